Context: an optimization exercise on an open-source flow, tuned for small area and few clock cycles per item. The choices shown serve that exercise and are no tape-out recipe.
The RTL was checked by simulation tests, not by an equivalence proof against the original design.
Runs are listed by start time; runs that overlapped did not see each other's results, and the first one shown may already differ from the original design.
Not every run is shown, and edits may drop behaviour that the tests do not exercise.
Power is estimated from default activity; no workload was simulated.

[design.v]
module add#(
WIDTH=64
) 
(
    input  logic clk,
    input  logic rst_n,
    input  logic add_valid,
	output logic add_ack,
    input  logic [WIDTH-1:0] add_a,
    input  logic [WIDTH-1:0] add_b,
	output logic [WIDTH-1:0] add_result,
	output logic add_res_valid,
	input  logic add_res_ready
);
always_ff @(posedge clk or negedge rst_n)
if (!rst_n) begin
	add_result<=0;
	add_res_valid<=0;
end else begin
	if (add_ack) begin
		add_res_valid<=1'b1;
		add_result<=add_a+add_b;
	end else if (add_res_ready)
		add_res_valid<=1'b0;
end
assign add_ack=add_valid && ((~add_res_valid) || add_res_ready);
endmodule
module sub#(
WIDTH=64
) 
(
    input  logic clk,
    input  logic rst_n,
    input  logic sub_valid,
	output logic sub_ack,
    input  logic [WIDTH-1:0] sub_a,
    input  logic [WIDTH-1:0] sub_b,
	output logic [WIDTH-1:0] sub_result,
	output logic sub_res_valid,
	input  logic sub_res_ready
);
always_ff @(posedge clk or negedge rst_n)
if (!rst_n) begin
	sub_result<=0;
	sub_res_valid<=0;
end else begin
	if (sub_ack) begin
		sub_res_valid<=1'b1;
		sub_result<=sub_a-sub_b;
	end else if (sub_res_ready)
		sub_res_valid<=1'b0;
end
assign sub_ack=sub_valid && ((~sub_res_valid) || sub_res_ready);
endmodule
module mul#(
WIDTH=64
) 
(
    input  logic clk,
    input  logic rst_n,
    input  logic mul_valid,
	output logic mul_ack,
    input  logic [WIDTH-1:0] mul_a,
    input  logic [WIDTH-1:0] mul_b,
	output logic [WIDTH-1:0] mul_result,
	output logic mul_res_valid,
	input  logic mul_res_ready
);
/*verilator lint_off UNUSED*/
localparam SIZE=64;
localparam DSIZE=SIZE*2;
localparam HSIZE=SIZE/2;
localparam b2b=HSIZE*HSIZE+HSIZE;
localparam b=HSIZE;
localparam b1=HSIZE+1;
logic [HSIZE-1:0] a_high;
logic [HSIZE-1:0] a_low;
logic [HSIZE-1:0] a_high_;
logic [HSIZE-1:0] a_low_;
logic [HSIZE-1:0] b_high;
logic [HSIZE-1:0] b_low;
logic [HSIZE-1:0] b_high_;
logic [HSIZE-1:0] b_low_;
logic [DSIZE-1:0] mul_res1;
logic [DSIZE-1:0] mul_res2;
logic [DSIZE-1:0] mul_res3;
logic [DSIZE-1:0] mul_res4;
logic [DSIZE-1:0] mul_res5;
logic [DSIZE-1:0] mul_res6;
logic [DSIZE-1:0] mul_res7;
logic [DSIZE-1:0]  keep_res;
logic [DSIZE-1:0] add_result;
logic [HSIZE-1:0] sub_res1;
logic [HSIZE-1:0] sub_res2;
logic [3:0] valid_pipe;
logic run_pipeline;
assign a_high_	=mul_a[SIZE-1:HSIZE];
assign a_low_	=mul_a[HSIZE-1:0];
assign b_high_	=mul_b[SIZE-1:HSIZE];
assign b_low_	=mul_b[HSIZE-1:0];
assign mul_res_valid = valid_pipe[3];
assign mul_result 	 = add_result[SIZE-1:0];
assign mul_ack=mul_valid && (run_pipeline);
assign run_pipeline= (mul_res_ready || (~valid_pipe[3]));	
always_ff @(posedge clk or negedge rst_n)
	if (!rst_n) begin
		mul_res1<=0;
		mul_res2<=0;
		mul_res3<=0;
		mul_res4<=0;
		mul_res5<=0;
		mul_res6<=0;
		mul_res7<=0;
		keep_res<=0;
		sub_res1<=0;
		sub_res2<=0;
		valid_pipe<=0;
		add_result<=0;
	end else begin
	if (run_pipeline)
	begin
			sub_res1<=a_high_-a_low_;
			sub_res2<=b_high_-b_low_;
			a_high<=a_high_;
			a_low<=a_low_;
			b_high<=b_high_;
			b_low<=b_low_;
		valid_pipe[0]<=mul_valid;
			mul_res1<=a_high*b_high;
			mul_res2<=sub_res1*sub_res2;
			mul_res3<=a_low*b_low;
		valid_pipe[1]<=valid_pipe[0];
			mul_res4<=mul_res1<<HSIZE;
			mul_res5<=mul_res1<<SIZE;	
			mul_res6<=mul_res2<<HSIZE;
			mul_res7<=mul_res3<<HSIZE;
			keep_res<=mul_res3;
		valid_pipe[2]<=valid_pipe[1];
			add_result<=mul_res4+mul_res5-mul_res6+mul_res7+keep_res;
		valid_pipe[3]<=valid_pipe[2];
	end
	end
endmodule
module arbiter_engine
(
input rst_n,
input clk,
input [2:0] req,
output[2:0]	grant
);
logic [3-1:0] grant_q ;
logic [3-1:0] pre_req  ;
logic [3-1:0] sel_gnt  ;
logic [3-1:0] isol_lsb ;
logic [3-1:0] mask_pre ;
logic [3-1:0] win      ;
always_ff @(posedge clk, negedge rst_n)
begin
if (!rst_n) begin
    pre_req <= 0;
end    
else begin
        if (win != 0) pre_req <= win;
end
end
assign grant_q = win;
assign grant    = grant_q;
assign mask_pre = req & ~(((pre_req) - 1) | pre_req);  
assign sel_gnt  = mask_pre  & ((~(mask_pre)) + 1);        
assign isol_lsb = req &  ((~(req)) + 1);             
always_comb begin 
	if (mask_pre !=0)
		win      = sel_gnt;
	else 
		win      = isol_lsb;
end
endmodule
module arbiter #(
WIDTH=64
)
(
input rst_n,
input clk,
input [WIDTH-1:0] a,
input a_valid,
output a_ready,
input [WIDTH-1:0] b,
input b_valid,
output b_ready,
input [WIDTH-1:0] c,
input c_valid,
output c_ready,
output [WIDTH-1:0] result,
output result_valid,
output [2:0] result_unit,
input result_ack
);
logic [2:0] req, grant;
logic [2:0] arbiter_ready;
logic [WIDTH-1:0] result_;
always_comb begin
            case (grant)
            3'b001 : result_=a[WIDTH-1:0];
            3'b010 : result_=b[WIDTH-1:0];
            3'b100 : result_=c[WIDTH-1:0];
            default: result_=0;
            endcase
            end
            assign req={c_valid,b_valid,a_valid};
            assign a_ready = arbiter_ready[0];
            assign b_ready = arbiter_ready[1];
            assign c_ready = arbiter_ready[2];
            arbiter_engine arbiter_engine_inst (
                .clk(clk),
                .rst_n(rst_n),
                .req(req),
                .grant(grant)
            );
            assign arbiter_ready= ((grant)&{result_ack,result_ack,result_ack});  
            assign			result_valid =grant[0]||grant[1]||grant[2];
            assign			result_unit =grant;
            assign 			result =result_;			
endmodule
/*verilator lint_off UNUSED*/
module calculator (
    input  logic clk,
    input  logic rst_n,
    input  logic add_valid,
    output logic add_ack,
    input  logic [WIDTH-1:0] add_a,
    input  logic [WIDTH-1:0] add_b,
    input  logic sub_valid,
    output logic sub_ack,
    input  logic [WIDTH-1:0] sub_a,
    input  logic [WIDTH-1:0] sub_b,
    input  logic mul_valid,
    output logic mul_ack,
    input  logic [WIDTH-1:0] mul_a,
    input  logic [WIDTH-1:0] mul_b,
    output logic result_valid,
    input  logic result_ack,
    output logic [2:0] result_unit,
    output logic [WIDTH-1:0] result
);
parameter WIDTH = 64;  
logic  add_res_ready;
logic [WIDTH-1:0] add_result;
logic add_res_valid;
logic sub_res_ready;
logic [WIDTH-1:0] sub_result;
logic sub_res_valid;
logic mul_res_ready;
logic [WIDTH-1:0] mul_result;
logic mul_res_valid;
add#(
    .WIDTH(WIDTH)
) add_inst (
	.rst_n(rst_n),
	.clk(clk),
	.add_valid(add_valid),
	.add_ack(add_ack),
	.add_a(add_a),
	.add_b(add_b),
	.add_result(add_result),
	.add_res_valid(add_res_valid),
	.add_res_ready(add_res_ready)
);
sub#(
    .WIDTH(WIDTH)
) sub_inst (
	.rst_n(rst_n),
	.clk(clk),
	.sub_valid(sub_valid),
	.sub_ack(sub_ack),
	.sub_a(sub_a),
	.sub_b(sub_b),
	.sub_result(sub_result),
	.sub_res_valid(sub_res_valid),
	.sub_res_ready(sub_res_ready)
);
mul#(
    .WIDTH(WIDTH)
) mul_inst (
	.rst_n(rst_n),
	.clk(clk),
	.mul_valid(mul_valid),
	.mul_ack(mul_ack),
	.mul_a(mul_a),
	.mul_b(mul_b),
	.mul_result(mul_result),
	.mul_res_valid(mul_res_valid),
	.mul_res_ready(mul_res_ready)
);
arbiter#(
    .WIDTH(WIDTH)
) arbiter_inst (
	.rst_n(rst_n),
	.clk(clk),
	.a(add_result[WIDTH-1:0]),
	.a_valid(add_res_valid),
	.a_ready(add_res_ready),
	.b(sub_result[WIDTH-1:0]),
	.b_valid(sub_res_valid),
	.b_ready(sub_res_ready),	
	.c(mul_result[WIDTH-1:0]),
	.c_valid(mul_res_valid),
	.c_ready(mul_res_ready),
	.result(result),
	.result_valid(result_valid),
	.result_unit(result_unit),	
	.result_ack(result_ack)
);
endmodule
[config.mk]
export PLATFORM = sky130hd
export DESIGN_NAME = calculator
export DESIGN_NICKNAME = calculator
export VERILOG_FILES = /design/flow/design.v
export SDC_FILE = /design/flow/constraint.sdc
export NUM_CORES = 4
export LEC_CHECK = 0
export CAP_MARGIN = 20
export CORE_MARGIN = 2
export CORE_UTILIZATION = 40
export SLEW_MARGIN = 20
[constraint.sdc]
create_clock -name core_clock -period 9.0 [get_ports {clk}]
set_input_delay 1.8000 -clock core_clock [delete_from_list [all_inputs] [get_ports {clk}]]
set_output_delay 1.8000 -clock core_clock [all_outputs]
set_load 0.01 [all_outputs]
[run.sh]
#!/bin/bash
# synth_recipe.tcl (not shown) runs the flow's synth.tcl, then flattens the netlist and writes it again
# the make line also repeats each setting of config.mk as NAME=value (left out here)
make -C /OpenROAD-flow-scripts/flow DESIGN_CONFIG=/design/flow/config.mk WORK_HOME=/design/flow/orfs CLKGATE_MAP_FILE= SYNTH_SCRIPT=/design/flow/synth_recipe.tcl finish
==> results of run 1 <==
cells by family (layout without fill, tap and decap cells):
logic type / Yosys count / in the layout / share of synthesized area (%)
AOI/OAI and AO/OA: 1555 / 1555 / 9.54
xor gates and xnor gates: 451 / 451 / 3.83
adders and majority gates: 2569 / 2569 / 44.1
buffers and inverters: 2855 / 3114 / 10.4
DFF: 649 / 649 / 16.4
muxes: 8 / 8 / 0.0848
other: 0 / 10 / 0
and+or+nand+nor: 3515 / 3515 / 15.7
worst max-delay path by stage:
stage,to,start,slack [ps],cells past startpoint
global placement,mul_inst.mul_res3[63],mul_inst.a_low[18],430,25
CTS,mul_inst.mul_res3[62],mul_inst.a_low[18],310,26
floorplan,mul_inst.mul_res3[62],mul_inst.b_low[8],1320,28
finish,mul_inst.mul_res3[63],mul_inst.b_low[13],490,27
detailed placement,mul_inst.mul_res3[62],mul_inst.a_low[18],350,26
global route,mul_inst.mul_res3[63],mul_inst.b_low[7],4,27
sequential cells by signal, indices dropped and copies added, names as in the netlist:
name and flops:
add_inst.add_result 64, mul_inst.add_result 64, mul_inst.keep_res 64, mul_inst.mul_res3 64
sub_inst.sub_result 64, mul_inst.a_high 32, mul_inst.a_low 32, mul_inst.b_high 32
mul_inst.b_low 32, mul_inst.mul_res1 32, mul_inst.mul_res2 32, mul_inst.mul_res4 32
mul_inst.mul_res6 32, mul_inst.sub_res1 32, mul_inst.sub_res2 32, mul_inst.valid_pipe 4
arbiter_inst.arbiter_engine_inst.pre_req 3, add_inst.add_res_valid 1, sub_inst.sub_res_valid 1
per-stage QoR:
stage / cell area [um^2] / util (%) / cells
finish: 115000 / 44.6 / 15300
CTS: 114000 / 44.5 / 15200
global placement: 111000 / 43.4 / 15100
floorplan: 103000 / - / 11600
detailed placement: 111000 / 43.4 / 15100
global route: 114000 / 44.6 / 15200
final cells by class:
| class | instances | area share [%] |
|---|---|---|
| Tap cell | 3384 | 3.70 |
| Timing Repair Buffer | 681 | 5.61 |
| Clock buffer | 111 | 2.01 |
| Antenna cell | 10 | 0.0219 |
| Clock inverter | 37 | 0.359 |
| Multi-Input combinational cell | 8098 | 66.1 |
| Sequential cell | 649 | 14.7 |
| Inverter | 2285 | 7.49 |
what timing repair did:
action / in CTS / in global routing
setup endpoints to repair: 0 / 6
buffers inserted: 0 / 22
gates resized for setup: 0 / 1
cells in the final DEF (no fill, tap or decap), drive strengths merged, types with 13 or more instances in the layout:
| cell type | Yosys | final |
|---|---|---|
| inv | 2285 | 2288 |
| nand2 | 1956 | 1956 |
| fa | 1778 | 1778 |
| and2 | 886 | 886 |
| ha | 791 | 791 |
| dfrtp | 521 | 521 |
| a21oi | 460 | 460 |
| clkdlybuf4s50 | 0 | 459 |
| o21ai | 447 | 447 |
| nor2 | 311 | 311 |
| xnor2 | 296 | 296 |
| buf | 26 | 222 |
| a21o | 220 | 220 |
| xor2 | 155 | 155 |
| edfxtp | 128 | 128 |
| clkbuf | 544 | 111 |
| nand2b | 71 | 71 |
| o21bai | 69 | 69 |
| a222oi | 64 | 64 |
| nand3 | 56 | 56 |
| nor3 | 52 | 52 |
| o21a | 43 | 43 |
| o31ai | 40 | 40 |
| nand4 | 37 | 37 |
| nor2b | 37 | 37 |
| and3 | 36 | 36 |
| a211oi | 35 | 35 |
| a31oi | 28 | 28 |
| clkinv | 0 | 25 |
| or3 | 17 | 17 |
| a211o | 14 | 14 |
| a21boi | 14 | 14 |
| o211ai | 14 | 14 |
| or2 | 13 | 13 |
routing by layer:
| metal | up-vias | global-route usage [%] | wire (um) |
|---|---|---|---|
| met2 | 2697 | 41.9 | 157000 |
| met4 | 6 | 12.3 | 18700 |
| li1 | 35900 | - | - |
| met5 | - | 0 | 37 |
| met1 | 40600 | 31.8 | 133000 |
| met3 | 610 | 3.93 | 21100 |
worst max-delay path: cells and delay by family (launching register included):
family,cells,cell delay [ps]
adder cells (fa/ha/maj),9,4330
AND/OR/NAND/NOR,2,430
XOR/XNOR,1,160
buffers and inverters,4,230
flip-flops,1,880
AO/OA/AOI/OAI,11,2350
==> flow_metrics.env, run 1 <==
export IMPL_io_buffers=460
export IMPL_synthCells=11600
export IMPL_rrSetupSlack_ps=490
export IMPL_drt_pass1_iter_count=8
export IMPL_critPathMaxStageDelay_ps=880
export IMPL_rsz0062_at_grt="false"
export IMPL_drc=0
export IMPL_async_flop_share_pct=80.3
export IMPL_min_from="mul_inst.valid_pipe[2]"
export IMPL_cts_root_buffer="clkbuf_16"
export IMPL_core_um2=257000
export IMPL_track_usage_pct=25.2
export IMPL_yosysMostFrequentCell="inv_1"
export IMPL_drive_gt1_share_pct=3.53
export IMPL_synth_top_area_share_pct=34.5
export IMPL_cts_htree_levels=3
export IMPL_timing_final_crit_share_pct=94.6
export IMPL_seq_area_um2=16900
export IMPL_start_kind="flip-flop"
export IMPL_finalSetupViolCount=0
export IMPL_place_hpwl_um=278000
export IMPL_synth_area_um2=103000
export IMPL_die_h_um=512
export IMPL_post_drt_wl_per_cell_um=21.7
export IMPL_grt_remaining_overflow=0
export IMPL_ys_seq_area_share_pct=16.4
export IMPL_place_congestion=0.935
export IMPL_slew_headroom_pct=26.9
export IMPL_ys_types=88
export IMPL_path_class="flip-flop to flip-flop"
export IMPL_initial_core_util_pct=40.2
export IMPL_cts_buffer_depth=3
export IMPL_syn_to_final_growth_pct=10.9
export IMPL_finalHoldViolCount=0
export IMPL_critical_path_max_fanout=23
export IMPL_synth_common_cells="inv_1, nand2_1, fa_1"
export IMPL_vias_per_cell=5.23
export IMPL_clk_pin_slew_ps=60
export IMPL_nets=14800
export IMPL_drt_iter0_drc=6106
export IMPL_nFillCells=24800
export IMPL_synth_edff_count=128
export IMPL_ios=461
export IMPL_timing_rr_end="mul_inst.mul_res3[63]"
export IMPL_slew_violations=0
export IMPL_crit_arrival_ps=9100
export IMPL_required_ps=9590
export IMPL_clk_latency_ps=740
export IMPL_cts_hold_buf=0
export IMPL_crit_top_cell="fa_1"
export IMPL_die_w_um=512
export IMPL_worstHoldPathType="flip-flop to flip-flop"
export IMPL_antenna_found_initial=22
export IMPL_worstMarginPinSlew_ps=1100
export IMPL_synth_area_leaders="fa_1, dfrtp_1, ha_1"
export IMPL_yosysWarnings=5
export IMPL_rows=186
export IMPL_ant_nets=0
export IMPL_crit_slowest_cell="edfxtp_1"
export IMPL_holdPathStages=2
export IMPL_whs_endpoint="mul_inst.valid_pipe[2]"
export IMPL_rr_startpoint="mul_inst.b_low[13]"
export IMPL_clock_skew_ps=69.2
export IMPL_rr_worst_depth=27
export IMPL_status="finished clean"
export IMPL_holdWs_ps=464
export IMPL_dieArea_um2=262000
export IMPL_period_needed_ps=8510
export IMPL_max_freq_mhz=118
export IMPL_place_ws_ps=347
export IMPL_fin_setup_tns_ps=0
export IMPL_cts_made_buffers=81
export IMPL_vias=79800
export IMPL_wirelength_um=330000
export IMPL_grt_pass1_wl_um=506000
export IMPL_synth_top_area_cell="fa_1"
export IMPL_setup_ws_ps=489
export IMPL_grt_max_degree=162
export IMPL_synth_flop_cell="dfrtp_1"
export IMPL_clock_sinks=649
export IMPL_drv_cap=0
export IMPL_multi_input_area_um2=75700
export IMPL_avgSynthCellArea_um2=8.90
export IMPL_first_global_vias=85400
export IMPL_cts_tree="yes"
export IMPL_cp_end_kind="flip-flop"
export IMPL_ys_ff_latch=649
Testbench counts, summed over its fixed seeds: cycles 4,267, items 4,259.
Power of run 1 is not shown: default switching activity piles up to over one toggle a cycle in this logic, so the estimate is an artifact.
## Run 2: large edit since run 1, in outline
design.v: 313 -> 2017 lines; modules unchanged: 0
  addsub: new, 8 lines
  mul: edited, 89 -> 1930 lines, shown in part
  arbiter: edited, 46 -> 21 lines
  calculator: edited, 89 -> 58 lines
  removed: add, sub, arbiter_engine
==> module addsub as of run 2 <==
module addsub (
    input  logic [63:0] x,
    input  logic [63:0] y,
    input  logic cin,
    output logic [63:0] sum
);
assign sum = x + y + {63'd0, cin};
endmodule
==> module mul, changes in run 2, first 65 of 2018 lines <==
@@ -1,89 +1,1930 @@
-module mul#(
-WIDTH=64
-) 
-(
-    input  logic clk,
-    input  logic rst_n,
-    input  logic mul_valid,
-	output logic mul_ack,
-    input  logic [WIDTH-1:0] mul_a,
-    input  logic [WIDTH-1:0] mul_b,
-	output logic [WIDTH-1:0] mul_result,
-	output logic mul_res_valid,
-	input  logic mul_res_ready
+module mul (
+  input  logic clk,
+  input  logic rst_n,
+  input  logic mul_valid,
+  output logic mul_ack,
+  input  logic [63:0] mul_a,
+  input  logic [63:0] mul_b,
+  output logic [63:0] mul_s,
+  output logic [63:0] mul_c,
+  output logic mul_res_valid,
+  input  logic mul_res_ready
 );
-/*verilator lint_off UNUSED*/
-localparam SIZE=64;
-localparam DSIZE=SIZE*2;
-localparam HSIZE=SIZE/2;
-localparam b2b=HSIZE*HSIZE+HSIZE;
-localparam b=HSIZE;
-localparam b1=HSIZE+1;
-logic [HSIZE-1:0] a_high;
-logic [HSIZE-1:0] a_low;
-logic [HSIZE-1:0] a_high_;
-logic [HSIZE-1:0] a_low_;
-logic [HSIZE-1:0] b_high;
-logic [HSIZE-1:0] b_low;
-logic [HSIZE-1:0] b_high_;
-logic [HSIZE-1:0] b_low_;
-logic [DSIZE-1:0] mul_res1;
-logic [DSIZE-1:0] mul_res2;
-logic [DSIZE-1:0] mul_res3;
-logic [DSIZE-1:0] mul_res4;
-logic [DSIZE-1:0] mul_res5;
-logic [DSIZE-1:0] mul_res6;
-logic [DSIZE-1:0] mul_res7;
-logic [DSIZE-1:0]  keep_res;
-logic [DSIZE-1:0] add_result;
-logic [HSIZE-1:0] sub_res1;
-logic [HSIZE-1:0] sub_res2;
-logic [3:0] valid_pipe;
-logic run_pipeline;
-assign a_high_	=mul_a[SIZE-1:HSIZE];
-assign a_low_	=mul_a[HSIZE-1:0];
-assign b_high_	=mul_b[SIZE-1:HSIZE];
-assign b_low_	=mul_b[HSIZE-1:0];
-assign mul_res_valid = valid_pipe[3];
-assign mul_result 	 = add_result[SIZE-1:0];
-assign mul_ack=mul_valid && (run_pipeline);
-assign run_pipeline= (mul_res_ready || (~valid_pipe[3]));	
-always_ff @(posedge clk or negedge rst_n)
-	if (!rst_n) begin
-		mul_res1<=0;
==> module arbiter as of run 2 <==
module arbiter (
    input  logic clk,
    input  logic rst_n,
    input  logic add_valid,
    input  logic sub_valid,
    input  logic mul_valid,
    input  logic result_ack,
    output logic g_add,
    output logic g_sub,
    output logic g_mul
);
logic sub_first;
assign g_mul = mul_valid;
assign g_add = ~mul_valid & add_valid & (~sub_valid | ~sub_first);
assign g_sub = ~mul_valid & sub_valid & (~add_valid | sub_first);
always_ff @(posedge clk or negedge rst_n)
    if (!rst_n)
        sub_first <= 1'b0;
    else if (result_ack & (g_add | g_sub))
        sub_first <= g_add;
endmodule
==> module calculator as of run 2 <==
module calculator (
    input  logic clk,
    input  logic rst_n,
    input  logic add_valid,
    output logic add_ack,
    input  logic [WIDTH-1:0] add_a,
    input  logic [WIDTH-1:0] add_b,
    input  logic sub_valid,
    output logic sub_ack,
    input  logic [WIDTH-1:0] sub_a,
    input  logic [WIDTH-1:0] sub_b,
    input  logic mul_valid,
    output logic mul_ack,
    input  logic [WIDTH-1:0] mul_a,
    input  logic [WIDTH-1:0] mul_b,
    output logic result_valid,
    input  logic result_ack,
    output logic [2:0] result_unit,
    output logic [WIDTH-1:0] result
);
parameter WIDTH = 64;  
logic [63:0] mul_s, mul_c;
logic mul_res_valid;
logic g_add, g_sub, g_mul;
mul mul_inst (
    .clk(clk),
    .rst_n(rst_n),
    .mul_valid(mul_valid),
    .mul_ack(mul_ack),
    .mul_a(mul_a),
    .mul_b(mul_b),
    .mul_s(mul_s),
    .mul_c(mul_c),
    .mul_res_valid(mul_res_valid),
    .mul_res_ready(result_ack)
);
arbiter arbiter_inst (
    .clk(clk),
    .rst_n(rst_n),
    .add_valid(add_valid),
    .sub_valid(sub_valid),
    .mul_valid(mul_res_valid),
    .result_ack(result_ack),
    .g_add(g_add),
    .g_sub(g_sub),
    .g_mul(g_mul)
);
assign add_ack = g_add & result_ack;
assign sub_ack = g_sub & result_ack;
assign result_valid = g_mul | ((g_add | g_sub) & result_ack);
assign result_unit = {g_mul, g_sub, g_add};
addsub addsub_inst (
    .x(g_mul ? mul_s : (g_sub ? sub_a : add_a)),
    .y(g_mul ? mul_c : (g_sub ? ~sub_b : add_b)),
    .cin(g_sub & ~g_mul),
    .sum(result)
);
endmodule
==> flow_metrics.env, run 2 <==
export IMPL_rrSetupSlack_ps=1650
export IMPL_fin_cells=5456
export IMPL_track_usage_pct=33.0
export IMPL_synth_area_leaders="fa_1, xnor2_1, o22ai_1"
export IMPL_async_flop_share_pct=2.29
export IMPL_swShare_pct=53.3
export IMPL_path_class="input pin to primary output"
export IMPL_p_clk_share_pct=5.1
export IMPL_start_kind="input pin"
export IMPL_layout_commonest_cell="fa_1"
export IMPL_antenna_found_initial=11
export IMPL_drt_pass1_iter_count=6
export IMPL_avgSynthCellArea_um2=8.39
export IMPL_dieArea_um2=86900
export IMPL_yosysWarnings=2
export IMPL_syn_to_final_growth_pct=19.2
export IMPL_drive_gt1_share_pct=6.54
export IMPL_rows=106
export IMPL_ir_drop_uv=387
export IMPL_nets=5284
export IMPL_period_needed_ps=8740
export IMPL_setup_ws_ps=257
export IMPL_grt_remaining_overflow=0
export IMPL_drv_cap=0
export IMPL_p_int_mw=6.88
export IMPL_clk_pin_slew_ps=70
export IMPL_nFillCells=8210
export IMPL_p_sw_mw=7.86
export IMPL_place_inst=5417
export IMPL_cts_root_buffer="clkbuf_16"
export IMPL_cp_end_kind="primary output"
export IMPL_top_regs="mul_inst.rc: 64 flops, mul_inst.rs: 64 flops"
export IMPL_cts_tree="yes"
export IMPL_worstMarginPinSlew_ps=1230
export IMPL_die_w_um=295
export IMPL_drc=0
export IMPL_clock_skew_ps=35.7
export IMPL_post_cts_buffers=0
export IMPL_cts_made_buffers=17
export IMPL_fin_area_um2=40300
export IMPL_cts_htree_levels=4
export IMPL_slew_headroom_pct=17.9
export IMPL_io_buffers=460
export IMPL_rsz0062_at_grt="false"
export IMPL_required_ps=7200
export IMPL_critical_path_max_fanout=53
export IMPL_synth_top_area_share_pct=31.4
export IMPL_finalHoldViolCount=0
export IMPL_synth_top_area_cell="fa_1"
export IMPL_place_hpwl_um=110000
export IMPL_fin_setup_tns_ps=0
export IMPL_grt_max_degree=167
export IMPL_worstHoldPathType="flip-flop to flip-flop"
export IMPL_vias_per_cell=5.88
export IMPL_synth_common_cells="fa_1, o22ai_1, inv_1"
export IMPL_die_h_um=295
export IMPL_combPwrFrac_pct=85.1
export IMPL_synth_flop_cell="dfxtp_1"
export IMPL_slew_violations=0
export IMPL_finalSetupViolCount=0
export IMPL_wirelength_um=144000
export IMPL_clock_sinks=131
export IMPL_status="finished clean"
export IMPL_place_congestion=1.02
export IMPL_cts_buffer_depth=2
export IMPL_post_drt_wl_per_cell_um=26.3
export IMPL_seq_power_share_pct=9.8
export IMPL_p_per_area_nw_per_um2=366
export IMPL_yosysMostFrequentCell="fa_1"
export IMPL_synth_edff_count=0
export IMPL_ios=461
export IMPL_cts_resized=0
export IMPL_initial_core_util_pct=40.4
export IMPL_core_um2=83700
export IMPL_crit_arrival_ps=6940
export IMPL_max_freq_mhz=114
export IMPL_synth_area_um2=33800
export IMPL_place_ws_ps=374
export IMPL_synthCells=4031
export IMPL_layout_common_cells="fa_1, o22ai_1, inv_1, clkdlybuf4s50_1, xnor2_1"
export IMPL_vias=32100
export IMPL_dpl_cell_area_um2=39700
export IMPL_leakage_nw=15.9
export IMPL_timing_final_crit_share_pct=97.1
export IMPL_grt_pass1_wl_um=211000
export IMPL_ys_ff_latch=131
export IMPL_drt_iter0_drc=3736
export IMPL_ant_nets=0
export IMPL_ys_types=85
export IMPL_cts_hold_buf=0
export IMPL_clk_latency_ps=510
export IMPL_ys_seq_area_share_pct=7.80
export IMPL_first_global_vias=32300
[run 2: cell count changes after synthesis, moves of 195 or more]
cell      previous run  this run
and2_1             886        41
dfrtp_1            521         3
inv_1             2285       481
a21o_1             220        25
clkbuf_1           544       213
o21ai_0            434       175
nand2_1           1956       339
fa_1              1778       530
ha_1               791        62
a21oi_1            456       146
o22ai_1              5       523
[run 2: cell type report]
cell class                 instances  area, um^2  area share [%]
inverter                         490        1840            4.56
clock buffer                      18         439            1.09
clock inverter                    14         166           0.413
sequential                       131        2650            6.56
tap                             1134        1420            3.52
antenna                            7        17.5          0.0434
timing repair buffer             597        5700            14.1
multi-input combinational       3065       28100            69.7
[run 2: worst paths after layout]
kind	start	end	cells past startpoint
setup / recovery	add_valid	result[40]	20
hold / removal	arbiter_inst.sub_first	arbiter_inst.sub_first	2
setup reg to reg	mul_inst.full	mul_inst.rc[63]	19
hold reg to reg	arbiter_inst.sub_first	arbiter_inst.sub_first	2
max in group asynchronous	rst_n	mul_inst.cnt	1
min in group asynchronous	rst_n	mul_inst.full	1
[run 2: per-layer routing]
layer	up-vias	GRT usage [%]	share of wire, %
met5	-	0	0.024
li1	13900	-	-
met2	2151	49.9	43
met1	15600	43.2	40
met3	478	8.86	11
met4	6	17.1	5.7
[run 2: worst max-delay path: stages]
cell and delay, ps:
clkdlybuf4s50_1 460, inv_1 70, o21ai_4 330, buf_12 330
nor2_1 120, inv_1 120, fa_1 220, inv_1 70
fa_1 400, a21oi_1 260, o211ai_2 200, a21oi_1 320
o221ai_2 220, o211ai_2 230, o211ai_1 120, a41o_1 320
a221oi_2 440, o31ai_1 150, xor2_1 180, clkdlybuf4s50_1 560
[run 2: kinds of logic after synthesis]
kind of cell	count (synthesis)	share of synthesized area (%)
AOI/OAI and AO/OA	1011	18.8
xor gates and xnor gates	671	17.4
adders and majority gates	592	33.7
buffers and inverters	835	9.82
DFF	131	7.80
muxes	131	3.93
and+or+nand+nor	660	8.66
[run 2: stage by stage]
step	util, %	hold slack (ps)	total power [mW]
after global placement	47.4	585	13.7
final	48.2	599	14.7
after global routing	48.2	647	16.5
after CTS	48.2	603	14.8
after detailed placement	47.4	594	14.0
after floorplan	-	518	9.75
[run 2: power groups by stage]
stage	clock network, mW	registers [mW]	logic, mW
3_5_place_dp	0	1.44	12.5
6_report	0.754	1.44	12.5
3_3_place_gp	0	1.43	12.2
5_1_grt	0.791	1.47	14.3
2_1_floorplan	0	1.29	8.46
4_1_cts	0.771	1.43	12.6
Testbench counts for the RTL of run 2, summed over its fixed seeds: cycles 4,311, items 4,259.
==> run 3: changes to the inputs <==
==> design.v (replaced) <==
module addsub (
    input  logic [63:0] x,
    input  logic [63:0] y,
    input  logic cin,
    output logic [63:0] sum
);
  wire [63:0] p = x ^ y;
  wire [63:0] g = x & y;
  wire gc0 = g[0] | (p[0] & cin);
  wire G1 = g[1] | (p[1] & gc0);
  wire G2 = g[3] | (p[3] & g[2]);
  wire P2 = p[3] & p[2];
  wire G3 = g[5] | (p[5] & g[4]);
  wire P3 = p[5] & p[4];
  wire G4 = g[7] | (p[7] & g[6]);
  wire P4 = p[7] & p[6];
  wire G5 = g[9] | (p[9] & g[8]);
  wire P5 = p[9] & p[8];
  wire G6 = g[11] | (p[11] & g[10]);
  wire P6 = p[11] & p[10];
  wire G7 = g[13] | (p[13] & g[12]);
  wire P7 = p[13] & p[12];
  wire G8 = g[15] | (p[15] & g[14]);
  wire P8 = p[15] & p[14];
  wire G9 = g[17] | (p[17] & g[16]);
  wire P9 = p[17] & p[16];
  wire G10 = g[19] | (p[19] & g[18]);
  wire P10 = p[19] & p[18];
  wire G11 = g[21] | (p[21] & g[20]);
  wire P11 = p[21] & p[20];
  wire G12 = g[23] | (p[23] & g[22]);
  wire P12 = p[23] & p[22];
  wire G13 = g[25] | (p[25] & g[24]);
  wire P13 = p[25] & p[24];
  wire G14 = g[27] | (p[27] & g[26]);
  wire P14 = p[27] & p[26];
  wire G15 = g[29] | (p[29] & g[28]);
  wire P15 = p[29] & p[28];
  wire G16 = g[31] | (p[31] & g[30]);
  wire P16 = p[31] & p[30];
  wire G17 = g[33] | (p[33] & g[32]);
  wire P17 = p[33] & p[32];
  wire G18 = g[35] | (p[35] & g[34]);
  wire P18 = p[35] & p[34];
  wire G19 = g[37] | (p[37] & g[36]);
  wire P19 = p[37] & p[36];
  wire G20 = g[39] | (p[39] & g[38]);
  wire P20 = p[39] & p[38];
  wire G21 = g[41] | (p[41] & g[40]);
  wire P21 = p[41] & p[40];
  wire G22 = g[43] | (p[43] & g[42]);
  wire P22 = p[43] & p[42];
  wire G23 = g[45] | (p[45] & g[44]);
  wire P23 = p[45] & p[44];
  wire G24 = g[47] | (p[47] & g[46]);
  wire P24 = p[47] & p[46];
  wire G25 = g[49] | (p[49] & g[48]);
  wire P25 = p[49] & p[48];
  wire G26 = g[51] | (p[51] & g[50]);
  wire P26 = p[51] & p[50];
  wire G27 = g[53] | (p[53] & g[52]);
  wire P27 = p[53] & p[52];
  wire G28 = g[55] | (p[55] & g[54]);
  wire P28 = p[55] & p[54];
  wire G29 = g[57] | (p[57] & g[56]);
  wire P29 = p[57] & p[56];
  wire G30 = g[59] | (p[59] & g[58]);
  wire P30 = p[59] & p[58];
  wire G31 = g[61] | (p[61] & g[60]);
  wire P31 = p[61] & p[60];
  wire G32 = g[63] | (p[63] & g[62]);
  wire P32 = p[63] & p[62];
  wire G33 = G2 | (P2 & G1);
  wire G34 = G4 | (P4 & G3);
  wire P34 = P4 & P3;
  wire G35 = G6 | (P6 & G5);
  wire P35 = P6 & P5;
  wire G36 = G8 | (P8 & G7);
  wire P36 = P8 & P7;
  wire G37 = G10 | (P10 & G9);
  wire P37 = P10 & P9;
  wire G38 = G12 | (P12 & G11);
  wire P38 = P12 & P11;
  wire G39 = G14 | (P14 & G13);
  wire P39 = P14 & P13;
  wire G40 = G16 | (P16 & G15);
  wire P40 = P16 & P15;
  wire G41 = G18 | (P18 & G17);
  wire P41 = P18 & P17;
  wire G42 = G20 | (P20 & G19);
  wire P42 = P20 & P19;
  wire G43 = G22 | (P22 & G21);
  wire P43 = P22 & P21;
  wire G44 = G24 | (P24 & G23);
  wire P44 = P24 & P23;
  wire G45 = G26 | (P26 & G25);
  wire P45 = P26 & P25;
  wire G46 = G28 | (P28 & G27);
  wire P46 = P28 & P27;
  wire G47 = G30 | (P30 & G29);
  wire P47 = P30 & P29;
  wire G48 = G32 | (P32 & G31);
  wire P48 = P32 & P31;
  wire G49 = G34 | (P34 & G33);
  wire G50 = G36 | (P36 & G35);
  wire P50 = P36 & P35;
  wire G51 = G38 | (P38 & G37);
  wire P51 = P38 & P37;
  wire G52 = G40 | (P40 & G39);
  wire P52 = P40 & P39;
  wire G53 = G42 | (P42 & G41);
  wire P53 = P42 & P41;
  wire G54 = G44 | (P44 & G43);
  wire P54 = P44 & P43;
  wire G55 = G46 | (P46 & G45);
  wire P55 = P46 & P45;
  wire G56 = G48 | (P48 & G47);
  wire P56 = P48 & P47;
  wire G57 = G50 | (P50 & G49);
  wire G58 = G52 | (P52 & G51);
  wire P58 = P52 & P51;
  wire G59 = G54 | (P54 & G53);
  wire P59 = P54 & P53;
  wire G60 = G56 | (P56 & G55);
  wire P60 = P56 & P55;
  wire G61 = G58 | (P58 & G57);
  wire G62 = G60 | (P60 & G59);
  wire P62 = P60 & P59;
  wire G63 = G62 | (P62 & G61);
  wire G64 = G59 | (P59 & G61);
  wire G65 = G51 | (P51 & G57);
  wire G66 = G53 | (P53 & G61);
  wire G67 = G55 | (P55 & G64);
  wire G68 = G35 | (P35 & G49);
  wire G69 = G37 | (P37 & G57);
  wire G70 = G39 | (P39 & G65);
  wire G71 = G41 | (P41 & G61);
  wire G72 = G43 | (P43 & G66);
  wire G73 = G45 | (P45 & G64);
  wire G74 = G47 | (P47 & G67);
  wire G75 = G3 | (P3 & G33);
  wire G76 = G5 | (P5 & G49);
  wire G77 = G7 | (P7 & G68);
  wire G78 = G9 | (P9 & G57);
  wire G79 = G11 | (P11 & G69);
  wire G80 = G13 | (P13 & G65);
  wire G81 = G15 | (P15 & G70);
  wire G82 = G17 | (P17 & G61);
  wire G83 = G19 | (P19 & G71);
  wire G84 = G21 | (P21 & G66);
  wire G85 = G23 | (P23 & G72);
  wire G86 = G25 | (P25 & G64);
  wire G87 = G27 | (P27 & G73);
  wire G88 = G29 | (P29 & G67);
  wire G89 = G31 | (P31 & G74);
  wire G90 = g[2] | (p[2] & G1);
  wire G91 = g[4] | (p[4] & G33);
  wire G92 = g[6] | (p[6] & G75);
  wire G93 = g[8] | (p[8] & G49);
  wire G94 = g[10] | (p[10] & G76);
  wire G95 = g[12] | (p[12] & G68);
  wire G96 = g[14] | (p[14] & G77);
  wire G97 = g[16] | (p[16] & G57);
  wire G98 = g[18] | (p[18] & G78);
  wire G99 = g[20] | (p[20] & G69);
  wire G100 = g[22] | (p[22] & G79);
  wire G101 = g[24] | (p[24] & G65);
  wire G102 = g[26] | (p[26] & G80);
  wire G103 = g[28] | (p[28] & G70);
  wire G104 = g[30] | (p[30] & G81);
  wire G105 = g[32] | (p[32] & G61);
  wire G106 = g[34] | (p[34] & G82);
  wire G107 = g[36] | (p[36] & G71);
  wire G108 = g[38] | (p[38] & G83);
  wire G109 = g[40] | (p[40] & G66);
  wire G110 = g[42] | (p[42] & G84);
  wire G111 = g[44] | (p[44] & G72);
  wire G112 = g[46] | (p[46] & G85);
  wire G113 = g[48] | (p[48] & G64);
  wire G114 = g[50] | (p[50] & G86);
  wire G115 = g[52] | (p[52] & G73);
  wire G116 = g[54] | (p[54] & G87);
  wire G117 = g[56] | (p[56] & G67);
  wire G118 = g[58] | (p[58] & G88);
  wire G119 = g[60] | (p[60] & G74);
  wire G120 = g[62] | (p[62] & G89);
  assign sum[0] = p[0] ^ cin;
  assign sum[1] = p[1] ^ gc0;
  assign sum[2] = p[2] ^ G1;
  assign sum[3] = p[3] ^ G90;
  assign sum[4] = p[4] ^ G33;
  assign sum[5] = p[5] ^ G91;
  assign sum[6] = p[6] ^ G75;
  assign sum[7] = p[7] ^ G92;
  assign sum[8] = p[8] ^ G49;
  assign sum[9] = p[9] ^ G93;
  assign sum[10] = p[10] ^ G76;
  assign sum[11] = p[11] ^ G94;
  assign sum[12] = p[12] ^ G68;
  assign sum[13] = p[13] ^ G95;
  assign sum[14] = p[14] ^ G77;
  assign sum[15] = p[15] ^ G96;
  assign sum[16] = p[16] ^ G57;
  assign sum[17] = p[17] ^ G97;
  assign sum[18] = p[18] ^ G78;
  assign sum[19] = p[19] ^ G98;
  assign sum[20] = p[20] ^ G69;
  assign sum[21] = p[21] ^ G99;
  assign sum[22] = p[22] ^ G79;
  assign sum[23] = p[23] ^ G100;
  assign sum[24] = p[24] ^ G65;
  assign sum[25] = p[25] ^ G101;
  assign sum[26] = p[26] ^ G80;
  assign sum[27] = p[27] ^ G102;
  assign sum[28] = p[28] ^ G70;
  assign sum[29] = p[29] ^ G103;
  assign sum[30] = p[30] ^ G81;
  assign sum[31] = p[31] ^ G104;
  assign sum[32] = p[32] ^ G61;
  assign sum[33] = p[33] ^ G105;
  assign sum[34] = p[34] ^ G82;
  assign sum[35] = p[35] ^ G106;
  assign sum[36] = p[36] ^ G71;
  assign sum[37] = p[37] ^ G107;
  assign sum[38] = p[38] ^ G83;
  assign sum[39] = p[39] ^ G108;
  assign sum[40] = p[40] ^ G66;
  assign sum[41] = p[41] ^ G109;
  assign sum[42] = p[42] ^ G84;
  assign sum[43] = p[43] ^ G110;
  assign sum[44] = p[44] ^ G72;
  assign sum[45] = p[45] ^ G111;
  assign sum[46] = p[46] ^ G85;
  assign sum[47] = p[47] ^ G112;
  assign sum[48] = p[48] ^ G64;
  assign sum[49] = p[49] ^ G113;
  assign sum[50] = p[50] ^ G86;
  assign sum[51] = p[51] ^ G114;
  assign sum[52] = p[52] ^ G73;
  assign sum[53] = p[53] ^ G115;
  assign sum[54] = p[54] ^ G87;
  assign sum[55] = p[55] ^ G116;
  assign sum[56] = p[56] ^ G67;
  assign sum[57] = p[57] ^ G117;
  assign sum[58] = p[58] ^ G88;
  assign sum[59] = p[59] ^ G118;
  assign sum[60] = p[60] ^ G74;
  assign sum[61] = p[61] ^ G119;
  assign sum[62] = p[62] ^ G89;
  assign sum[63] = p[63] ^ G120;
endmodule
module fa (
    input  logic a,
    input  logic b,
    input  logic c,
    output logic s,
    output logic co
);
assign s = a ^ b ^ c;
assign co = (a & b) | (a & c) | (b & c);
endmodule
module mul (
  input  logic clk,
  input  logic rst_n,
  input  logic mul_valid,
  output logic mul_ack,
  input  logic [63:0] mul_a,
  input  logic [63:0] mul_b,
  output logic [63:0] mul_s,
  output logic [63:0] mul_c,
  output logic mul_res_valid,
  input  logic mul_res_ready
);
  logic [1:0] cnt;
  logic full;
  logic [63:0] rs, rc;
  wire hold = full & ~mul_res_ready;
  wire adv  = mul_valid & ~hold;
  wire last = (cnt == 2'd2);
  assign mul_ack = mul_valid & last;
  assign mul_res_valid = full;
  assign mul_s = rs;
  assign mul_c = rc;
  wire accen = (cnt != 2'd0) | hold;
  always_ff @(posedge clk or negedge rst_n)
    if (!rst_n) begin
      cnt  <= 2'd0;
      full <= 1'b0;
    end else begin
      cnt  <= (adv & ~last) ? cnt + 2'd1 : 2'd0;
      full <= (adv & last) | hold;
    end
  logic [63:0] x;
  always_comb begin
    case (cnt)
      2'd0: x = mul_a;
      2'd1: x = {mul_a[61:0], 2'd0};
      2'd2: x = {mul_a[59:0], 4'd0};
      default: x = mul_a;
    endcase
  end
  wire [64:0] bb = {mul_b, 1'b0};
  logic [2:0] t0;
  logic [2:0] t1;
  logic [2:0] t2;
  logic [2:0] t3;
  logic [2:0] t4;
  logic [2:0] t5;
  logic [2:0] t6;
  logic [2:0] t7;
  logic [2:0] t8;
  logic [2:0] t9;
  logic [2:0] t10;
  always_comb begin
    case (cnt)
      2'd0: begin
        t0 = bb[2:0];
        t1 = bb[8:6];
        t2 = bb[14:12];
        t3 = bb[20:18];
        t4 = bb[26:24];
        t5 = bb[32:30];
        t6 = bb[38:36];
        t7 = bb[44:42];
        t8 = bb[50:48];
        t9 = bb[56:54];
        t10 = bb[62:60];
      end
      2'd1: begin
        t0 = bb[4:2];
        t1 = bb[10:8];
        t2 = bb[16:14];
        t3 = bb[22:20];
        t4 = bb[28:26];
        t5 = bb[34:32];
        t6 = bb[40:38];
        t7 = bb[46:44];
        t8 = bb[52:50];
        t9 = bb[58:56];
        t10 = bb[64:62];
      end
      2'd2: begin
        t0 = bb[6:4];
        t1 = bb[12:10];
        t2 = bb[18:16];
        t3 = bb[24:22];
        t4 = bb[30:28];
        t5 = bb[36:34];
        t6 = bb[42:40];
        t7 = bb[48:46];
        t8 = bb[54:52];
        t9 = bb[60:58];
        t10 = 3'b000;
      end
      default: begin
        t0 = 3'b000;
        t1 = 3'b000;
        t2 = 3'b000;
        t3 = 3'b000;
        t4 = 3'b000;
        t5 = 3'b000;
        t6 = 3'b000;
        t7 = 3'b000;
        t8 = 3'b000;
        t9 = 3'b000;
        t10 = 3'b000;
      end
    endcase
  end
  wire n0 = adv & t0[2];
  wire o0 = adv & (t0[1] ^ t0[0]);
  wire w0 = adv & ((t0[2] & ~t0[1] & ~t0[0]) | (~t0[2] & t0[1] & t0[0]));
  wire [63:0] p0;
  assign p0[0] = (o0 & x[0]) ^ n0;
  assign p0[1] = ((o0 & x[1]) | (w0 & x[0])) ^ n0;
  assign p0[2] = ((o0 & x[2]) | (w0 & x[1])) ^ n0;
  assign p0[3] = ((o0 & x[3]) | (w0 & x[2])) ^ n0;
  assign p0[4] = ((o0 & x[4]) | (w0 & x[3])) ^ n0;
  assign p0[5] = ((o0 & x[5]) | (w0 & x[4])) ^ n0;
  assign p0[6] = ((o0 & x[6]) | (w0 & x[5])) ^ n0;
  assign p0[7] = ((o0 & x[7]) | (w0 & x[6])) ^ n0;
  assign p0[8] = ((o0 & x[8]) | (w0 & x[7])) ^ n0;
  assign p0[9] = ((o0 & x[9]) | (w0 & x[8])) ^ n0;
  assign p0[10] = ((o0 & x[10]) | (w0 & x[9])) ^ n0;
  assign p0[11] = ((o0 & x[11]) | (w0 & x[10])) ^ n0;
  assign p0[12] = ((o0 & x[12]) | (w0 & x[11])) ^ n0;
  assign p0[13] = ((o0 & x[13]) | (w0 & x[12])) ^ n0;
  assign p0[14] = ((o0 & x[14]) | (w0 & x[13])) ^ n0;
  assign p0[15] = ((o0 & x[15]) | (w0 & x[14])) ^ n0;
  assign p0[16] = ((o0 & x[16]) | (w0 & x[15])) ^ n0;
  assign p0[17] = ((o0 & x[17]) | (w0 & x[16])) ^ n0;
  assign p0[18] = ((o0 & x[18]) | (w0 & x[17])) ^ n0;
  assign p0[19] = ((o0 & x[19]) | (w0 & x[18])) ^ n0;
  assign p0[20] = ((o0 & x[20]) | (w0 & x[19])) ^ n0;
  assign p0[21] = ((o0 & x[21]) | (w0 & x[20])) ^ n0;
  assign p0[22] = ((o0 & x[22]) | (w0 & x[21])) ^ n0;
  assign p0[23] = ((o0 & x[23]) | (w0 & x[22])) ^ n0;
  assign p0[24] = ((o0 & x[24]) | (w0 & x[23])) ^ n0;
  assign p0[25] = ((o0 & x[25]) | (w0 & x[24])) ^ n0;
  assign p0[26] = ((o0 & x[26]) | (w0 & x[25])) ^ n0;
  assign p0[27] = ((o0 & x[27]) | (w0 & x[26])) ^ n0;
  assign p0[28] = ((o0 & x[28]) | (w0 & x[27])) ^ n0;
  assign p0[29] = ((o0 & x[29]) | (w0 & x[28])) ^ n0;
  assign p0[30] = ((o0 & x[30]) | (w0 & x[29])) ^ n0;
  assign p0[31] = ((o0 & x[31]) | (w0 & x[30])) ^ n0;
  assign p0[32] = ((o0 & x[32]) | (w0 & x[31])) ^ n0;
  assign p0[33] = ((o0 & x[33]) | (w0 & x[32])) ^ n0;
  assign p0[34] = ((o0 & x[34]) | (w0 & x[33])) ^ n0;
  assign p0[35] = ((o0 & x[35]) | (w0 & x[34])) ^ n0;
  assign p0[36] = ((o0 & x[36]) | (w0 & x[35])) ^ n0;
  assign p0[37] = ((o0 & x[37]) | (w0 & x[36])) ^ n0;
  assign p0[38] = ((o0 & x[38]) | (w0 & x[37])) ^ n0;
  assign p0[39] = ((o0 & x[39]) | (w0 & x[38])) ^ n0;
  assign p0[40] = ((o0 & x[40]) | (w0 & x[39])) ^ n0;
  assign p0[41] = ((o0 & x[41]) | (w0 & x[40])) ^ n0;
  assign p0[42] = ((o0 & x[42]) | (w0 & x[41])) ^ n0;
  assign p0[43] = ((o0 & x[43]) | (w0 & x[42])) ^ n0;
  assign p0[44] = ((o0 & x[44]) | (w0 & x[43])) ^ n0;
  assign p0[45] = ((o0 & x[45]) | (w0 & x[44])) ^ n0;
  assign p0[46] = ((o0 & x[46]) | (w0 & x[45])) ^ n0;
  assign p0[47] = ((o0 & x[47]) | (w0 & x[46])) ^ n0;
  assign p0[48] = ((o0 & x[48]) | (w0 & x[47])) ^ n0;
  assign p0[49] = ((o0 & x[49]) | (w0 & x[48])) ^ n0;
  assign p0[50] = ((o0 & x[50]) | (w0 & x[49])) ^ n0;
  assign p0[51] = ((o0 & x[51]) | (w0 & x[50])) ^ n0;
  assign p0[52] = ((o0 & x[52]) | (w0 & x[51])) ^ n0;
  assign p0[53] = ((o0 & x[53]) | (w0 & x[52])) ^ n0;
  assign p0[54] = ((o0 & x[54]) | (w0 & x[53])) ^ n0;
  assign p0[55] = ((o0 & x[55]) | (w0 & x[54])) ^ n0;
  assign p0[56] = ((o0 & x[56]) | (w0 & x[55])) ^ n0;
  assign p0[57] = ((o0 & x[57]) | (w0 & x[56])) ^ n0;
  assign p0[58] = ((o0 & x[58]) | (w0 & x[57])) ^ n0;
  assign p0[59] = ((o0 & x[59]) | (w0 & x[58])) ^ n0;
  assign p0[60] = ((o0 & x[60]) | (w0 & x[59])) ^ n0;
  assign p0[61] = ((o0 & x[61]) | (w0 & x[60])) ^ n0;
  assign p0[62] = ((o0 & x[62]) | (w0 & x[61])) ^ n0;
  assign p0[63] = ((o0 & x[63]) | (w0 & x[62])) ^ n0;
  wire n1 = adv & t1[2];
  wire o1 = adv & (t1[1] ^ t1[0]);
  wire w1 = adv & ((t1[2] & ~t1[1] & ~t1[0]) | (~t1[2] & t1[1] & t1[0]));
  wire [57:0] p1;
  assign p1[0] = (o1 & x[0]) ^ n1;
  assign p1[1] = ((o1 & x[1]) | (w1 & x[0])) ^ n1;
  assign p1[2] = ((o1 & x[2]) | (w1 & x[1])) ^ n1;
  assign p1[3] = ((o1 & x[3]) | (w1 & x[2])) ^ n1;
  assign p1[4] = ((o1 & x[4]) | (w1 & x[3])) ^ n1;
  assign p1[5] = ((o1 & x[5]) | (w1 & x[4])) ^ n1;
  assign p1[6] = ((o1 & x[6]) | (w1 & x[5])) ^ n1;
  assign p1[7] = ((o1 & x[7]) | (w1 & x[6])) ^ n1;
  assign p1[8] = ((o1 & x[8]) | (w1 & x[7])) ^ n1;
  assign p1[9] = ((o1 & x[9]) | (w1 & x[8])) ^ n1;
  assign p1[10] = ((o1 & x[10]) | (w1 & x[9])) ^ n1;
  assign p1[11] = ((o1 & x[11]) | (w1 & x[10])) ^ n1;
  assign p1[12] = ((o1 & x[12]) | (w1 & x[11])) ^ n1;
  assign p1[13] = ((o1 & x[13]) | (w1 & x[12])) ^ n1;
  assign p1[14] = ((o1 & x[14]) | (w1 & x[13])) ^ n1;
  assign p1[15] = ((o1 & x[15]) | (w1 & x[14])) ^ n1;
  assign p1[16] = ((o1 & x[16]) | (w1 & x[15])) ^ n1;
  assign p1[17] = ((o1 & x[17]) | (w1 & x[16])) ^ n1;
  assign p1[18] = ((o1 & x[18]) | (w1 & x[17])) ^ n1;
  assign p1[19] = ((o1 & x[19]) | (w1 & x[18])) ^ n1;
  assign p1[20] = ((o1 & x[20]) | (w1 & x[19])) ^ n1;
  assign p1[21] = ((o1 & x[21]) | (w1 & x[20])) ^ n1;
  assign p1[22] = ((o1 & x[22]) | (w1 & x[21])) ^ n1;
  assign p1[23] = ((o1 & x[23]) | (w1 & x[22])) ^ n1;
  assign p1[24] = ((o1 & x[24]) | (w1 & x[23])) ^ n1;
  assign p1[25] = ((o1 & x[25]) | (w1 & x[24])) ^ n1;
  assign p1[26] = ((o1 & x[26]) | (w1 & x[25])) ^ n1;
  assign p1[27] = ((o1 & x[27]) | (w1 & x[26])) ^ n1;
  assign p1[28] = ((o1 & x[28]) | (w1 & x[27])) ^ n1;
  assign p1[29] = ((o1 & x[29]) | (w1 & x[28])) ^ n1;
  assign p1[30] = ((o1 & x[30]) | (w1 & x[29])) ^ n1;
  assign p1[31] = ((o1 & x[31]) | (w1 & x[30])) ^ n1;
  assign p1[32] = ((o1 & x[32]) | (w1 & x[31])) ^ n1;
  assign p1[33] = ((o1 & x[33]) | (w1 & x[32])) ^ n1;
  assign p1[34] = ((o1 & x[34]) | (w1 & x[33])) ^ n1;
  assign p1[35] = ((o1 & x[35]) | (w1 & x[34])) ^ n1;
  assign p1[36] = ((o1 & x[36]) | (w1 & x[35])) ^ n1;
  assign p1[37] = ((o1 & x[37]) | (w1 & x[36])) ^ n1;
  assign p1[38] = ((o1 & x[38]) | (w1 & x[37])) ^ n1;
  assign p1[39] = ((o1 & x[39]) | (w1 & x[38])) ^ n1;
  assign p1[40] = ((o1 & x[40]) | (w1 & x[39])) ^ n1;
  assign p1[41] = ((o1 & x[41]) | (w1 & x[40])) ^ n1;
  assign p1[42] = ((o1 & x[42]) | (w1 & x[41])) ^ n1;
  assign p1[43] = ((o1 & x[43]) | (w1 & x[42])) ^ n1;
  assign p1[44] = ((o1 & x[44]) | (w1 & x[43])) ^ n1;
  assign p1[45] = ((o1 & x[45]) | (w1 & x[44])) ^ n1;
  assign p1[46] = ((o1 & x[46]) | (w1 & x[45])) ^ n1;
  assign p1[47] = ((o1 & x[47]) | (w1 & x[46])) ^ n1;
  assign p1[48] = ((o1 & x[48]) | (w1 & x[47])) ^ n1;
  assign p1[49] = ((o1 & x[49]) | (w1 & x[48])) ^ n1;
  assign p1[50] = ((o1 & x[50]) | (w1 & x[49])) ^ n1;
  assign p1[51] = ((o1 & x[51]) | (w1 & x[50])) ^ n1;
  assign p1[52] = ((o1 & x[52]) | (w1 & x[51])) ^ n1;
  assign p1[53] = ((o1 & x[53]) | (w1 & x[52])) ^ n1;
  assign p1[54] = ((o1 & x[54]) | (w1 & x[53])) ^ n1;
  assign p1[55] = ((o1 & x[55]) | (w1 & x[54])) ^ n1;
  assign p1[56] = ((o1 & x[56]) | (w1 & x[55])) ^ n1;
  assign p1[57] = ((o1 & x[57]) | (w1 & x[56])) ^ n1;
  wire n2 = adv & t2[2];
  wire o2 = adv & (t2[1] ^ t2[0]);
  wire w2 = adv & ((t2[2] & ~t2[1] & ~t2[0]) | (~t2[2] & t2[1] & t2[0]));
  wire [51:0] p2;
  assign p2[0] = (o2 & x[0]) ^ n2;
  assign p2[1] = ((o2 & x[1]) | (w2 & x[0])) ^ n2;
  assign p2[2] = ((o2 & x[2]) | (w2 & x[1])) ^ n2;
  assign p2[3] = ((o2 & x[3]) | (w2 & x[2])) ^ n2;
  assign p2[4] = ((o2 & x[4]) | (w2 & x[3])) ^ n2;
  assign p2[5] = ((o2 & x[5]) | (w2 & x[4])) ^ n2;
  assign p2[6] = ((o2 & x[6]) | (w2 & x[5])) ^ n2;
  assign p2[7] = ((o2 & x[7]) | (w2 & x[6])) ^ n2;
  assign p2[8] = ((o2 & x[8]) | (w2 & x[7])) ^ n2;
  assign p2[9] = ((o2 & x[9]) | (w2 & x[8])) ^ n2;
  assign p2[10] = ((o2 & x[10]) | (w2 & x[9])) ^ n2;
  assign p2[11] = ((o2 & x[11]) | (w2 & x[10])) ^ n2;
  assign p2[12] = ((o2 & x[12]) | (w2 & x[11])) ^ n2;
  assign p2[13] = ((o2 & x[13]) | (w2 & x[12])) ^ n2;
  assign p2[14] = ((o2 & x[14]) | (w2 & x[13])) ^ n2;
  assign p2[15] = ((o2 & x[15]) | (w2 & x[14])) ^ n2;
  assign p2[16] = ((o2 & x[16]) | (w2 & x[15])) ^ n2;
  assign p2[17] = ((o2 & x[17]) | (w2 & x[16])) ^ n2;
  assign p2[18] = ((o2 & x[18]) | (w2 & x[17])) ^ n2;
  assign p2[19] = ((o2 & x[19]) | (w2 & x[18])) ^ n2;
  assign p2[20] = ((o2 & x[20]) | (w2 & x[19])) ^ n2;
  assign p2[21] = ((o2 & x[21]) | (w2 & x[20])) ^ n2;
  assign p2[22] = ((o2 & x[22]) | (w2 & x[21])) ^ n2;
  assign p2[23] = ((o2 & x[23]) | (w2 & x[22])) ^ n2;
  assign p2[24] = ((o2 & x[24]) | (w2 & x[23])) ^ n2;
  assign p2[25] = ((o2 & x[25]) | (w2 & x[24])) ^ n2;
  assign p2[26] = ((o2 & x[26]) | (w2 & x[25])) ^ n2;
  assign p2[27] = ((o2 & x[27]) | (w2 & x[26])) ^ n2;
  assign p2[28] = ((o2 & x[28]) | (w2 & x[27])) ^ n2;
  assign p2[29] = ((o2 & x[29]) | (w2 & x[28])) ^ n2;
  assign p2[30] = ((o2 & x[30]) | (w2 & x[29])) ^ n2;
  assign p2[31] = ((o2 & x[31]) | (w2 & x[30])) ^ n2;
  assign p2[32] = ((o2 & x[32]) | (w2 & x[31])) ^ n2;
  assign p2[33] = ((o2 & x[33]) | (w2 & x[32])) ^ n2;
  assign p2[34] = ((o2 & x[34]) | (w2 & x[33])) ^ n2;
  assign p2[35] = ((o2 & x[35]) | (w2 & x[34])) ^ n2;
  assign p2[36] = ((o2 & x[36]) | (w2 & x[35])) ^ n2;
  assign p2[37] = ((o2 & x[37]) | (w2 & x[36])) ^ n2;
  assign p2[38] = ((o2 & x[38]) | (w2 & x[37])) ^ n2;
  assign p2[39] = ((o2 & x[39]) | (w2 & x[38])) ^ n2;
  assign p2[40] = ((o2 & x[40]) | (w2 & x[39])) ^ n2;
  assign p2[41] = ((o2 & x[41]) | (w2 & x[40])) ^ n2;
  assign p2[42] = ((o2 & x[42]) | (w2 & x[41])) ^ n2;
  assign p2[43] = ((o2 & x[43]) | (w2 & x[42])) ^ n2;
  assign p2[44] = ((o2 & x[44]) | (w2 & x[43])) ^ n2;
  assign p2[45] = ((o2 & x[45]) | (w2 & x[44])) ^ n2;
  assign p2[46] = ((o2 & x[46]) | (w2 & x[45])) ^ n2;
  assign p2[47] = ((o2 & x[47]) | (w2 & x[46])) ^ n2;
  assign p2[48] = ((o2 & x[48]) | (w2 & x[47])) ^ n2;
  assign p2[49] = ((o2 & x[49]) | (w2 & x[48])) ^ n2;
  assign p2[50] = ((o2 & x[50]) | (w2 & x[49])) ^ n2;
  assign p2[51] = ((o2 & x[51]) | (w2 & x[50])) ^ n2;
  wire n3 = adv & t3[2];
  wire o3 = adv & (t3[1] ^ t3[0]);
  wire w3 = adv & ((t3[2] & ~t3[1] & ~t3[0]) | (~t3[2] & t3[1] & t3[0]));
  wire [45:0] p3;
  assign p3[0] = (o3 & x[0]) ^ n3;
  assign p3[1] = ((o3 & x[1]) | (w3 & x[0])) ^ n3;
  assign p3[2] = ((o3 & x[2]) | (w3 & x[1])) ^ n3;
  assign p3[3] = ((o3 & x[3]) | (w3 & x[2])) ^ n3;
  assign p3[4] = ((o3 & x[4]) | (w3 & x[3])) ^ n3;
  assign p3[5] = ((o3 & x[5]) | (w3 & x[4])) ^ n3;
  assign p3[6] = ((o3 & x[6]) | (w3 & x[5])) ^ n3;
  assign p3[7] = ((o3 & x[7]) | (w3 & x[6])) ^ n3;
  assign p3[8] = ((o3 & x[8]) | (w3 & x[7])) ^ n3;
  assign p3[9] = ((o3 & x[9]) | (w3 & x[8])) ^ n3;
  assign p3[10] = ((o3 & x[10]) | (w3 & x[9])) ^ n3;
  assign p3[11] = ((o3 & x[11]) | (w3 & x[10])) ^ n3;
  assign p3[12] = ((o3 & x[12]) | (w3 & x[11])) ^ n3;
  assign p3[13] = ((o3 & x[13]) | (w3 & x[12])) ^ n3;
  assign p3[14] = ((o3 & x[14]) | (w3 & x[13])) ^ n3;
  assign p3[15] = ((o3 & x[15]) | (w3 & x[14])) ^ n3;
  assign p3[16] = ((o3 & x[16]) | (w3 & x[15])) ^ n3;
  assign p3[17] = ((o3 & x[17]) | (w3 & x[16])) ^ n3;
  assign p3[18] = ((o3 & x[18]) | (w3 & x[17])) ^ n3;
  assign p3[19] = ((o3 & x[19]) | (w3 & x[18])) ^ n3;
  assign p3[20] = ((o3 & x[20]) | (w3 & x[19])) ^ n3;
  assign p3[21] = ((o3 & x[21]) | (w3 & x[20])) ^ n3;
  assign p3[22] = ((o3 & x[22]) | (w3 & x[21])) ^ n3;
  assign p3[23] = ((o3 & x[23]) | (w3 & x[22])) ^ n3;
  assign p3[24] = ((o3 & x[24]) | (w3 & x[23])) ^ n3;
  assign p3[25] = ((o3 & x[25]) | (w3 & x[24])) ^ n3;
  assign p3[26] = ((o3 & x[26]) | (w3 & x[25])) ^ n3;
  assign p3[27] = ((o3 & x[27]) | (w3 & x[26])) ^ n3;
  assign p3[28] = ((o3 & x[28]) | (w3 & x[27])) ^ n3;
  assign p3[29] = ((o3 & x[29]) | (w3 & x[28])) ^ n3;
  assign p3[30] = ((o3 & x[30]) | (w3 & x[29])) ^ n3;
  assign p3[31] = ((o3 & x[31]) | (w3 & x[30])) ^ n3;
  assign p3[32] = ((o3 & x[32]) | (w3 & x[31])) ^ n3;
  assign p3[33] = ((o3 & x[33]) | (w3 & x[32])) ^ n3;
  assign p3[34] = ((o3 & x[34]) | (w3 & x[33])) ^ n3;
  assign p3[35] = ((o3 & x[35]) | (w3 & x[34])) ^ n3;
  assign p3[36] = ((o3 & x[36]) | (w3 & x[35])) ^ n3;
  assign p3[37] = ((o3 & x[37]) | (w3 & x[36])) ^ n3;
  assign p3[38] = ((o3 & x[38]) | (w3 & x[37])) ^ n3;
  assign p3[39] = ((o3 & x[39]) | (w3 & x[38])) ^ n3;
  assign p3[40] = ((o3 & x[40]) | (w3 & x[39])) ^ n3;
  assign p3[41] = ((o3 & x[41]) | (w3 & x[40])) ^ n3;
  assign p3[42] = ((o3 & x[42]) | (w3 & x[41])) ^ n3;
  assign p3[43] = ((o3 & x[43]) | (w3 & x[42])) ^ n3;
  assign p3[44] = ((o3 & x[44]) | (w3 & x[43])) ^ n3;
  assign p3[45] = ((o3 & x[45]) | (w3 & x[44])) ^ n3;
  wire n4 = adv & t4[2];
  wire o4 = adv & (t4[1] ^ t4[0]);
  wire w4 = adv & ((t4[2] & ~t4[1] & ~t4[0]) | (~t4[2] & t4[1] & t4[0]));
  wire [39:0] p4;
  assign p4[0] = (o4 & x[0]) ^ n4;
  assign p4[1] = ((o4 & x[1]) | (w4 & x[0])) ^ n4;
  assign p4[2] = ((o4 & x[2]) | (w4 & x[1])) ^ n4;
  assign p4[3] = ((o4 & x[3]) | (w4 & x[2])) ^ n4;
  assign p4[4] = ((o4 & x[4]) | (w4 & x[3])) ^ n4;
  assign p4[5] = ((o4 & x[5]) | (w4 & x[4])) ^ n4;
  assign p4[6] = ((o4 & x[6]) | (w4 & x[5])) ^ n4;
  assign p4[7] = ((o4 & x[7]) | (w4 & x[6])) ^ n4;
  assign p4[8] = ((o4 & x[8]) | (w4 & x[7])) ^ n4;
  assign p4[9] = ((o4 & x[9]) | (w4 & x[8])) ^ n4;
  assign p4[10] = ((o4 & x[10]) | (w4 & x[9])) ^ n4;
  assign p4[11] = ((o4 & x[11]) | (w4 & x[10])) ^ n4;
  assign p4[12] = ((o4 & x[12]) | (w4 & x[11])) ^ n4;
  assign p4[13] = ((o4 & x[13]) | (w4 & x[12])) ^ n4;
  assign p4[14] = ((o4 & x[14]) | (w4 & x[13])) ^ n4;
  assign p4[15] = ((o4 & x[15]) | (w4 & x[14])) ^ n4;
  assign p4[16] = ((o4 & x[16]) | (w4 & x[15])) ^ n4;
  assign p4[17] = ((o4 & x[17]) | (w4 & x[16])) ^ n4;
  assign p4[18] = ((o4 & x[18]) | (w4 & x[17])) ^ n4;
  assign p4[19] = ((o4 & x[19]) | (w4 & x[18])) ^ n4;
  assign p4[20] = ((o4 & x[20]) | (w4 & x[19])) ^ n4;
  assign p4[21] = ((o4 & x[21]) | (w4 & x[20])) ^ n4;
  assign p4[22] = ((o4 & x[22]) | (w4 & x[21])) ^ n4;
  assign p4[23] = ((o4 & x[23]) | (w4 & x[22])) ^ n4;
  assign p4[24] = ((o4 & x[24]) | (w4 & x[23])) ^ n4;
  assign p4[25] = ((o4 & x[25]) | (w4 & x[24])) ^ n4;
  assign p4[26] = ((o4 & x[26]) | (w4 & x[25])) ^ n4;
  assign p4[27] = ((o4 & x[27]) | (w4 & x[26])) ^ n4;
  assign p4[28] = ((o4 & x[28]) | (w4 & x[27])) ^ n4;
  assign p4[29] = ((o4 & x[29]) | (w4 & x[28])) ^ n4;
  assign p4[30] = ((o4 & x[30]) | (w4 & x[29])) ^ n4;
  assign p4[31] = ((o4 & x[31]) | (w4 & x[30])) ^ n4;
  assign p4[32] = ((o4 & x[32]) | (w4 & x[31])) ^ n4;
  assign p4[33] = ((o4 & x[33]) | (w4 & x[32])) ^ n4;
  assign p4[34] = ((o4 & x[34]) | (w4 & x[33])) ^ n4;
  assign p4[35] = ((o4 & x[35]) | (w4 & x[34])) ^ n4;
  assign p4[36] = ((o4 & x[36]) | (w4 & x[35])) ^ n4;
  assign p4[37] = ((o4 & x[37]) | (w4 & x[36])) ^ n4;
  assign p4[38] = ((o4 & x[38]) | (w4 & x[37])) ^ n4;
  assign p4[39] = ((o4 & x[39]) | (w4 & x[38])) ^ n4;
  wire n5 = adv & t5[2];
  wire o5 = adv & (t5[1] ^ t5[0]);
  wire w5 = adv & ((t5[2] & ~t5[1] & ~t5[0]) | (~t5[2] & t5[1] & t5[0]));
  wire [33:0] p5;
  assign p5[0] = (o5 & x[0]) ^ n5;
  assign p5[1] = ((o5 & x[1]) | (w5 & x[0])) ^ n5;
  assign p5[2] = ((o5 & x[2]) | (w5 & x[1])) ^ n5;
  assign p5[3] = ((o5 & x[3]) | (w5 & x[2])) ^ n5;
  assign p5[4] = ((o5 & x[4]) | (w5 & x[3])) ^ n5;
  assign p5[5] = ((o5 & x[5]) | (w5 & x[4])) ^ n5;
  assign p5[6] = ((o5 & x[6]) | (w5 & x[5])) ^ n5;
  assign p5[7] = ((o5 & x[7]) | (w5 & x[6])) ^ n5;
  assign p5[8] = ((o5 & x[8]) | (w5 & x[7])) ^ n5;
  assign p5[9] = ((o5 & x[9]) | (w5 & x[8])) ^ n5;
  assign p5[10] = ((o5 & x[10]) | (w5 & x[9])) ^ n5;
  assign p5[11] = ((o5 & x[11]) | (w5 & x[10])) ^ n5;
  assign p5[12] = ((o5 & x[12]) | (w5 & x[11])) ^ n5;
  assign p5[13] = ((o5 & x[13]) | (w5 & x[12])) ^ n5;
  assign p5[14] = ((o5 & x[14]) | (w5 & x[13])) ^ n5;
  assign p5[15] = ((o5 & x[15]) | (w5 & x[14])) ^ n5;
  assign p5[16] = ((o5 & x[16]) | (w5 & x[15])) ^ n5;
  assign p5[17] = ((o5 & x[17]) | (w5 & x[16])) ^ n5;
  assign p5[18] = ((o5 & x[18]) | (w5 & x[17])) ^ n5;
  assign p5[19] = ((o5 & x[19]) | (w5 & x[18])) ^ n5;
  assign p5[20] = ((o5 & x[20]) | (w5 & x[19])) ^ n5;
  assign p5[21] = ((o5 & x[21]) | (w5 & x[20])) ^ n5;
  assign p5[22] = ((o5 & x[22]) | (w5 & x[21])) ^ n5;
  assign p5[23] = ((o5 & x[23]) | (w5 & x[22])) ^ n5;
  assign p5[24] = ((o5 & x[24]) | (w5 & x[23])) ^ n5;
  assign p5[25] = ((o5 & x[25]) | (w5 & x[24])) ^ n5;
  assign p5[26] = ((o5 & x[26]) | (w5 & x[25])) ^ n5;
  assign p5[27] = ((o5 & x[27]) | (w5 & x[26])) ^ n5;
  assign p5[28] = ((o5 & x[28]) | (w5 & x[27])) ^ n5;
  assign p5[29] = ((o5 & x[29]) | (w5 & x[28])) ^ n5;
  assign p5[30] = ((o5 & x[30]) | (w5 & x[29])) ^ n5;
  assign p5[31] = ((o5 & x[31]) | (w5 & x[30])) ^ n5;
  assign p5[32] = ((o5 & x[32]) | (w5 & x[31])) ^ n5;
  assign p5[33] = ((o5 & x[33]) | (w5 & x[32])) ^ n5;
  wire n6 = adv & t6[2];
  wire o6 = adv & (t6[1] ^ t6[0]);
  wire w6 = adv & ((t6[2] & ~t6[1] & ~t6[0]) | (~t6[2] & t6[1] & t6[0]));
  wire [27:0] p6;
  assign p6[0] = (o6 & x[0]) ^ n6;
  assign p6[1] = ((o6 & x[1]) | (w6 & x[0])) ^ n6;
  assign p6[2] = ((o6 & x[2]) | (w6 & x[1])) ^ n6;
  assign p6[3] = ((o6 & x[3]) | (w6 & x[2])) ^ n6;
  assign p6[4] = ((o6 & x[4]) | (w6 & x[3])) ^ n6;
  assign p6[5] = ((o6 & x[5]) | (w6 & x[4])) ^ n6;
  assign p6[6] = ((o6 & x[6]) | (w6 & x[5])) ^ n6;
  assign p6[7] = ((o6 & x[7]) | (w6 & x[6])) ^ n6;
  assign p6[8] = ((o6 & x[8]) | (w6 & x[7])) ^ n6;
  assign p6[9] = ((o6 & x[9]) | (w6 & x[8])) ^ n6;
  assign p6[10] = ((o6 & x[10]) | (w6 & x[9])) ^ n6;
  assign p6[11] = ((o6 & x[11]) | (w6 & x[10])) ^ n6;
  assign p6[12] = ((o6 & x[12]) | (w6 & x[11])) ^ n6;
  assign p6[13] = ((o6 & x[13]) | (w6 & x[12])) ^ n6;
  assign p6[14] = ((o6 & x[14]) | (w6 & x[13])) ^ n6;
  assign p6[15] = ((o6 & x[15]) | (w6 & x[14])) ^ n6;
  assign p6[16] = ((o6 & x[16]) | (w6 & x[15])) ^ n6;
  assign p6[17] = ((o6 & x[17]) | (w6 & x[16])) ^ n6;
  assign p6[18] = ((o6 & x[18]) | (w6 & x[17])) ^ n6;
  assign p6[19] = ((o6 & x[19]) | (w6 & x[18])) ^ n6;
  assign p6[20] = ((o6 & x[20]) | (w6 & x[19])) ^ n6;
  assign p6[21] = ((o6 & x[21]) | (w6 & x[20])) ^ n6;
  assign p6[22] = ((o6 & x[22]) | (w6 & x[21])) ^ n6;
  assign p6[23] = ((o6 & x[23]) | (w6 & x[22])) ^ n6;
  assign p6[24] = ((o6 & x[24]) | (w6 & x[23])) ^ n6;
  assign p6[25] = ((o6 & x[25]) | (w6 & x[24])) ^ n6;
  assign p6[26] = ((o6 & x[26]) | (w6 & x[25])) ^ n6;
  assign p6[27] = ((o6 & x[27]) | (w6 & x[26])) ^ n6;
  wire n7 = adv & t7[2];
  wire o7 = adv & (t7[1] ^ t7[0]);
  wire w7 = adv & ((t7[2] & ~t7[1] & ~t7[0]) | (~t7[2] & t7[1] & t7[0]));
  wire [21:0] p7;
  assign p7[0] = (o7 & x[0]) ^ n7;
  assign p7[1] = ((o7 & x[1]) | (w7 & x[0])) ^ n7;
  assign p7[2] = ((o7 & x[2]) | (w7 & x[1])) ^ n7;
  assign p7[3] = ((o7 & x[3]) | (w7 & x[2])) ^ n7;
  assign p7[4] = ((o7 & x[4]) | (w7 & x[3])) ^ n7;
  assign p7[5] = ((o7 & x[5]) | (w7 & x[4])) ^ n7;
  assign p7[6] = ((o7 & x[6]) | (w7 & x[5])) ^ n7;
  assign p7[7] = ((o7 & x[7]) | (w7 & x[6])) ^ n7;
  assign p7[8] = ((o7 & x[8]) | (w7 & x[7])) ^ n7;
  assign p7[9] = ((o7 & x[9]) | (w7 & x[8])) ^ n7;
  assign p7[10] = ((o7 & x[10]) | (w7 & x[9])) ^ n7;
  assign p7[11] = ((o7 & x[11]) | (w7 & x[10])) ^ n7;
  assign p7[12] = ((o7 & x[12]) | (w7 & x[11])) ^ n7;
  assign p7[13] = ((o7 & x[13]) | (w7 & x[12])) ^ n7;
  assign p7[14] = ((o7 & x[14]) | (w7 & x[13])) ^ n7;
  assign p7[15] = ((o7 & x[15]) | (w7 & x[14])) ^ n7;
  assign p7[16] = ((o7 & x[16]) | (w7 & x[15])) ^ n7;
  assign p7[17] = ((o7 & x[17]) | (w7 & x[16])) ^ n7;
  assign p7[18] = ((o7 & x[18]) | (w7 & x[17])) ^ n7;
  assign p7[19] = ((o7 & x[19]) | (w7 & x[18])) ^ n7;
  assign p7[20] = ((o7 & x[20]) | (w7 & x[19])) ^ n7;
  assign p7[21] = ((o7 & x[21]) | (w7 & x[20])) ^ n7;
  wire n8 = adv & t8[2];
  wire o8 = adv & (t8[1] ^ t8[0]);
  wire w8 = adv & ((t8[2] & ~t8[1] & ~t8[0]) | (~t8[2] & t8[1] & t8[0]));
  wire [15:0] p8;
  assign p8[0] = (o8 & x[0]) ^ n8;
  assign p8[1] = ((o8 & x[1]) | (w8 & x[0])) ^ n8;
  assign p8[2] = ((o8 & x[2]) | (w8 & x[1])) ^ n8;
  assign p8[3] = ((o8 & x[3]) | (w8 & x[2])) ^ n8;
  assign p8[4] = ((o8 & x[4]) | (w8 & x[3])) ^ n8;
  assign p8[5] = ((o8 & x[5]) | (w8 & x[4])) ^ n8;
  assign p8[6] = ((o8 & x[6]) | (w8 & x[5])) ^ n8;
  assign p8[7] = ((o8 & x[7]) | (w8 & x[6])) ^ n8;
  assign p8[8] = ((o8 & x[8]) | (w8 & x[7])) ^ n8;
  assign p8[9] = ((o8 & x[9]) | (w8 & x[8])) ^ n8;
  assign p8[10] = ((o8 & x[10]) | (w8 & x[9])) ^ n8;
  assign p8[11] = ((o8 & x[11]) | (w8 & x[10])) ^ n8;
  assign p8[12] = ((o8 & x[12]) | (w8 & x[11])) ^ n8;
  assign p8[13] = ((o8 & x[13]) | (w8 & x[12])) ^ n8;
  assign p8[14] = ((o8 & x[14]) | (w8 & x[13])) ^ n8;
  assign p8[15] = ((o8 & x[15]) | (w8 & x[14])) ^ n8;
  wire n9 = adv & t9[2];
  wire o9 = adv & (t9[1] ^ t9[0]);
  wire w9 = adv & ((t9[2] & ~t9[1] & ~t9[0]) | (~t9[2] & t9[1] & t9[0]));
  wire [9:0] p9;
  assign p9[0] = (o9 & x[0]) ^ n9;
  assign p9[1] = ((o9 & x[1]) | (w9 & x[0])) ^ n9;
  assign p9[2] = ((o9 & x[2]) | (w9 & x[1])) ^ n9;
  assign p9[3] = ((o9 & x[3]) | (w9 & x[2])) ^ n9;
  assign p9[4] = ((o9 & x[4]) | (w9 & x[3])) ^ n9;
  assign p9[5] = ((o9 & x[5]) | (w9 & x[4])) ^ n9;
  assign p9[6] = ((o9 & x[6]) | (w9 & x[5])) ^ n9;
  assign p9[7] = ((o9 & x[7]) | (w9 & x[6])) ^ n9;
  assign p9[8] = ((o9 & x[8]) | (w9 & x[7])) ^ n9;
  assign p9[9] = ((o9 & x[9]) | (w9 & x[8])) ^ n9;
  wire n10 = adv & t10[2];
  wire o10 = adv & (t10[1] ^ t10[0]);
  wire w10 = adv & ((t10[2] & ~t10[1] & ~t10[0]) | (~t10[2] & t10[1] & t10[0]));
  wire [3:0] p10;
  assign p10[0] = (o10 & x[0]) ^ n10;
  assign p10[1] = ((o10 & x[1]) | (w10 & x[0])) ^ n10;
  assign p10[2] = ((o10 & x[2]) | (w10 & x[1])) ^ n10;
  assign p10[3] = ((o10 & x[3]) | (w10 & x[2])) ^ n10;
  wire [63:0] as_ = rs & {64{accen}};
  wire [63:0] ac_ = rc & {64{accen}};
  wire s1, k2;
  fa us1 (.a(ac_[0]), .b(as_[0]), .c(n0), .s(s1), .co(k2));
  wire s3, k4;
  fa us3 (.a(ac_[1]), .b(as_[1]), .c(p0[1]), .s(s3), .co(k4));
  wire s5, k6;
  fa us5 (.a(ac_[2]), .b(as_[2]), .c(p0[2]), .s(s5), .co(k6));
  wire s7, k8;
  fa us7 (.a(ac_[3]), .b(as_[3]), .c(p0[3]), .s(s7), .co(k8));
  wire s9, k10;
  fa us9 (.a(ac_[4]), .b(as_[4]), .c(p0[4]), .s(s9), .co(k10));
  wire s11, k12;
  fa us11 (.a(ac_[5]), .b(as_[5]), .c(p0[5]), .s(s11), .co(k12));
  wire s13, k14;
  fa us13 (.a(ac_[6]), .b(as_[6]), .c(n1), .s(s13), .co(k14));
  wire s15, k16;
  fa us15 (.a(p0[6]), .b(p1[0]), .c(k12), .s(s15), .co(k16));
  wire s17, k18;
  fa us17 (.a(ac_[7]), .b(as_[7]), .c(p0[7]), .s(s17), .co(k18));
  wire s19, k20;
  fa us19 (.a(p1[1]), .b(k14), .c(s17), .s(s19), .co(k20));
  wire s21, k22;
  fa us21 (.a(ac_[8]), .b(as_[8]), .c(p0[8]), .s(s21), .co(k22));
  wire s23, k24;
  fa us23 (.a(p1[2]), .b(k18), .c(s21), .s(s23), .co(k24));
  wire s25, k26;
  fa us25 (.a(ac_[9]), .b(as_[9]), .c(p0[9]), .s(s25), .co(k26));
  wire s27, k28;
  fa us27 (.a(p1[3]), .b(k22), .c(s25), .s(s27), .co(k28));
  wire s29, k30;
  fa us29 (.a(ac_[10]), .b(as_[10]), .c(p0[10]), .s(s29), .co(k30));
  wire s31, k32;
  fa us31 (.a(p1[4]), .b(k26), .c(s29), .s(s31), .co(k32));
  wire s33, k34;
  fa us33 (.a(ac_[11]), .b(as_[11]), .c(p0[11]), .s(s33), .co(k34));
  wire s35, k36;
  fa us35 (.a(p1[5]), .b(k30), .c(s33), .s(s35), .co(k36));
  wire s37, k38;
  fa us37 (.a(ac_[12]), .b(as_[12]), .c(n2), .s(s37), .co(k38));
  wire s39, k40;
  fa us39 (.a(p0[12]), .b(p1[6]), .c(p2[0]), .s(s39), .co(k40));
  wire s41, k42;
  fa us41 (.a(k34), .b(s37), .c(s39), .s(s41), .co(k42));
  wire s43, k44;
  fa us43 (.a(ac_[13]), .b(as_[13]), .c(p0[13]), .s(s43), .co(k44));
  wire s45, k46;
  fa us45 (.a(p1[7]), .b(p2[1]), .c(k38), .s(s45), .co(k46));
  wire s47, k48;
  fa us47 (.a(k40), .b(s43), .c(k42), .s(s47), .co(k48));
  wire s49, k50;
  fa us49 (.a(ac_[14]), .b(as_[14]), .c(p0[14]), .s(s49), .co(k50));
  wire s51, k52;
  fa us51 (.a(p1[8]), .b(p2[2]), .c(k44), .s(s51), .co(k52));
  wire s53, k54;
  fa us53 (.a(s49), .b(k46), .c(s51), .s(s53), .co(k54));
  wire s55, k56;
  fa us55 (.a(ac_[15]), .b(as_[15]), .c(p0[15]), .s(s55), .co(k56));
  wire s57, k58;
  fa us57 (.a(p1[9]), .b(p2[3]), .c(k50), .s(s57), .co(k58));
  wire s59, k60;
  fa us59 (.a(s55), .b(k52), .c(s57), .s(s59), .co(k60));
  wire s61, k62;
  fa us61 (.a(ac_[16]), .b(as_[16]), .c(p0[16]), .s(s61), .co(k62));
  wire s63, k64;
  fa us63 (.a(p1[10]), .b(p2[4]), .c(k56), .s(s63), .co(k64));
  wire s65, k66;
  fa us65 (.a(s61), .b(k58), .c(s63), .s(s65), .co(k66));
  wire s67, k68;
  fa us67 (.a(ac_[17]), .b(as_[17]), .c(p0[17]), .s(s67), .co(k68));
  wire s69, k70;
  fa us69 (.a(p1[11]), .b(p2[5]), .c(k62), .s(s69), .co(k70));
  wire s71, k72;
  fa us71 (.a(s67), .b(k64), .c(s69), .s(s71), .co(k72));
  wire s73, k74;
  fa us73 (.a(ac_[18]), .b(as_[18]), .c(n3), .s(s73), .co(k74));
  wire s75, k76;
  fa us75 (.a(p0[18]), .b(p1[12]), .c(p2[6]), .s(s75), .co(k76));
  wire s77, k78;
  fa us77 (.a(p3[0]), .b(k68), .c(s73), .s(s77), .co(k78));
  wire s79, k80;
  fa us79 (.a(s75), .b(k70), .c(s77), .s(s79), .co(k80));
  wire s81, k82;
  fa us81 (.a(ac_[19]), .b(as_[19]), .c(p0[19]), .s(s81), .co(k82));
  wire s83, k84;
  fa us83 (.a(p1[13]), .b(p2[7]), .c(p3[1]), .s(s83), .co(k84));
  wire s85, k86;
  fa us85 (.a(k74), .b(k76), .c(s81), .s(s85), .co(k86));
  wire s87, k88;
  fa us87 (.a(s83), .b(k78), .c(s85), .s(s87), .co(k88));
  wire s89, k90;
  fa us89 (.a(ac_[20]), .b(as_[20]), .c(p0[20]), .s(s89), .co(k90));
  wire s91, k92;
  fa us91 (.a(p1[14]), .b(p2[8]), .c(p3[2]), .s(s91), .co(k92));
  wire s93, k94;
  fa us93 (.a(k82), .b(k84), .c(s89), .s(s93), .co(k94));
  wire s95, k96;
  fa us95 (.a(s91), .b(k86), .c(s93), .s(s95), .co(k96));
  wire s97, k98;
  fa us97 (.a(ac_[21]), .b(as_[21]), .c(p0[21]), .s(s97), .co(k98));
  wire s99, k100;
  fa us99 (.a(p1[15]), .b(p2[9]), .c(p3[3]), .s(s99), .co(k100));
  wire s101, k102;
  fa us101 (.a(k90), .b(k92), .c(s97), .s(s101), .co(k102));
  wire s103, k104;
  fa us103 (.a(s99), .b(k94), .c(s101), .s(s103), .co(k104));
  wire s105, k106;
  fa us105 (.a(ac_[22]), .b(as_[22]), .c(p0[22]), .s(s105), .co(k106));
  wire s107, k108;
  fa us107 (.a(p1[16]), .b(p2[10]), .c(p3[4]), .s(s107), .co(k108));
  wire s109, k110;
  fa us109 (.a(k100), .b(k98), .c(s105), .s(s109), .co(k110));
  wire s111, k112;
  fa us111 (.a(s107), .b(k102), .c(s109), .s(s111), .co(k112));
  wire s113, k114;
  fa us113 (.a(ac_[23]), .b(as_[23]), .c(p0[23]), .s(s113), .co(k114));
  wire s115, k116;
  fa us115 (.a(p1[17]), .b(p2[11]), .c(p3[5]), .s(s115), .co(k116));
  wire s117, k118;
  fa us117 (.a(k106), .b(k108), .c(s113), .s(s117), .co(k118));
  wire s119, k120;
  fa us119 (.a(s115), .b(k110), .c(s117), .s(s119), .co(k120));
  wire s121, k122;
  fa us121 (.a(ac_[24]), .b(as_[24]), .c(n4), .s(s121), .co(k122));
  wire s123, k124;
  fa us123 (.a(p0[24]), .b(p1[18]), .c(p2[12]), .s(s123), .co(k124));
  wire s125, k126;
  fa us125 (.a(p3[6]), .b(p4[0]), .c(k114), .s(s125), .co(k126));
  wire s127, k128;
  fa us127 (.a(k116), .b(s121), .c(s123), .s(s127), .co(k128));
  wire s129, k130;
  fa us129 (.a(k118), .b(s125), .c(s127), .s(s129), .co(k130));
  wire s131, k132;
  fa us131 (.a(ac_[25]), .b(as_[25]), .c(p0[25]), .s(s131), .co(k132));
  wire s133, k134;
  fa us133 (.a(p1[19]), .b(p2[13]), .c(p3[7]), .s(s133), .co(k134));
  wire s135, k136;
  fa us135 (.a(p4[1]), .b(k122), .c(k124), .s(s135), .co(k136));
  wire s137, k138;
  fa us137 (.a(s131), .b(s133), .c(k126), .s(s137), .co(k138));
  wire s139, k140;
  fa us139 (.a(k128), .b(s135), .c(s137), .s(s139), .co(k140));
  wire s141, k142;
  fa us141 (.a(ac_[26]), .b(as_[26]), .c(p0[26]), .s(s141), .co(k142));
  wire s143, k144;
  fa us143 (.a(p1[20]), .b(p2[14]), .c(p3[8]), .s(s143), .co(k144));
  wire s145, k146;
  fa us145 (.a(p4[2]), .b(k132), .c(k134), .s(s145), .co(k146));
  wire s147, k148;
  fa us147 (.a(s141), .b(s143), .c(k136), .s(s147), .co(k148));
  wire s149, k150;
  fa us149 (.a(s145), .b(k138), .c(s147), .s(s149), .co(k150));
  wire s151, k152;
  fa us151 (.a(ac_[27]), .b(as_[27]), .c(p0[27]), .s(s151), .co(k152));
  wire s153, k154;
  fa us153 (.a(p1[21]), .b(p2[15]), .c(p3[9]), .s(s153), .co(k154));
  wire s155, k156;
  fa us155 (.a(p4[3]), .b(k142), .c(k144), .s(s155), .co(k156));
  wire s157, k158;
  fa us157 (.a(s151), .b(s153), .c(k146), .s(s157), .co(k158));
  wire s159, k160;
  fa us159 (.a(s155), .b(k148), .c(s157), .s(s159), .co(k160));
  wire s161, k162;
  fa us161 (.a(ac_[28]), .b(as_[28]), .c(p0[28]), .s(s161), .co(k162));
  wire s163, k164;
  fa us163 (.a(p1[22]), .b(p2[16]), .c(p3[10]), .s(s163), .co(k164));
  wire s165, k166;
  fa us165 (.a(p4[4]), .b(k152), .c(k154), .s(s165), .co(k166));
  wire s167, k168;
  fa us167 (.a(s161), .b(s163), .c(k156), .s(s167), .co(k168));
  wire s169, k170;
  fa us169 (.a(s165), .b(k158), .c(s167), .s(s169), .co(k170));
  wire s171, k172;
  fa us171 (.a(ac_[29]), .b(as_[29]), .c(p0[29]), .s(s171), .co(k172));
  wire s173, k174;
  fa us173 (.a(p1[23]), .b(p2[17]), .c(p3[11]), .s(s173), .co(k174));
  wire s175, k176;
  fa us175 (.a(p4[5]), .b(k162), .c(k164), .s(s175), .co(k176));
  wire s177, k178;
  fa us177 (.a(s171), .b(s173), .c(k166), .s(s177), .co(k178));
  wire s179, k180;
  fa us179 (.a(s175), .b(k168), .c(s177), .s(s179), .co(k180));
  wire s181, k182;
  fa us181 (.a(ac_[30]), .b(as_[30]), .c(n5), .s(s181), .co(k182));
  wire s183, k184;
  fa us183 (.a(p0[30]), .b(p1[24]), .c(p2[18]), .s(s183), .co(k184));
  wire s185, k186;
  fa us185 (.a(p3[12]), .b(p4[6]), .c(p5[0]), .s(s185), .co(k186));
  wire s187, k188;
  fa us187 (.a(k172), .b(k174), .c(s181), .s(s187), .co(k188));
  wire s189, k190;
  fa us189 (.a(s183), .b(s185), .c(k176), .s(s189), .co(k190));
  wire s191, k192;
  fa us191 (.a(s187), .b(k178), .c(s189), .s(s191), .co(k192));
  wire s193, k194;
  fa us193 (.a(ac_[31]), .b(as_[31]), .c(p0[31]), .s(s193), .co(k194));
  wire s195, k196;
  fa us195 (.a(p1[25]), .b(p2[19]), .c(p3[13]), .s(s195), .co(k196));
  wire s197, k198;
  fa us197 (.a(p4[7]), .b(p5[1]), .c(k182), .s(s197), .co(k198));
  wire s199, k200;
  fa us199 (.a(k184), .b(k186), .c(s193), .s(s199), .co(k200));
  wire s201, k202;
  fa us201 (.a(s195), .b(k188), .c(s197), .s(s201), .co(k202));
  wire s203, k204;
  fa us203 (.a(s199), .b(k190), .c(s201), .s(s203), .co(k204));
  wire s205, k206;
  fa us205 (.a(ac_[32]), .b(as_[32]), .c(p0[32]), .s(s205), .co(k206));
  wire s207, k208;
  fa us207 (.a(p1[26]), .b(p2[20]), .c(p3[14]), .s(s207), .co(k208));
  wire s209, k210;
  fa us209 (.a(p4[8]), .b(p5[2]), .c(k194), .s(s209), .co(k210));
  wire s211, k212;
  fa us211 (.a(k196), .b(s205), .c(s207), .s(s211), .co(k212));
  wire s213, k214;
  fa us213 (.a(k198), .b(k200), .c(s209), .s(s213), .co(k214));
  wire s215, k216;
  fa us215 (.a(s211), .b(k202), .c(s213), .s(s215), .co(k216));
  wire s217, k218;
  fa us217 (.a(ac_[33]), .b(as_[33]), .c(p0[33]), .s(s217), .co(k218));
  wire s219, k220;
  fa us219 (.a(p1[27]), .b(p2[21]), .c(p3[15]), .s(s219), .co(k220));
  wire s221, k222;
  fa us221 (.a(p4[9]), .b(p5[3]), .c(k206), .s(s221), .co(k222));
  wire s223, k224;
  fa us223 (.a(k208), .b(s217), .c(s219), .s(s223), .co(k224));
  wire s225, k226;
  fa us225 (.a(k210), .b(k212), .c(s221), .s(s225), .co(k226));
  wire s227, k228;
  fa us227 (.a(s223), .b(k214), .c(s225), .s(s227), .co(k228));
  wire s229, k230;
  fa us229 (.a(ac_[34]), .b(as_[34]), .c(p0[34]), .s(s229), .co(k230));
  wire s231, k232;
  fa us231 (.a(p1[28]), .b(p2[22]), .c(p3[16]), .s(s231), .co(k232));
  wire s233, k234;
  fa us233 (.a(p4[10]), .b(p5[4]), .c(k218), .s(s233), .co(k234));
  wire s235, k236;
  fa us235 (.a(k220), .b(s229), .c(s231), .s(s235), .co(k236));
  wire s237, k238;
  fa us237 (.a(k222), .b(k224), .c(s233), .s(s237), .co(k238));
  wire s239, k240;
  fa us239 (.a(s235), .b(k226), .c(s237), .s(s239), .co(k240));
  wire s241, k242;
  fa us241 (.a(ac_[35]), .b(as_[35]), .c(p0[35]), .s(s241), .co(k242));
  wire s243, k244;
  fa us243 (.a(p1[29]), .b(p2[23]), .c(p3[17]), .s(s243), .co(k244));
  wire s245, k246;
  fa us245 (.a(p4[11]), .b(p5[5]), .c(k230), .s(s245), .co(k246));
  wire s247, k248;
  fa us247 (.a(k232), .b(s241), .c(s243), .s(s247), .co(k248));
  wire s249, k250;
  fa us249 (.a(k234), .b(k236), .c(s245), .s(s249), .co(k250));
  wire s251, k252;
  fa us251 (.a(s247), .b(k238), .c(s249), .s(s251), .co(k252));
  wire s253, k254;
  fa us253 (.a(ac_[36]), .b(as_[36]), .c(n6), .s(s253), .co(k254));
  wire s255, k256;
  fa us255 (.a(p0[36]), .b(p1[30]), .c(p2[24]), .s(s255), .co(k256));
  wire s257, k258;
  fa us257 (.a(p3[18]), .b(p4[12]), .c(p5[6]), .s(s257), .co(k258));
  wire s259, k260;
  fa us259 (.a(p6[0]), .b(k242), .c(k244), .s(s259), .co(k260));
  wire s261, k262;
  fa us261 (.a(s253), .b(s255), .c(s257), .s(s261), .co(k262));
  wire s263, k264;
  fa us263 (.a(k246), .b(k248), .c(s259), .s(s263), .co(k264));
  wire s265, k266;
  fa us265 (.a(s261), .b(k250), .c(s263), .s(s265), .co(k266));
  wire s267, k268;
  fa us267 (.a(ac_[37]), .b(as_[37]), .c(p0[37]), .s(s267), .co(k268));
  wire s269, k270;
  fa us269 (.a(p1[31]), .b(p2[25]), .c(p3[19]), .s(s269), .co(k270));
  wire s271, k272;
  fa us271 (.a(p4[13]), .b(p5[7]), .c(p6[1]), .s(s271), .co(k272));
  wire s273, k274;
  fa us273 (.a(k254), .b(k256), .c(k258), .s(s273), .co(k274));
  wire s275, k276;
  fa us275 (.a(s267), .b(s269), .c(s271), .s(s275), .co(k276));
  wire s277, k278;
  fa us277 (.a(k260), .b(k262), .c(s273), .s(s277), .co(k278));
  wire s279, k280;
  fa us279 (.a(s275), .b(k264), .c(s277), .s(s279), .co(k280));
  wire s281, k282;
  fa us281 (.a(ac_[38]), .b(as_[38]), .c(p0[38]), .s(s281), .co(k282));
  wire s283, k284;
  fa us283 (.a(p1[32]), .b(p2[26]), .c(p3[20]), .s(s283), .co(k284));
  wire s285, k286;
  fa us285 (.a(p4[14]), .b(p5[8]), .c(p6[2]), .s(s285), .co(k286));
  wire s287, k288;
  fa us287 (.a(k268), .b(k270), .c(k272), .s(s287), .co(k288));
  wire s289, k290;
  fa us289 (.a(s281), .b(s283), .c(s285), .s(s289), .co(k290));
  wire s291, k292;
  fa us291 (.a(k274), .b(k276), .c(s287), .s(s291), .co(k292));
  wire s293, k294;
  fa us293 (.a(s289), .b(k278), .c(s291), .s(s293), .co(k294));
  wire s295, k296;
  fa us295 (.a(ac_[39]), .b(as_[39]), .c(p0[39]), .s(s295), .co(k296));
  wire s297, k298;
  fa us297 (.a(p1[33]), .b(p2[27]), .c(p3[21]), .s(s297), .co(k298));
  wire s299, k300;
  fa us299 (.a(p4[15]), .b(p5[9]), .c(p6[3]), .s(s299), .co(k300));
  wire s301, k302;
  fa us301 (.a(k282), .b(k284), .c(k286), .s(s301), .co(k302));
  wire s303, k304;
  fa us303 (.a(s295), .b(s297), .c(s299), .s(s303), .co(k304));
  wire s305, k306;
  fa us305 (.a(k288), .b(k290), .c(s301), .s(s305), .co(k306));
  wire s307, k308;
  fa us307 (.a(s303), .b(k292), .c(s305), .s(s307), .co(k308));
  wire s309, k310;
  fa us309 (.a(ac_[40]), .b(as_[40]), .c(p0[40]), .s(s309), .co(k310));
  wire s311, k312;
  fa us311 (.a(p1[34]), .b(p2[28]), .c(p3[22]), .s(s311), .co(k312));
  wire s313, k314;
  fa us313 (.a(p4[16]), .b(p5[10]), .c(p6[4]), .s(s313), .co(k314));
  wire s315, k316;
  fa us315 (.a(k296), .b(k298), .c(k300), .s(s315), .co(k316));
  wire s317, k318;
  fa us317 (.a(s309), .b(s311), .c(s313), .s(s317), .co(k318));
  wire s319, k320;
  fa us319 (.a(k302), .b(k304), .c(s315), .s(s319), .co(k320));
  wire s321, k322;
  fa us321 (.a(s317), .b(k306), .c(s319), .s(s321), .co(k322));
  wire s323, k324;
  fa us323 (.a(ac_[41]), .b(as_[41]), .c(p0[41]), .s(s323), .co(k324));
  wire s325, k326;
  fa us325 (.a(p1[35]), .b(p2[29]), .c(p3[23]), .s(s325), .co(k326));
  wire s327, k328;
  fa us327 (.a(p4[17]), .b(p5[11]), .c(p6[5]), .s(s327), .co(k328));
  wire s329, k330;
  fa us329 (.a(k310), .b(k312), .c(k314), .s(s329), .co(k330));
  wire s331, k332;
  fa us331 (.a(s323), .b(s325), .c(s327), .s(s331), .co(k332));
  wire s333, k334;
  fa us333 (.a(k316), .b(k318), .c(s329), .s(s333), .co(k334));
  wire s335, k336;
  fa us335 (.a(s331), .b(k320), .c(s333), .s(s335), .co(k336));
  wire s337, k338;
  fa us337 (.a(ac_[42]), .b(as_[42]), .c(n7), .s(s337), .co(k338));
  wire s339, k340;
  fa us339 (.a(p0[42]), .b(p1[36]), .c(p2[30]), .s(s339), .co(k340));
  wire s341, k342;
  fa us341 (.a(p3[24]), .b(p4[18]), .c(p5[12]), .s(s341), .co(k342));
  wire s343, k344;
  fa us343 (.a(p6[6]), .b(p7[0]), .c(k324), .s(s343), .co(k344));
  wire s345, k346;
  fa us345 (.a(k326), .b(k328), .c(s337), .s(s345), .co(k346));
  wire s347, k348;
  fa us347 (.a(s339), .b(s341), .c(k330), .s(s347), .co(k348));
  wire s349, k350;
  fa us349 (.a(k332), .b(s343), .c(s345), .s(s349), .co(k350));
  wire s351, k352;
  fa us351 (.a(k334), .b(s347), .c(s349), .s(s351), .co(k352));
  wire s353, k354;
  fa us353 (.a(ac_[43]), .b(as_[43]), .c(p0[43]), .s(s353), .co(k354));
  wire s355, k356;
  fa us355 (.a(p1[37]), .b(p2[31]), .c(p3[25]), .s(s355), .co(k356));
  wire s357, k358;
  fa us357 (.a(p4[19]), .b(p5[13]), .c(p6[7]), .s(s357), .co(k358));
  wire s359, k360;
  fa us359 (.a(p7[1]), .b(k338), .c(k340), .s(s359), .co(k360));
  wire s361, k362;
  fa us361 (.a(k342), .b(s353), .c(s355), .s(s361), .co(k362));
  wire s363, k364;
  fa us363 (.a(s357), .b(k344), .c(k346), .s(s363), .co(k364));
  wire s365, k366;
  fa us365 (.a(s359), .b(s361), .c(k348), .s(s365), .co(k366));
  wire s367, k368;
  fa us367 (.a(k350), .b(s363), .c(s365), .s(s367), .co(k368));
  wire s369, k370;
  fa us369 (.a(ac_[44]), .b(as_[44]), .c(p0[44]), .s(s369), .co(k370));
  wire s371, k372;
  fa us371 (.a(p1[38]), .b(p2[32]), .c(p3[26]), .s(s371), .co(k372));
  wire s373, k374;
  fa us373 (.a(p4[20]), .b(p5[14]), .c(p6[8]), .s(s373), .co(k374));
  wire s375, k376;
  fa us375 (.a(p7[2]), .b(k354), .c(k356), .s(s375), .co(k376));
  wire s377, k378;
  fa us377 (.a(k358), .b(s369), .c(s371), .s(s377), .co(k378));
  wire s379, k380;
  fa us379 (.a(s373), .b(k360), .c(k362), .s(s379), .co(k380));
  wire s381, k382;
  fa us381 (.a(s375), .b(s377), .c(k364), .s(s381), .co(k382));
  wire s383, k384;
  fa us383 (.a(s379), .b(k366), .c(s381), .s(s383), .co(k384));
  wire s385, k386;
  fa us385 (.a(ac_[45]), .b(as_[45]), .c(p0[45]), .s(s385), .co(k386));
  wire s387, k388;
  fa us387 (.a(p1[39]), .b(p2[33]), .c(p3[27]), .s(s387), .co(k388));
  wire s389, k390;
  fa us389 (.a(p4[21]), .b(p5[15]), .c(p6[9]), .s(s389), .co(k390));
  wire s391, k392;
  fa us391 (.a(p7[3]), .b(k370), .c(k372), .s(s391), .co(k392));
  wire s393, k394;
  fa us393 (.a(k374), .b(s385), .c(s387), .s(s393), .co(k394));
  wire s395, k396;
  fa us395 (.a(s389), .b(k376), .c(k378), .s(s395), .co(k396));
  wire s397, k398;
  fa us397 (.a(s391), .b(s393), .c(k380), .s(s397), .co(k398));
  wire s399, k400;
  fa us399 (.a(s395), .b(k382), .c(s397), .s(s399), .co(k400));
  wire s401, k402;
  fa us401 (.a(ac_[46]), .b(as_[46]), .c(p0[46]), .s(s401), .co(k402));
  wire s403, k404;
  fa us403 (.a(p1[40]), .b(p2[34]), .c(p3[28]), .s(s403), .co(k404));
  wire s405, k406;
  fa us405 (.a(p4[22]), .b(p5[16]), .c(p6[10]), .s(s405), .co(k406));
  wire s407, k408;
  fa us407 (.a(p7[4]), .b(k386), .c(k388), .s(s407), .co(k408));
  wire s409, k410;
  fa us409 (.a(k390), .b(s401), .c(s403), .s(s409), .co(k410));
  wire s411, k412;
  fa us411 (.a(s405), .b(k392), .c(k394), .s(s411), .co(k412));
  wire s413, k414;
  fa us413 (.a(s407), .b(s409), .c(k396), .s(s413), .co(k414));
  wire s415, k416;
  fa us415 (.a(s411), .b(k398), .c(s413), .s(s415), .co(k416));
  wire s417, k418;
  fa us417 (.a(ac_[47]), .b(as_[47]), .c(p0[47]), .s(s417), .co(k418));
  wire s419, k420;
  fa us419 (.a(p1[41]), .b(p2[35]), .c(p3[29]), .s(s419), .co(k420));
  wire s421, k422;
  fa us421 (.a(p4[23]), .b(p5[17]), .c(p6[11]), .s(s421), .co(k422));
  wire s423, k424;
  fa us423 (.a(p7[5]), .b(k402), .c(k404), .s(s423), .co(k424));
  wire s425, k426;
  fa us425 (.a(k406), .b(s417), .c(s419), .s(s425), .co(k426));
  wire s427, k428;
  fa us427 (.a(s421), .b(k408), .c(k410), .s(s427), .co(k428));
  wire s429, k430;
  fa us429 (.a(s423), .b(s425), .c(k412), .s(s429), .co(k430));
  wire s431, k432;
  fa us431 (.a(s427), .b(k414), .c(s429), .s(s431), .co(k432));
  wire s433, k434;
  fa us433 (.a(ac_[48]), .b(as_[48]), .c(n8), .s(s433), .co(k434));
  wire s435, k436;
  fa us435 (.a(p0[48]), .b(p1[42]), .c(p2[36]), .s(s435), .co(k436));
  wire s437, k438;
  fa us437 (.a(p3[30]), .b(p4[24]), .c(p5[18]), .s(s437), .co(k438));
  wire s439, k440;
  fa us439 (.a(p6[12]), .b(p7[6]), .c(p8[0]), .s(s439), .co(k440));
  wire s441, k442;
  fa us441 (.a(k418), .b(k420), .c(k422), .s(s441), .co(k442));
  wire s443, k444;
  fa us443 (.a(s433), .b(s435), .c(s437), .s(s443), .co(k444));
  wire s445, k446;
  fa us445 (.a(s439), .b(k424), .c(k426), .s(s445), .co(k446));
  wire s447, k448;
  fa us447 (.a(s441), .b(s443), .c(k428), .s(s447), .co(k448));
  wire s449, k450;
  fa us449 (.a(s445), .b(k430), .c(s447), .s(s449), .co(k450));
  wire s451, k452;
  fa us451 (.a(ac_[49]), .b(as_[49]), .c(p0[49]), .s(s451), .co(k452));
  wire s453, k454;
  fa us453 (.a(p1[43]), .b(p2[37]), .c(p3[31]), .s(s453), .co(k454));
  wire s455, k456;
  fa us455 (.a(p4[25]), .b(p5[19]), .c(p6[13]), .s(s455), .co(k456));
  wire s457, k458;
  fa us457 (.a(p7[7]), .b(p8[1]), .c(k434), .s(s457), .co(k458));
  wire s459, k460;
  fa us459 (.a(k436), .b(k438), .c(k440), .s(s459), .co(k460));
  wire s461, k462;
  fa us461 (.a(s451), .b(s453), .c(s455), .s(s461), .co(k462));
  wire s463, k464;
  fa us463 (.a(k442), .b(k444), .c(s457), .s(s463), .co(k464));
  wire s465, k466;
  fa us465 (.a(s459), .b(s461), .c(k446), .s(s465), .co(k466));
  wire s467, k468;
  fa us467 (.a(s463), .b(k448), .c(s465), .s(s467), .co(k468));
  wire s469, k470;
  fa us469 (.a(ac_[50]), .b(as_[50]), .c(p0[50]), .s(s469), .co(k470));
  wire s471, k472;
  fa us471 (.a(p1[44]), .b(p2[38]), .c(p3[32]), .s(s471), .co(k472));
  wire s473, k474;
  fa us473 (.a(p4[26]), .b(p5[20]), .c(p6[14]), .s(s473), .co(k474));
  wire s475, k476;
  fa us475 (.a(p7[8]), .b(p8[2]), .c(k452), .s(s475), .co(k476));
  wire s477, k478;
  fa us477 (.a(k454), .b(k456), .c(s469), .s(s477), .co(k478));
  wire s479, k480;
  fa us479 (.a(s471), .b(s473), .c(k458), .s(s479), .co(k480));
  wire s481, k482;
  fa us481 (.a(k460), .b(k462), .c(s475), .s(s481), .co(k482));
  wire s483, k484;
  fa us483 (.a(s477), .b(k464), .c(s479), .s(s483), .co(k484));
  wire s485, k486;
  fa us485 (.a(s481), .b(k466), .c(s483), .s(s485), .co(k486));
  wire s487, k488;
  fa us487 (.a(ac_[51]), .b(as_[51]), .c(p0[51]), .s(s487), .co(k488));
  wire s489, k490;
  fa us489 (.a(p1[45]), .b(p2[39]), .c(p3[33]), .s(s489), .co(k490));
  wire s491, k492;
  fa us491 (.a(p4[27]), .b(p5[21]), .c(p6[15]), .s(s491), .co(k492));
  wire s493, k494;
  fa us493 (.a(p7[9]), .b(p8[3]), .c(k470), .s(s493), .co(k494));
  wire s495, k496;
  fa us495 (.a(k472), .b(k474), .c(s487), .s(s495), .co(k496));
  wire s497, k498;
  fa us497 (.a(s489), .b(s491), .c(k476), .s(s497), .co(k498));
  wire s499, k500;
  fa us499 (.a(k478), .b(s493), .c(s495), .s(s499), .co(k500));
  wire s501, k502;
  fa us501 (.a(k480), .b(k482), .c(s497), .s(s501), .co(k502));
  wire s503, k504;
  fa us503 (.a(s499), .b(k484), .c(s501), .s(s503), .co(k504));
  wire s505, k506;
  fa us505 (.a(ac_[52]), .b(as_[52]), .c(p0[52]), .s(s505), .co(k506));
  wire s507, k508;
  fa us507 (.a(p1[46]), .b(p2[40]), .c(p3[34]), .s(s507), .co(k508));
  wire s509, k510;
  fa us509 (.a(p4[28]), .b(p5[22]), .c(p6[16]), .s(s509), .co(k510));
  wire s511, k512;
  fa us511 (.a(p7[10]), .b(p8[4]), .c(k488), .s(s511), .co(k512));
  wire s513, k514;
  fa us513 (.a(k490), .b(k492), .c(s505), .s(s513), .co(k514));
  wire s515, k516;
  fa us515 (.a(s507), .b(s509), .c(k494), .s(s515), .co(k516));
  wire s517, k518;
  fa us517 (.a(k496), .b(s511), .c(s513), .s(s517), .co(k518));
  wire s519, k520;
  fa us519 (.a(k498), .b(s515), .c(k500), .s(s519), .co(k520));
  wire s521, k522;
  fa us521 (.a(s517), .b(k502), .c(s519), .s(s521), .co(k522));
  wire s523, k524;
  fa us523 (.a(ac_[53]), .b(as_[53]), .c(p0[53]), .s(s523), .co(k524));
  wire s525, k526;
  fa us525 (.a(p1[47]), .b(p2[41]), .c(p3[35]), .s(s525), .co(k526));
  wire s527, k528;
  fa us527 (.a(p4[29]), .b(p5[23]), .c(p6[17]), .s(s527), .co(k528));
  wire s529, k530;
  fa us529 (.a(p7[11]), .b(p8[5]), .c(k506), .s(s529), .co(k530));
  wire s531, k532;
  fa us531 (.a(k508), .b(k510), .c(s523), .s(s531), .co(k532));
  wire s533, k534;
  fa us533 (.a(s525), .b(s527), .c(k512), .s(s533), .co(k534));
  wire s535, k536;
  fa us535 (.a(k514), .b(s529), .c(s531), .s(s535), .co(k536));
  wire s537, k538;
  fa us537 (.a(k516), .b(s533), .c(k518), .s(s537), .co(k538));
  wire s539, k540;
  fa us539 (.a(s535), .b(k520), .c(s537), .s(s539), .co(k540));
  wire s541, k542;
  fa us541 (.a(ac_[54]), .b(as_[54]), .c(n9), .s(s541), .co(k542));
  wire s543, k544;
  fa us543 (.a(p0[54]), .b(p1[48]), .c(p2[42]), .s(s543), .co(k544));
  wire s545, k546;
  fa us545 (.a(p3[36]), .b(p4[30]), .c(p5[24]), .s(s545), .co(k546));
  wire s547, k548;
  fa us547 (.a(p6[18]), .b(p7[12]), .c(p8[6]), .s(s547), .co(k548));
  wire s549, k550;
  fa us549 (.a(p9[0]), .b(k524), .c(k526), .s(s549), .co(k550));
  wire s551, k552;
  fa us551 (.a(k528), .b(s541), .c(s543), .s(s551), .co(k552));
  wire s553, k554;
  fa us553 (.a(s545), .b(s547), .c(k530), .s(s553), .co(k554));
  wire s555, k556;
  fa us555 (.a(k532), .b(s549), .c(s551), .s(s555), .co(k556));
  wire s557, k558;
  fa us557 (.a(k534), .b(s553), .c(k536), .s(s557), .co(k558));
  wire s559, k560;
  fa us559 (.a(s555), .b(k538), .c(s557), .s(s559), .co(k560));
  wire s561, k562;
  fa us561 (.a(ac_[55]), .b(as_[55]), .c(p0[55]), .s(s561), .co(k562));
  wire s563, k564;
  fa us563 (.a(p1[49]), .b(p2[43]), .c(p3[37]), .s(s563), .co(k564));
  wire s565, k566;
  fa us565 (.a(p4[31]), .b(p5[25]), .c(p6[19]), .s(s565), .co(k566));
  wire s567, k568;
  fa us567 (.a(p7[13]), .b(p8[7]), .c(p9[1]), .s(s567), .co(k568));
  wire s569, k570;
  fa us569 (.a(k542), .b(k544), .c(k546), .s(s569), .co(k570));
  wire s571, k572;
  fa us571 (.a(k548), .b(s561), .c(s563), .s(s571), .co(k572));
  wire s573, k574;
  fa us573 (.a(s565), .b(s567), .c(k550), .s(s573), .co(k574));
  wire s575, k576;
  fa us575 (.a(k552), .b(s569), .c(s571), .s(s575), .co(k576));
  wire s577, k578;
  fa us577 (.a(k554), .b(s573), .c(k556), .s(s577), .co(k578));
  wire s579, k580;
  fa us579 (.a(s575), .b(k558), .c(s577), .s(s579), .co(k580));
  wire s581, k582;
  fa us581 (.a(ac_[56]), .b(as_[56]), .c(p0[56]), .s(s581), .co(k582));
  wire s583, k584;
  fa us583 (.a(p1[50]), .b(p2[44]), .c(p3[38]), .s(s583), .co(k584));
  wire s585, k586;
  fa us585 (.a(p4[32]), .b(p5[26]), .c(p6[20]), .s(s585), .co(k586));
  wire s587, k588;
  fa us587 (.a(p7[14]), .b(p8[8]), .c(p9[2]), .s(s587), .co(k588));
  wire s589, k590;
  fa us589 (.a(k562), .b(k564), .c(k566), .s(s589), .co(k590));
  wire s591, k592;
  fa us591 (.a(k568), .b(s581), .c(s583), .s(s591), .co(k592));
  wire s593, k594;
  fa us593 (.a(s585), .b(s587), .c(k570), .s(s593), .co(k594));
  wire s595, k596;
  fa us595 (.a(k572), .b(s589), .c(s591), .s(s595), .co(k596));
  wire s597, k598;
  fa us597 (.a(k574), .b(s593), .c(k576), .s(s597), .co(k598));
  wire s599, k600;
  fa us599 (.a(s595), .b(k578), .c(s597), .s(s599), .co(k600));
  wire s601, k602;
  fa us601 (.a(ac_[57]), .b(as_[57]), .c(p0[57]), .s(s601), .co(k602));
  wire s603, k604;
  fa us603 (.a(p1[51]), .b(p2[45]), .c(p3[39]), .s(s603), .co(k604));
  wire s605, k606;
  fa us605 (.a(p4[33]), .b(p5[27]), .c(p6[21]), .s(s605), .co(k606));
  wire s607, k608;
  fa us607 (.a(p7[15]), .b(p8[9]), .c(p9[3]), .s(s607), .co(k608));
  wire s609, k610;
  fa us609 (.a(k582), .b(k584), .c(k586), .s(s609), .co(k610));
  wire s611, k612;
  fa us611 (.a(k588), .b(s601), .c(s603), .s(s611), .co(k612));
  wire s613, k614;
  fa us613 (.a(s605), .b(s607), .c(k590), .s(s613), .co(k614));
  wire s615, k616;
  fa us615 (.a(k592), .b(s609), .c(s611), .s(s615), .co(k616));
  wire s617, k618;
  fa us617 (.a(k594), .b(s613), .c(k596), .s(s617), .co(k618));
  wire s619, k620;
  fa us619 (.a(s615), .b(k598), .c(s617), .s(s619), .co(k620));
  wire s621, k622;
  fa us621 (.a(ac_[58]), .b(as_[58]), .c(p0[58]), .s(s621), .co(k622));
  wire s623, k624;
  fa us623 (.a(p1[52]), .b(p2[46]), .c(p3[40]), .s(s623), .co(k624));
  wire s625, k626;
  fa us625 (.a(p4[34]), .b(p5[28]), .c(p6[22]), .s(s625), .co(k626));
  wire s627, k628;
  fa us627 (.a(p7[16]), .b(p8[10]), .c(p9[4]), .s(s627), .co(k628));
  wire s629, k630;
  fa us629 (.a(k602), .b(k604), .c(k606), .s(s629), .co(k630));
  wire s631, k632;
  fa us631 (.a(k608), .b(s621), .c(s623), .s(s631), .co(k632));
  wire s633, k634;
  fa us633 (.a(s625), .b(s627), .c(k610), .s(s633), .co(k634));
  wire s635, k636;
  fa us635 (.a(k612), .b(s629), .c(s631), .s(s635), .co(k636));
  wire s637, k638;
  fa us637 (.a(k614), .b(s633), .c(k616), .s(s637), .co(k638));
  wire s639, k640;
  fa us639 (.a(s635), .b(k618), .c(s637), .s(s639), .co(k640));
  wire s641, k642;
  fa us641 (.a(ac_[59]), .b(as_[59]), .c(p0[59]), .s(s641), .co(k642));
  wire s643, k644;
  fa us643 (.a(p1[53]), .b(p2[47]), .c(p3[41]), .s(s643), .co(k644));
  wire s645, k646;
  fa us645 (.a(p4[35]), .b(p5[29]), .c(p6[23]), .s(s645), .co(k646));
  wire s647, k648;
  fa us647 (.a(p7[17]), .b(p8[11]), .c(p9[5]), .s(s647), .co(k648));
  wire s649, k650;
  fa us649 (.a(k622), .b(k624), .c(k626), .s(s649), .co(k650));
  wire s651, k652;
  fa us651 (.a(k628), .b(s641), .c(s643), .s(s651), .co(k652));
  wire s653, k654;
  fa us653 (.a(s645), .b(s647), .c(k630), .s(s653), .co(k654));
  wire s655, k656;
  fa us655 (.a(k632), .b(s649), .c(s651), .s(s655), .co(k656));
  wire s657, k658;
  fa us657 (.a(k634), .b(s653), .c(k636), .s(s657), .co(k658));
  wire s659, k660;
  fa us659 (.a(s655), .b(k638), .c(s657), .s(s659), .co(k660));
  wire s661, k662;
  fa us661 (.a(ac_[60]), .b(as_[60]), .c(n10), .s(s661), .co(k662));
  wire s663, k664;
  fa us663 (.a(p0[60]), .b(p10[0]), .c(p1[54]), .s(s663), .co(k664));
  wire s665, k666;
  fa us665 (.a(p2[48]), .b(p3[42]), .c(p4[36]), .s(s665), .co(k666));
  wire s667, k668;
  fa us667 (.a(p5[30]), .b(p6[24]), .c(p7[18]), .s(s667), .co(k668));
  wire s669, k670;
  fa us669 (.a(p8[12]), .b(p9[6]), .c(k642), .s(s669), .co(k670));
  wire s671, k672;
  fa us671 (.a(k644), .b(k646), .c(k648), .s(s671), .co(k672));
  wire s673, k674;
  fa us673 (.a(s661), .b(s663), .c(s665), .s(s673), .co(k674));
  wire s675, k676;
  fa us675 (.a(s667), .b(k650), .c(k652), .s(s675), .co(k676));
  wire s677, k678;
  fa us677 (.a(s669), .b(s671), .c(s673), .s(s677), .co(k678));
  wire s679, k680;
  fa us679 (.a(k654), .b(k656), .c(s675), .s(s679), .co(k680));
  wire s681, k682;
  fa us681 (.a(s677), .b(k658), .c(s679), .s(s681), .co(k682));
  wire s683, k684;
  fa us683 (.a(ac_[61]), .b(as_[61]), .c(p0[61]), .s(s683), .co(k684));
  wire s685, k686;
  fa us685 (.a(p10[1]), .b(p1[55]), .c(p2[49]), .s(s685), .co(k686));
  wire s687, k688;
  fa us687 (.a(p3[43]), .b(p4[37]), .c(p5[31]), .s(s687), .co(k688));
  wire s689, k690;
  fa us689 (.a(p6[25]), .b(p7[19]), .c(p8[13]), .s(s689), .co(k690));
  wire s691, k692;
  fa us691 (.a(p9[7]), .b(k662), .c(k664), .s(s691), .co(k692));
  wire s693, k694;
  fa us693 (.a(k666), .b(k668), .c(s683), .s(s693), .co(k694));
  wire s695, k696;
  fa us695 (.a(s685), .b(s687), .c(s689), .s(s695), .co(k696));
  wire s697, k698;
  fa us697 (.a(k670), .b(k672), .c(k674), .s(s697), .co(k698));
  wire s699, k700;
  fa us699 (.a(s691), .b(s693), .c(s695), .s(s699), .co(k700));
  wire s701, k702;
  fa us701 (.a(k676), .b(k678), .c(s697), .s(s701), .co(k702));
  wire s703, k704;
  fa us703 (.a(s699), .b(k680), .c(s701), .s(s703), .co(k704));
  wire s705, k706;
  fa us705 (.a(ac_[62]), .b(as_[62]), .c(p0[62]), .s(s705), .co(k706));
  wire s707, k708;
  fa us707 (.a(p10[2]), .b(p1[56]), .c(p2[50]), .s(s707), .co(k708));
  wire s709, k710;
  fa us709 (.a(p3[44]), .b(p4[38]), .c(p5[32]), .s(s709), .co(k710));
  wire s711, k712;
  fa us711 (.a(p6[26]), .b(p7[20]), .c(p8[14]), .s(s711), .co(k712));
  wire s713, k714;
  fa us713 (.a(p9[8]), .b(k684), .c(k686), .s(s713), .co(k714));
  wire s715, k716;
  fa us715 (.a(k688), .b(k690), .c(s705), .s(s715), .co(k716));
  wire s717, k718;
  fa us717 (.a(s707), .b(s709), .c(s711), .s(s717), .co(k718));
  wire s719, k720;
  fa us719 (.a(k692), .b(k694), .c(k696), .s(s719), .co(k720));
  wire s721, k722;
  fa us721 (.a(s713), .b(s715), .c(s717), .s(s721), .co(k722));
  wire s723, k724;
  fa us723 (.a(k698), .b(k700), .c(s719), .s(s723), .co(k724));
  wire s725, k726;
  fa us725 (.a(s721), .b(k702), .c(s723), .s(s725), .co(k726));
  wire s727 = ac_[63] ^ as_[63] ^ p0[63];
  wire s728 = p10[3] ^ p1[57] ^ p2[51];
  wire s729 = p3[45] ^ p4[39] ^ p5[33];
  wire s730 = p6[27] ^ p7[21] ^ p8[15];
  wire s731 = p9[9] ^ k706 ^ k708;
  wire s732 = k710 ^ k712 ^ s727;
  wire s733 = s728 ^ s729 ^ s730;
  wire s734 = k714 ^ k716 ^ k718;
  wire s735 = s731 ^ s732 ^ s733;
  wire s736 = k720 ^ k722 ^ s734;
  wire s737 = s735 ^ k724 ^ s736;
  logic [63:0] ns, nc;
  assign ns[0] = p0[0];
  assign nc[0] = s1;
  assign ns[1] = k2;
  assign nc[1] = s3;
  assign ns[2] = k4;
  assign nc[2] = s5;
  assign ns[3] = k6;
  assign nc[3] = s7;
  assign ns[4] = k8;
  assign nc[4] = s9;
  assign ns[5] = k10;
  assign nc[5] = s11;
  assign ns[6] = s13;
  assign nc[6] = s15;
  assign ns[7] = k16;
  assign nc[7] = s19;
  assign ns[8] = k20;
  assign nc[8] = s23;
  assign ns[9] = k24;
  assign nc[9] = s27;
  assign ns[10] = k28;
  assign nc[10] = s31;
  assign ns[11] = k32;
  assign nc[11] = s35;
  assign ns[12] = k36;
  assign nc[12] = s41;
  assign ns[13] = s45;
  assign nc[13] = s47;
  assign ns[14] = k48;
  assign nc[14] = s53;
  assign ns[15] = k54;
  assign nc[15] = s59;
  assign ns[16] = k60;
  assign nc[16] = s65;
  assign ns[17] = k66;
  assign nc[17] = s71;
  assign ns[18] = k72;
  assign nc[18] = s79;
  assign ns[19] = k80;
  assign nc[19] = s87;
  assign ns[20] = k88;
  assign nc[20] = s95;
  assign ns[21] = k96;
  assign nc[21] = s103;
  assign ns[22] = k104;
  assign nc[22] = s111;
  assign ns[23] = k112;
  assign nc[23] = s119;
  assign ns[24] = k120;
  assign nc[24] = s129;
  assign ns[25] = k130;
  assign nc[25] = s139;
  assign ns[26] = k140;
  assign nc[26] = s149;
  assign ns[27] = k150;
  assign nc[27] = s159;
  assign ns[28] = k160;
  assign nc[28] = s169;
  assign ns[29] = k170;
  assign nc[29] = s179;
  assign ns[30] = k180;
  assign nc[30] = s191;
  assign ns[31] = k192;
  assign nc[31] = s203;
  assign ns[32] = k204;
  assign nc[32] = s215;
  assign ns[33] = k216;
  assign nc[33] = s227;
  assign ns[34] = k228;
  assign nc[34] = s239;
  assign ns[35] = k240;
  assign nc[35] = s251;
  assign ns[36] = k252;
  assign nc[36] = s265;
  assign ns[37] = k266;
  assign nc[37] = s279;
  assign ns[38] = k280;
  assign nc[38] = s293;
  assign ns[39] = k294;
  assign nc[39] = s307;
  assign ns[40] = k308;
  assign nc[40] = s321;
  assign ns[41] = k322;
  assign nc[41] = s335;
  assign ns[42] = k336;
  assign nc[42] = s351;
  assign ns[43] = k352;
  assign nc[43] = s367;
  assign ns[44] = k368;
  assign nc[44] = s383;
  assign ns[45] = k384;
  assign nc[45] = s399;
  assign ns[46] = k400;
  assign nc[46] = s415;
  assign ns[47] = k416;
  assign nc[47] = s431;
  assign ns[48] = k432;
  assign nc[48] = s449;
  assign ns[49] = k450;
  assign nc[49] = s467;
  assign ns[50] = k468;
  assign nc[50] = s485;
  assign ns[51] = k486;
  assign nc[51] = s503;
  assign ns[52] = k504;
  assign nc[52] = s521;
  assign ns[53] = k522;
  assign nc[53] = s539;
  assign ns[54] = k540;
  assign nc[54] = s559;
  assign ns[55] = k560;
  assign nc[55] = s579;
  assign ns[56] = k580;
  assign nc[56] = s599;
  assign ns[57] = k600;
  assign nc[57] = s619;
  assign ns[58] = k620;
  assign nc[58] = s639;
  assign ns[59] = k640;
  assign nc[59] = s659;
  assign ns[60] = k660;
  assign nc[60] = s681;
  assign ns[61] = k682;
  assign nc[61] = s703;
  assign ns[62] = k704;
  assign nc[62] = s725;
  assign ns[63] = k726;
  assign nc[63] = s737;
  always_ff @(posedge clk) begin
    rs <= ns;
    rc <= nc;
  end
endmodule
module arbiter (
    input  logic clk,
    input  logic rst_n,
    input  logic add_valid,
    input  logic sub_valid,
    input  logic mul_valid,
    input  logic result_ack,
    output logic g_add,
    output logic g_sub,
    output logic g_mul
);
logic sub_first;
assign g_mul = mul_valid;
assign g_add = ~mul_valid & add_valid & (~sub_valid | ~sub_first);
assign g_sub = ~mul_valid & sub_valid & (~add_valid | sub_first);
always_ff @(posedge clk or negedge rst_n)
    if (!rst_n)
        sub_first <= 1'b0;
    else if (result_ack & (g_add | g_sub))
        sub_first <= g_add;
endmodule
module calculator (
    input  logic clk,
    input  logic rst_n,
    input  logic add_valid,
    output logic add_ack,
    input  logic [WIDTH-1:0] add_a,
    input  logic [WIDTH-1:0] add_b,
    input  logic sub_valid,
    output logic sub_ack,
    input  logic [WIDTH-1:0] sub_a,
    input  logic [WIDTH-1:0] sub_b,
    input  logic mul_valid,
    output logic mul_ack,
    input  logic [WIDTH-1:0] mul_a,
    input  logic [WIDTH-1:0] mul_b,
    output logic result_valid,
    input  logic result_ack,
    output logic [2:0] result_unit,
    output logic [WIDTH-1:0] result
);
parameter WIDTH = 64;  
logic [63:0] mul_s, mul_c;
logic mul_res_valid;
logic g_add, g_sub, g_mul;
mul mul_inst (
    .clk(clk),
    .rst_n(rst_n),
    .mul_valid(mul_valid),
    .mul_ack(mul_ack),
    .mul_a(mul_a),
    .mul_b(mul_b),
    .mul_s(mul_s),
    .mul_c(mul_c),
    .mul_res_valid(mul_res_valid),
    .mul_res_ready(result_ack)
);
arbiter arbiter_inst (
    .clk(clk),
    .rst_n(rst_n),
    .add_valid(add_valid),
    .sub_valid(sub_valid),
    .mul_valid(mul_res_valid),
    .result_ack(result_ack),
    .g_add(g_add),
    .g_sub(g_sub),
    .g_mul(g_mul)
);
assign add_ack = g_add & result_ack;
assign sub_ack = g_sub & result_ack;
assign result_valid = g_mul | ((g_add | g_sub) & result_ack);
assign result_unit = {g_mul, g_sub, g_add};
addsub addsub_inst (
    .x(({64{g_mul}} & mul_s) | ({64{g_add}} & add_a) | ({64{g_sub}} & sub_a)),
    .y(({64{g_mul}} & mul_c) | ({64{g_add}} & add_b) | ({64{g_sub}} & ~sub_b)),
    .cin(g_sub),
    .sum(result)
);
endmodule
--- a/config.mk
+++ b/config.mk
@@ -10,2 +10,4 @@
 export CORE_UTILIZATION = 40
 export SLEW_MARGIN = 20
+export SYNTH_HIERARCHICAL = 1
+export SYNTH_MINIMUM_KEEP_SIZE = 0
==> flow_metrics.env, run 3 <==
export IMPL_nets=3729
export IMPL_rsz0062_at_grt="false"
export IMPL_crit_arrival_ps=6860
export IMPL_drt_iter0_drc=2818
export IMPL_synth_top_area_cell="fa_1"
export IMPL_fin_setup_tns_ps=0
export IMPL_die_h_um=251
export IMPL_ys_types=59
export IMPL_track_usage_pct=30.4
export IMPL_path_class="input pin to primary output"
export IMPL_worstMarginPinSlew_ps=1260
export IMPL_post_drt_wl_per_cell_um=26.5
export IMPL_vias_per_cell=6.16
export IMPL_drv_cap=0
export IMPL_yosysWarnings=8
export IMPL_finalSetupViolCount=0
export IMPL_timing_final_crit_share_pct=96.2
export IMPL_critical_path_max_fanout=29
export IMPL_grt_max_degree=119
export IMPL_io_buffers=460
export IMPL_crit_family="compound AO/OA/AOI/OAI gates"
export IMPL_slew_violations=0
export IMPL_synth_area_leaders="fa_1, a22oi_1, xnor2_1"
export IMPL_cts_htree_levels=4
export IMPL_synth_flop_cell="dfxtp_1"
export IMPL_vias=22600
export IMPL_max_freq_mhz=116
export IMPL_finalHoldViolCount=0
export IMPL_die_w_um=251
export IMPL_worstHoldPathType="flip-flop to flip-flop"
export IMPL_crit_top_cell="fa_1"
export IMPL_ant_nets=0
export IMPL_cts_buffer_depth=2
export IMPL_initial_core_util_pct=40.5
export IMPL_cp_end_kind="primary output"
export IMPL_crit_slowest_cell="clkdlybuf4s50_1"
export IMPL_async_flop_share_pct=3.03
export IMPL_ys_seq_area_share_pct=10.9
export IMPL_slew_headroom_pct=16.1
export IMPL_syn_to_final_growth_pct=25.2
export IMPL_ys_ff_latch=132
export IMPL_cts_root_buffer="clkbuf_16"
export IMPL_synth_area_um2=24500
export IMPL_layout_common_cells="a22oi_1, clkdlybuf4s50_1, fa_1, xnor2_1"
export IMPL_drive_gt1_share_pct=6.23
export IMPL_cts_made_buffers=17
export IMPL_synth_top_area_share_pct=32.4
export IMPL_place_congestion=0.923
export IMPL_first_global_vias=23500
export IMPL_clock_skew_ps=14.2
export IMPL_status="finished clean"
export IMPL_cts_hold_buf=0
export IMPL_drc=0
export IMPL_synth_common_cells="a22oi_1, fa_1, xnor2_1"
export IMPL_cts_resized=0
export IMPL_layout_commonest_cell="a22oi_1"
export IMPL_grt_remaining_overflow=0
export IMPL_start_kind="input pin"
export IMPL_drt_pass1_iter_count=9
export IMPL_antenna_found_initial=3
export IMPL_cts_tree="yes"
export IMPL_avgSynthCellArea_um2=9.59
export IMPL_clk_latency_ps=470
export IMPL_wirelength_um=97200
export IMPL_ios=461
export IMPL_rows=90
export IMPL_required_ps=7200
export IMPL_synthCells=2549
export IMPL_post_cts_buffers=0
export IMPL_period_needed_ps=8660
export IMPL_critPathMaxStageDelay_ps=490
export IMPL_yosysMostFrequentCell="a22oi_1"
export IMPL_grt_pass1_wl_um=146000
export IMPL_top_regs="mul_inst.rc: 64 flops, mul_inst.rs: 64 flops, mul_inst.cnt: 2 flops"
export IMPL_place_hpwl_um=74200
export IMPL_crit_chain="clkdlybuf4s50_1 > nor2b_1 > nor3b_2 > buf_4 > buf_12 > inv_1 > fa_1 > fa_1 > nand2b_1 > a21oi_1 > o21a_4 > o311ai_4 > a21oi_4 > a31oi_4 > o21ai_4 > a41oi_2 > o31ai_1 > fa_1 > clkdlybuf4s50_1"
export IMPL_worst_path_buf_inv=5
export IMPL_synth_edff_count=0
export IMPL_clock_sinks=132
export IMPL_core_um2=60400
export IMPL_clk_pin_slew_ps=60
export IMPL_dieArea_um2=63100
==> run 3: cell types whose count changed after synthesis, moves of 62 or more <==
cell / previous run / this run
a21oi_1: 146 / 76
a222oi_1: 0 / 93
a22oi_1: 8 / 465
and2_1: 41 / 128
fa_1: 530 / 396
inv_1: 481 / 111
mux2i_1: 117 / 1
nand2_1: 339 / 57
nor2_1: 156 / 94
o21ai_0: 175 / 75
o22ai_1: 523 / 28
xnor2_1: 451 / 382
xor2_1: 220 / 52
==> run 3: worst paths after layout <==
kind | slack [ps] | startpoint | cells after the start | end
setup / recovery | 340 | add_valid | 19 | result[62]
max in group asynchronous | 7030 | rst_n | 1 | mul_inst.full
hold reg to reg | 540 | arbiter_inst.sub_first | 1 | arbiter_inst.sub_first
min in group asynchronous | 1630 | rst_n | 1 | mul_inst.cnt[1]
setup reg to reg | 2080 | mul_inst.cnt[0] | 19 | mul_inst.rc[63]
hold / removal | 540 | arbiter_inst.sub_first | 1 | arbiter_inst.sub_first
==> run 3: area by class of cell <==
type,count,area [um^2]
diodes,3,7.51
clock buffers,20,447
clock inverters,12,180
fillers,5538,29800
inverters,112,420
multi-input cells,2057,20500
flip-flops and latches,132,2670
well taps,782,978
repair buffers,558,5390
==> run 3: Yosys stat by module, one instance, submodules excluded <==
| module | cells | flip-flops and latches | copies in the design | cell area, um^2 |
|---|---|---|---|---|
| fa | 1 | 0 | 363 | 20.0 |
| arbiter | 9 | 1 | 1 | 82.6 |
| addsub | 300 | 0 | 1 | 2720 |
| calculator | 306 | 0 | 1 | 1930 |
| mul | 1571 | 131 | 1 | 12500 |
==> run 3: worst register-to-register path, cell delays in order (launching register included) <==
cell and delay [ps]:
dfrtp_1 440, inv_1 150, ha_2 610, buf_4 620
a22oi_1 150, a21oi_1 990, a22oi_1 260, xnor2_1 230
fa_1 600, fa_1 450, fa_1 410, fa_1 450
xnor2_1 240, xnor2_1 160, xnor2_1 160, xnor2_1 170
xnor2_1 180, xnor2_1 170, xnor2_1 100, xnor2_1 290
==> run 3: cell families (layout without fill, tap and decap cells) <==
group                      count (synthesis)  after routing  synth area share (%)
DFF                                      132            132                  10.9
and+or+nand+nor                          347            347                  7.36
AOI/OAI and AO/OA                        813            813                  24.4
xor gates and xnor gates                 435            435                  15.6
adders and majority gates                461            461                  35.7
other                                      0              3                     0
buffers and inverters                    360            702                  5.97
muxes                                      1              1                0.0409
==> run 3: stage by stage <==
step / area [um^2] / setup WS, ps / utilization, % / hold WS (ps) / cells
floorplan: 24500 / 1570 / - / 494 / 2549
global placement: 30000 / 356 / 49.7 / 517 / 3641
detailed placement: 30000 / 301 / 49.7 / 521 / 3641
CTS: 30600 / 300 / 50.7 / 534 / 3673
global route: 30600 / 142 / 50.7 / 557 / 3675
finish: 30600 / 344 / 50.7 / 535 / 3676
==> run 3: routing by layer <==
layer | GRT usage, % | vias to the layer above | wire (um)
met5 | 0 | - | 0
met4 | 10.2 | 0 | 3370
met1 | 41.2 | 11400 | 39700
met3 | 6.16 | 185 | 9340
li1 | - | 9708 | -
met2 | 48.5 | 1329 | 44800
Testbench counts for the RTL of run 3, summed over its fixed seeds: cycles 4,633, items 4,259.
Power of run 3 is left out: the tool's default activity adds up to more than one toggle a clock period on the data nets, which glitch-free logic cannot reach.
==> run 4: changes to the inputs <==
==> flow/run.sh (new file) <==
#!/bin/bash
# The standard flow, with the port buffers that placement inserts made of
# the smallest buffer cell (every input and output port still gets one).
set -uo pipefail
bash standard.sh synth > synth.log 2>&1 || exit 1
export BUFFER_PORTS_ARGS="-buffer_cell sky130_fd_sc_hd__buf_1"
bash standard.sh finish > layout.log 2>&1 || exit 1
==> standard.sh (new file) <==
#!/bin/bash
# synth_recipe.tcl (not shown) runs the flow's synth.tcl, then flattens the netlist and writes it again
# the make line also repeats each setting of config.mk as NAME=value (left out here)
make -C /OpenROAD-flow-scripts/flow DESIGN_CONFIG=/design/flow/config.mk WORK_HOME=/design/flow/orfs CLKGATE_MAP_FILE= SYNTH_SCRIPT=/design/flow/synth_recipe.tcl "${@:-finish}"
removed: run.sh
==> flow_metrics.env, run 4 <==
export IMPL_crit_arrival_ps=6500
export IMPL_place_congestion=0.986
export IMPL_cts_buffer_depth=2
export IMPL_dieArea_um2=63100
export IMPL_cts_root_buffer="clkbuf_16"
export IMPL_layout_commonest_cell="a22oi_1"
export IMPL_grt_max_degree=119
export IMPL_nFillCells=5837
export IMPL_top_regs="mul_inst.rc: 64 flops, mul_inst.rs: 64 flops, mul_inst.cnt: 2 flops"
export IMPL_place_hpwl_um=70600
export IMPL_worstHoldPathType="flip-flop to flip-flop"
export IMPL_fin_setup_tns_ps=0
export IMPL_ant_nets=0
export IMPL_status="finished clean"
export IMPL_ys_seq_area_share_pct=10.9
export IMPL_drv_cap=0
export IMPL_drive_gt1_share_pct=5.98
export IMPL_path_class="input pin to primary output"
export IMPL_yosys_area_share_xor_xnor_pct=15.6
export IMPL_synth_compound_area_share_pct=24.4
export IMPL_cp_end_kind="primary output"
export IMPL_ys_ff_latch=132
export IMPL_synthCells=2549
export IMPL_place_ws_ps=703
export IMPL_cts_tree="yes"
export IMPL_period_needed_ps=8300
export IMPL_finalHoldViolCount=0
export IMPL_vias_per_cell=6.14
export IMPL_synth_top_area_cell="fa_1"
export IMPL_slew_violations=0
export IMPL_die_h_um=251
export IMPL_yosysMostFrequentCell="a22oi_1"
export IMPL_synthAdderAreaFrac_pct=35.7
export IMPL_post_cts_buffers=0
export IMPL_syn_to_final_growth_pct=12.9
export IMPL_clk_latency_ps=490
export IMPL_timing_final_crit_share_pct=92.2
export IMPL_drc=0
export IMPL_clk_pin_slew_ps=60
export IMPL_synth_top_area_share_pct=32.4
export IMPL_critical_path_max_fanout=51
export IMPL_grt_pass1_wl_um=141000
export IMPL_clock_skew_ps=12.8
export IMPL_ios=461
export IMPL_synth_simple_area_share_pct=7.36
export IMPL_initial_core_util_pct=40.5
export IMPL_required_ps=7200
export IMPL_synth_area_mux_share_pct=0.0409
export IMPL_synth_common_cells="a22oi_1, fa_1, xnor2_1"
export IMPL_drt_iter0_drc=2968
export IMPL_cts_htree_levels=4
export IMPL_cts_hold_buf=0
export IMPL_drt_pass1_iter_count=10
export IMPL_nets=3716
export IMPL_yosysWarnings=8
export IMPL_finalSetupViolCount=0
export IMPL_clock_sinks=132
export IMPL_layout_common_cells="a22oi_1, buf_1, fa_1, xnor2_1"
export IMPL_first_global_vias=23200
export IMPL_synth_area_leaders="fa_1, a22oi_1, xnor2_1"
export IMPL_synth_area_um2=24500
export IMPL_slew_headroom_pct=20.5
export IMPL_core_um2=60400
export IMPL_synth_flop_cell="dfxtp_1"
export IMPL_wirelength_um=93900
export IMPL_async_flop_share_pct=3.03
export IMPL_track_usage_pct=29.6
export IMPL_antenna_cells=0
export IMPL_rows=90
export IMPL_rsz0062_at_grt="false"
export IMPL_setup_ws_ps=699
export IMPL_max_freq_mhz=120
export IMPL_avgSynthCellArea_um2=9.59
export IMPL_antenna_found_initial=0
export IMPL_vias=22500
export IMPL_synth_edff_count=0
export IMPL_io_buffers=460
export IMPL_die_w_um=251
export IMPL_worstMarginPinSlew_ps=1190
export IMPL_synth_top_family_by_area="adder cells"
export IMPL_post_drt_wl_per_cell_um=25.7
export IMPL_grt_remaining_overflow=0
export IMPL_start_kind="input pin"
export IMPL_cts_made_buffers=17
export IMPL_ys_types=59
export IMPL_cts_resized=0
## run 4: per-module statistics from Yosys (local to each module, per instance)
| module | area, um^2 | flip-flops and latches | times used |
|---|---|---|---|
| fa | 20.0 | 0 | 363 |
| calculator | 1930 | 0 | 1 |
| addsub | 2720 | 0 | 1 |
| mul | 12500 | 131 | 1 |
| arbiter | 82.6 | 1 | 1 |
## run 4: final timing paths
| path | start | endpoint | slack, ps | cells after the start |
|---|---|---|---|---|
| max | sub_valid | result[43] | 700 | 19 |
| min reg2reg | arbiter_inst.sub_first | arbiter_inst.sub_first | 550 | 1 |
| min in group asynchronous | rst_n | mul_inst.cnt[1] | 1290 | 1 |
| max reg2reg | mul_inst.cnt[0] | mul_inst.rc[63] | 2000 | 22 |
| max in group asynchronous | rst_n | mul_inst.full | 7270 | 1 |
| min | arbiter_inst.sub_first | arbiter_inst.sub_first | 550 | 1 |
## run 4: area by class of cell
| class | count | area, um^2 | share of cell area (%) |
|---|---|---|---|
| multi-input combinational | 2057 | 20500 | 74.4 |
| inverter | 112 | 420 | 1.52 |
| sequential | 132 | 2670 | 9.66 |
| tap | 782 | 978 | 3.54 |
| timing repair buffer | 545 | 2380 | 8.61 |
| clock buffer | 18 | 439 | 1.59 |
| clock inverter | 14 | 190 | 0.689 |
## run 4: per-stage QoR
step                instances  hold WS, ps  util, %  cell area (um^2)
detailed placement       3628          532     44.7             27000
global route             3660          565     45.7             27600
floorplan                2549          494        -             24500
global placement         3628          530     44.7             27000
CTS                      3660          543     45.7             27600
finish                   3660          549     45.7             27600
## run 4: critical path, stage by stage
cell	delay, ps
buf_1	100
nand2_1	80
and3b_4	500
buf_4	580
a22oi_1	140
o21ai_0	240
ha_1	330
nand2_1	100
o21ai_1	90
a221o_1	410
a21oi_1	140
o21ai_1	110
a31oi_4	300
nor3_1	90
nor2_1	460
o21bai_1	170
fa_1	400
xor2_1	190
buf_1	180
## run 4: kinds of logic (layout without fill, tap and decap cells)
logic type	Yosys count	after routing
flip-flops	132	132
buffers and inverters	360	689
multiplexers	1	1
adder cells (fa/ha/maj)	461	461
XOR/XNOR	435	435
AO/OA/AOI/OAI	813	813
AND/OR/NAND/NOR	347	347
## run 4: layer usage
layer	track usage (%)	up-vias	routed length, um
met5	0	-	0
met4	10.3	0	3250
met3	7.58	200	10400
met2	45.8	1406	42500
met1	40.1	11200	37800
li1	-	9692	-
Power of run 4 is left out for the same reason.
==> run 5: changes to the inputs <==
--- a/design.v
+++ b/design.v
@@ -71,182 +71,345 @@
   wire G32 = g[63] | (p[63] & g[62]);
   wire P32 = p[63] & p[62];
-  wire G33 = G2 | (P2 & G1);
-  wire G34 = G4 | (P4 & G3);
-  wire P34 = P4 & P3;
-  wire G35 = G6 | (P6 & G5);
-  wire P35 = P6 & P5;
-  wire G36 = G8 | (P8 & G7);
-  wire P36 = P8 & P7;
-  wire G37 = G10 | (P10 & G9);
-  wire P37 = P10 & P9;
-  wire G38 = G12 | (P12 & G11);
-  wire P38 = P12 & P11;
-  wire G39 = G14 | (P14 & G13);
-  wire P39 = P14 & P13;
-  wire G40 = G16 | (P16 & G15);
-  wire P40 = P16 & P15;
-  wire G41 = G18 | (P18 & G17);
-  wire P41 = P18 & P17;
-  wire G42 = G20 | (P20 & G19);
-  wire P42 = P20 & P19;
-  wire G43 = G22 | (P22 & G21);
-  wire P43 = P22 & P21;
-  wire G44 = G24 | (P24 & G23);
-  wire P44 = P24 & P23;
-  wire G45 = G26 | (P26 & G25);
-  wire P45 = P26 & P25;
-  wire G46 = G28 | (P28 & G27);
-  wire P46 = P28 & P27;
-  wire G47 = G30 | (P30 & G29);
-  wire P47 = P30 & P29;
-  wire G48 = G32 | (P32 & G31);
-  wire P48 = P32 & P31;
-  wire G49 = G34 | (P34 & G33);
-  wire G50 = G36 | (P36 & G35);
-  wire P50 = P36 & P35;
-  wire G51 = G38 | (P38 & G37);
-  wire P51 = P38 & P37;
-  wire G52 = G40 | (P40 & G39);
-  wire P52 = P40 & P39;
-  wire G53 = G42 | (P42 & G41);
-  wire P53 = P42 & P41;
-  wire G54 = G44 | (P44 & G43);
-  wire P54 = P44 & P43;
-  wire G55 = G46 | (P46 & G45);
-  wire P55 = P46 & P45;
-  wire G56 = G48 | (P48 & G47);
-  wire P56 = P48 & P47;
-  wire G57 = G50 | (P50 & G49);
-  wire G58 = G52 | (P52 & G51);
-  wire P58 = P52 & P51;
-  wire G59 = G54 | (P54 & G53);
-  wire P59 = P54 & P53;
-  wire G60 = G56 | (P56 & G55);
-  wire P60 = P56 & P55;
-  wire G61 = G58 | (P58 & G57);
-  wire G62 = G60 | (P60 & G59);
-  wire P62 = P60 & P59;
-  wire G63 = G62 | (P62 & G61);
-  wire G64 = G59 | (P59 & G61);
-  wire G65 = G51 | (P51 & G57);
-  wire G66 = G53 | (P53 & G61);
-  wire G67 = G55 | (P55 & G64);
-  wire G68 = G35 | (P35 & G49);
-  wire G69 = G37 | (P37 & G57);
-  wire G70 = G39 | (P39 & G65);
-  wire G71 = G41 | (P41 & G61);
-  wire G72 = G43 | (P43 & G66);
-  wire G73 = G45 | (P45 & G64);
-  wire G74 = G47 | (P47 & G67);
-  wire G75 = G3 | (P3 & G33);
-  wire G76 = G5 | (P5 & G49);
-  wire G77 = G7 | (P7 & G68);
-  wire G78 = G9 | (P9 & G57);
-  wire G79 = G11 | (P11 & G69);
-  wire G80 = G13 | (P13 & G65);
-  wire G81 = G15 | (P15 & G70);
-  wire G82 = G17 | (P17 & G61);
-  wire G83 = G19 | (P19 & G71);
-  wire G84 = G21 | (P21 & G66);
-  wire G85 = G23 | (P23 & G72);
-  wire G86 = G25 | (P25 & G64);
-  wire G87 = G27 | (P27 & G73);
-  wire G88 = G29 | (P29 & G67);
-  wire G89 = G31 | (P31 & G74);
-  wire G90 = g[2] | (p[2] & G1);
-  wire G91 = g[4] | (p[4] & G33);
-  wire G92 = g[6] | (p[6] & G75);
-  wire G93 = g[8] | (p[8] & G49);
-  wire G94 = g[10] | (p[10] & G76);
-  wire G95 = g[12] | (p[12] & G68);
-  wire G96 = g[14] | (p[14] & G77);
-  wire G97 = g[16] | (p[16] & G57);
-  wire G98 = g[18] | (p[18] & G78);
-  wire G99 = g[20] | (p[20] & G69);
-  wire G100 = g[22] | (p[22] & G79);
-  wire G101 = g[24] | (p[24] & G65);
-  wire G102 = g[26] | (p[26] & G80);
-  wire G103 = g[28] | (p[28] & G70);
-  wire G104 = g[30] | (p[30] & G81);
-  wire G105 = g[32] | (p[32] & G61);
-  wire G106 = g[34] | (p[34] & G82);
-  wire G107 = g[36] | (p[36] & G71);
-  wire G108 = g[38] | (p[38] & G83);
-  wire G109 = g[40] | (p[40] & G66);
-  wire G110 = g[42] | (p[42] & G84);
-  wire G111 = g[44] | (p[44] & G72);
-  wire G112 = g[46] | (p[46] & G85);
-  wire G113 = g[48] | (p[48] & G64);
-  wire G114 = g[50] | (p[50] & G86);
-  wire G115 = g[52] | (p[52] & G73);
-  wire G116 = g[54] | (p[54] & G87);
-  wire G117 = g[56] | (p[56] & G67);
-  wire G118 = g[58] | (p[58] & G88);
-  wire G119 = g[60] | (p[60] & G74);
-  wire G120 = g[62] | (p[62] & G89);
+  wire G33 = g[2] | (p[2] & G1);
+  wire G34 = G2 | (P2 & G1);
+  wire G35 = g[6] | (p[6] & G3);
+  wire P35 = p[6] & P3;
+  wire G36 = G4 | (P4 & G3);
+  wire P36 = P4 & P3;
+  wire G37 = g[10] | (p[10] & G5);
+  wire P37 = p[10] & P5;
+  wire G38 = G6 | (P6 & G5);
+  wire P38 = P6 & P5;
+  wire G39 = g[14] | (p[14] & G7);
+  wire P39 = p[14] & P7;
+  wire G40 = G8 | (P8 & G7);
+  wire P40 = P8 & P7;
+  wire G41 = g[18] | (p[18] & G9);
+  wire P41 = p[18] & P9;
+  wire G42 = G10 | (P10 & G9);
+  wire P42 = P10 & P9;
+  wire G43 = g[22] | (p[22] & G11);
+  wire P43 = p[22] & P11;
+  wire G44 = G12 | (P12 & G11);
+  wire P44 = P12 & P11;
+  wire G45 = g[26] | (p[26] & G13);
+  wire P45 = p[26] & P13;
+  wire G46 = G14 | (P14 & G13);
+  wire P46 = P14 & P13;
+  wire G47 = g[30] | (p[30] & G15);
+  wire P47 = p[30] & P15;
+  wire G48 = G16 | (P16 & G15);
+  wire P48 = P16 & P15;
+  wire G49 = g[34] | (p[34] & G17);
+  wire P49 = p[34] & P17;
+  wire G50 = G18 | (P18 & G17);
+  wire P50 = P18 & P17;
+  wire G51 = g[38] | (p[38] & G19);
+  wire P51 = p[38] & P19;
+  wire G52 = G20 | (P20 & G19);
+  wire P52 = P20 & P19;
+  wire G53 = g[42] | (p[42] & G21);
+  wire P53 = p[42] & P21;
+  wire G54 = G22 | (P22 & G21);
+  wire P54 = P22 & P21;
+  wire G55 = g[46] | (p[46] & G23);
+  wire P55 = p[46] & P23;
+  wire G56 = G24 | (P24 & G23);
+  wire P56 = P24 & P23;
+  wire G57 = g[50] | (p[50] & G25);
+  wire P57 = p[50] & P25;
+  wire G58 = G26 | (P26 & G25);
+  wire P58 = P26 & P25;
+  wire G59 = g[54] | (p[54] & G27);
+  wire P59 = p[54] & P27;
+  wire G60 = G28 | (P28 & G27);
+  wire P60 = P28 & P27;
+  wire G61 = g[58] | (p[58] & G29);
+  wire P61 = p[58] & P29;
+  wire G62 = G30 | (P30 & G29);
+  wire P62 = P30 & P29;
+  wire G63 = g[62] | (p[62] & G31);
+  wire P63 = p[62] & P31;
+  wire G64 = G32 | (P32 & G31);
+  wire P64 = P32 & P31;
+  wire G65 = g[4] | (p[4] & G34);
+  wire G66 = G3 | (P3 & G34);
+  wire G67 = G35 | (P35 & G34);
+  wire G68 = G36 | (P36 & G34);
+  wire G69 = g[12] | (p[12] & G38);
+  wire P69 = p[12] & P38;
+  wire G70 = G7 | (P7 & G38);
+  wire P70 = P7 & P38;
+  wire G71 = G39 | (P39 & G38);
+  wire P71 = P39 & P38;
+  wire G72 = G40 | (P40 & G38);
+  wire P72 = P40 & P38;
+  wire G73 = g[20] | (p[20] & G42);
+  wire P73 = p[20] & P42;
+  wire G74 = G11 | (P11 & G42);
+  wire P74 = P11 & P42;
+  wire G75 = G43 | (P43 & G42);
+  wire P75 = P43 & P42;
+  wire G76 = G44 | (P44 & G42);
+  wire P76 = P44 & P42;
+  wire G77 = g[28] | (p[28] & G46);
+  wire P77 = p[28] & P46;
+  wire G78 = G15 | (P15 & G46);
+  wire P78 = P15 & P46;
+  wire G79 = G47 | (P47 & G46);
+  wire P79 = P47 & P46;
+  wire G80 = G48 | (P48 & G46);
+  wire P80 = P48 & P46;
+  wire G81 = g[36] | (p[36] & G50);
+  wire P81 = p[36] & P50;
+  wire G82 = G19 | (P19 & G50);
+  wire P82 = P19 & P50;
+  wire G83 = G51 | (P51 & G50);
+  wire P83 = P51 & P50;
+  wire G84 = G52 | (P52 & G50);
+  wire P84 = P52 & P50;
+  wire G85 = g[44] | (p[44] & G54);
+  wire P85 = p[44] & P54;
+  wire G86 = G23 | (P23 & G54);
+  wire P86 = P23 & P54;
+  wire G87 = G55 | (P55 & G54);
+  wire P87 = P55 & P54;
+  wire G88 = G56 | (P56 & G54);
+  wire P88 = P56 & P54;
+  wire G89 = g[52] | (p[52] & G58);
+  wire P89 = p[52] & P58;
+  wire G90 = G27 | (P27 & G58);
+  wire P90 = P27 & P58;
+  wire G91 = G59 | (P59 & G58);
+  wire P91 = P59 & P58;
+  wire G92 = G60 | (P60 & G58);
+  wire P92 = P60 & P58;
+  wire G93 = g[60] | (p[60] & G62);
+  wire P93 = p[60] & P62;
+  wire G94 = G31 | (P31 & G62);
+  wire P94 = P31 & P62;
+  wire G95 = G63 | (P63 & G62);
+  wire P95 = P63 & P62;
+  wire G96 = G64 | (P64 & G62);
+  wire P96 = P64 & P62;
+  wire G97 = g[8] | (p[8] & G68);
+  wire G98 = G5 | (P5 & G68);
+  wire G99 = G37 | (P37 & G68);
+  wire G100 = G38 | (P38 & G68);
+  wire G101 = G69 | (P69 & G68);
+  wire G102 = G70 | (P70 & G68);
+  wire G103 = G71 | (P71 & G68);
+  wire G104 = G72 | (P72 & G68);
+  wire G105 = g[24] | (p[24] & G76);
+  wire P105 = p[24] & P76;
+  wire G106 = G13 | (P13 & G76);
+  wire P106 = P13 & P76;
+  wire G107 = G45 | (P45 & G76);
+  wire P107 = P45 & P76;
+  wire G108 = G46 | (P46 & G76);
+  wire P108 = P46 & P76;
+  wire G109 = G77 | (P77 & G76);
+  wire P109 = P77 & P76;
+  wire G110 = G78 | (P78 & G76);
+  wire P110 = P78 & P76;
+  wire G111 = G79 | (P79 & G76);
+  wire P111 = P79 & P76;
+  wire G112 = G80 | (P80 & G76);
+  wire P112 = P80 & P76;
+  wire G113 = g[40] | (p[40] & G84);
+  wire P113 = p[40] & P84;
+  wire G114 = G21 | (P21 & G84);
+  wire P114 = P21 & P84;
+  wire G115 = G53 | (P53 & G84);
+  wire P115 = P53 & P84;
+  wire G116 = G54 | (P54 & G84);
+  wire P116 = P54 & P84;
+  wire G117 = G85 | (P85 & G84);
+  wire P117 = P85 & P84;
+  wire G118 = G86 | (P86 & G84);
+  wire P118 = P86 & P84;
+  wire G119 = G87 | (P87 & G84);
+  wire P119 = P87 & P84;
+  wire G120 = G88 | (P88 & G84);
+  wire P120 = P88 & P84;
+  wire G121 = g[56] | (p[56] & G92);
+  wire P121 = p[56] & P92;
+  wire G122 = G29 | (P29 & G92);
+  wire P122 = P29 & P92;
+  wire G123 = G61 | (P61 & G92);
+  wire P123 = P61 & P92;
+  wire G124 = G62 | (P62 & G92);
+  wire P124 = P62 & P92;
+  wire G125 = G93 | (P93 & G92);
+  wire P125 = P93 & P92;
+  wire G126 = G94 | (P94 & G92);
+  wire P126 = P94 & P92;
+  wire G127 = G95 | (P95 & G92);
+  wire P127 = P95 & P92;
+  wire G128 = G96 | (P96 & G92);
+  wire P128 = P96 & P92;
+  wire G129 = g[16] | (p[16] & G104);
+  wire G130 = G9 | (P9 & G104);
+  wire G131 = G41 | (P41 & G104);
+  wire G132 = G42 | (P42 & G104);
+  wire G133 = G73 | (P73 & G104);
+  wire G134 = G74 | (P74 & G104);
+  wire G135 = G75 | (P75 & G104);
+  wire G136 = G76 | (P76 & G104);
+  wire G137 = G105 | (P105 & G104);
+  wire G138 = G106 | (P106 & G104);
+  wire G139 = G107 | (P107 & G104);
+  wire G140 = G108 | (P108 & G104);
+  wire G141 = G109 | (P109 & G104);
+  wire G142 = G110 | (P110 & G104);
+  wire G143 = G111 | (P111 & G104);
+  wire G144 = G112 | (P112 & G104);
+  wire G145 = g[48] | (p[48] & G120);
+  wire P145 = p[48] & P120;
+  wire G146 = G25 | (P25 & G120);
+  wire P146 = P25 & P120;
+  wire G147 = G57 | (P57 & G120);
+  wire P147 = P57 & P120;
+  wire G148 = G58 | (P58 & G120);
+  wire P148 = P58 & P120;
+  wire G149 = G89 | (P89 & G120);
+  wire P149 = P89 & P120;
+  wire G150 = G90 | (P90 & G120);
+  wire P150 = P90 & P120;
+  wire G151 = G91 | (P91 & G120);
+  wire P151 = P91 & P120;
+  wire G152 = G92 | (P92 & G120);
+  wire P152 = P92 & P120;
+  wire G153 = G121 | (P121 & G120);
+  wire P153 = P121 & P120;
+  wire G154 = G122 | (P122 & G120);
+  wire P154 = P122 & P120;
+  wire G155 = G123 | (P123 & G120);
+  wire P155 = P123 & P120;
+  wire G156 = G124 | (P124 & G120);
+  wire P156 = P124 & P120;
+  wire G157 = G125 | (P125 & G120);
+  wire P157 = P125 & P120;
+  wire G158 = G126 | (P126 & G120);
+  wire P158 = P126 & P120;
+  wire G159 = G127 | (P127 & G120);
+  wire P159 = P127 & P120;
+  wire G160 = G128 | (P128 & G120);
+  wire P160 = P128 & P120;
+  wire G161 = g[32] | (p[32] & G144);
+  wire G162 = G17 | (P17 & G144);
+  wire G163 = G49 | (P49 & G144);
+  wire G164 = G50 | (P50 & G144);
+  wire G165 = G81 | (P81 & G144);
+  wire G166 = G82 | (P82 & G144);
+  wire G167 = G83 | (P83 & G144);
+  wire G168 = G84 | (P84 & G144);
+  wire G169 = G113 | (P113 & G144);
+  wire G170 = G114 | (P114 & G144);
+  wire G171 = G115 | (P115 & G144);
+  wire G172 = G116 | (P116 & G144);
+  wire G173 = G117 | (P117 & G144);
+  wire G174 = G118 | (P118 & G144);
+  wire G175 = G119 | (P119 & G144);
+  wire G176 = G120 | (P120 & G144);
+  wire G177 = G145 | (P145 & G144);
+  wire G178 = G146 | (P146 & G144);
+  wire G179 = G147 | (P147 & G144);
+  wire G180 = G148 | (P148 & G144);
+  wire G181 = G149 | (P149 & G144);
+  wire G182 = G150 | (P150 & G144);
+  wire G183 = G151 | (P151 & G144);
+  wire G184 = G152 | (P152 & G144);
+  wire G185 = G153 | (P153 & G144);
+  wire G186 = G154 | (P154 & G144);
+  wire G187 = G155 | (P155 & G144);
+  wire G188 = G156 | (P156 & G144);
+  wire G189 = G157 | (P157 & G144);
+  wire G190 = G158 | (P158 & G144);
+  wire G191 = G159 | (P159 & G144);
+  wire G192 = G160 | (P160 & G144);
   assign sum[0] = p[0] ^ cin;
   assign sum[1] = p[1] ^ gc0;
   assign sum[2] = p[2] ^ G1;
-  assign sum[3] = p[3] ^ G90;
-  assign sum[4] = p[4] ^ G33;
-  assign sum[5] = p[5] ^ G91;
-  assign sum[6] = p[6] ^ G75;
-  assign sum[7] = p[7] ^ G92;
-  assign sum[8] = p[8] ^ G49;
-  assign sum[9] = p[9] ^ G93;
-  assign sum[10] = p[10] ^ G76;
-  assign sum[11] = p[11] ^ G94;
-  assign sum[12] = p[12] ^ G68;
-  assign sum[13] = p[13] ^ G95;
-  assign sum[14] = p[14] ^ G77;
-  assign sum[15] = p[15] ^ G96;
-  assign sum[16] = p[16] ^ G57;
-  assign sum[17] = p[17] ^ G97;
-  assign sum[18] = p[18] ^ G78;
-  assign sum[19] = p[19] ^ G98;
-  assign sum[20] = p[20] ^ G69;
-  assign sum[21] = p[21] ^ G99;
-  assign sum[22] = p[22] ^ G79;
-  assign sum[23] = p[23] ^ G100;
-  assign sum[24] = p[24] ^ G65;
-  assign sum[25] = p[25] ^ G101;
-  assign sum[26] = p[26] ^ G80;
-  assign sum[27] = p[27] ^ G102;
-  assign sum[28] = p[28] ^ G70;
-  assign sum[29] = p[29] ^ G103;
-  assign sum[30] = p[30] ^ G81;
-  assign sum[31] = p[31] ^ G104;
-  assign sum[32] = p[32] ^ G61;
-  assign sum[33] = p[33] ^ G105;
-  assign sum[34] = p[34] ^ G82;
-  assign sum[35] = p[35] ^ G106;
-  assign sum[36] = p[36] ^ G71;
-  assign sum[37] = p[37] ^ G107;
-  assign sum[38] = p[38] ^ G83;
-  assign sum[39] = p[39] ^ G108;
-  assign sum[40] = p[40] ^ G66;
-  assign sum[41] = p[41] ^ G109;
-  assign sum[42] = p[42] ^ G84;
-  assign sum[43] = p[43] ^ G110;
-  assign sum[44] = p[44] ^ G72;
-  assign sum[45] = p[45] ^ G111;
-  assign sum[46] = p[46] ^ G85;
-  assign sum[47] = p[47] ^ G112;
-  assign sum[48] = p[48] ^ G64;
-  assign sum[49] = p[49] ^ G113;
-  assign sum[50] = p[50] ^ G86;
-  assign sum[51] = p[51] ^ G114;
-  assign sum[52] = p[52] ^ G73;
-  assign sum[53] = p[53] ^ G115;
-  assign sum[54] = p[54] ^ G87;
-  assign sum[55] = p[55] ^ G116;
-  assign sum[56] = p[56] ^ G67;
-  assign sum[57] = p[57] ^ G117;
-  assign sum[58] = p[58] ^ G88;
-  assign sum[59] = p[59] ^ G118;
-  assign sum[60] = p[60] ^ G74;
-  assign sum[61] = p[61] ^ G119;
-  assign sum[62] = p[62] ^ G89;
-  assign sum[63] = p[63] ^ G120;
+  assign sum[3] = p[3] ^ G33;
+  assign sum[4] = p[4] ^ G34;
+  assign sum[5] = p[5] ^ G65;
+  assign sum[6] = p[6] ^ G66;
+  assign sum[7] = p[7] ^ G67;
+  assign sum[8] = p[8] ^ G68;
+  assign sum[9] = p[9] ^ G97;
+  assign sum[10] = p[10] ^ G98;
+  assign sum[11] = p[11] ^ G99;
+  assign sum[12] = p[12] ^ G100;
+  assign sum[13] = p[13] ^ G101;
+  assign sum[14] = p[14] ^ G102;
+  assign sum[15] = p[15] ^ G103;
+  assign sum[16] = p[16] ^ G104;
+  assign sum[17] = p[17] ^ G129;
+  assign sum[18] = p[18] ^ G130;
+  assign sum[19] = p[19] ^ G131;
+  assign sum[20] = p[20] ^ G132;
+  assign sum[21] = p[21] ^ G133;
+  assign sum[22] = p[22] ^ G134;
+  assign sum[23] = p[23] ^ G135;
+  assign sum[24] = p[24] ^ G136;
+  assign sum[25] = p[25] ^ G137;
+  assign sum[26] = p[26] ^ G138;
+  assign sum[27] = p[27] ^ G139;
+  assign sum[28] = p[28] ^ G140;
+  assign sum[29] = p[29] ^ G141;
+  assign sum[30] = p[30] ^ G142;
+  assign sum[31] = p[31] ^ G143;
+  assign sum[32] = p[32] ^ G144;
+  assign sum[33] = p[33] ^ G161;
+  assign sum[34] = p[34] ^ G162;
+  assign sum[35] = p[35] ^ G163;
+  assign sum[36] = p[36] ^ G164;
+  assign sum[37] = p[37] ^ G165;
+  assign sum[38] = p[38] ^ G166;
+  assign sum[39] = p[39] ^ G167;
+  assign sum[40] = p[40] ^ G168;
+  assign sum[41] = p[41] ^ G169;
+  assign sum[42] = p[42] ^ G170;
+  assign sum[43] = p[43] ^ G171;
+  assign sum[44] = p[44] ^ G172;
+  assign sum[45] = p[45] ^ G173;
+  assign sum[46] = p[46] ^ G174;
+  assign sum[47] = p[47] ^ G175;
+  assign sum[48] = p[48] ^ G176;
+  assign sum[49] = p[49] ^ G177;
+  assign sum[50] = p[50] ^ G178;
+  assign sum[51] = p[51] ^ G179;
+  assign sum[52] = p[52] ^ G180;
+  assign sum[53] = p[53] ^ G181;
+  assign sum[54] = p[54] ^ G182;
+  assign sum[55] = p[55] ^ G183;
+  assign sum[56] = p[56] ^ G184;
+  assign sum[57] = p[57] ^ G185;
+  assign sum[58] = p[58] ^ G186;
+  assign sum[59] = p[59] ^ G187;
+  assign sum[60] = p[60] ^ G188;
+  assign sum[61] = p[61] ^ G189;
+  assign sum[62] = p[62] ^ G190;
+  assign sum[63] = p[63] ^ G191;
+endmodule
+module bpp (
+    input  logic xn0,
+    input  logic xn1,
+    input  logic on,
+    input  logic wn,
+    input  logic n,
+    output logic p
+);
+assign p = ~((xn0 | on) & (xn1 | wn)) ^ n;
+endmodule
+module ha (
+    input  logic a,
+    input  logic b,
+    output logic s,
+    output logic co
+);
+assign s = a ^ b;
+assign co = a & b;
 endmodule
 module fa (
@@ -275,4 +438,5 @@
   logic full;
   logic [63:0] rs, rc;
+  logic [20:0] rcs;
   wire hold = full & ~mul_res_ready;
   wire adv  = mul_valid & ~hold;
@@ -300,4 +464,5 @@
     endcase
   end
+  wire [63:0] xn = ~x;
   wire [64:0] bb = {mul_b, 1'b0};
   logic [2:0] t0;
@@ -787,43 +952,43 @@
   assign p10[3] = ((o10 & x[3]) | (w10 & x[2])) ^ n10;
   wire [63:0] as_ = rs & {64{accen}};
-  wire [63:0] ac_ = rc & {64{accen}};
+  wire [20:0] ac_ = rcs & {21{accen}};
   wire s1, k2;
-  fa us1 (.a(ac_[0]), .b(as_[0]), .c(n0), .s(s1), .co(k2));
+  fa us1 (.a(as_[0]), .b(n0), .c(p0[0]), .s(s1), .co(k2));
   wire s3, k4;
-  fa us3 (.a(ac_[1]), .b(as_[1]), .c(p0[1]), .s(s3), .co(k4));
+  fa us3 (.a(as_[1]), .b(p0[1]), .c(k2), .s(s3), .co(k4));
   wire s5, k6;
-  fa us5 (.a(ac_[2]), .b(as_[2]), .c(p0[2]), .s(s5), .co(k6));
+  fa us5 (.a(as_[2]), .b(p0[2]), .c(k4), .s(s5), .co(k6));
   wire s7, k8;
-  fa us7 (.a(ac_[3]), .b(as_[3]), .c(p0[3]), .s(s7), .co(k8));
+  fa us7 (.a(ac_[0]), .b(as_[3]), .c(p0[3]), .s(s7), .co(k8));
   wire s9, k10;
-  fa us9 (.a(ac_[4]), .b(as_[4]), .c(p0[4]), .s(s9), .co(k10));
+  fa us9 (.a(as_[4]), .b(p0[4]), .c(k8), .s(s9), .co(k10));
   wire s11, k12;
-  fa us11 (.a(ac_[5]), .b(as_[5]), .c(p0[5]), .s(s11), .co(k12));
+  fa us11 (.a(as_[5]), .b(p0[5]), .c(k10), .s(s11), .co(k12));
   wire s13, k14;
-  fa us13 (.a(ac_[6]), .b(as_[6]), .c(n1), .s(s13), .co(k14));
+  fa us13 (.a(ac_[1]), .b(as_[6]), .c(n1), .s(s13), .co(k14));
   wire s15, k16;
-  fa us15 (.a(p0[6]), .b(p1[0]), .c(k12), .s(s15), .co(k16));
+  fa us15 (.a(p0[6]), .b(p1[0]), .c(s13), .s(s15), .co(k16));
   wire s17, k18;
-  fa us17 (.a(ac_[7]), .b(as_[7]), .c(p0[7]), .s(s17), .co(k18));
+  fa us17 (.a(as_[7]), .b(p0[7]), .c(p1[1]), .s(s17), .co(k18));
   wire s19, k20;
-  fa us19 (.a(p1[1]), .b(k14), .c(s17), .s(s19), .co(k20));
+  fa us19 (.a(k14), .b(s17), .c(k16), .s(s19), .co(k20));
   wire s21, k22;
-  fa us21 (.a(ac_[8]), .b(as_[8]), .c(p0[8]), .s(s21), .co(k22));
+  fa us21 (.a(as_[8]), .b(p0[8]), .c(p1[2]), .s(s21), .co(k22));
   wire s23, k24;
-  fa us23 (.a(p1[2]), .b(k18), .c(s21), .s(s23), .co(k24));
+  fa us23 (.a(k18), .b(s21), .c(k20), .s(s23), .co(k24));
   wire s25, k26;
-  fa us25 (.a(ac_[9]), .b(as_[9]), .c(p0[9]), .s(s25), .co(k26));
+  fa us25 (.a(ac_[2]), .b(as_[9]), .c(p0[9]), .s(s25), .co(k26));
   wire s27, k28;
   fa us27 (.a(p1[3]), .b(k22), .c(s25), .s(s27), .co(k28));
   wire s29, k30;
-  fa us29 (.a(ac_[10]), .b(as_[10]), .c(p0[10]), .s(s29), .co(k30));
+  fa us29 (.a(as_[10]), .b(p0[10]), .c(p1[4]), .s(s29), .co(k30));
   wire s31, k32;
-  fa us31 (.a(p1[4]), .b(k26), .c(s29), .s(s31), .co(k32));
+  fa us31 (.a(k26), .b(s29), .c(k28), .s(s31), .co(k32));
   wire s33, k34;
-  fa us33 (.a(ac_[11]), .b(as_[11]), .c(p0[11]), .s(s33), .co(k34));
+  fa us33 (.a(as_[11]), .b(p0[11]), .c(p1[5]), .s(s33), .co(k34));
   wire s35, k36;
-  fa us35 (.a(p1[5]), .b(k30), .c(s33), .s(s35), .co(k36));
+  fa us35 (.a(k30), .b(s33), .c(k32), .s(s35), .co(k36));
   wire s37, k38;
-  fa us37 (.a(ac_[12]), .b(as_[12]), .c(n2), .s(s37), .co(k38));
+  fa us37 (.a(ac_[3]), .b(as_[12]), .c(n2), .s(s37), .co(k38));
   wire s39, k40;
   fa us39 (.a(p0[12]), .b(p1[6]), .c(p2[0]), .s(s39), .co(k40));
@@ -831,17 +996,17 @@
   fa us41 (.a(k34), .b(s37), .c(s39), .s(s41), .co(k42));
   wire s43, k44;
-  fa us43 (.a(ac_[13]), .b(as_[13]), .c(p0[13]), .s(s43), .co(k44));
+  fa us43 (.a(as_[13]), .b(p0[13]), .c(p1[7]), .s(s43), .co(k44));
   wire s45, k46;
-  fa us45 (.a(p1[7]), .b(p2[1]), .c(k38), .s(s45), .co(k46));
+  fa us45 (.a(p2[1]), .b(k38), .c(k40), .s(s45), .co(k46));
   wire s47, k48;
-  fa us47 (.a(k40), .b(s43), .c(k42), .s(s47), .co(k48));
+  fa us47 (.a(s43), .b(k42), .c(s45), .s(s47), .co(k48));
   wire s49, k50;
-  fa us49 (.a(ac_[14]), .b(as_[14]), .c(p0[14]), .s(s49), .co(k50));
+  fa us49 (.a(as_[14]), .b(p0[14]), .c(p1[8]), .s(s49), .co(k50));
   wire s51, k52;
-  fa us51 (.a(p1[8]), .b(p2[2]), .c(k44), .s(s51), .co(k52));
+  fa us51 (.a(p2[2]), .b(k44), .c(s49), .s(s51), .co(k52));
   wire s53, k54;
-  fa us53 (.a(s49), .b(k46), .c(s51), .s(s53), .co(k54));
+  fa us53 (.a(k46), .b(s51), .c(k48), .s(s53), .co(k54));
   wire s55, k56;
-  fa us55 (.a(ac_[15]), .b(as_[15]), .c(p0[15]), .s(s55), .co(k56));
+  fa us55 (.a(ac_[4]), .b(as_[15]), .c(p0[15]), .s(s55), .co(k56));
   wire s57, k58;
   fa us57 (.a(p1[9]), .b(p2[3]), .c(k50), .s(s57), .co(k58));
@@ -849,17 +1014,17 @@
   fa us59 (.a(s55), .b(k52), .c(s57), .s(s59), .co(k60));
   wire s61, k62;
-  fa us61 (.a(ac_[16]), .b(as_[16]), .c(p0[16]), .s(s61), .co(k62));
+  fa us61 (.a(as_[16]), .b(p0[16]), .c(p1[10]), .s(s61), .co(k62));
   wire s63, k64;
-  fa us63 (.a(p1[10]), .b(p2[4]), .c(k56), .s(s63), .co(k64));
+  fa us63 (.a(p2[4]), .b(k56), .c(s61), .s(s63), .co(k64));
   wire s65, k66;
-  fa us65 (.a(s61), .b(k58), .c(s63), .s(s65), .co(k66));
+  fa us65 (.a(k58), .b(s63), .c(k60), .s(s65), .co(k66));
   wire s67, k68;
-  fa us67 (.a(ac_[17]), .b(as_[17]), .c(p0[17]), .s(s67), .co(k68));
+  fa us67 (.a(as_[17]), .b(p0[17]), .c(p1[11]), .s(s67), .co(k68));
   wire s69, k70;
-  fa us69 (.a(p1[11]), .b(p2[5]), .c(k62), .s(s69), .co(k70));
+  fa us69 (.a(p2[5]), .b(k62), .c(s67), .s(s69), .co(k70));
   wire s71, k72;
-  fa us71 (.a(s67), .b(k64), .c(s69), .s(s71), .co(k72));
+  fa us71 (.a(k64), .b(s69), .c(k66), .s(s71), .co(k72));
   wire s73, k74;
-  fa us73 (.a(ac_[18]), .b(as_[18]), .c(n3), .s(s73), .co(k74));
+  fa us73 (.a(ac_[5]), .b(as_[18]), .c(n3), .s(s73), .co(k74));
   wire s75, k76;
   fa us75 (.a(p0[18]), .b(p1[12]), .c(p2[6]), .s(s75), .co(k76));
@@ -869,45 +1034,45 @@
   fa us79 (.a(s75), .b(k70), .c(s77), .s(s79), .co(k80));
   wire s81, k82;
-  fa us81 (.a(ac_[19]), .b(as_[19]), .c(p0[19]), .s(s81), .co(k82));
+  fa us81 (.a(as_[19]), .b(p0[19]), .c(p1[13]), .s(s81), .co(k82));
   wire s83, k84;
-  fa us83 (.a(p1[13]), .b(p2[7]), .c(p3[1]), .s(s83), .co(k84));
+  fa us83 (.a(p2[7]), .b(p3[1]), .c(k74), .s(s83), .co(k84));
   wire s85, k86;
-  fa us85 (.a(k74), .b(k76), .c(s81), .s(s85), .co(k86));
+  fa us85 (.a(k76), .b(s81), .c(k78), .s(s85), .co(k86));
   wire s87, k88;
-  fa us87 (.a(s83), .b(k78), .c(s85), .s(s87), .co(k88));
+  fa us87 (.a(s83), .b(k80), .c(s85), .s(s87), .co(k88));
   wire s89, k90;
-  fa us89 (.a(ac_[20]), .b(as_[20]), .c(p0[20]), .s(s89), .co(k90));
+  fa us89 (.a(as_[20]), .b(p0[20]), .c(p1[14]), .s(s89), .co(k90));
   wire s91, k92;
-  fa us91 (.a(p1[14]), .b(p2[8]), .c(p3[2]), .s(s91), .co(k92));
+  fa us91 (.a(p2[8]), .b(p3[2]), .c(k82), .s(s91), .co(k92));
   wire s93, k94;
-  fa us93 (.a(k82), .b(k84), .c(s89), .s(s93), .co(k94));
+  fa us93 (.a(s89), .b(k84), .c(s91), .s(s93), .co(k94));
   wire s95, k96;
-  fa us95 (.a(s91), .b(k86), .c(s93), .s(s95), .co(k96));
+  fa us95 (.a(k86), .b(s93), .c(k88), .s(s95), .co(k96));
   wire s97, k98;
-  fa us97 (.a(ac_[21]), .b(as_[21]), .c(p0[21]), .s(s97), .co(k98));
+  fa us97 (.a(ac_[6]), .b(as_[21]), .c(p0[21]), .s(s97), .co(k98));
   wire s99, k100;
   fa us99 (.a(p1[15]), .b(p2[9]), .c(p3[3]), .s(s99), .co(k100));
   wire s101, k102;
-  fa us101 (.a(k90), .b(k92), .c(s97), .s(s101), .co(k102));
+  fa us101 (.a(k90), .b(s97), .c(s99), .s(s101), .co(k102));
   wire s103, k104;
-  fa us103 (.a(s99), .b(k94), .c(s101), .s(s103), .co(k104));
+  fa us103 (.a(k92), .b(s101), .c(k94), .s(s103), .co(k104));
   wire s105, k106;
-  fa us105 (.a(ac_[22]), .b(as_[22]), .c(p0[22]), .s(s105), .co(k106));
+  fa us105 (.a(as_[22]), .b(p0[22]), .c(p1[16]), .s(s105), .co(k106));
   wire s107, k108;
-  fa us107 (.a(p1[16]), .b(p2[10]), .c(p3[4]), .s(s107), .co(k108));
+  fa us107 (.a(p2[10]), .b(p3[4]), .c(k100), .s(s107), .co(k108));
   wire s109, k110;
-  fa us109 (.a(k100), .b(k98), .c(s105), .s(s109), .co(k110));
+  fa us109 (.a(k98), .b(s105), .c(k102), .s(s109), .co(k110));
   wire s111, k112;
-  fa us111 (.a(s107), .b(k102), .c(s109), .s(s111), .co(k112));
+  fa us111 (.a(s107), .b(s109), .c(k104), .s(s111), .co(k112));
   wire s113, k114;
-  fa us113 (.a(ac_[23]), .b(as_[23]), .c(p0[23]), .s(s113), .co(k114));
+  fa us113 (.a(as_[23]), .b(p0[23]), .c(p1[17]), .s(s113), .co(k114));
   wire s115, k116;
-  fa us115 (.a(p1[17]), .b(p2[11]), .c(p3[5]), .s(s115), .co(k116));
+  fa us115 (.a(p2[11]), .b(p3[5]), .c(k106), .s(s115), .co(k116));
   wire s117, k118;
-  fa us117 (.a(k106), .b(k108), .c(s113), .s(s117), .co(k118));
+  fa us117 (.a(s113), .b(k108), .c(s115), .s(s117), .co(k118));
   wire s119, k120;
-  fa us119 (.a(s115), .b(k110), .c(s117), .s(s119), .co(k120));
+  fa us119 (.a(k110), .b(s117), .c(k112), .s(s119), .co(k120));
   wire s121, k122;
-  fa us121 (.a(ac_[24]), .b(as_[24]), .c(n4), .s(s121), .co(k122));
+  fa us121 (.a(ac_[7]), .b(as_[24]), .c(n4), .s(s121), .co(k122));
   wire s123, k124;
   fa us123 (.a(p0[24]), .b(p1[18]), .c(p2[12]), .s(s123), .co(k124));
@@ -915,29 +1080,29 @@
   fa us125 (.a(p3[6]), .b(p4[0]), .c(k114), .s(s125), .co(k126));
   wire s127, k128;
-  fa us127 (.a(k116), .b(s121), .c(s123), .s(s127), .co(k128));
+  fa us127 (.a(s121), .b(s123), .c(k116), .s(s127), .co(k128));
   wire s129, k130;
-  fa us129 (.a(k118), .b(s125), .c(s127), .s(s129), .co(k130));
+  fa us129 (.a(s125), .b(k118), .c(s127), .s(s129), .co(k130));
   wire s131, k132;
-  fa us131 (.a(ac_[25]), .b(as_[25]), .c(p0[25]), .s(s131), .co(k132));
+  fa us131 (.a(as_[25]), .b(p0[25]), .c(p1[19]), .s(s131), .co(k132));
   wire s133, k134;
-  fa us133 (.a(p1[19]), .b(p2[13]), .c(p3[7]), .s(s133), .co(k134));
+  fa us133 (.a(p2[13]), .b(p3[7]), .c(p4[1]), .s(s133), .co(k134));
   wire s135, k136;
-  fa us135 (.a(p4[1]), .b(k122), .c(k124), .s(s135), .co(k136));
+  fa us135 (.a(k122), .b(k124), .c(s131), .s(s135), .co(k136));
   wire s137, k138;
-  fa us137 (.a(s131), .b(s133), .c(k126), .s(s137), .co(k138));
+  fa us137 (.a(s133), .b(k126), .c(s135), .s(s137), .co(k138));
   wire s139, k140;
-  fa us139 (.a(k128), .b(s135), .c(s137), .s(s139), .co(k140));
+  fa us139 (.a(k128), .b(s137), .c(k130), .s(s139), .co(k140));
   wire s141, k142;
-  fa us141 (.a(ac_[26]), .b(as_[26]), .c(p0[26]), .s(s141), .co(k142));
+  fa us141 (.a(as_[26]), .b(p0[26]), .c(p1[20]), .s(s141), .co(k142));
   wire s143, k144;
-  fa us143 (.a(p1[20]), .b(p2[14]), .c(p3[8]), .s(s143), .co(k144));
+  fa us143 (.a(p2[14]), .b(p3[8]), .c(p4[2]), .s(s143), .co(k144));
   wire s145, k146;
-  fa us145 (.a(p4[2]), .b(k132), .c(k134), .s(s145), .co(k146));
+  fa us145 (.a(k132), .b(k134), .c(s141), .s(s145), .co(k146));
   wire s147, k148;
-  fa us147 (.a(s141), .b(s143), .c(k136), .s(s147), .co(k148));
+  fa us147 (.a(s143), .b(k136), .c(s145), .s(s147), .co(k148));
   wire s149, k150;
-  fa us149 (.a(s145), .b(k138), .c(s147), .s(s149), .co(k150));
+  fa us149 (.a(k138), .b(s147), .c(k140), .s(s149), .co(k150));
   wire s151, k152;
-  fa us151 (.a(ac_[27]), .b(as_[27]), .c(p0[27]), .s(s151), .co(k152));
+  fa us151 (.a(ac_[8]), .b(as_[27]), .c(p0[27]), .s(s151), .co(k152));
   wire s153, k154;
   fa us153 (.a(p1[21]), .b(p2[15]), .c(p3[9]), .s(s153), .co(k154));
@@ -949,25 +1114,25 @@
   fa us159 (.a(s155), .b(k148), .c(s157), .s(s159), .co(k160));
   wire s161, k162;
-  fa us161 (.a(ac_[28]), .b(as_[28]), .c(p0[28]), .s(s161), .co(k162));
+  fa us161 (.a(as_[28]), .b(p0[28]), .c(p1[22]), .s(s161), .co(k162));
   wire s163, k164;
-  fa us163 (.a(p1[22]), .b(p2[16]), .c(p3[10]), .s(s163), .co(k164));
+  fa us163 (.a(p2[16]), .b(p3[10]), .c(p4[4]), .s(s163), .co(k164));
   wire s165, k166;
-  fa us165 (.a(p4[4]), .b(k152), .c(k154), .s(s165), .co(k166));
+  fa us165 (.a(k152), .b(k154), .c(s161), .s(s165), .co(k166));
   wire s167, k168;
-  fa us167 (.a(s161), .b(s163), .c(k156), .s(s167), .co(k168));
+  fa us167 (.a(s163), .b(k156), .c(s165), .s(s167), .co(k168));
   wire s169, k170;
-  fa us169 (.a(s165), .b(k158), .c(s167), .s(s169), .co(k170));
+  fa us169 (.a(k158), .b(s167), .c(k160), .s(s169), .co(k170));
   wire s171, k172;
-  fa us171 (.a(ac_[29]), .b(as_[29]), .c(p0[29]), .s(s171), .co(k172));
+  fa us171 (.a(as_[29]), .b(p0[29]), .c(p1[23]), .s(s171), .co(k172));
   wire s173, k174;
-  fa us173 (.a(p1[23]), .b(p2[17]), .c(p3[11]), .s(s173), .co(k174));
+  fa us173 (.a(p2[17]), .b(p3[11]), .c(p4[5]), .s(s173), .co(k174));
   wire s175, k176;
-  fa us175 (.a(p4[5]), .b(k162), .c(k164), .s(s175), .co(k176));
+  fa us175 (.a(k162), .b(k164), .c(s171), .s(s175), .co(k176));
   wire s177, k178;
-  fa us177 (.a(s171), .b(s173), .c(k166), .s(s177), .co(k178));
+  fa us177 (.a(s173), .b(k166), .c(s175), .s(s177), .co(k178));
   wire s179, k180;
-  fa us179 (.a(s175), .b(k168), .c(s177), .s(s179), .co(k180));
+  fa us179 (.a(k168), .b(s177), .c(k170), .s(s179), .co(k180));
   wire s181, k182;
-  fa us181 (.a(ac_[30]), .b(as_[30]), .c(n5), .s(s181), .co(k182));
+  fa us181 (.a(ac_[9]), .b(as_[30]), .c(n5), .s(s181), .co(k182));
   wire s183, k184;
   fa us183 (.a(p0[30]), .b(p1[24]), .c(p2[18]), .s(s183), .co(k184));
@@ -981,29 +1146,29 @@
   fa us191 (.a(s187), .b(k178), .c(s189), .s(s191), .co(k192));
   wire s193, k194;
-  fa us193 (.a(ac_[31]), .b(as_[31]), .c(p0[31]), .s(s193), .co(k194));
+  fa us193 (.a(as_[31]), .b(p0[31]), .c(p1[25]), .s(s193), .co(k194));
   wire s195, k196;
-  fa us195 (.a(p1[25]), .b(p2[19]), .c(p3[13]), .s(s195), .co(k196));
+  fa us195 (.a(p2[19]), .b(p3[13]), .c(p4[7]), .s(s195), .co(k196));
   wire s197, k198;
-  fa us197 (.a(p4[7]), .b(p5[1]), .c(k182), .s(s197), .co(k198));
+  fa us197 (.a(p5[1]), .b(k182), .c(k184), .s(s197), .co(k198));
   wire s199, k200;
-  fa us199 (.a(k184), .b(k186), .c(s193), .s(s199), .co(k200));
+  fa us199 (.a(k186), .b(s193), .c(s195), .s(s199), .co(k200));
   wire s201, k202;
-  fa us201 (.a(s195), .b(k188), .c(s197), .s(s201), .co(k202));
+  fa us201 (.a(k188), .b(s197), .c(s199), .s(s201), .co(k202));
   wire s203, k204;
-  fa us203 (.a(s199), .b(k190), .c(s201), .s(s203), .co(k204));
+  fa us203 (.a(k190), .b(s201), .c(k192), .s(s203), .co(k204));
   wire s205, k206;
-  fa us205 (.a(ac_[32]), .b(as_[32]), .c(p0[32]), .s(s205), .co(k206));
+  fa us205 (.a(as_[32]), .b(p0[32]), .c(p1[26]), .s(s205), .co(k206));
   wire s207, k208;
-  fa us207 (.a(p1[26]), .b(p2[20]), .c(p3[14]), .s(s207), .co(k208));
+  fa us207 (.a(p2[20]), .b(p3[14]), .c(p4[8]), .s(s207), .co(k208));
   wire s209, k210;
-  fa us209 (.a(p4[8]), .b(p5[2]), .c(k194), .s(s209), .co(k210));
+  fa us209 (.a(p5[2]), .b(k194), .c(k196), .s(s209), .co(k210));
   wire s211, k212;
-  fa us211 (.a(k196), .b(s205), .c(s207), .s(s211), .co(k212));
+  fa us211 (.a(s205), .b(s207), .c(k198), .s(s211), .co(k212));
   wire s213, k214;
-  fa us213 (.a(k198), .b(k200), .c(s209), .s(s213), .co(k214));
+  fa us213 (.a(k200), .b(s209), .c(s211), .s(s213), .co(k214));
   wire s215, k216;
-  fa us215 (.a(s211), .b(k202), .c(s213), .s(s215), .co(k216));
+  fa us215 (.a(k202), .b(s213), .c(k204), .s(s215), .co(k216));
   wire s217, k218;
-  fa us217 (.a(ac_[33]), .b(as_[33]), .c(p0[33]), .s(s217), .co(k218));
+  fa us217 (.a(ac_[10]), .b(as_[33]), .c(p0[33]), .s(s217), .co(k218));
   wire s219, k220;
   fa us219 (.a(p1[27]), .b(p2[21]), .c(p3[15]), .s(s219), .co(k220));
@@ -1013,33 +1178,33 @@
   fa us223 (.a(k208), .b(s217), .c(s219), .s(s223), .co(k224));
   wire s225, k226;
-  fa us225 (.a(k210), .b(k212), .c(s221), .s(s225), .co(k226));
+  fa us225 (.a(k210), .b(s221), .c(s223), .s(s225), .co(k226));
   wire s227, k228;
-  fa us227 (.a(s223), .b(k214), .c(s225), .s(s227), .co(k228));
+  fa us227 (.a(k212), .b(s225), .c(k214), .s(s227), .co(k228));
   wire s229, k230;
-  fa us229 (.a(ac_[34]), .b(as_[34]), .c(p0[34]), .s(s229), .co(k230));
+  fa us229 (.a(as_[34]), .b(p0[34]), .c(p1[28]), .s(s229), .co(k230));
   wire s231, k232;
-  fa us231 (.a(p1[28]), .b(p2[22]), .c(p3[16]), .s(s231), .co(k232));
+  fa us231 (.a(p2[22]), .b(p3[16]), .c(p4[10]), .s(s231), .co(k232));
   wire s233, k234;
-  fa us233 (.a(p4[10]), .b(p5[4]), .c(k218), .s(s233), .co(k234));
+  fa us233 (.a(p5[4]), .b(k218), .c(k220), .s(s233), .co(k234));
   wire s235, k236;
-  fa us235 (.a(k220), .b(s229), .c(s231), .s(s235), .co(k236));
+  fa us235 (.a(s229), .b(s231), .c(k222), .s(s235), .co(k236));
   wire s237, k238;
-  fa us237 (.a(k222), .b(k224), .c(s233), .s(s237), .co(k238));
+  fa us237 (.a(k224), .b(s233), .c(s235), .s(s237), .co(k238));
   wire s239, k240;
-  fa us239 (.a(s235), .b(k226), .c(s237), .s(s239), .co(k240));
+  fa us239 (.a(k226), .b(s237), .c(k228), .s(s239), .co(k240));
   wire s241, k242;
-  fa us241 (.a(ac_[35]), .b(as_[35]), .c(p0[35]), .s(s241), .co(k242));
+  fa us241 (.a(as_[35]), .b(p0[35]), .c(p1[29]), .s(s241), .co(k242));
   wire s243, k244;
-  fa us243 (.a(p1[29]), .b(p2[23]), .c(p3[17]), .s(s243), .co(k244));
+  fa us243 (.a(p2[23]), .b(p3[17]), .c(p4[11]), .s(s243), .co(k244));
   wire s245, k246;
-  fa us245 (.a(p4[11]), .b(p5[5]), .c(k230), .s(s245), .co(k246));
+  fa us245 (.a(p5[5]), .b(k230), .c(k232), .s(s245), .co(k246));
   wire s247, k248;
-  fa us247 (.a(k232), .b(s241), .c(s243), .s(s247), .co(k248));
+  fa us247 (.a(s241), .b(s243), .c(k234), .s(s247), .co(k248));
   wire s249, k250;
-  fa us249 (.a(k234), .b(k236), .c(s245), .s(s249), .co(k250));
+  fa us249 (.a(s245), .b(k236), .c(s247), .s(s249), .co(k250));
   wire s251, k252;
-  fa us251 (.a(s247), .b(k238), .c(s249), .s(s251), .co(k252));
+  fa us251 (.a(k238), .b(s249), .c(k240), .s(s251), .co(k252));
   wire s253, k254;
-  fa us253 (.a(ac_[36]), .b(as_[36]), .c(n6), .s(s253), .co(k254));
+  fa us253 (.a(ac_[11]), .b(as_[36]), .c(n6), .s(s253), .co(k254));
   wire s255, k256;
   fa us255 (.a(p0[36]), .b(p1[30]), .c(p2[24]), .s(s255), .co(k256));
@@ -1051,37 +1216,37 @@
   fa us261 (.a(s253), .b(s255), .c(s257), .s(s261), .co(k262));
   wire s263, k264;
-  fa us263 (.a(k246), .b(k248), .c(s259), .s(s263), .co(k264));
+  fa us263 (.a(k246), .b(s259), .c(s261), .s(s263), .co(k264));
   wire s265, k266;
-  fa us265 (.a(s261), .b(k250), .c(s263), .s(s265), .co(k266));
+  fa us265 (.a(k248), .b(s263), .c(k250), .s(s265), .co(k266));
   wire s267, k268;
-  fa us267 (.a(ac_[37]), .b(as_[37]), .c(p0[37]), .s(s267), .co(k268));
+  fa us267 (.a(as_[37]), .b(p0[37]), .c(p1[31]), .s(s267), .co(k268));
   wire s269, k270;
-  fa us269 (.a(p1[31]), .b(p2[25]), .c(p3[19]), .s(s269), .co(k270));
+  fa us269 (.a(p2[25]), .b(p3[19]), .c(p4[13]), .s(s269), .co(k270));
   wire s271, k272;
-  fa us271 (.a(p4[13]), .b(p5[7]), .c(p6[1]), .s(s271), .co(k272));
+  fa us271 (.a(p5[7]), .b(p6[1]), .c(k254), .s(s271), .co(k272));
   wire s273, k274;
-  fa us273 (.a(k254), .b(k256), .c(k258), .s(s273), .co(k274));
+  fa us273 (.a(k256), .b(k258), .c(s267), .s(s273), .co(k274));
   wire s275, k276;
-  fa us275 (.a(s267), .b(s269), .c(s271), .s(s275), .co(k276));
+  fa us275 (.a(s269), .b(k260), .c(k262), .s(s275), .co(k276));
   wire s277, k278;
-  fa us277 (.a(k260), .b(k262), .c(s273), .s(s277), .co(k278));
+  fa us277 (.a(s271), .b(s273), .c(k264), .s(s277), .co(k278));
   wire s279, k280;
-  fa us279 (.a(s275), .b(k264), .c(s277), .s(s279), .co(k280));
+  fa us279 (.a(s275), .b(s277), .c(k266), .s(s279), .co(k280));
   wire s281, k282;
-  fa us281 (.a(ac_[38]), .b(as_[38]), .c(p0[38]), .s(s281), .co(k282));
+  fa us281 (.a(as_[38]), .b(p0[38]), .c(p1[32]), .s(s281), .co(k282));
   wire s283, k284;
-  fa us283 (.a(p1[32]), .b(p2[26]), .c(p3[20]), .s(s283), .co(k284));
+  fa us283 (.a(p2[26]), .b(p3[20]), .c(p4[14]), .s(s283), .co(k284));
   wire s285, k286;
-  fa us285 (.a(p4[14]), .b(p5[8]), .c(p6[2]), .s(s285), .co(k286));
+  fa us285 (.a(p5[8]), .b(p6[2]), .c(k268), .s(s285), .co(k286));
   wire s287, k288;
-  fa us287 (.a(k268), .b(k270), .c(k272), .s(s287), .co(k288));
+  fa us287 (.a(k270), .b(s281), .c(s283), .s(s287), .co(k288));
   wire s289, k290;
-  fa us289 (.a(s281), .b(s283), .c(s285), .s(s289), .co(k290));
+  fa us289 (.a(k272), .b(k274), .c(s285), .s(s289), .co(k290));
   wire s291, k292;
-  fa us291 (.a(k274), .b(k276), .c(s287), .s(s291), .co(k292));
+  fa us291 (.a(s287), .b(k276), .c(s289), .s(s291), .co(k292));
   wire s293, k294;
-  fa us293 (.a(s289), .b(k278), .c(s291), .s(s293), .co(k294));
+  fa us293 (.a(k278), .b(s291), .c(k280), .s(s293), .co(k294));
   wire s295, k296;
-  fa us295 (.a(ac_[39]), .b(as_[39]), .c(p0[39]), .s(s295), .co(k296));
+  fa us295 (.a(ac_[12]), .b(as_[39]), .c(p0[39]), .s(s295), .co(k296));
   wire s297, k298;
   fa us297 (.a(p1[33]), .b(p2[27]), .c(p3[21]), .s(s297), .co(k298));
@@ -1089,41 +1254,41 @@
   fa us299 (.a(p4[15]), .b(p5[9]), .c(p6[3]), .s(s299), .co(k300));
   wire s301, k302;
-  fa us301 (.a(k282), .b(k284), .c(k286), .s(s301), .co(k302));
+  fa us301 (.a(k282), .b(k284), .c(s295), .s(s301), .co(k302));
   wire s303, k304;
-  fa us303 (.a(s295), .b(s297), .c(s299), .s(s303), .co(k304));
+  fa us303 (.a(s297), .b(s299), .c(k286), .s(s303), .co(k304));
   wire s305, k306;
-  fa us305 (.a(k288), .b(k290), .c(s301), .s(s305), .co(k306));
+  fa us305 (.a(k288), .b(s301), .c(k290), .s(s305), .co(k306));
   wire s307, k308;
   fa us307 (.a(s303), .b(k292), .c(s305), .s(s307), .co(k308));
   wire s309, k310;
-  fa us309 (.a(ac_[40]), .b(as_[40]), .c(p0[40]), .s(s309), .co(k310));
+  fa us309 (.a(as_[40]), .b(p0[40]), .c(p1[34]), .s(s309), .co(k310));
   wire s311, k312;
-  fa us311 (.a(p1[34]), .b(p2[28]), .c(p3[22]), .s(s311), .co(k312));
+  fa us311 (.a(p2[28]), .b(p3[22]), .c(p4[16]), .s(s311), .co(k312));
   wire s313, k314;
-  fa us313 (.a(p4[16]), .b(p5[10]), .c(p6[4]), .s(s313), .co(k314));
+  fa us313 (.a(p5[10]), .b(p6[4]), .c(k296), .s(s313), .co(k314));
   wire s315, k316;
-  fa us315 (.a(k296), .b(k298), .c(k300), .s(s315), .co(k316));
+  fa us315 (.a(k298), .b(k300), .c(s309), .s(s315), .co(k316));
   wire s317, k318;
-  fa us317 (.a(s309), .b(s311), .c(s313), .s(s317), .co(k318));
+  fa us317 (.a(s311), .b(k302), .c(s313), .s(s317), .co(k318));
   wire s319, k320;
-  fa us319 (.a(k302), .b(k304), .c(s315), .s(s319), .co(k320));
+  fa us319 (.a(s315), .b(k304), .c(s317), .s(s319), .co(k320));
   wire s321, k322;
-  fa us321 (.a(s317), .b(k306), .c(s319), .s(s321), .co(k322));
+  fa us321 (.a(k306), .b(s319), .c(k308), .s(s321), .co(k322));
   wire s323, k324;
-  fa us323 (.a(ac_[41]), .b(as_[41]), .c(p0[41]), .s(s323), .co(k324));
+  fa us323 (.a(as_[41]), .b(p0[41]), .c(p1[35]), .s(s323), .co(k324));
   wire s325, k326;
-  fa us325 (.a(p1[35]), .b(p2[29]), .c(p3[23]), .s(s325), .co(k326));
+  fa us325 (.a(p2[29]), .b(p3[23]), .c(p4[17]), .s(s325), .co(k326));
   wire s327, k328;
-  fa us327 (.a(p4[17]), .b(p5[11]), .c(p6[5]), .s(s327), .co(k328));
+  fa us327 (.a(p5[11]), .b(p6[5]), .c(k310), .s(s327), .co(k328));
   wire s329, k330;
-  fa us329 (.a(k310), .b(k312), .c(k314), .s(s329), .co(k330));
+  fa us329 (.a(k312), .b(s323), .c(s325), .s(s329), .co(k330));
   wire s331, k332;
-  fa us331 (.a(s323), .b(s325), .c(s327), .s(s331), .co(k332));
+  fa us331 (.a(k314), .b(k316), .c(s327), .s(s331), .co(k332));
   wire s333, k334;
-  fa us333 (.a(k316), .b(k318), .c(s329), .s(s333), .co(k334));
+  fa us333 (.a(s329), .b(k318), .c(s331), .s(s333), .co(k334));
   wire s335, k336;
-  fa us335 (.a(s331), .b(k320), .c(s333), .s(s335), .co(k336));
+  fa us335 (.a(k320), .b(s333), .c(k322), .s(s335), .co(k336));
   wire s337, k338;
-  fa us337 (.a(ac_[42]), .b(as_[42]), .c(n7), .s(s337), .co(k338));
+  fa us337 (.a(ac_[13]), .b(as_[42]), .c(n7), .s(s337), .co(k338));
   wire s339, k340;
   fa us339 (.a(p0[42]), .b(p1[36]), .c(p2[30]), .s(s339), .co(k340));
@@ -1133,45 +1298,45 @@
   fa us343 (.a(p6[6]), .b(p7[0]), .c(k324), .s(s343), .co(k344));
   wire s345, k346;
-  fa us345 (.a(k326), .b(k328), .c(s337), .s(s345), .co(k346));
+  fa us345 (.a(k326), .b(s337), .c(s339), .s(s345), .co(k346));
   wire s347, k348;
-  fa us347 (.a(s339), .b(s341), .c(k330), .s(s347), .co(k348));
+  fa us347 (.a(s341), .b(k328), .c(k330), .s(s347), .co(k348));
   wire s349, k350;
-  fa us349 (.a(k332), .b(s343), .c(s345), .s(s349), .co(k350));
+  fa us349 (.a(s343), .b(s345), .c(k332), .s(s349), .co(k350));
   wire s351, k352;
-  fa us351 (.a(k334), .b(s347), .c(s349), .s(s351), .co(k352));
+  fa us351 (.a(s347), .b(k334), .c(s349), .s(s351), .co(k352));
   wire s353, k354;
-  fa us353 (.a(ac_[43]), .b(as_[43]), .c(p0[43]), .s(s353), .co(k354));
+  fa us353 (.a(as_[43]), .b(p0[43]), .c(p1[37]), .s(s353), .co(k354));
   wire s355, k356;
-  fa us355 (.a(p1[37]), .b(p2[31]), .c(p3[25]), .s(s355), .co(k356));
+  fa us355 (.a(p2[31]), .b(p3[25]), .c(p4[19]), .s(s355), .co(k356));
   wire s357, k358;
-  fa us357 (.a(p4[19]), .b(p5[13]), .c(p6[7]), .s(s357), .co(k358));
+  fa us357 (.a(p5[13]), .b(p6[7]), .c(p7[1]), .s(s357), .co(k358));
   wire s359, k360;
-  fa us359 (.a(p7[1]), .b(k338), .c(k340), .s(s359), .co(k360));
+  fa us359 (.a(k338), .b(k340), .c(k342), .s(s359), .co(k360));
   wire s361, k362;
-  fa us361 (.a(k342), .b(s353), .c(s355), .s(s361), .co(k362));
+  fa us361 (.a(s353), .b(s355), .c(s357), .s(s361), .co(k362));
   wire s363, k364;
-  fa us363 (.a(s357), .b(k344), .c(k346), .s(s363), .co(k364));
+  fa us363 (.a(k344), .b(k346), .c(s359), .s(s363), .co(k364));
   wire s365, k366;
-  fa us365 (.a(s359), .b(s361), .c(k348), .s(s365), .co(k366));
+  fa us365 (.a(s361), .b(k348), .c(s363), .s(s365), .co(k366));
   wire s367, k368;
-  fa us367 (.a(k350), .b(s363), .c(s365), .s(s367), .co(k368));
+  fa us367 (.a(k350), .b(s365), .c(k352), .s(s367), .co(k368));
   wire s369, k370;
-  fa us369 (.a(ac_[44]), .b(as_[44]), .c(p0[44]), .s(s369), .co(k370));
+  fa us369 (.a(as_[44]), .b(p0[44]), .c(p1[38]), .s(s369), .co(k370));
   wire s371, k372;
-  fa us371 (.a(p1[38]), .b(p2[32]), .c(p3[26]), .s(s371), .co(k372));
+  fa us371 (.a(p2[32]), .b(p3[26]), .c(p4[20]), .s(s371), .co(k372));
   wire s373, k374;
-  fa us373 (.a(p4[20]), .b(p5[14]), .c(p6[8]), .s(s373), .co(k374));
+  fa us373 (.a(p5[14]), .b(p6[8]), .c(p7[2]), .s(s373), .co(k374));
   wire s375, k376;
-  fa us375 (.a(p7[2]), .b(k354), .c(k356), .s(s375), .co(k376));
+  fa us375 (.a(k354), .b(k356), .c(k358), .s(s375), .co(k376));
   wire s377, k378;
-  fa us377 (.a(k358), .b(s369), .c(s371), .s(s377), .co(k378));
+  fa us377 (.a(s369), .b(s371), .c(s373), .s(s377), .co(k378));
   wire s379, k380;
-  fa us379 (.a(s373), .b(k360), .c(k362), .s(s379), .co(k380));
+  fa us379 (.a(k360), .b(k362), .c(s375), .s(s379), .co(k380));
   wire s381, k382;
-  fa us381 (.a(s375), .b(s377), .c(k364), .s(s381), .co(k382));
+  fa us381 (.a(s377), .b(k364), .c(s379), .s(s381), .co(k382));
   wire s383, k384;
-  fa us383 (.a(s379), .b(k366), .c(s381), .s(s383), .co(k384));
+  fa us383 (.a(k366), .b(s381), .c(k368), .s(s383), .co(k384));
   wire s385, k386;
-  fa us385 (.a(ac_[45]), .b(as_[45]), .c(p0[45]), .s(s385), .co(k386));
+  fa us385 (.a(ac_[14]), .b(as_[45]), .c(p0[45]), .s(s385), .co(k386));
   wire s387, k388;
   fa us387 (.a(p1[39]), .b(p2[33]), .c(p3[27]), .s(s387), .co(k388));
@@ -1189,37 +1354,37 @@
   fa us399 (.a(s395), .b(k382), .c(s397), .s(s399), .co(k400));
   wire s401, k402;
-  fa us401 (.a(ac_[46]), .b(as_[46]), .c(p0[46]), .s(s401), .co(k402));
+  fa us401 (.a(as_[46]), .b(p0[46]), .c(p1[40]), .s(s401), .co(k402));
   wire s403, k404;
-  fa us403 (.a(p1[40]), .b(p2[34]), .c(p3[28]), .s(s403), .co(k404));
+  fa us403 (.a(p2[34]), .b(p3[28]), .c(p4[22]), .s(s403), .co(k404));
   wire s405, k406;
-  fa us405 (.a(p4[22]), .b(p5[16]), .c(p6[10]), .s(s405), .co(k406));
+  fa us405 (.a(p5[16]), .b(p6[10]), .c(p7[4]), .s(s405), .co(k406));
   wire s407, k408;
-  fa us407 (.a(p7[4]), .b(k386), .c(k388), .s(s407), .co(k408));
+  fa us407 (.a(k386), .b(k388), .c(k390), .s(s407), .co(k408));
   wire s409, k410;
-  fa us409 (.a(k390), .b(s401), .c(s403), .s(s409), .co(k410));
+  fa us409 (.a(s401), .b(s403), .c(s405), .s(s409), .co(k410));
   wire s411, k412;
-  fa us411 (.a(s405), .b(k392), .c(k394), .s(s411), .co(k412));
+  fa us411 (.a(k392), .b(k394), .c(s407), .s(s411), .co(k412));
   wire s413, k414;
-  fa us413 (.a(s407), .b(s409), .c(k396), .s(s413), .co(k414));
+  fa us413 (.a(s409), .b(k396), .c(s411), .s(s413), .co(k414));
   wire s415, k416;
-  fa us415 (.a(s411), .b(k398), .c(s413), .s(s415), .co(k416));
+  fa us415 (.a(k398), .b(s413), .c(k400), .s(s415), .co(k416));
   wire s417, k418;
-  fa us417 (.a(ac_[47]), .b(as_[47]), .c(p0[47]), .s(s417), .co(k418));
+  fa us417 (.a(as_[47]), .b(p0[47]), .c(p1[41]), .s(s417), .co(k418));
   wire s419, k420;
-  fa us419 (.a(p1[41]), .b(p2[35]), .c(p3[29]), .s(s419), .co(k420));
+  fa us419 (.a(p2[35]), .b(p3[29]), .c(p4[23]), .s(s419), .co(k420));
   wire s421, k422;
-  fa us421 (.a(p4[23]), .b(p5[17]), .c(p6[11]), .s(s421), .co(k422));
+  fa us421 (.a(p5[17]), .b(p6[11]), .c(p7[5]), .s(s421), .co(k422));
   wire s423, k424;
-  fa us423 (.a(p7[5]), .b(k402), .c(k404), .s(s423), .co(k424));
+  fa us423 (.a(k402), .b(k404), .c(k406), .s(s423), .co(k424));
   wire s425, k426;
-  fa us425 (.a(k406), .b(s417), .c(s419), .s(s425), .co(k426));
+  fa us425 (.a(s417), .b(s419), .c(s421), .s(s425), .co(k426));
   wire s427, k428;
-  fa us427 (.a(s421), .b(k408), .c(k410), .s(s427), .co(k428));
+  fa us427 (.a(k408), .b(k410), .c(s423), .s(s427), .co(k428));
   wire s429, k430;
-  fa us429 (.a(s423), .b(s425), .c(k412), .s(s429), .co(k430));
+  fa us429 (.a(s425), .b(k412), .c(s427), .s(s429), .co(k430));
   wire s431, k432;
-  fa us431 (.a(s427), .b(k414), .c(s429), .s(s431), .co(k432));
+  fa us431 (.a(k414), .b(s429), .c(k416), .s(s431), .co(k432));
   wire s433, k434;
-  fa us433 (.a(ac_[48]), .b(as_[48]), .c(n8), .s(s433), .co(k434));
+  fa us433 (.a(ac_[15]), .b(as_[48]), .c(n8), .s(s433), .co(k434));
   wire s435, k436;
   fa us435 (.a(p0[48]), .b(p1[42]), .c(p2[36]), .s(s435), .co(k436));
@@ -1239,41 +1404,41 @@
   fa us449 (.a(s445), .b(k430), .c(s447), .s(s449), .co(k450));
   wire s451, k452;
-  fa us451 (.a(ac_[49]), .b(as_[49]), .c(p0[49]), .s(s451), .co(k452));
+  fa us451 (.a(as_[49]), .b(p0[49]), .c(p1[43]), .s(s451), .co(k452));
   wire s453, k454;
-  fa us453 (.a(p1[43]), .b(p2[37]), .c(p3[31]), .s(s453), .co(k454));
+  fa us453 (.a(p2[37]), .b(p3[31]), .c(p4[25]), .s(s453), .co(k454));
   wire s455, k456;
-  fa us455 (.a(p4[25]), .b(p5[19]), .c(p6[13]), .s(s455), .co(k456));
+  fa us455 (.a(p5[19]), .b(p6[13]), .c(p7[7]), .s(s455), .co(k456));
   wire s457, k458;
-  fa us457 (.a(p7[7]), .b(p8[1]), .c(k434), .s(s457), .co(k458));
+  fa us457 (.a(p8[1]), .b(k434), .c(k436), .s(s457), .co(k458));
   wire s459, k460;
-  fa us459 (.a(k436), .b(k438), .c(k440), .s(s459), .co(k460));
+  fa us459 (.a(k438), .b(k440), .c(s451), .s(s459), .co(k460));
   wire s461, k462;
-  fa us461 (.a(s451), .b(s453), .c(s455), .s(s461), .co(k462));
+  fa us461 (.a(s453), .b(s455), .c(k442), .s(s461), .co(k462));
   wire s463, k464;
-  fa us463 (.a(k442), .b(k444), .c(s457), .s(s463), .co(k464));
+  fa us463 (.a(k444), .b(s457), .c(s459), .s(s463), .co(k464));
   wire s465, k466;
-  fa us465 (.a(s459), .b(s461), .c(k446), .s(s465), .co(k466));
+  fa us465 (.a(k446), .b(s461), .c(s463), .s(s465), .co(k466));
   wire s467, k468;
-  fa us467 (.a(s463), .b(k448), .c(s465), .s(s467), .co(k468));
+  fa us467 (.a(k448), .b(s465), .c(k450), .s(s467), .co(k468));
   wire s469, k470;
-  fa us469 (.a(ac_[50]), .b(as_[50]), .c(p0[50]), .s(s469), .co(k470));
+  fa us469 (.a(as_[50]), .b(p0[50]), .c(p1[44]), .s(s469), .co(k470));
   wire s471, k472;
-  fa us471 (.a(p1[44]), .b(p2[38]), .c(p3[32]), .s(s471), .co(k472));
+  fa us471 (.a(p2[38]), .b(p3[32]), .c(p4[26]), .s(s471), .co(k472));
   wire s473, k474;
-  fa us473 (.a(p4[26]), .b(p5[20]), .c(p6[14]), .s(s473), .co(k474));
+  fa us473 (.a(p5[20]), .b(p6[14]), .c(p7[8]), .s(s473), .co(k474));
   wire s475, k476;
-  fa us475 (.a(p7[8]), .b(p8[2]), .c(k452), .s(s475), .co(k476));
+  fa us475 (.a(p8[2]), .b(k452), .c(k454), .s(s475), .co(k476));
   wire s477, k478;
-  fa us477 (.a(k454), .b(k456), .c(s469), .s(s477), .co(k478));
+  fa us477 (.a(k456), .b(s469), .c(s471), .s(s477), .co(k478));
   wire s479, k480;
-  fa us479 (.a(s471), .b(s473), .c(k458), .s(s479), .co(k480));
+  fa us479 (.a(s473), .b(k458), .c(k460), .s(s479), .co(k480));
   wire s481, k482;
-  fa us481 (.a(k460), .b(k462), .c(s475), .s(s481), .co(k482));
+  fa us481 (.a(s475), .b(s477), .c(k462), .s(s481), .co(k482));
   wire s483, k484;
-  fa us483 (.a(s477), .b(k464), .c(s479), .s(s483), .co(k484));
+  fa us483 (.a(k464), .b(s479), .c(s481), .s(s483), .co(k484));
   wire s485, k486;
-  fa us485 (.a(s481), .b(k466), .c(s483), .s(s485), .co(k486));
+  fa us485 (.a(k466), .b(s483), .c(k468), .s(s485), .co(k486));
   wire s487, k488;
-  fa us487 (.a(ac_[51]), .b(as_[51]), .c(p0[51]), .s(s487), .co(k488));
+  fa us487 (.a(ac_[16]), .b(as_[51]), .c(p0[51]), .s(s487), .co(k488));
   wire s489, k490;
   fa us489 (.a(p1[45]), .b(p2[39]), .c(p3[33]), .s(s489), .co(k490));
@@ -1289,45 +1454,45 @@
   fa us499 (.a(k478), .b(s493), .c(s495), .s(s499), .co(k500));
   wire s501, k502;
-  fa us501 (.a(k480), .b(k482), .c(s497), .s(s501), .co(k502));
+  fa us501 (.a(k480), .b(s497), .c(s499), .s(s501), .co(k502));
   wire s503, k504;
-  fa us503 (.a(s499), .b(k484), .c(s501), .s(s503), .co(k504));
+  fa us503 (.a(k482), .b(s501), .c(k484), .s(s503), .co(k504));
   wire s505, k506;
-  fa us505 (.a(ac_[52]), .b(as_[52]), .c(p0[52]), .s(s505), .co(k506));
+  fa us505 (.a(as_[52]), .b(p0[52]), .c(p1[46]), .s(s505), .co(k506));
   wire s507, k508;
-  fa us507 (.a(p1[46]), .b(p2[40]), .c(p3[34]), .s(s507), .co(k508));
+  fa us507 (.a(p2[40]), .b(p3[34]), .c(p4[28]), .s(s507), .co(k508));
   wire s509, k510;
-  fa us509 (.a(p4[28]), .b(p5[22]), .c(p6[16]), .s(s509), .co(k510));
+  fa us509 (.a(p5[22]), .b(p6[16]), .c(p7[10]), .s(s509), .co(k510));
   wire s511, k512;
-  fa us511 (.a(p7[10]), .b(p8[4]), .c(k488), .s(s511), .co(k512));
+  fa us511 (.a(p8[4]), .b(k488), .c(k490), .s(s511), .co(k512));
   wire s513, k514;
-  fa us513 (.a(k490), .b(k492), .c(s505), .s(s513), .co(k514));
+  fa us513 (.a(k492), .b(s505), .c(s507), .s(s513), .co(k514));
   wire s515, k516;
-  fa us515 (.a(s507), .b(s509), .c(k494), .s(s515), .co(k516));
+  fa us515 (.a(s509), .b(k494), .c(k496), .s(s515), .co(k516));
   wire s517, k518;
-  fa us517 (.a(k496), .b(s511), .c(s513), .s(s517), .co(k518));
+  fa us517 (.a(s511), .b(s513), .c(k498), .s(s517), .co(k518));
   wire s519, k520;
-  fa us519 (.a(k498), .b(s515), .c(k500), .s(s519), .co(k520));
+  fa us519 (.a(k500), .b(s515), .c(s517), .s(s519), .co(k520));
   wire s521, k522;
-  fa us521 (.a(s517), .b(k502), .c(s519), .s(s521), .co(k522));
+  fa us521 (.a(k502), .b(s519), .c(k504), .s(s521), .co(k522));
   wire s523, k524;
-  fa us523 (.a(ac_[53]), .b(as_[53]), .c(p0[53]), .s(s523), .co(k524));
+  fa us523 (.a(as_[53]), .b(p0[53]), .c(p1[47]), .s(s523), .co(k524));
   wire s525, k526;
-  fa us525 (.a(p1[47]), .b(p2[41]), .c(p3[35]), .s(s525), .co(k526));
+  fa us525 (.a(p2[41]), .b(p3[35]), .c(p4[29]), .s(s525), .co(k526));
   wire s527, k528;
-  fa us527 (.a(p4[29]), .b(p5[23]), .c(p6[17]), .s(s527), .co(k528));
+  fa us527 (.a(p5[23]), .b(p6[17]), .c(p7[11]), .s(s527), .co(k528));
   wire s529, k530;
-  fa us529 (.a(p7[11]), .b(p8[5]), .c(k506), .s(s529), .co(k530));
+  fa us529 (.a(p8[5]), .b(k506), .c(k508), .s(s529), .co(k530));
   wire s531, k532;
-  fa us531 (.a(k508), .b(k510), .c(s523), .s(s531), .co(k532));
+  fa us531 (.a(k510), .b(s523), .c(s525), .s(s531), .co(k532));
   wire s533, k534;
-  fa us533 (.a(s525), .b(s527), .c(k512), .s(s533), .co(k534));
+  fa us533 (.a(s527), .b(k512), .c(k514), .s(s533), .co(k534));
   wire s535, k536;
-  fa us535 (.a(k514), .b(s529), .c(s531), .s(s535), .co(k536));
+  fa us535 (.a(s529), .b(s531), .c(k516), .s(s535), .co(k536));
   wire s537, k538;
-  fa us537 (.a(k516), .b(s533), .c(k518), .s(s537), .co(k538));
+  fa us537 (.a(s533), .b(k518), .c(s535), .s(s537), .co(k538));
   wire s539, k540;
-  fa us539 (.a(s535), .b(k520), .c(s537), .s(s539), .co(k540));
+  fa us539 (.a(k520), .b(s537), .c(k522), .s(s539), .co(k540));
   wire s541, k542;
-  fa us541 (.a(ac_[54]), .b(as_[54]), .c(n9), .s(s541), .co(k542));
+  fa us541 (.a(ac_[17]), .b(as_[54]), .c(n9), .s(s541), .co(k542));
   wire s543, k544;
   fa us543 (.a(p0[54]), .b(p1[48]), .c(p2[42]), .s(s543), .co(k544));
@@ -1345,49 +1510,49 @@
   fa us555 (.a(k532), .b(s549), .c(s551), .s(s555), .co(k556));
   wire s557, k558;
-  fa us557 (.a(k534), .b(s553), .c(k536), .s(s557), .co(k558));
+  fa us557 (.a(k534), .b(s553), .c(s555), .s(s557), .co(k558));
   wire s559, k560;
-  fa us559 (.a(s555), .b(k538), .c(s557), .s(s559), .co(k560));
+  fa us559 (.a(k536), .b(s557), .c(k538), .s(s559), .co(k560));
   wire s561, k562;
-  fa us561 (.a(ac_[55]), .b(as_[55]), .c(p0[55]), .s(s561), .co(k562));
+  fa us561 (.a(as_[55]), .b(p0[55]), .c(p1[49]), .s(s561), .co(k562));
   wire s563, k564;
-  fa us563 (.a(p1[49]), .b(p2[43]), .c(p3[37]), .s(s563), .co(k564));
+  fa us563 (.a(p2[43]), .b(p3[37]), .c(p4[31]), .s(s563), .co(k564));
   wire s565, k566;
-  fa us565 (.a(p4[31]), .b(p5[25]), .c(p6[19]), .s(s565), .co(k566));
+  fa us565 (.a(p5[25]), .b(p6[19]), .c(p7[13]), .s(s565), .co(k566));
   wire s567, k568;
-  fa us567 (.a(p7[13]), .b(p8[7]), .c(p9[1]), .s(s567), .co(k568));
+  fa us567 (.a(p8[7]), .b(p9[1]), .c(k542), .s(s567), .co(k568));
   wire s569, k570;
-  fa us569 (.a(k542), .b(k544), .c(k546), .s(s569), .co(k570));
+  fa us569 (.a(k544), .b(k546), .c(k548), .s(s569), .co(k570));
   wire s571, k572;
-  fa us571 (.a(k548), .b(s561), .c(s563), .s(s571), .co(k572));
+  fa us571 (.a(s561), .b(s563), .c(s565), .s(s571), .co(k572));
   wire s573, k574;
-  fa us573 (.a(s565), .b(s567), .c(k550), .s(s573), .co(k574));
+  fa us573 (.a(k550), .b(k552), .c(s567), .s(s573), .co(k574));
   wire s575, k576;
-  fa us575 (.a(k552), .b(s569), .c(s571), .s(s575), .co(k576));
+  fa us575 (.a(s569), .b(s571), .c(k554), .s(s575), .co(k576));
   wire s577, k578;
-  fa us577 (.a(k554), .b(s573), .c(k556), .s(s577), .co(k578));
+  fa us577 (.a(k556), .b(s573), .c(s575), .s(s577), .co(k578));
   wire s579, k580;
-  fa us579 (.a(s575), .b(k558), .c(s577), .s(s579), .co(k580));
+  fa us579 (.a(k558), .b(s577), .c(k560), .s(s579), .co(k580));
   wire s581, k582;
-  fa us581 (.a(ac_[56]), .b(as_[56]), .c(p0[56]), .s(s581), .co(k582));
+  fa us581 (.a(as_[56]), .b(p0[56]), .c(p1[50]), .s(s581), .co(k582));
   wire s583, k584;
-  fa us583 (.a(p1[50]), .b(p2[44]), .c(p3[38]), .s(s583), .co(k584));
+  fa us583 (.a(p2[44]), .b(p3[38]), .c(p4[32]), .s(s583), .co(k584));
   wire s585, k586;
-  fa us585 (.a(p4[32]), .b(p5[26]), .c(p6[20]), .s(s585), .co(k586));
+  fa us585 (.a(p5[26]), .b(p6[20]), .c(p7[14]), .s(s585), .co(k586));
   wire s587, k588;
-  fa us587 (.a(p7[14]), .b(p8[8]), .c(p9[2]), .s(s587), .co(k588));
+  fa us587 (.a(p8[8]), .b(p9[2]), .c(k562), .s(s587), .co(k588));
   wire s589, k590;
-  fa us589 (.a(k562), .b(k564), .c(k566), .s(s589), .co(k590));
+  fa us589 (.a(k564), .b(k566), .c(s581), .s(s589), .co(k590));
   wire s591, k592;
-  fa us591 (.a(k568), .b(s581), .c(s583), .s(s591), .co(k592));
+  fa us591 (.a(s583), .b(s585), .c(k568), .s(s591), .co(k592));
   wire s593, k594;
-  fa us593 (.a(s585), .b(s587), .c(k570), .s(s593), .co(k594));
+  fa us593 (.a(k570), .b(k572), .c(s587), .s(s593), .co(k594));
   wire s595, k596;
-  fa us595 (.a(k572), .b(s589), .c(s591), .s(s595), .co(k596));
+  fa us595 (.a(s589), .b(k574), .c(s591), .s(s595), .co(k596));
   wire s597, k598;
-  fa us597 (.a(k574), .b(s593), .c(k576), .s(s597), .co(k598));
+  fa us597 (.a(s593), .b(k576), .c(s595), .s(s597), .co(k598));
   wire s599, k600;
-  fa us599 (.a(s595), .b(k578), .c(s597), .s(s599), .co(k600));
+  fa us599 (.a(k578), .b(s597), .c(k580), .s(s599), .co(k600));
   wire s601, k602;
-  fa us601 (.a(ac_[57]), .b(as_[57]), .c(p0[57]), .s(s601), .co(k602));
+  fa us601 (.a(ac_[18]), .b(as_[57]), .c(p0[57]), .s(s601), .co(k602));
   wire s603, k604;
   fa us603 (.a(p1[51]), .b(p2[45]), .c(p3[39]), .s(s603), .co(k604));
@@ -1399,9 +1564,9 @@
   fa us609 (.a(k582), .b(k584), .c(k586), .s(s609), .co(k610));
   wire s611, k612;
-  fa us611 (.a(k588), .b(s601), .c(s603), .s(s611), .co(k612));
+  fa us611 (.a(s601), .b(s603), .c(s605), .s(s611), .co(k612));
   wire s613, k614;
-  fa us613 (.a(s605), .b(s607), .c(k590), .s(s613), .co(k614));
+  fa us613 (.a(s607), .b(k588), .c(k590), .s(s613), .co(k614));
   wire s615, k616;
-  fa us615 (.a(k592), .b(s609), .c(s611), .s(s615), .co(k616));
+  fa us615 (.a(s609), .b(s611), .c(k592), .s(s615), .co(k616));
   wire s617, k618;
   fa us617 (.a(k594), .b(s613), .c(k596), .s(s617), .co(k618));
@@ -1409,45 +1574,45 @@
   fa us619 (.a(s615), .b(k598), .c(s617), .s(s619), .co(k620));
   wire s621, k622;
-  fa us621 (.a(ac_[58]), .b(as_[58]), .c(p0[58]), .s(s621), .co(k622));
+  fa us621 (.a(as_[58]), .b(p0[58]), .c(p1[52]), .s(s621), .co(k622));
   wire s623, k624;
-  fa us623 (.a(p1[52]), .b(p2[46]), .c(p3[40]), .s(s623), .co(k624));
+  fa us623 (.a(p2[46]), .b(p3[40]), .c(p4[34]), .s(s623), .co(k624));
   wire s625, k626;
-  fa us625 (.a(p4[34]), .b(p5[28]), .c(p6[22]), .s(s625), .co(k626));
+  fa us625 (.a(p5[28]), .b(p6[22]), .c(p7[16]), .s(s625), .co(k626));
   wire s627, k628;
-  fa us627 (.a(p7[16]), .b(p8[10]), .c(p9[4]), .s(s627), .co(k628));
+  fa us627 (.a(p8[10]), .b(p9[4]), .c(k602), .s(s627), .co(k628));
   wire s629, k630;
-  fa us629 (.a(k602), .b(k604), .c(k606), .s(s629), .co(k630));
+  fa us629 (.a(k604), .b(k606), .c(k608), .s(s629), .co(k630));
   wire s631, k632;
-  fa us631 (.a(k608), .b(s621), .c(s623), .s(s631), .co(k632));
+  fa us631 (.a(s621), .b(s623), .c(s625), .s(s631), .co(k632));
   wire s633, k634;
-  fa us633 (.a(s625), .b(s627), .c(k610), .s(s633), .co(k634));
+  fa us633 (.a(k610), .b(k612), .c(s627), .s(s633), .co(k634));
   wire s635, k636;
-  fa us635 (.a(k612), .b(s629), .c(s631), .s(s635), .co(k636));
+  fa us635 (.a(s629), .b(s631), .c(k614), .s(s635), .co(k636));
   wire s637, k638;
-  fa us637 (.a(k614), .b(s633), .c(k616), .s(s637), .co(k638));
+  fa us637 (.a(s633), .b(k616), .c(s635), .s(s637), .co(k638));
   wire s639, k640;
-  fa us639 (.a(s635), .b(k618), .c(s637), .s(s639), .co(k640));
+  fa us639 (.a(k618), .b(s637), .c(k620), .s(s639), .co(k640));
   wire s641, k642;
-  fa us641 (.a(ac_[59]), .b(as_[59]), .c(p0[59]), .s(s641), .co(k642));
+  fa us641 (.a(as_[59]), .b(p0[59]), .c(p1[53]), .s(s641), .co(k642));
   wire s643, k644;
-  fa us643 (.a(p1[53]), .b(p2[47]), .c(p3[41]), .s(s643), .co(k644));
+  fa us643 (.a(p2[47]), .b(p3[41]), .c(p4[35]), .s(s643), .co(k644));
   wire s645, k646;
-  fa us645 (.a(p4[35]), .b(p5[29]), .c(p6[23]), .s(s645), .co(k646));
+  fa us645 (.a(p5[29]), .b(p6[23]), .c(p7[17]), .s(s645), .co(k646));
   wire s647, k648;
-  fa us647 (.a(p7[17]), .b(p8[11]), .c(p9[5]), .s(s647), .co(k648));
+  fa us647 (.a(p8[11]), .b(p9[5]), .c(k622), .s(s647), .co(k648));
   wire s649, k650;
-  fa us649 (.a(k622), .b(k624), .c(k626), .s(s649), .co(k650));
+  fa us649 (.a(k624), .b(k626), .c(s641), .s(s649), .co(k650));
   wire s651, k652;
-  fa us651 (.a(k628), .b(s641), .c(s643), .s(s651), .co(k652));
+  fa us651 (.a(s643), .b(s645), .c(k628), .s(s651), .co(k652));
   wire s653, k654;
-  fa us653 (.a(s645), .b(s647), .c(k630), .s(s653), .co(k654));
+  fa us653 (.a(k630), .b(k632), .c(s647), .s(s653), .co(k654));
   wire s655, k656;
-  fa us655 (.a(k632), .b(s649), .c(s651), .s(s655), .co(k656));
+  fa us655 (.a(s649), .b(k634), .c(s651), .s(s655), .co(k656));
   wire s657, k658;
-  fa us657 (.a(k634), .b(s653), .c(k636), .s(s657), .co(k658));
+  fa us657 (.a(s653), .b(k636), .c(s655), .s(s657), .co(k658));
   wire s659, k660;
-  fa us659 (.a(s655), .b(k638), .c(s657), .s(s659), .co(k660));
+  fa us659 (.a(k638), .b(s657), .c(k640), .s(s659), .co(k660));
   wire s661, k662;
-  fa us661 (.a(ac_[60]), .b(as_[60]), .c(n10), .s(s661), .co(k662));
+  fa us661 (.a(ac_[19]), .b(as_[60]), .c(n10), .s(s661), .co(k662));
   wire s663, k664;
   fa us663 (.a(p0[60]), .b(p10[0]), .c(p1[54]), .s(s663), .co(k664));
@@ -1459,60 +1624,60 @@
   fa us669 (.a(p8[12]), .b(p9[6]), .c(k642), .s(s669), .co(k670));
   wire s671, k672;
-  fa us671 (.a(k644), .b(k646), .c(k648), .s(s671), .co(k672));
+  fa us671 (.a(k644), .b(k646), .c(s661), .s(s671), .co(k672));
   wire s673, k674;
-  fa us673 (.a(s661), .b(s663), .c(s665), .s(s673), .co(k674));
+  fa us673 (.a(s663), .b(s665), .c(s667), .s(s673), .co(k674));
   wire s675, k676;
-  fa us675 (.a(s667), .b(k650), .c(k652), .s(s675), .co(k676));
+  fa us675 (.a(k648), .b(k650), .c(s669), .s(s675), .co(k676));
   wire s677, k678;
-  fa us677 (.a(s669), .b(s671), .c(s673), .s(s677), .co(k678));
+  fa us677 (.a(s671), .b(s673), .c(k652), .s(s677), .co(k678));
   wire s679, k680;
-  fa us679 (.a(k654), .b(k656), .c(s675), .s(s679), .co(k680));
+  fa us679 (.a(k654), .b(s675), .c(k656), .s(s679), .co(k680));
   wire s681, k682;
   fa us681 (.a(s677), .b(k658), .c(s679), .s(s681), .co(k682));
   wire s683, k684;
-  fa us683 (.a(ac_[61]), .b(as_[61]), .c(p0[61]), .s(s683), .co(k684));
+  fa us683 (.a(as_[61]), .b(p0[61]), .c(p10[1]), .s(s683), .co(k684));
   wire s685, k686;
-  fa us685 (.a(p10[1]), .b(p1[55]), .c(p2[49]), .s(s685), .co(k686));
+  fa us685 (.a(p1[55]), .b(p2[49]), .c(p3[43]), .s(s685), .co(k686));
   wire s687, k688;
-  fa us687 (.a(p3[43]), .b(p4[37]), .c(p5[31]), .s(s687), .co(k688));
+  fa us687 (.a(p4[37]), .b(p5[31]), .c(p6[25]), .s(s687), .co(k688));
   wire s689, k690;
-  fa us689 (.a(p6[25]), .b(p7[19]), .c(p8[13]), .s(s689), .co(k690));
+  fa us689 (.a(p7[19]), .b(p8[13]), .c(p9[7]), .s(s689), .co(k690));
   wire s691, k692;
-  fa us691 (.a(p9[7]), .b(k662), .c(k664), .s(s691), .co(k692));
+  fa us691 (.a(k662), .b(k664), .c(k666), .s(s691), .co(k692));
   wire s693, k694;
-  fa us693 (.a(k666), .b(k668), .c(s683), .s(s693), .co(k694));
+  fa us693 (.a(k668), .b(s683), .c(s685), .s(s693), .co(k694));
   wire s695, k696;
-  fa us695 (.a(s685), .b(s687), .c(s689), .s(s695), .co(k696));
+  fa us695 (.a(s687), .b(s689), .c(k670), .s(s695), .co(k696));
   wire s697, k698;
-  fa us697 (.a(k670), .b(k672), .c(k674), .s(s697), .co(k698));
+  fa us697 (.a(k672), .b(k674), .c(s691), .s(s697), .co(k698));
   wire s699, k700;
-  fa us699 (.a(s691), .b(s693), .c(s695), .s(s699), .co(k700));
+  fa us699 (.a(s693), .b(k676), .c(s695), .s(s699), .co(k700));
   wire s701, k702;
-  fa us701 (.a(k676), .b(k678), .c(s697), .s(s701), .co(k702));
+  fa us701 (.a(s697), .b(k678), .c(s699), .s(s701), .co(k702));
   wire s703, k704;
-  fa us703 (.a(s699), .b(k680), .c(s701), .s(s703), .co(k704));
+  fa us703 (.a(k680), .b(s701), .c(k682), .s(s703), .co(k704));
   wire s705, k706;
-  fa us705 (.a(ac_[62]), .b(as_[62]), .c(p0[62]), .s(s705), .co(k706));
+  fa us705 (.a(as_[62]), .b(p0[62]), .c(p10[2]), .s(s705), .co(k706));
   wire s707, k708;
-  fa us707 (.a(p10[2]), .b(p1[56]), .c(p2[50]), .s(s707), .co(k708));
+  fa us707 (.a(p1[56]), .b(p2[50]), .c(p3[44]), .s(s707), .co(k708));
   wire s709, k710;
-  fa us709 (.a(p3[44]), .b(p4[38]), .c(p5[32]), .s(s709), .co(k710));
+  fa us709 (.a(p4[38]), .b(p5[32]), .c(p6[26]), .s(s709), .co(k710));
   wire s711, k712;
-  fa us711 (.a(p6[26]), .b(p7[20]), .c(p8[14]), .s(s711), .co(k712));
+  fa us711 (.a(p7[20]), .b(p8[14]), .c(p9[8]), .s(s711), .co(k712));
   wire s713, k714;
-  fa us713 (.a(p9[8]), .b(k684), .c(k686), .s(s713), .co(k714));
+  fa us713 (.a(k684), .b(k686), .c(k688), .s(s713), .co(k714));
   wire s715, k716;
-  fa us715 (.a(k688), .b(k690), .c(s705), .s(s715), .co(k716));
+  fa us715 (.a(k690), .b(s705), .c(s707), .s(s715), .co(k716));
   wire s717, k718;
-  fa us717 (.a(s707), .b(s709), .c(s711), .s(s717), .co(k718));
+  fa us717 (.a(s709), .b(s711), .c(k692), .s(s717), .co(k718));
   wire s719, k720;
-  fa us719 (.a(k692), .b(k694), .c(k696), .s(s719), .co(k720));
+  fa us719 (.a(k694), .b(s713), .c(s715), .s(s719), .co(k720));
   wire s721, k722;
-  fa us721 (.a(s713), .b(s715), .c(s717), .s(s721), .co(k722));
+  fa us721 (.a(k696), .b(k698), .c(s717), .s(s721), .co(k722));
   wire s723, k724;
-  fa us723 (.a(k698), .b(k700), .c(s719), .s(s723), .co(k724));
+  fa us723 (.a(s719), .b(k700), .c(s721), .s(s723), .co(k724));
   wire s725, k726;
-  fa us725 (.a(s721), .b(k702), .c(s723), .s(s725), .co(k726));
-  wire s727 = ac_[63] ^ as_[63] ^ p0[63];
+  fa us725 (.a(k702), .b(s723), .c(k704), .s(s725), .co(k726));
+  wire s727 = ac_[20] ^ as_[63] ^ p0[63];
   wire s728 = p10[3] ^ p1[57] ^ p2[51];
   wire s729 = p3[45] ^ p4[39] ^ p5[33];
@@ -1521,140 +1686,122 @@
   wire s732 = k710 ^ k712 ^ s727;
   wire s733 = s728 ^ s729 ^ s730;
-  wire s734 = k714 ^ k716 ^ k718;
-  wire s735 = s731 ^ s732 ^ s733;
-  wire s736 = k720 ^ k722 ^ s734;
+  wire s734 = k714 ^ k716 ^ s731;
+  wire s735 = s732 ^ s733 ^ k718;
+  wire s736 = k720 ^ s734 ^ k722;
   wire s737 = s735 ^ k724 ^ s736;
-  logic [63:0] ns, nc;
-  assign ns[0] = p0[0];
-  assign nc[0] = s1;
-  assign ns[1] = k2;
-  assign nc[1] = s3;
-  assign ns[2] = k4;
-  assign nc[2] = s5;
+  logic [63:0] ns;
+  logic [20:0] nc;
+  assign ns[0] = s1;
+  assign ns[1] = s3;
+  assign ns[2] = s5;
   assign ns[3] = k6;
-  assign nc[3] = s7;
-  assign ns[4] = k8;
-  assign nc[4] = s9;
-  assign ns[5] = k10;
-  assign nc[5] = s11;
-  assign ns[6] = s13;
-  assign nc[6] = s15;
-  assign ns[7] = k16;
-  assign nc[7] = s19;
-  assign ns[8] = k20;
-  assign nc[8] = s23;
+  assign ns[4] = s9;
+  assign ns[5] = s11;
+  assign ns[6] = k12;
+  assign ns[7] = s19;
+  assign ns[8] = s23;
   assign ns[9] = k24;
-  assign nc[9] = s27;
-  assign ns[10] = k28;
-  assign nc[10] = s31;
-  assign ns[11] = k32;
-  assign nc[11] = s35;
+  assign ns[10] = s31;
+  assign ns[11] = s35;
   assign ns[12] = k36;
-  assign nc[12] = s41;
-  assign ns[13] = s45;
-  assign nc[13] = s47;
-  assign ns[14] = k48;
-  assign nc[14] = s53;
+  assign ns[13] = s47;
+  assign ns[14] = s53;
   assign ns[15] = k54;
-  assign nc[15] = s59;
-  assign ns[16] = k60;
-  assign nc[16] = s65;
-  assign ns[17] = k66;
-  assign nc[17] = s71;
+  assign ns[16] = s65;
+  assign ns[17] = s71;
   assign ns[18] = k72;
-  assign nc[18] = s79;
-  assign ns[19] = k80;
-  assign nc[19] = s87;
-  assign ns[20] = k88;
-  assign nc[20] = s95;
+  assign ns[19] = s87;
+  assign ns[20] = s95;
   assign ns[21] = k96;
-  assign nc[21] = s103;
-  assign ns[22] = k104;
-  assign nc[22] = s111;
-  assign ns[23] = k112;
-  assign nc[23] = s119;
+  assign ns[22] = s111;
+  assign ns[23] = s119;
   assign ns[24] = k120;
-  assign nc[24] = s129;
-  assign ns[25] = k130;
-  assign nc[25] = s139;
-  assign ns[26] = k140;
-  assign nc[26] = s149;
+  assign ns[25] = s139;
+  assign ns[26] = s149;
   assign ns[27] = k150;
-  assign nc[27] = s159;
-  assign ns[28] = k160;
-  assign nc[28] = s169;
-  assign ns[29] = k170;
-  assign nc[29] = s179;
+  assign ns[28] = s169;
+  assign ns[29] = s179;
   assign ns[30] = k180;
-  assign nc[30] = s191;
-  assign ns[31] = k192;
-  assign nc[31] = s203;
-  assign ns[32] = k204;
-  assign nc[32] = s215;
+  assign ns[31] = s203;
+  assign ns[32] = s215;
   assign ns[33] = k216;
-  assign nc[33] = s227;
-  assign ns[34] = k228;
-  assign nc[34] = s239;
-  assign ns[35] = k240;
-  assign nc[35] = s251;
+  assign ns[34] = s239;
+  assign ns[35] = s251;
   assign ns[36] = k252;
-  assign nc[36] = s265;
-  assign ns[37] = k266;
-  assign nc[37] = s279;
-  assign ns[38] = k280;
-  assign nc[38] = s293;
+  assign ns[37] = s279;
+  assign ns[38] = s293;
   assign ns[39] = k294;
-  assign nc[39] = s307;
-  assign ns[40] = k308;
-  assign nc[40] = s321;
-  assign ns[41] = k322;
-  assign nc[41] = s335;
+  assign ns[40] = s321;
+  assign ns[41] = s335;
   assign ns[42] = k336;
-  assign nc[42] = s351;
-  assign ns[43] = k352;
-  assign nc[43] = s367;
-  assign ns[44] = k368;
-  assign nc[44] = s383;
+  assign ns[43] = s367;
+  assign ns[44] = s383;
   assign ns[45] = k384;
-  assign nc[45] = s399;
-  assign ns[46] = k400;
-  assign nc[46] = s415;
-  assign ns[47] = k416;
-  assign nc[47] = s431;
+  assign ns[46] = s415;
+  assign ns[47] = s431;
   assign ns[48] = k432;
-  assign nc[48] = s449;
-  assign ns[49] = k450;
-  assign nc[49] = s467;
-  assign ns[50] = k468;
-  assign nc[50] = s485;
+  assign ns[49] = s467;
+  assign ns[50] = s485;
   assign ns[51] = k486;
-  assign nc[51] = s503;
-  assign ns[52] = k504;
-  assign nc[52] = s521;
-  assign ns[53] = k522;
-  assign nc[53] = s539;
+  assign ns[52] = s521;
+  assign ns[53] = s539;
   assign ns[54] = k540;
-  assign nc[54] = s559;
-  assign ns[55] = k560;
-  assign nc[55] = s579;
-  assign ns[56] = k580;
-  assign nc[56] = s599;
+  assign ns[55] = s579;
+  assign ns[56] = s599;
   assign ns[57] = k600;
-  assign nc[57] = s619;
-  assign ns[58] = k620;
-  assign nc[58] = s639;
-  assign ns[59] = k640;
-  assign nc[59] = s659;
+  assign ns[58] = s639;
+  assign ns[59] = s659;
   assign ns[60] = k660;
-  assign nc[60] = s681;
-  assign ns[61] = k682;
-  assign nc[61] = s703;
-  assign ns[62] = k704;
-  assign nc[62] = s725;
+  assign ns[61] = s703;
+  assign ns[62] = s725;
   assign ns[63] = k726;
-  assign nc[63] = s737;
+  assign nc[0] = s7;
+  assign nc[1] = s15;
+  assign nc[2] = s27;
+  assign nc[3] = s41;
+  assign nc[4] = s59;
+  assign nc[5] = s79;
+  assign nc[6] = s103;
+  assign nc[7] = s129;
+  assign nc[8] = s159;
+  assign nc[9] = s191;
+  assign nc[10] = s227;
+  assign nc[11] = s265;
+  assign nc[12] = s307;
+  assign nc[13] = s351;
+  assign nc[14] = s399;
+  assign nc[15] = s449;
+  assign nc[16] = s503;
+  assign nc[17] = s559;
+  assign nc[18] = s619;
+  assign nc[19] = s681;
+  assign nc[20] = s737;
   always_ff @(posedge clk) begin
     rs <= ns;
-    rc <= nc;
+    rcs <= nc;
+  end
+  always_comb begin
+    rc = 64'd0;
+    rc[3] = rcs[0];
+    rc[6] = rcs[1];
+    rc[9] = rcs[2];
+    rc[12] = rcs[3];
+    rc[15] = rcs[4];
+    rc[18] = rcs[5];
+    rc[21] = rcs[6];
+    rc[24] = rcs[7];
+    rc[27] = rcs[8];
+    rc[30] = rcs[9];
+    rc[33] = rcs[10];
+    rc[36] = rcs[11];
+    rc[39] = rcs[12];
+    rc[42] = rcs[13];
+    rc[45] = rcs[14];
+    rc[48] = rcs[15];
+    rc[51] = rcs[16];
+    rc[54] = rcs[17];
+    rc[57] = rcs[18];
+    rc[60] = rcs[19];
+    rc[63] = rcs[20];
   end
 endmodule
==> flow_metrics.env, run 5 <==
export IMPL_status="finished clean"
export IMPL_io_buffers=460
export IMPL_clock_sinks=89
export IMPL_async_flop_share_pct=4.49
export IMPL_crit_chain="buf_1 > nand2_1 > and3b_4 > buf_4 > a22oi_1 > o21ai_0 > ha_1 > and4_4 > and2_0 > o311a_1 > a221oi_2 > nand2_2 > a41o_4 > a31oi_4 > nor4_1 > or3_1 > xor2_1 > buf_1"
export IMPL_place_congestion=0.995
export IMPL_largest_reg_flops=64
export IMPL_antenna_found_initial=0
export IMPL_layout_common_cells="buf_1, a22oi_1, xnor2_1, fa_1, buf_4"
export IMPL_synth_top_area_cell="fa_1"
export IMPL_drive_gt1_share_pct=6.31
export IMPL_vias_per_cell=6.05
export IMPL_holdWs_ps=542
export IMPL_ant_nets=0
export IMPL_grt_remaining_overflow=0
export IMPL_crit_slowest_cell="buf_4"
export IMPL_ys_types=74
export IMPL_worstMarginPinSlew_ps=1330
export IMPL_rows=88
export IMPL_fin_cells=3649
export IMPL_core_um2=57900
export IMPL_layout_commonest_cell="buf_1"
export IMPL_required_ps=7200
export IMPL_crit_top_cell="buf_1"
export IMPL_avgSynthCellArea_um2=9.24
export IMPL_clk_pin_slew_ps=70
export IMPL_max_freq_mhz=122
export IMPL_drt_iter0_drc=2565
export IMPL_top_regs="mul_inst.rs: 64 flops, mul_inst.rcs: 21 flops, mul_inst.cnt: 2 flops"
export IMPL_initial_core_util_pct=40.7
export IMPL_drv_cap=0
export IMPL_ios=461
export IMPL_dpl_cell_area_um2=26100
export IMPL_synth_flop_cell="dfxtp_1"
export IMPL_cts_buffer_depth=2
export IMPL_die_h_um=247
export IMPL_drc=0
export IMPL_nFillCells=5759
export IMPL_dieArea_um2=60900
export IMPL_ys_ff_latch=89
export IMPL_synth_edff_count=0
export IMPL_ys_seq_area_share_pct=7.65
export IMPL_cts_resized=0
export IMPL_fin_area_um2=26400
export IMPL_critical_path_max_fanout=66
export IMPL_die_w_um=247
export IMPL_post_drt_wl_per_cell_um=23.9
export IMPL_crit_arrival_ps=6430
export IMPL_cp_end_kind="primary output"
export IMPL_timing_final_crit_share_pct=91.4
export IMPL_regMostFlops="mul_inst.rs"
export IMPL_grt_pass1_wl_um=132000
export IMPL_synthCells=2549
export IMPL_vias=22100
export IMPL_worst_path_buf_inv=3
export IMPL_antenna_cells=0
export IMPL_critPathMaxStageDelay_ps=630
export IMPL_cts_hold_buf=0
export IMPL_cts_root_buffer="clkbuf_16"
export IMPL_path_class="input pin to primary output"
export IMPL_slew_violations=0
export IMPL_nets=3705
export IMPL_worstHoldPathType="flip-flop to flip-flop"
export IMPL_finalSetupViolCount=0
export IMPL_finalHoldViolCount=0
export IMPL_cts_tree="yes"
export IMPL_grt_max_degree=86
export IMPL_multi_input_area_um2=20400
export IMPL_place_hpwl_um=67700
export IMPL_track_usage_pct=28.5
export IMPL_syn_to_final_growth_pct=12.0
export IMPL_start_kind="input pin"
export IMPL_yosysWarnings=8
export IMPL_period_needed_ps=8230
export IMPL_drt_pass1_iter_count=10
export IMPL_first_global_vias=22400
export IMPL_synth_common_cells="a22oi_1, xnor2_1, fa_1"
export IMPL_cts_htree_levels=3
export IMPL_post_cts_buffers=0
export IMPL_clk_latency_ps=390
export IMPL_synth_area_leaders="fa_1, xnor2_1, a22oi_1"
export IMPL_synth_top_area_share_pct=31.4
export IMPL_rsz0062_at_grt="false"
export IMPL_wirelength_um=87400
export IMPL_yosysMostFrequentCell="a22oi_1"
export IMPL_synth_area_um2=23600
export IMPL_crit_family="compound AO/OA/AOI/OAI gates"
export IMPL_seq_area_um2=1810
export IMPL_fin_setup_tns_ps=0
export IMPL_slew_headroom_pct=11.1
export IMPL_cts_made_buffers=9
export IMPL_place_inst=3632
export IMPL_clock_skew_ps=12.5
run 5: changes by cell type in the layout (fill, tap and decap cells not counted), sizes merged, moves of 20 or more:
cell	delta
conb	+43
dfxtp	-43
and2	-35
fa	-26
a21o	-21
buf	+20
run 5: per-layer routing:
metal | up-vias | part of all wire (%) | GRT usage (%)
li1 | 9706 | - | -
met1 | 10900 | 40 | 37.3
met2 | 1274 | 47 | 46.3
met3 | 224 | 9.5 | 5.77
met4 | 0 | 4.0 | 10.4
met5 | - | 0 | 0
run 5: kinds of logic after synthesis:
family	after synthesis	share of synthesized area, %
compound gates	836	25.9
xor+xnor	448	16.7
fa+ha+maj	436	34.9
buf+inv	386	7.23
simple gates	351	7.50
flops	89	7.65
mux	2	0.0850
other cells	1	0.0159
run 5: path summary, 6_finish.rpt:
path	from	end	slack (ps)	cells after the start
min in group asynchronous	rst_n	mul_inst.cnt[0]	1320	1
min reg2reg	arbiter_inst.sub_first	arbiter_inst.sub_first	540	1
max	sub_valid	result[58]	770	18
max reg2reg	mul_inst.cnt[0]	mul_inst.rs[53]	1720	17
min	arbiter_inst.sub_first	arbiter_inst.sub_first	540	1
max in group asynchronous	rst_n	mul_inst.full	7350	1
run 5: final cells by class:
class | count | share of cell area [%]
Multi-Input combinational cell | 2116 | 77.4
Timing Repair Buffer | 565 | 9.63
Sequential cell | 89 | 6.84
Tap cell | 765 | 3.63
Inverter | 98 | 1.39
Clock buffer | 9 | 0.854
Clock inverter | 7 | 0.275
run 5: per-module statistics from Yosys (local to each module, per instance):
| module | flops+latches | area (um^2) | times used |
|---|---|---|---|
| addsub | 0 | 2640 | 1 |
| arbiter | 1 | 82.6 | 1 |
| fa | 0 | 20.0 | 363 |
| calculator | 0 | 1930 | 1 |
| mul | 88 | 11600 | 1 |
run 5: per-stage QoR:
stage	setup WS [ps]	utilization, %
after floorplan	1450	-
after global placement	820	45.0
after detailed placement	755	45.0
after CTS	740	45.5
after global routing	446	45.5
final	770	45.5
Testbench counts for the RTL of run 5, summed over its fixed seeds: cycles 4,633, items 4,259.
Power of run 5 is left out for the same reason.
==> run 6: changes to the inputs <==
==> flow/run.sh (replaced) <==
#!/bin/bash
# The standard flow, with the port buffers that placement inserts made of
# the smallest buffer cell (every input and output port still gets one),
# and a clock tree of smaller buffers without dummy loads.
set -uo pipefail
bash standard.sh synth > synth.log 2>&1 || exit 1
export BUFFER_PORTS_ARGS="-buffer_cell sky130_fd_sc_hd__buf_1"
export CTS_ARGS="-sink_clustering_enable -repair_clock_nets -sink_clustering_size 30 -sink_clustering_max_diameter 100 -buf_list sky130_fd_sc_hd__clkbuf_8 -dont_use_dummy_load"
bash standard.sh finish > layout.log 2>&1 || exit 1
--- a/config.mk
+++ b/config.mk
@@ -6,8 +6,8 @@
 export NUM_CORES = 4
 export LEC_CHECK = 0
-export CAP_MARGIN = 20
+export CAP_MARGIN = 0
 export CORE_MARGIN = 2
 export CORE_UTILIZATION = 40
-export SLEW_MARGIN = 20
+export SLEW_MARGIN = 0
 export SYNTH_HIERARCHICAL = 1
 export SYNTH_MINIMUM_KEEP_SIZE = 0
==> flow_metrics.env, run 6 <==
export IMPL_synth_simple_area_share_pct=7.50
export IMPL_ys_ff_latch=89
export IMPL_cts_resized=0
export IMPL_initial_core_util_pct=40.7
export IMPL_grt_busiest_layer="met2"
export IMPL_nets=3704
export IMPL_post_cts_buffers=0
export IMPL_clk_pin_slew_ps=80
export IMPL_crit_slowest_cell="buf_4"
export IMPL_slew_headroom_pct=13.2
export IMPL_vias=22100
export IMPL_drv_cap=0
export IMPL_track_usage_pct=28.4
export IMPL_synth_top_area_cell="fa_1"
export IMPL_crit_chain="buf_1 > nand2_1 > and3b_4 > buf_4 > a22oi_1 > o21ai_0 > ha_1 > and4_4 > and2_0 > o311a_1 > a221oi_2 > nand2_2 > a41o_4 > a31oi_4 > nor4_1 > or3_1 > xor2_1 > buf_1"
export IMPL_wirelength_um=87300
export IMPL_rsz0062_at_grt="false"
export IMPL_fin_area_um2=26200
export IMPL_synth_area_leaders="fa_1, xnor2_1, a22oi_1"
export IMPL_yosys_area_share_xor_xnor_pct=16.7
export IMPL_synth_area_um2=23600
export IMPL_holdWs_ps=543
export IMPL_clock_skew_ps=43.6
export IMPL_place_hpwl_um=67700
export IMPL_required_ps=7200
export IMPL_regMostFlops="mul_inst.rs"
export IMPL_rows=88
export IMPL_grt_max_degree=86
export IMPL_synthCells=2549
export IMPL_dpl_cell_area_um2=26100
export IMPL_vias_per_cell=6.06
export IMPL_drive_gt1_share_pct=6.02
export IMPL_ys_types=74
export IMPL_die_h_um=247
export IMPL_crit_top_cell="buf_1"
export IMPL_start_kind="input pin"
export IMPL_cp_end_kind="primary output"
export IMPL_die_w_um=247
export IMPL_async_flop_share_pct=4.49
export IMPL_fin_setup_tns_ps=0
export IMPL_syn_to_final_growth_pct=11.1
export IMPL_layout_common_cells="buf_1, a22oi_1, xnor2_1, fa_1, buf_4"
export IMPL_synth_edff_count=0
export IMPL_avgSynthCellArea_um2=9.24
export IMPL_slew_violations=0
export IMPL_cts_made_buffers=9
export IMPL_synth_area_mux_share_pct=0.0850
export IMPL_finalHoldViolCount=0
export IMPL_synth_top_area_share_pct=31.4
export IMPL_crit_arrival_ps=6400
export IMPL_path_class="input pin to primary output"
export IMPL_cts_hold_buf=0
export IMPL_io_buffers=460
export IMPL_synthAdderAreaFrac_pct=34.9
export IMPL_ant_nets=0
export IMPL_worstHoldPathType="flip-flop to flip-flop"
export IMPL_antenna_found_initial=1
export IMPL_grt_pass1_wl_um=132000
export IMPL_synth_flop_cell="dfxtp_1"
export IMPL_worst_path_buf_inv=3
export IMPL_layout_commonest_cell="buf_1"
export IMPL_place_congestion=0.995
export IMPL_cts_htree_levels=3
export IMPL_synth_common_cells="a22oi_1, xnor2_1, fa_1"
export IMPL_yosysWarnings=8
export IMPL_dieArea_um2=60900
export IMPL_ios=461
export IMPL_grt_remaining_overflow=0
export IMPL_max_freq_mhz=122
export IMPL_finalSetupViolCount=0
export IMPL_status="finished clean"
export IMPL_drc=0
export IMPL_post_drt_wl_per_cell_um=24.0
export IMPL_yosysMostFrequentCell="a22oi_1"
export IMPL_core_um2=57900
export IMPL_gr_usage_met3_pct=5.72
export IMPL_drt_iter0_drc=2602
export IMPL_clk_latency_ps=440
export IMPL_timing_final_crit_share_pct=91.1
export IMPL_critical_path_max_fanout=66
export IMPL_ys_seq_area_share_pct=7.65
export IMPL_period_needed_ps=8200
export IMPL_grt_util_met2_pct=46.1
export IMPL_cts_root_buffer="clkbuf_8"
export IMPL_drt_pass1_iter_count=9
export IMPL_crit_family="compound AO/OA/AOI/OAI gates"
export IMPL_synth_compound_area_share_pct=25.9
export IMPL_clock_sinks=89
export IMPL_worstMarginPinSlew_ps=1300
export IMPL_top_regs="mul_inst.rs: 64 flops, mul_inst.rcs: 21 flops, mul_inst.cnt: 2 flops"
export IMPL_first_global_vias=22400
export IMPL_largest_reg_flops=64
export IMPL_cts_buffer_depth=2
export IMPL_critPathMaxStageDelay_ps=610
export IMPL_met1_usage_pct=37.4
export IMPL_cts_tree="yes"
export IMPL_synth_top_family_by_area="adder cells"
run 6: cell counts after synthesis:
No cell type changed its count.
run 6: worst paths after layout:
path / start / end / slack (ps) / cells past startpoint
worst max-delay path: sub_valid / result[58] / 800 / 18
worst min-delay path: arbiter_inst.sub_first / arbiter_inst.sub_first / 540 / 1
worst max register to register: mul_inst.cnt[1] / mul_inst.rs[62] / 1740 / 18
worst min register to register: arbiter_inst.sub_first / arbiter_inst.sub_first / 540 / 1
max in group asynchronous: rst_n / mul_inst.full / 7330 / 1
min in group asynchronous: rst_n / mul_inst.cnt[0] / 1300 / 1
run 6: cells by family (layout without fill, tap and decap cells):
logic type	after synthesis	count (layout)
compound gates	836	836
xor+xnor	448	448
fa+ha+maj	436	436
buf+inv	386	671
simple gates	351	351
flops	89	89
mux	2	2
other cells	1	44
run 6: metal layers:
metal / wire length (um) / up-vias
met5: 0 / -
met4: 3770 / 0
met3: 8620 / 226
met2: 40400 / 1262
met1: 34400 / 10900
li1: - / 9697
run 6: final cells by class:
type / instances / area [um^2]
antenna: 1 / 2.50
timing repair buffer: 564 / 2520
inverter: 98 / 368
multi-input combinational: 2116 / 20400
tap: 765 / 957
clock buffer: 9 / 124
fill: 5767 / 31700
sequential: 89 / 1810
run 6: through the flow:
step           util (%)  setup WS, ps  std cells
2_1_floorplan         -          1450       2591
3_3_place_gp       45.0           820       3632
3_5_place_dp       45.0           755       3632
4_1_cts            45.2           740       3641
5_1_grt            45.2           446       3642
6_report           45.2           798       3642
run 6: worst reg2reg max path, cell delays in order (launching register included):
cell	delay, ps
dfrtp_1	420
inv_1	140
ha_2	490
buf_4	630
a222oi_1	250
nand2b_1	200
o22ai_1	330
nor2b_2	360
buf_4	390
a22oi_1	150
xnor2_1	230
fa_1	550
fa_1	400
fa_1	470
fa_1	490
fa_1	410
fa_1	420
fa_1	390
fa_1	440
run 6: modules after synthesis, one instance, submodules excluded:
module | flip-flops and latches | cell area [um^2] | cells | times used
mul | 88 | 11600 | 1533 | 1
calculator | 0 | 1930 | 306 | 1
arbiter | 1 | 82.6 | 9 | 1
addsub | 0 | 2640 | 338 | 1
fa | 0 | 20.0 | 1 | 363
Power of run 6 is left out for the same reason.
==> run 7: changes to the inputs <==
--- a/flow/run.sh
+++ b/flow/run.sh
@@ -6,4 +6,4 @@
 bash standard.sh synth > synth.log 2>&1 || exit 1
 export BUFFER_PORTS_ARGS="-buffer_cell sky130_fd_sc_hd__buf_1"
-export CTS_ARGS="-sink_clustering_enable -repair_clock_nets -sink_clustering_size 30 -sink_clustering_max_diameter 100 -buf_list sky130_fd_sc_hd__clkbuf_8 -dont_use_dummy_load"
+export CTS_ARGS="-sink_clustering_enable -repair_clock_nets -sink_clustering_size 20 -sink_clustering_max_diameter 60 -buf_list sky130_fd_sc_hd__clkbuf_8 -dont_use_dummy_load"
 bash standard.sh finish > layout.log 2>&1 || exit 1
--- a/config.mk
+++ b/config.mk
@@ -8,5 +8,5 @@
 export CAP_MARGIN = 0
 export CORE_MARGIN = 2
-export CORE_UTILIZATION = 40
+export CORE_UTILIZATION = 60
 export SLEW_MARGIN = 0
 export SYNTH_HIERARCHICAL = 1
==> flow_metrics.env, run 7 <==
export IMPL_status="finished clean"
export IMPL_cts_buffer_depth=2
export IMPL_min_from="arbiter_inst.sub_first"
export IMPL_finalSetupViolCount=0
export IMPL_cts_tree="yes"
export IMPL_grt_pass1_wl_um=132000
export IMPL_synth_compound_area_share_pct=25.9
export IMPL_place_hpwl_um=66000
export IMPL_crit_arrival_ps=6400
export IMPL_synth_common_cells="a22oi_1, xnor2_1, fa_1"
export IMPL_required_ps=7200
export IMPL_rsz0062_at_grt="false"
export IMPL_drive_gt1_share_pct=5.69
export IMPL_synth_area_leaders="fa_1, xnor2_1, a22oi_1"
export IMPL_rows=72
export IMPL_syn_to_final_growth_pct=9.46
export IMPL_fin_cells=3384
export IMPL_clock_skew_ps=31.1
export IMPL_setup_worst_path_start="add_valid"
export IMPL_regMostFlops="mul_inst.rs"
export IMPL_ant_nets=0
export IMPL_fin_setup_tns_ps=0
export IMPL_slew_violations=0
export IMPL_rr_startpoint="mul_inst.cnt[1]"
export IMPL_grt_remaining_overflow=0
export IMPL_synth_top_family_by_area="adder cells"
export IMPL_worstHoldPathType="flip-flop to flip-flop"
export IMPL_synth_simple_area_share_pct=7.50
export IMPL_clk_pin_slew_ps=80
export IMPL_top_regs="mul_inst.rs: 64 flops, mul_inst.rcs: 21 flops, mul_inst.cnt: 2 flops"
export IMPL_antenna_found_initial=0
export IMPL_synth_area_um2=23600
export IMPL_yosysMostFrequentCell="a22oi_1"
export IMPL_wirelength_um=86400
export IMPL_clock_sinks=89
export IMPL_vias_per_cell=6.65
export IMPL_cts_root_buffer="clkbuf_8"
export IMPL_clk_latency_ps=450
export IMPL_ys_seq_area_share_pct=7.65
export IMPL_drc=0
export IMPL_dieArea_um2=40900
export IMPL_synth_area_mux_share_pct=0.0850
export IMPL_layout_commonest_cell="buf_1"
export IMPL_post_cts_buffers=0
export IMPL_max_freq_mhz=122
export IMPL_slew_headroom_pct=12.4
export IMPL_track_usage_pct=42.2
export IMPL_synthCells=2549
export IMPL_layout_common_cells="buf_1, a22oi_1, xnor2_1, fa_1, nor2_1"
export IMPL_nFillCells=3298
export IMPL_period_needed_ps=8200
export IMPL_nets=3694
export IMPL_ys_types=74
export IMPL_synthAdderAreaFrac_pct=34.9
export IMPL_cts_hold_buf=0
export IMPL_die_h_um=202
export IMPL_finalHoldViolCount=0
export IMPL_post_drt_wl_per_cell_um=25.5
export IMPL_place_inst=3375
export IMPL_cts_resized=0
export IMPL_io_buffers=460
export IMPL_yosys_area_share_xor_xnor_pct=16.7
export IMPL_start_kind="input pin"
export IMPL_holdWs_ps=542
export IMPL_initial_core_util_pct=60.8
export IMPL_timing_final_crit_share_pct=91.1
export IMPL_drt_pass1_iter_count=8
export IMPL_cts_htree_levels=3
export IMPL_die_w_um=202
export IMPL_yosysWarnings=8
export IMPL_ios=461
export IMPL_async_flop_share_pct=4.49
export IMPL_antenna_cells=0
export IMPL_avgSynthCellArea_um2=9.24
export IMPL_cts_made_buffers=9
export IMPL_core_um2=38700
export IMPL_synth_top_area_share_pct=31.4
export IMPL_critical_path_max_fanout=67
export IMPL_drt_iter0_drc=3562
export IMPL_grt_max_degree=99
export IMPL_vias=22500
export IMPL_place_congestion=0.989
export IMPL_cp_end_kind="primary output"
export IMPL_largest_reg_flops=64
export IMPL_synth_top_area_cell="fa_1"
export IMPL_path_class="input pin to primary output"
export IMPL_first_global_vias=23000
export IMPL_ys_ff_latch=89
export IMPL_worstMarginPinSlew_ps=1310
export IMPL_synth_edff_count=0
export IMPL_synth_flop_cell="dfxtp_1"
export IMPL_utilization_pct=66.6
export IMPL_drv_cap=0
[run 7: layout make-up]
class | count | area, um^2 | area share, %
timing repair buffer | 554 | 2480 | 9.62
sequential | 89 | 1810 | 7.00
multi-input combinational | 2116 | 20400 | 79.0
clock buffer | 9 | 124 | 0.480
inverter | 98 | 368 | 1.43
tap | 518 | 648 | 2.51
[run 7: cells by family (layout without fill, tap and decap cells)]
logic type	after synthesis	count (layout)
AO/OA/AOI/OAI	836	836
AND/OR/NAND/NOR	351	351
multiplexers	2	2
flip-flops	89	89
XOR/XNOR	448	448
adder cells (fa/ha/maj)	436	436
other	1	43
buffers and inverters	386	661
[run 7: worst paths after layout]
path | end | slack [ps] | cells past startpoint
max in group asynchronous | mul_inst.full | 7350 | 1
worst min-delay path | arbiter_inst.sub_first | 540 | 1
min in group asynchronous | mul_inst.cnt[1] | 1290 | 1
worst min register to register | arbiter_inst.sub_first | 540 | 1
worst max-delay path | result[62] | 800 | 18
worst max register to register | mul_inst.rs[53] | 1700 | 18
[run 7: routing by layer]
layer	global-route usage [%]	up-vias	wire length [um]
li1	-	9668	-
met1	54.9	10800	32400
met4	21.7	0	5300
met3	11.3	353	11100
met2	65.1	1674	37600
met5	0	-	0
[run 7: per-stage QoR]
stage                     area, um^2  worst slack, ps
after floorplan                23700             1450
after CTS                      25800              824
after detailed placement       25700              829
final                          25800              799
after global routing           25800              550
after global placement         25700              893
[run 7: per-module statistics from Yosys (local to each module, per instance)]
module | copies in the design | cells | flip-flops and latches
fa | 363 | 1 | 0
addsub | 1 | 338 | 0
arbiter | 1 | 9 | 1
calculator | 1 | 306 | 0
mul | 1 | 1533 | 88
[run 7: worst max-delay path, cell delays in order]
cell	delay, ps
buf_1	90
nor2b_1	140
nor3b_2	240
buf_4	640
inv_1	150
fa_1	420
fa_1	410
nand2b_1	170
a21oi_1	260
o21a_1	190
o21ai_1	160
nand2_2	160
a41o_4	280
a31oi_4	200
o41ai_2	530
a31oi_1	140
a211oi_1	220
buf_1	170
Power of run 7 is left out for the same reason.
==> run 8: changes to the inputs <==
--- a/design.v
+++ b/design.v
@@ -431,5 +431,5 @@
   input  logic [63:0] mul_b,
   output logic [63:0] mul_s,
-  output logic [63:0] mul_c,
+  output logic [20:0] mul_cs,
   output logic mul_res_valid,
   input  logic mul_res_ready
@@ -445,5 +445,5 @@
   assign mul_res_valid = full;
   assign mul_s = rs;
-  assign mul_c = rc;
+  assign mul_cs = rcs;
   wire accen = (cnt != 2'd0) | hold;
   always_ff @(posedge clk or negedge rst_n)
@@ -1848,5 +1848,13 @@
 );
 parameter WIDTH = 64;  
+localparam CSB = 3;
+localparam NC = 63 / CSB;
 logic [63:0] mul_s, mul_c;
+logic [NC-1:0] mul_cs;
+always_comb begin
+    mul_c = 64'd0;
+    for (int i = 0; i < NC; i++)
+        mul_c[CSB * (i + 1)] = mul_cs[i];
+end
 logic mul_res_valid;
 logic g_add, g_sub, g_mul;
@@ -1859,5 +1867,5 @@
     .mul_b(mul_b),
     .mul_s(mul_s),
-    .mul_c(mul_c),
+    .mul_cs(mul_cs),
     .mul_res_valid(mul_res_valid),
     .mul_res_ready(result_ack)
==> flow/run.sh (replaced) <==
#!/bin/bash
# The standard flow, with the port buffers that placement inserts made of
# the smallest buffer cell (every input and output port still gets one).
set -uo pipefail
bash standard.sh synth > synth.log 2>&1 || exit 1
export BUFFER_PORTS_ARGS="-buffer_cell sky130_fd_sc_hd__buf_1"
bash standard.sh finish > layout.log 2>&1 || exit 1
--- a/config.mk
+++ b/config.mk
@@ -6,8 +6,8 @@
 export NUM_CORES = 4
 export LEC_CHECK = 0
-export CAP_MARGIN = 0
+export CAP_MARGIN = 20
 export CORE_MARGIN = 2
-export CORE_UTILIZATION = 60
-export SLEW_MARGIN = 0
+export CORE_UTILIZATION = 40
+export SLEW_MARGIN = 20
 export SYNTH_HIERARCHICAL = 1
 export SYNTH_MINIMUM_KEEP_SIZE = 0
==> flow_metrics.env, run 8 <==
export IMPL_synth_flop_cell="dfxtp_1"
export IMPL_ys_types=71
export IMPL_yosys_area_share_xor_xnor_pct=17.0
export IMPL_core_um2=57400
export IMPL_synth_top_family_by_area="adder cells"
export IMPL_drc=0
export IMPL_rsz0062_at_grt="false"
export IMPL_cts_made_buffers=9
export IMPL_grt_pass1_wl_um=131000
export IMPL_cts_tree="yes"
export IMPL_crit_slowest_cell="o41ai_2"
export IMPL_clk_pin_slew_ps=70
export IMPL_vias_per_cell=6.03
export IMPL_status="finished clean"
export IMPL_slew_headroom_pct=17.0
export IMPL_antenna_cells=0
export IMPL_ant_nets=0
export IMPL_post_drt_wl_per_cell_um=24.0
export IMPL_vias=21700
export IMPL_yosysMostFrequentCell="a22oi_1"
export IMPL_yosysWarnings=9
export IMPL_largest_reg_flops=64
export IMPL_antenna_found_initial=0
export IMPL_cp_end_kind="primary output"
export IMPL_critical_path_max_fanout=9
export IMPL_synth_compound_area_share_pct=25.0
export IMPL_drt_iter0_drc=2418
export IMPL_async_flop_share_pct=4.49
export IMPL_start_kind="input pin"
export IMPL_dieArea_um2=59700
export IMPL_worst_path_buf_inv=4
export IMPL_rows=88
export IMPL_crit_chain="buf_1 > nor2b_1 > nor3b_2 > inv_2 > o21ai_0 > inv_1 > fa_1 > fa_1 > nand2b_1 > a21oi_1 > o21a_1 > o21ai_0 > nand2_2 > a41o_4 > a31oi_4 > o41ai_2 > a31oi_1 > a211oi_1 > buf_1"
export IMPL_cts_hold_buf=0
export IMPL_ys_seq_area_share_pct=7.80
export IMPL_cts_htree_levels=3
export IMPL_synthCells=2501
export IMPL_clock_skew_ps=9.32
export IMPL_synthAdderAreaFrac_pct=35.6
export IMPL_initial_core_util_pct=40.3
export IMPL_synth_area_leaders="fa_1, xnor2_1, a22oi_1"
export IMPL_drv_cap=0
export IMPL_layout_common_cells="buf_1, a22oi_1, xnor2_1, fa_1"
export IMPL_cts_buffer_depth=2
export IMPL_fin_setup_tns_ps=0
export IMPL_required_ps=7200
export IMPL_multi_input_area_um2=20100
export IMPL_ys_ff_latch=89
export IMPL_nFillCells=5669
export IMPL_max_freq_mhz=122
export IMPL_synth_area_mux_share_pct=0.0866
export IMPL_clock_sinks=89
export IMPL_track_usage_pct=28.6
export IMPL_avgSynthCellArea_um2=9.24
export IMPL_drt_pass1_iter_count=8
export IMPL_drive_gt1_share_pct=6.13
export IMPL_seq_area_um2=1810
export IMPL_synth_area_um2=23100
export IMPL_finalSetupViolCount=0
export IMPL_worstHoldPathType="flip-flop to flip-flop"
export IMPL_crit_family="compound AO/OA/AOI/OAI gates"
export IMPL_synth_common_cells="a22oi_1, xnor2_1, fa_1"
export IMPL_synth_edff_count=0
export IMPL_slew_violations=0
export IMPL_path_class="input pin to primary output"
export IMPL_synth_top_area_cell="fa_1"
export IMPL_timing_final_crit_share_pct=91.4
export IMPL_syn_to_final_growth_pct=12.6
export IMPL_grt_max_degree=69
export IMPL_synth_top_area_share_pct=32.1
export IMPL_wirelength_um=86500
export IMPL_layout_commonest_cell="buf_1"
export IMPL_place_hpwl_um=67400
export IMPL_die_h_um=244
export IMPL_nets=3659
export IMPL_critPathMaxStageDelay_ps=590
export IMPL_clk_latency_ps=380
export IMPL_cts_root_buffer="clkbuf_16"
export IMPL_first_global_vias=22100
export IMPL_finalHoldViolCount=0
export IMPL_grt_remaining_overflow=0
export IMPL_cts_resized=0
export IMPL_die_w_um=244
export IMPL_post_cts_buffers=0
export IMPL_period_needed_ps=8220
export IMPL_worstMarginPinSlew_ps=1250
export IMPL_synth_simple_area_share_pct=8.34
export IMPL_ios=461
export IMPL_place_congestion=0.965
export IMPL_regMostFlops="mul_inst.rs"
export IMPL_top_regs="mul_inst.rs: 64 flops, mul_inst.rcs: 21 flops, mul_inst.cnt: 2 flops"
export IMPL_crit_arrival_ps=6420
export IMPL_io_buffers=460
## run 8: cell types whose count changed in the layout (fill, tap and decap cells not counted), moves of 8 or more
cell / change
nand2_1: +41
a22oi_1: -42
buf_4: +11
conb_1: -43
clkbuf_8: -8
clkbuf_16: +9
## run 8: kinds of logic after synthesis
group | count (synthesis)
AOI/OAI and AO/OA | 795
xor gates and xnor gates | 448
adders and majority gates | 436
and+or+nand+nor | 393
buffers and inverters | 338
DFF | 89
muxes | 2
## run 8: final timing paths
path,start,endpoint,slack (ps),cells past startpoint
max,add_valid,result[62],780,19
min,arbiter_inst.sub_first,arbiter_inst.sub_first,540,1
max reg2reg,mul_inst.cnt[0],mul_inst.rs[62],1820,15
min reg2reg,arbiter_inst.sub_first,arbiter_inst.sub_first,540,1
max in group asynchronous,rst_n,mul_inst.full,7330,1
min in group asynchronous,rst_n,mul_inst.cnt[0],1330,1
## run 8: through the flow
step	cells	area, um^2	utilization (%)	setup slack, ps	hold slack (ps)
final	3603	26000	45.4	778	540
after global routing	3603	26000	45.4	462	564
after CTS	3603	26000	45.4	770	547
after detailed placement	3587	25700	44.8	790	534
after global placement	3587	25700	44.8	852	531
after floorplan	2501	23100	-	1450	494
## run 8: area by class of cell
cell class	instances	share of cell area [%]
Multi-Input combinational cell	2074	77.2
Timing Repair Buffer	562	9.63
Sequential cell	89	6.94
Tap cell	765	3.68
Inverter	97	1.40
Clock buffer	12	0.947
Clock inverter	4	0.207
## run 8: per-module statistics from Yosys, one instance, submodules excluded
module | cells inside | flip-flops and latches | cell area [um^2] | copies in the design
mul | 1489 | 88 | 11300 | 1
addsub | 339 | 0 | 2650 | 1
calculator | 301 | 0 | 1800 | 1
arbiter | 9 | 1 | 82.6 | 1
fa | 1 | 0 | 20.0 | 363
## run 8: layer usage
metal  vias up  track usage, %  wire length, um
met5         -               0                0
met4         0            11.4             3780
met3       212            5.10             8150
met2      1260            46.5            40000
met1     10700            37.9            34500
li1       9576               -                -
## run 8: worst reg2reg max path: cells and delay by family, from the launching register on
kind	cells	cell delay, ps
compound gates	3	1420
flops	1	430
fa+ha+maj	9	4240
xor+xnor	1	280
buf+inv	2	690
Testbench counts for the RTL of run 8, summed over its fixed seeds: cycles 4,633, items 4,259.
Power of run 8 is left out for the same reason.
==> run 9: changes to the inputs <==
==> flow/run.sh (replaced) <==
#!/bin/bash
# The standard flow, with the port buffers that placement inserts made of
# the smallest buffer cell (every input and output port still gets one),
# and a clock tree of smaller buffers without dummy loads.
set -uo pipefail
bash standard.sh synth > synth.log 2>&1 || exit 1
export BUFFER_PORTS_ARGS="-buffer_cell sky130_fd_sc_hd__buf_1"
export CTS_ARGS="-sink_clustering_enable -repair_clock_nets -sink_clustering_size 20 -sink_clustering_max_diameter 60 -root_buf sky130_fd_sc_hd__clkbuf_16 -buf_list sky130_fd_sc_hd__clkbuf_8 -dont_use_dummy_load"
bash standard.sh finish > layout.log 2>&1 || exit 1
==> flow_metrics.env, run 9 <==
export IMPL_grt_pass1_wl_um=130000
export IMPL_post_cts_buffers=0
export IMPL_ys_seq_area_share_pct=7.80
export IMPL_max_freq_mhz=121
export IMPL_cts_tree="yes"
export IMPL_drt_iter0_drc=2391
export IMPL_cts_made_buffers=9
export IMPL_layout_commonest_cell="buf_1"
export IMPL_path_class="input pin to primary output"
export IMPL_grt_remaining_overflow=0
export IMPL_largest_reg_flops=64
export IMPL_rr_startpoint="mul_inst.cnt[0]"
export IMPL_rows=88
export IMPL_grt_max_degree=69
export IMPL_finalSetupViolCount=0
export IMPL_cts_resized=0
export IMPL_die_h_um=244
export IMPL_drc=0
export IMPL_timing_rr_end="mul_inst.rs[62]"
export IMPL_yosysMostFrequentCell="a22oi_1"
export IMPL_holdPathStages=1
export IMPL_period_needed_ps=8240
export IMPL_cts_hold_buf=0
export IMPL_ys_types=71
export IMPL_core_um2=57400
export IMPL_slew_headroom_pct=17.2
export IMPL_ys_ff_latch=89
export IMPL_cp_end_kind="primary output"
export IMPL_rsz0062_at_grt="false"
export IMPL_synth_top_area_cell="fa_1"
export IMPL_syn_to_final_growth_pct=12.3
export IMPL_track_usage_pct=28.6
export IMPL_drt_pass1_iter_count=7
export IMPL_clock_skew_ps=19.7
export IMPL_finalHoldViolCount=0
export IMPL_status="finished clean"
export IMPL_timing_final_crit_share_pct=91.5
export IMPL_whs_endpoint="arbiter_inst.sub_first"
export IMPL_top_regs="mul_inst.rs: 64 flops, mul_inst.rcs: 21 flops, mul_inst.cnt: 2 flops"
export IMPL_synth_edff_count=0
export IMPL_rrSetupSlack_ps=1840
export IMPL_min_from="arbiter_inst.sub_first"
export IMPL_utilization_pct=45.2
export IMPL_ios=461
export IMPL_synth_area_um2=23100
export IMPL_crit_arrival_ps=6440
export IMPL_synth_common_cells="a22oi_1, xnor2_1, fa_1"
export IMPL_ant_nets=0
export IMPL_dieArea_um2=59700
export IMPL_worstHoldPathType="flip-flop to flip-flop"
export IMPL_synth_top_area_share_pct=32.1
export IMPL_nets=3659
export IMPL_synth_area_leaders="fa_1, xnor2_1, a22oi_1"
export IMPL_drv_cap=0
export IMPL_clk_latency_ps=380
export IMPL_rr_worst_depth=15
export IMPL_first_global_vias=22100
export IMPL_cts_root_buffer="clkbuf_16"
export IMPL_avgSynthCellArea_um2=9.24
export IMPL_vias=21700
export IMPL_layout_common_cells="buf_1, a22oi_1, xnor2_1, fa_1"
export IMPL_initial_core_util_pct=40.3
export IMPL_start_kind="input pin"
export IMPL_slew_violations=0
export IMPL_clock_sinks=89
export IMPL_async_flop_share_pct=4.49
export IMPL_post_drt_wl_per_cell_um=24.0
export IMPL_cts_htree_levels=3
export IMPL_yosysWarnings=9
export IMPL_place_hpwl_um=67400
export IMPL_place_congestion=0.965
export IMPL_required_ps=7200
export IMPL_io_buffers=460
export IMPL_regMostFlops="mul_inst.rs"
export IMPL_critical_path_max_fanout=9
export IMPL_clk_pin_slew_ps=60
export IMPL_setup_worst_path_start="add_valid"
export IMPL_drive_gt1_share_pct=5.97
export IMPL_antenna_cells=0
export IMPL_vias_per_cell=6.03
export IMPL_synthCells=2501
export IMPL_cts_buffer_depth=2
export IMPL_die_w_um=244
export IMPL_wirelength_um=86200
export IMPL_synth_flop_cell="dfxtp_1"
export IMPL_worstMarginPinSlew_ps=1240
export IMPL_antenna_found_initial=0
export IMPL_fin_setup_tns_ps=0
## run 9: cell count changes in the layout (fill, tap and decap cells not counted), sizes merged
cell | previous run | this run
clkbuf | 12 | 9
clkinvlp | 2 | 0
bufinv | 1 | 0
clkinv | 1 | 0
## run 9: cell type report
class | count | area [um^2]
inverters | 97 | 364
clock buffers | 9 | 225
fillers | 5673 | 31400
well taps | 765 | 957
flip-flops and latches | 89 | 1810
multi-input cells | 2074 | 20100
repair buffers | 562 | 2500
## run 9: routing by layer
metal | GRT usage, % | wire [um]
met1 | 37.8 | 34300
met2 | 46.3 | 40100
met4 | 11.5 | 3720
met5 | 0 | 0
met3 | 5.14 | 8180
## run 9: logic make-up after synthesis
family          after synthesis  synth area share, %
compound gates              795                 25.0
xor+xnor                    448                 17.0
fa+ha+maj                   436                 35.6
buf+inv                     338                 6.09
flops                        89                 7.80
mux                           2               0.0866
simple gates                393                 8.34
## run 9: how the worst max path moves through the flow
stage	end	slack, ps	depth (start not counted)
finish	result[62]	760	19
global route	result[51]	460	19
CTS	result[62]	770	19
detailed placement	result[62]	790	19
global placement	result[62]	850	19
floorplan	mul_inst.rs[62]	1450	17
## run 9: through the flow
stage / hold WS (ps) / setup slack (ps) / cells / cell area (um^2)
final: 540 / 762 / 3596 / 25900
after CTS: 546 / 770 / 3596 / 25900
after global routing: 563 / 462 / 3596 / 25900
after floorplan: 494 / 1450 / 2501 / 23100
after global placement: 531 / 852 / 3587 / 25700
after detailed placement: 534 / 790 / 3587 / 25700
## run 9: per-module statistics from Yosys (local to each module, per instance)
module	cells	flip-flops and latches
fa	1	0
addsub	339	0
calculator	301	0
mul	1489	88
arbiter	9	1
## run 9: worst max-delay path: stages
cell and delay [ps]:
buf_1 100, nor2b_1 140, nor3b_2 340, inv_2 70, o21ai_0 200, inv_1 90, fa_1 430, fa_1 420
nand2b_1 180, a21oi_1 250, o21a_1 240, o21ai_0 240, nand2_2 210, a41o_4 290, a31oi_4 250, o41ai_2 590
a31oi_1 150, a211oi_1 260, buf_1 180
Power of run 9 is left out for the same reason.

-- static timing again, ports no longer ideal --
How much do the figures lean on ideal ports? The routed layouts below were timed once more, with nothing changed but the port constraints. Step 1 assumes that a clkbuf_16 drives the clock port and a buf_2 every other input. Step 2 moves the port delays by t, midway between the first and last clock arrival at a register: inputs arrive t later, outputs are due t later. That takes back most of the time a late clock gives input paths. a / b / c = ideal ports / drivers / drivers and shift; a / b = the first two.
run | t, ns | setup slack, ns | hold slack, ns | latest minus earliest clock arrival (ns) | cell pins on the clock port's net
run 1 | 0.776 | 0.489 / 0.489 / 0.489 | 0.464 / 0.464 / 0.464 | 0.069 / 0.069 | 1
run 2 | 0.563 | 0.257 / 0.227 / 0.227 | 0.599 / 0.599 / 0.599 | 0.036 / 0.036 | 1
run 3 | 0.522 | 0.344 / 0.312 / 0.312 | 0.535 / 0.535 / 0.535 | 0.014 / 0.014 | 1
run 4 | 0.546 | 0.699 / 0.658 / 0.658 | 0.549 / 0.549 / 0.549 | 0.012 / 0.013 | 1
run 5 | 0.440 | 0.770 / 0.745 / 0.745 | 0.542 / 0.542 / 0.542 | 0.015 / 0.015 | 1
run 6 | 0.473 | 0.798 / 0.772 / 0.772 | 0.543 / 0.543 / 0.543 | 0.044 / 0.045 | 1
run 7 | 0.485 | 0.799 / 0.777 / 0.777 | 0.542 / 0.542 / 0.542 | 0.038 / 0.039 | 1
run 8 | 0.432 | 0.778 / 0.758 / 0.758 | 0.540 / 0.540 / 0.540 | 0.011 / 0.010 | 1
run 9 | 0.432 | 0.762 / 0.742 / 0.742 | 0.540 / 0.540 / 0.540 | 0.020 / 0.020 | 1
After both steps setup and hold are still met in every run listed. The setup slack of run 4, which loses most, moves by -0.041 ns with the drivers and by -0.041 ns with both steps.
